This is an optimization exercise on Yosys and OpenROAD, whose aim is small area, not a production implementation.
Where RTL was checked, it was by simulation tests only, not by an equivalence proof against the original.
The runs stand in the order in which they began. Some may have run side by side, so a run need not build on the results above it, and the first need not be the original design.
The series may have gaps, and a smaller design here may also do less where the tests do not look.
No functional check of the RTL was part of run 2.
The clock port is modelled as an ideal driver; clocking choices that lean on that would not hold on a real chip.

==> flow/config.mk <==
export PLATFORM = sky130hd
export DESIGN_NAME = top
export DESIGN_NICKNAME = top
export VERILOG_FILES = /design/flow/design.v
export SDC_FILE = /design/flow/constraint.sdc
export NUM_CORES = 4
export LEC_CHECK = 0
export CAP_MARGIN = 20
export CORE_MARGIN = 2
export CORE_UTILIZATION = 40
export PLACE_DENSITY = 0.6
export SLEW_MARGIN = 20
==> flow/constraint.sdc <==
create_clock -name core_clock -period 10.0 [get_ports {CLK}]
set_input_delay 2.0000 -clock core_clock [delete_from_list [all_inputs] [get_ports {CLK}]]
set_output_delay 2.0000 -clock core_clock [all_outputs]
set_load 0.01 [all_outputs]
==> flow/design.v <==
module vga640x480(
    input wire i_clk,            
    input wire i_pix_stb,        
    input wire i_rst,            
    output wire o_hs,            
    output wire o_vs,            
    output wire o_blanking,      
    output wire o_active,        
    output wire o_screenend,     
    output wire o_animate,       
    output wire [9:0] o_x,       
    output wire [8:0] o_y        
    );
    localparam HS_STA = 16;               
    localparam HS_END = 16 + 96;          
    localparam HA_STA = 16 + 96 + 48;     
    localparam VS_STA = 480 + 11;         
    localparam VS_END = 480 + 11 + 2;     
    localparam VA_END = 480;              
    localparam LINE   = 800;              
    localparam SCREEN = 524;              
    reg [9:0] h_count;   
    reg [9:0] v_count;   
    assign o_hs = ~((h_count >= HS_STA) & (h_count < HS_END));
    assign o_vs = ~((v_count >= VS_STA) & (v_count < VS_END));
    assign o_x = (h_count < HA_STA) ? 0 : (h_count - HA_STA);
    assign o_y = (v_count >= VA_END) ? (VA_END - 1) : (v_count);
    assign o_blanking = ((h_count < HA_STA) | (v_count > VA_END - 1));
    assign o_active = ~((h_count < HA_STA) | (v_count > VA_END - 1)); 
    assign o_screenend = ((v_count == SCREEN - 1) & (h_count == LINE));
    assign o_animate = ((v_count == VA_END - 1) & (h_count == LINE));
    always @ (posedge i_clk)
    begin
        if (i_rst)   
        begin
            h_count <= 0;
            v_count <= 0;
        end
        if (i_pix_stb)   
        begin
            if (h_count == LINE)   
            begin
                h_count <= 0;
                v_count <= v_count + 1;
            end
            else 
                h_count <= h_count + 1;
            if (v_count == SCREEN)   
                v_count <= 0;
        end
    end
endmodule
module square #(
    parameter H_SIZE=80,       
    IX=320,          
    IY=240,          
    IX_DIR=1,        
    IY_DIR=1,        
    D_WIDTH=640,     
    D_HEIGHT=480     
    )
    (
    input wire i_clk,          
    input wire i_ani_stb,      
    input wire i_rst,          
    input wire i_animate,      
    output wire [11:0] o_x1,   
    output wire [11:0] o_x2,   
    output wire [11:0] o_y1,   
    output wire [11:0] o_y2    
    );
    reg [11:0] x;         
    reg [11:0] y;         
    reg x_dir;            
    reg y_dir;            
    assign o_x1 = x - H_SIZE;   
    assign o_x2 = x + H_SIZE;   
    assign o_y1 = y - H_SIZE;   
    assign o_y2 = y + H_SIZE;   
    always @ (posedge i_clk)
    begin
        if (i_rst)   
        begin
            x <= IX;
            y <= IY;
            x_dir <= IX_DIR;
            y_dir <= IY_DIR;
        end
        if (i_animate && i_ani_stb)
        begin
            x <= (x_dir) ? x + 1 : x - 1;   
            y <= (y_dir) ? y + 1 : y - 1;   
            if (x <= H_SIZE + 1)   
                x_dir <= 1;   
            if (x >= (D_WIDTH - H_SIZE - 1))   
                x_dir <= 0;   
            if (y <= H_SIZE + 1)   
                y_dir <= 1;   
            if (y >= (D_HEIGHT - H_SIZE - 1))   
                y_dir <= 0;   
        end
    end
endmodule
module top(
    input wire CLK,              
    input wire RST_BTN,          
    output wire VGA_HS_O,        
    output wire VGA_VS_O,        
    output wire [3:0] VGA_R,     
    output wire [3:0] VGA_G,     
    output wire [3:0] VGA_B      
    );
    wire rst = ~RST_BTN;     
    wire [9:0] x;   
    wire [8:0] y;   
    wire animate;   
    reg [15:0] cnt;
    reg pix_stb;
    always @(posedge CLK)
        if (rst)
            {pix_stb, cnt} <= 0;
        else
            {pix_stb, cnt} <= cnt + 16'h8000;   
  vga640x480 display (
        .i_clk(CLK),
        .i_pix_stb(pix_stb),
        .i_rst(rst),
        .o_hs(VGA_HS_O), 
        .o_vs(VGA_VS_O), 
        .o_x(x), 
        .o_y(y),
        .o_animate(animate)
    );
    wire sq_a, sq_b, sq_c;
    wire [11:0] sq_a_x1, sq_a_x2, sq_a_y1, sq_a_y2;   
    wire [11:0] sq_b_x1, sq_b_x2, sq_b_y1, sq_b_y2;
    wire [11:0] sq_c_x1, sq_c_x2, sq_c_y1, sq_c_y2;
    square #(.IX(160), .IY(120), .H_SIZE(60)) sq_a_anim (
        .i_clk(CLK), 
        .i_ani_stb(pix_stb),
        .i_rst(rst),
        .i_animate(animate),
        .o_x1(sq_a_x1),
        .o_x2(sq_a_x2),
        .o_y1(sq_a_y1),
        .o_y2(sq_a_y2)
    );
    square #(.IX(320), .IY(240), .IY_DIR(0)) sq_b_anim (
        .i_clk(CLK), 
        .i_ani_stb(pix_stb),
        .i_rst(rst),
        .i_animate(animate),
        .o_x1(sq_b_x1),
        .o_x2(sq_b_x2),
        .o_y1(sq_b_y1),
        .o_y2(sq_b_y2)
    );    
    square #(.IX(480), .IY(360), .H_SIZE(100)) sq_c_anim (
        .i_clk(CLK), 
        .i_ani_stb(pix_stb),
        .i_rst(rst),
        .i_animate(animate),
        .o_x1(sq_c_x1),
        .o_x2(sq_c_x2),
        .o_y1(sq_c_y1),
        .o_y2(sq_c_y2)
    );
    assign sq_a = ((x > sq_a_x1) & (y > sq_a_y1) &
        (x < sq_a_x2) & (y < sq_a_y2)) ? 1 : 0;
    assign sq_b = ((x > sq_b_x1) & (y > sq_b_y1) &
        (x < sq_b_x2) & (y < sq_b_y2)) ? 1 : 0;
    assign sq_c = ((x > sq_c_x1) & (y > sq_c_y1) &
        (x < sq_c_x2) & (y < sq_c_y2)) ? 1 : 0;
    assign VGA_R[3] = sq_a;   
    assign VGA_G[3] = sq_b;   
    assign VGA_B[3] = sq_c;   
    assign VGA_R[2:0] = 3'b000;
    assign VGA_G[2:0] = 3'b000;
    assign VGA_B[2:0] = 3'b000;
endmodule
==> flow/run.sh <==
#!/bin/bash
# synth_recipe.tcl (not shown) runs the flow's synth.tcl, then flattens the netlist and writes it again
# the make line also repeats each setting of config.mk as NAME=value (left out here)
make -C /OpenROAD-flow-scripts/flow DESIGN_CONFIG=/design/flow/config.mk WORK_HOME=/design/flow/orfs CLKGATE_MAP_FILE= SYNTH_SCRIPT=/design/flow/synth_recipe.tcl finish
==> results of run 1 <==
cells in the mapped netlist (all sizes together), types with 26 or more instances:
| master | count |
|---|---|
| or3 | 26 |
| o21ai | 69 |
| xor2 | 44 |
| xnor2 | 83 |
| edfxtp | 82 |
| nand2 | 86 |
| clkbuf | 27 |
| a21oi | 104 |
| ha | 176 |
| inv | 74 |
| o21a | 42 |
| nor2 | 101 |
| nand3 | 30 |
worst paths after layout:
path	to	slack (ns)	depth (start not counted)
setup / recovery	VGA_G[3]	3.64	9
hold / removal	cnt[15]	0.41	1
setup reg to reg	sq_c_anim.y[11]	6.97	7
hold reg to reg	cnt[15]	0.41	1
layout make-up:
type                            instances  area [µm²]  area share [%]
Multi-Input combinational cell       1064        7824           66.34
Sequential cell                       100        2823           23.94
Tap cell                              378       473.0           4.011
Inverter                               74       277.8           2.355
Clock buffer                           11       275.3           2.334
Timing Repair Buffer                    8       75.07          0.6366
Clock inverter                          5       45.04          0.3820
registers in the layout (all words and copies together), names as in the netlist, 10 cells and up:
| register | count |
|---|---|
| display.h_count | 10 |
| display.v_count | 10 |
| sq_a_anim.x | 12 |
| sq_a_anim.y | 12 |
| sq_b_anim.x | 12 |
| sq_b_anim.y | 12 |
| sq_c_anim.x | 12 |
| sq_c_anim.y | 12 |
worst reg2reg max path, delay by kind of cell, from the launching register on:
family	cells	cell delay (ns)
simple gates	4	1.52
buf+inv	2	0.49
flops	1	0.44
fa+ha+maj	1	0.15
through the flow:
step | util, % | hold WS (ns)
after floorplan | - | 0.3840
after global placement | 41.61 | 0.3934
after detailed placement | 41.61 | 0.3950
after CTS | 42.77 | 0.4138
after global routing | 42.80 | 0.4244
final | 42.80 | 0.4146
kinds of logic (layout without fill, tap and decap cells):
group / count (synthesis) / in the layout / synth area share, %
and+or+nand+nor: 380 / 380 / 17.31
AOI/OAI and AO/OA: 362 / 362 / 21.23
adders and majority gates: 183 / 183 / 20.96
xor gates and xnor gates: 127 / 127 / 9.994
buffers and inverters: 125 / 98 / 4.823
DFF: 100 / 100 / 25.36
muxes: 3 / 3 / 0.2923
other: 1 / 9 / 0.03369
layer usage:
metal / vias up / GRT usage (%) / part of all wire, %
li1: 4662 / - / -
met1: 4266 / 25.98 / 49
met2: 150 / 30.80 / 46
met3: 31 / 2.105 / 2.9
met4: 0 / 4.905 / 1.7
met5: - / 0 / 0
==> summary.md, run 1 <==
| Metric | Value |
|---|---|
| Via count of the first global-routing pass | `8,770` |
| Most common cell after layout, fill and taps aside | `sky130_fd_sc_hd__ha_1` |
| Setup Total Neg Slack | `0 ns` |
| Number of buffers inserted during clock tree synthesis | `9` |
| Layout Area Growth over Synthesis | `5.959%` |
| Placed inst area | `11,460 µm²` |
| Final worst path period share | `63.59%` |
| CTS tree | `done` |
| Max stage delay cell, worst path | `sky130_fd_sc_hd__o21ai_0` |
| Worst endpoint data arrival time | `4.36 ns` |
| Number of buffer cells added on primary ports | `6` |
| Relative slew margins | `25.79%` |
| Startpoint class of the critical path | `flop` |
| Share of final-layout standard cells stronger than drive strength 1 | `3.328%` |
| Minimum setup slack in the final design | `3.641 ns` |
| Final Critical Period | `6.359 ns` |
| Type of the worst min-delay path | `flop to flop` |
| Fraction of registers with async set/reset | `0%` |
| Global routing usage summed across all routing layers | `18.68%` |
| Tightest Pin Transition | `1.102 ns` |
| Avg Synthesized Cell Area | `8.688 µm²` |
| Gr ovfl total | `0` |
| Max cap viols | `0` |
| Count of final hold-check violations | `0` |
| Drt wl/cell | `16.03 µm` |
| Dominant cell type by area after synthesis | `sky130_fd_sc_hd__edfxtp_1` |
| Syn Std Cell Area | `11,130 µm²` |
| Number of antenna-violating nets in the routed design | `0` |
| Insertion delay of the later-clocked pin in the worst-skew pair | `0.36 ns` |
| Leading cell types by total area after synthesis | `sky130_fd_sc_hd__edfxtp_1 22%, sky130_fd_sc_hd__ha_1 20%, sky130_fd_sc_hd__xnor2_1 6.5%` |
| Antenna diodes | `0` |
| Initial core utilization | `40.39%` |
| Layout fillers | `2,731` |
| Kind of end point of the critical path | `output port` |
| Reg2reg start | `display.h_count[1]` |
| Number of flip-flops and latches in the synthesized netlist | `100` |
| Startpoint of the most critical setup path | `display.h_count[7]` |
| Final std cells w/o fill | `1,640` |
| Setup repair after global routing missed its margin | `false` |
| Highest Clock Rate | `0.1573 GHz` |
| Number of max-slew violations in the final report | `0` |
| Hpwl dp | `19.41 mm` |
| Final-report setup violation count | `0` |
| Synth Flop Type | `sky130_fd_sc_hd__edfxtp_1` |
| Post-route DRC | `0` |
| CP most frequent cell | `sky130_fd_sc_hd__o21ai_0` |
| Area of the core region | `27,550 µm²` |
| Drt initial violations | `536` |
| Largest stage delay, worst path | `0.90 ns` |
| Hold-fix buffers at CTS | `0` |
| Post-placement cell count | `1,624` |
| Outcome | `timing/DRC/antenna clean` |
| Kind of cell adding the most delay to the critical path | `compound AO/OA/AOI/OAI gates` |
| Y dimension of the die | `170.8 µm` |
| Number of instances in the synthesized netlist | `1,281` |
| Clock Tree Buf Depth | `2` |
| Clock tree root buffer cell | `sky130_fd_sc_hd__clkbuf_16` |
| First-pass DRT Iterations | `5` |
| Area enclosed by the die boundary | `29,170 µm²` |
| Share of Yosys cell area claimed by the top area cell type | `22.12%` |
| Most used cells in the layout excluding fill and tap cells | `176 x sky130_fd_sc_hd__ha_1, 104 x sky130_fd_sc_hd__a21oi_1, 101 x sky130_fd_sc_hd__nor2_1` |
| Horizontal die dimension | `170.8 µm` |
| Sequential fraction of the synthesis area | `25.36%` |
| Synth cell types | `78` |
| Resized cells post-CTS | `0` |
| Clock-pin slew on the worst setup and hold paths | `0.08 ns` |
| Buffer count from post-CTS setup fixing | `0` |
| Bufs and invs on worst path | `1` |
| Start point of the worst min-delay path | `cnt[15]` |
| Global-route wire length before repair | `44.24 mm` |
| Via density | `5.554` |
| Design area | `11,790 µm²` |
| Core Rows | `61` |
| Yosys synthesis warning count | `5` |
| Post-place setup slack | `4.065 ns` |
| H-tree depth | `3` |
| Initial antenna violation count | `0` |
| Required time of the critical path | `8.00 ns` |
| RD Place Congestion | `0.8872` |
| Vias after detailed routing | `9,109` |
| Crit Path Class | `flop to output port` |
| DRT Wirelength | `26.29 mm` |
| Clock sink count | `100` |
| Clock tree skew after final layout | `0.01350 ns` |
| Maximum number of pins on one net before global-route repair | `73` |
| Cell breakdown of the critical path | `o21ai_0 > o21ai_0 > ha_1 > o21a_1 > o21ai_0 > a31oi_1 > o21a_1 > a2111oi_0 > clkdlybuf4s50_1` |
| Maximum net fanout on the critical path | `8` |
| Count of nets after finishing | `1,441` |
| I/O Pins | `16` |
| Post-synth EDFFs | `82` |
Power of run 1 is not shown: the default activity estimate is doubtful for this run.
==> run 2: changes to the inputs <==
==> flow/design.v (replaced) <==
module vga640x480(
    input  wire       i_clk,
    input  wire       i_rst,
    output wire       o_hs,
    output wire       o_vs,
    output wire [10:0] o_hc,      
    output wire [9:0] o_v,
    output wire       o_stb,      
    output wire       o_eol       
    );
    reg [10:0] hc;
    reg [9:0]  v;
    wire [9:0] h = hc[10:1];
    wire eol = (hc == 11'd1601);
    wire vstep = hc[0] & (eol | (v == 10'd524));
    assign o_hs  = ~((h >= 10'd16) & (h < 10'd112));
    assign o_vs  = ~((v >= 10'd491) & (v < 10'd493));
    assign o_hc  = hc;
    assign o_v   = v;
    assign o_stb = hc[0];
    assign o_eol = eol;
    always @(posedge i_clk) begin
        if (i_rst) begin
            hc <= 11'd1601;
            v  <= 10'd524;
        end else begin
            hc <= eol ? 11'd0 : hc + 11'd1;
            if (vstep)
                v <= (v == 10'd524) ? 10'd0 : v + 10'd1;
        end
    end
endmodule
module square #(
    parameter H_SIZE=80,       
    IX=320,                    
    IY=240,                    
    IX_DIR=1,                  
    IY_DIR=1,                  
    D_WIDTH=640,
    D_HEIGHT=480
    )
    (
    input  wire i_clk,
    input  wire i_rst,
    input  wire i_stb,       
    input  wire i_pre,       
    input  wire i_upd,       
    input  wire i_vb,        
    input  wire i_ystep,     
    input  wire i_h161,      
    input  wire i_h799,      
    input  wire i_line1,     
    output wire o_on
    );
    localparam [9:0] C0 = 10'd640 - (IX - H_SIZE);
    localparam [8:0] D0 = 9'd480 - (IY - H_SIZE);
    localparam [8:0] DB = 2*H_SIZE;
    reg [9:0] c;
    reg [8:0] d;
    reg x_dir, y_dir;
    wire cstep = (i_stb & ~(i_upd & x_dir)) | (i_pre & ~x_dir);
    wire dstep = (i_ystep & ~(i_upd & y_dir)) | (i_pre & ~y_dir);
    wire on_x = (c != 10'd0) & (c < 2*H_SIZE);
    wire on_y = i_vb ? (d == DB) : ((d != 9'd0) & (d < DB));
    assign o_on = on_x & on_y;
    always @(posedge i_clk) begin
        if (i_rst) begin
            c <= C0;
            d <= D0;
            x_dir <= IX_DIR;
            y_dir <= IY_DIR;
        end else begin
            if (cstep)
                c <= (c == 10'd800) ? 10'd0 : c + 10'd1;
            if (dstep)
                d <= (d == 9'd480) ? 9'd0 : d + 9'd1;
            if (on_x & i_h161) x_dir <= 1'b1;
            if (on_x & i_h799) x_dir <= 1'b0;
            if (on_y & i_line1) y_dir <= 1'b1;
            if (on_y & i_vb) y_dir <= 1'b0;
        end
    end
endmodule
module top(
    input wire CLK,              
    input wire RST_BTN,          
    output wire VGA_HS_O,        
    output wire VGA_VS_O,        
    output wire [3:0] VGA_R,     
    output wire [3:0] VGA_G,     
    output wire [3:0] VGA_B      
    );
    wire rst = ~RST_BTN;     
    wire [10:0] hc;
    wire [9:0] v;
    wire stb, eol;
    vga640x480 display (
        .i_clk(CLK),
        .i_rst(rst),
        .o_hs(VGA_HS_O),
        .o_vs(VGA_VS_O),
        .o_hc(hc),
        .o_v(v),
        .o_stb(stb),
        .o_eol(eol)
    );
    wire line479 = (v == 10'd479);
    wire pre = line479 & (hc == 11'd1600);
    wire upd = line479 & eol;
    wire vb = (v >= 10'd480);
    wire h161 = (hc == 11'd323);
    wire h799 = (hc == 11'd1599);
    wire line1 = (v == 10'd1);
    wire ystep = stb & ((eol & ~vb) | (v == 10'd524));
    wire sq_a, sq_b, sq_c;
    square #(.IX(160), .IY(120), .H_SIZE(60)) sq_a_anim (
        .i_clk(CLK), .i_rst(rst), .i_stb(stb), .i_pre(pre), .i_upd(upd),
        .i_vb(vb), .i_ystep(ystep),
        .i_h161(h161), .i_h799(h799), .i_line1(line1),
        .o_on(sq_a)
    );
    square #(.IX(320), .IY(240), .IY_DIR(0)) sq_b_anim (
        .i_clk(CLK), .i_rst(rst), .i_stb(stb), .i_pre(pre), .i_upd(upd),
        .i_vb(vb), .i_ystep(ystep),
        .i_h161(h161), .i_h799(h799), .i_line1(line1),
        .o_on(sq_b)
    );
    square #(.IX(480), .IY(360), .H_SIZE(100)) sq_c_anim (
        .i_clk(CLK), .i_rst(rst), .i_stb(stb), .i_pre(pre), .i_upd(upd),
        .i_vb(vb), .i_ystep(ystep),
        .i_h161(h161), .i_h799(h799), .i_line1(line1),
        .o_on(sq_c)
    );
    assign VGA_R[3] = sq_a;   
    assign VGA_G[3] = sq_b;   
    assign VGA_B[3] = sq_c;   
    assign VGA_R[2:0] = 3'b000;
    assign VGA_G[2:0] = 3'b000;
    assign VGA_B[2:0] = 3'b000;
endmodule
==> summary.md, run 2 <==
| Metric | Value |
|---|---|
| Outcome | `timing/DRC/antenna clean` |
| Post-synth EDFFs | `0` |
| Avg Synthesized Cell Area | `8.003 µm²` |
| Number of buffers inserted during clock tree synthesis | `9` |
| Most common cell in the netlist | `sky130_fd_sc_hd__dfxtp_1` |
| Tightest Pin Transition | `0.8705 ns` |
| Global routing usage summed across all routing layers | `17.12%` |
| Buffer count from post-CTS setup fixing | `0` |
| Post-route worst hold slack | `0.4866 ns` |
| Area enclosed by the die boundary | `13,270 µm²` |
| Initial core utilization | `41.01%` |
| Maximum net fanout on the critical path | `7` |
| Setup Total Neg Slack | `0 ns` |
| Count of nets after finishing | `626` |
| Gr ovfl total | `0` |
| Layer with the highest usage | `met2` |
| Clock tree skew after final layout | `0.007139 ns` |
| DRT Wirelength | `10.76 mm` |
| Hold-fix buffers at CTS | `0` |
| Syn Std Cell Area | `4946 µm²` |
| Basic-gate share of the synthesized area counting and, or, nand and nor cells | `30.18%` |
| Maximum number of pins on one net before global-route repair | `52` |
| Met1 layer usage reported by global route | `22.14%` |
| Drt wl/cell | `13.84 µm` |
| Horizontal die dimension | `115.2 µm` |
| Number of antenna-violating nets in the routed design | `0` |
| Startpoint class of the critical path | `flop` |
| Resized cells post-CTS | `0` |
| Via density | `5.635` |
| Core Rows | `40` |
| Share of the synthesized area in compound gates (AO/OA/AOI/OAI) | `20.04%` |
| Dominant cell type by area after synthesis | `sky130_fd_sc_hd__dfxtp_1` |
| Area of the core region | `12,060 µm²` |
| Leading cell types by total area after synthesis | `sky130_fd_sc_hd__dfxtp_1 34%, sky130_fd_sc_hd__ha_1 4.8%, sky130_fd_sc_hd__o21ai_0 4.6%` |
| Minimum setup slack in the final design | `4.973 ns` |
| Number of instances in the synthesized netlist | `618` |
| Required time of the critical path | `8.00 ns` |
| Crit Path Class | `flop to output port` |
| Arithmetic-cell share of the synthesized area counting full adders, half adders and majority gates | `4.806%` |
| XOR/XNOR share of the synthesized area | `2.833%` |
| RD Place Congestion | `0.8464` |
| Clock sink count | `84` |
| CTS tree | `done` |
| Vias after detailed routing | `4,384` |
| Share of final-layout standard cells stronger than drive strength 1 | `6.885%` |
| I/O Pins | `16` |
| Synth cell types | `73` |
| Clock-pin slew on the worst setup and hold paths | `0.06 ns` |
| Relative slew margins | `41.97%` |
| Final-report setup violation count | `0` |
| Number of max-slew violations in the final report | `0` |
| Type of the worst min-delay path | `flop to flop` |
| Post-route DRC | `0` |
| Initial antenna violation count | `0` |
| Setup repair after global routing missed its margin | `false` |
| Share of cell area taken by muxes after synthesis | `1.240%` |
| Share of Yosys cell area claimed by the top area cell type | `34.00%` |
| Hpwl dp | `7.429 mm` |
| Most common cell after layout, fill and taps aside | `sky130_fd_sc_hd__dfxtp_1` |
| Via count of the first global-routing pass | `4,007` |
| Layout Area Growth over Synthesis | `7.513%` |
| Fraction of registers with async set/reset | `0%` |
| Global-route wire length before repair | `18.65 mm` |
| H-tree depth | `3` |
| Met3 capacity usage during global routing | `2.425%` |
| Commonest cells post-synth | `84 x sky130_fd_sc_hd__dfxtp_1, 58 x sky130_fd_sc_hd__nand2_1, 52 x sky130_fd_sc_hd__nor2_1` |
| Synth Flop Type | `sky130_fd_sc_hd__dfxtp_1` |
| Met2 Track Usage GR | `28.94%` |
| Yosys synthesis warning count | `4` |
| Number of buffer cells added on primary ports | `6` |
| Dominant combinational cell family by area after synthesis | `simple AND/OR/NAND/NOR gates` |
| Final worst path period share | `50.27%` |
| Drt initial violations | `316` |
| Insertion delay of the later-clocked pin in the worst-skew pair | `0.34 ns` |
| Post-place setup slack | `5.362 ns` |
| Worst endpoint data arrival time | `3.03 ns` |
| Final Critical Period | `5.027 ns` |
| Count of final hold-check violations | `0` |
| First-pass DRT Iterations | `5` |
| Number of flip-flops and latches in the synthesized netlist | `84` |
| Most used cells in the layout excluding fill and tap cells | `84 x sky130_fd_sc_hd__dfxtp_1, 58 x sky130_fd_sc_hd__nand2_1, 52 x sky130_fd_sc_hd__nor2_1` |
| Clock tree root buffer cell | `sky130_fd_sc_hd__clkbuf_16` |
| Max reg flops | `11` |
| Clock Tree Buf Depth | `2` |
| Highest Clock Rate | `0.1989 GHz` |
| Sequential fraction of the synthesis area | `34.00%` |
| Kind of end point of the critical path | `output port` |
| Antenna diodes | `0` |
| Register name with the most flops | `display.hc` |
| Y dimension of the die | `115.2 µm` |
| Max cap viols | `0` |
-- run 2: stage by stage --
stage | area [µm²] | std cells | utilization [%]
2_1_floorplan | 4976 | 626 | -
3_3_place_gp | 5027 | 762 | 41.68
3_5_place_dp | 5027 | 762 | 41.68
4_1_cts | 5318 | 778 | 44.09
5_1_grt | 5318 | 778 | 44.09
6_report | 5318 | 778 | 44.09
-- run 2: final cells by class --
class / count / area (µm²)
well taps: 168 / 210.2
fillers: 1188 / 6744
clock inverters: 3 / 20.02
flip-flops and latches: 84 / 1682
inverters: 27 / 101.3
clock buffers: 13 / 270.3
multi-input cells: 474 / 2957
repair buffers: 9 / 77.57
-- run 2: kinds of logic (layout without fill, tap and decap cells) --
| family | Yosys count | in the layout |
|---|---|---|
| compound gates | 153 | 153 |
| xor+xnor | 16 | 16 |
| fa+ha+maj | 19 | 19 |
| buf+inv | 68 | 52 |
| flops | 84 | 84 |
| mux | 6 | 6 |
| other cells | 1 | 9 |
| simple gates | 271 | 271 |
-- run 2: worst max-delay path, stage by stage (launching register included) --
cell and delay (ns):
sky130_fd_sc_hd__dfxtp_1 0.37, sky130_fd_sc_hd__inv_1 0.08, sky130_fd_sc_hd__ha_1 0.15, sky130_fd_sc_hd__nor4b_1 0.56, sky130_fd_sc_hd__a21oi_1 0.14, sky130_fd_sc_hd__or4_1 0.58, sky130_fd_sc_hd__nor3_1 0.23, sky130_fd_sc_hd__clkdlybuf4s50_1 0.57
-- run 2: worst paths after layout --
check / startpoint / endpoint / slack, ns / cells after the start
max: sq_b_anim.d[0] / VGA_G[3] / 4.97 / 7
max reg2reg: display.hc[0] / sq_c_anim.c[8] / 7.06 / 7
min: sq_a_anim.d[1] / sq_a_anim.d[1] / 0.49 / 2
min reg2reg: sq_a_anim.d[1] / sq_a_anim.d[1] / 0.49 / 2
-- run 2: routing by layer --
| layer | part of all wire (%) | vias to the layer above | wire length, µm |
|---|---|---|---|
| met5 | 0 | - | 0 |
| met4 | 1.6 | 0 | 174 |
| met3 | 2.5 | 13 | 266 |
| met2 | 47 | 67 | 5028 |
| met1 | 49 | 2091 | 5294 |
| li1 | - | 2213 | - |
Power of run 2 is not shown: the default activity estimate is doubtful for this run.
==> run 3: changes to the inputs <==
==> flow/design.v (replaced) <==
module ctr #(
    parameter W = 10,
    parameter M = 1024,
    parameter RST = 0            
    )
    (
    input  wire         i_clk,
    input  wire         i_rst,
    input  wire         i_en,
    output reg  [W-1:0] o_q,
    output wire         o_wrap   
    );
    localparam [W-1:0] LOAD = (1 << W) - M;
    localparam [W-1:0] RV = RST;
    reg [W-1:0] cy;              
    integer i;
    always @* begin
        cy[0] = i_en;
        for (i = 1; i < W; i = i + 1)
            cy[i] = cy[i-1] & o_q[i-1];
    end
    assign o_wrap = cy[W-1] & o_q[W-1];
    always @(posedge i_clk)
        if (i_rst)
            o_q <= RV;
        else if (o_wrap)
            o_q <= LOAD;
        else
            o_q <= o_q ^ cy;
endmodule
module vga640x480(
    input  wire        i_clk,
    input  wire        i_rst,
    output wire        o_hs,
    output wire        o_vs,
    output wire        o_stb,     
    output wire        o_eol,     
    output wire        o_pre,     
    output wire        o_upd,     
    output wire        o_vb,      
    output wire        o_ystep,   
    output wire        o_h161,    
    output wire        o_h799,    
    output wire        o_line1    
    );
    localparam HOFF = 2048 - 1602;
    localparam VOFF = 1024 - 525;
    wire [10:0] hq;
    wire [9:0]  vq;
    wire eol, vwrap;
    wire stb = hq[0];                        
    wire vend = &vq;                         
    wire vstep = stb & (eol | vend);
    ctr #(.W(11), .M(1602), .RST(1601 + HOFF)) hcnt (
        .i_clk(i_clk), .i_rst(i_rst), .i_en(1'b1), .o_q(hq), .o_wrap(eol));
    ctr #(.W(10), .M(525), .RST(524 + VOFF)) vcnt (
        .i_clk(i_clk), .i_rst(i_rst), .i_en(vstep), .o_q(vq), .o_wrap(vwrap));
    wire line479 = (vq == 479 + VOFF);
    assign o_vb  = (vq >= 480 + VOFF);
    assign o_hs  = ~((hq >= 32 + HOFF) & (hq <= 223 + HOFF));    
    assign o_vs  = ~(vq[9:1] == (491 + VOFF) / 2);               
    assign o_stb = stb;
    assign o_eol = eol;
    assign o_pre = line479 & (hq == 1600 + HOFF);
    assign o_upd = line479 & eol;
    assign o_ystep = stb & ((eol & ~o_vb) | vend);
    assign o_h161 = (hq == 323 + HOFF);
    assign o_h799 = (hq == 1599 + HOFF);
    assign o_line1 = (vq == 1 + VOFF);
endmodule
module square #(
    parameter H_SIZE=80,       
    IX=320,                    
    IY=240,                    
    IX_DIR=1,                  
    IY_DIR=1,                  
    D_WIDTH=640,
    D_HEIGHT=480
    )
    (
    input  wire i_clk,
    input  wire i_rst,
    input  wire i_stb,       
    input  wire i_pre,       
    input  wire i_upd,       
    input  wire i_vb,        
    input  wire i_ystep,     
    input  wire i_h161,      
    input  wire i_h799,      
    input  wire i_line1,     
    output wire o_on
    );
    localparam C0 = 640 - (IX - H_SIZE);
    localparam D0 = 480 - (IY - H_SIZE);
    localparam COFF = 1024 - 801;
    localparam DOFF = 512 - 481;
    localparam CLO = (1 + 801 - C0) % 801 + COFF;
    localparam CHI = (2*H_SIZE - 1 + 801 - C0) % 801 + COFF;
    localparam DLO = (1 + 481 - D0) % 481 + DOFF;
    localparam DHI = (2*H_SIZE - 1 + 481 - D0) % 481 + DOFF;
    localparam DB  = (2*H_SIZE + 481 - D0) % 481 + DOFF;
    wire [9:0] cq;
    wire [8:0] dq;
    wire cwrap, dwrap;
    reg x_dir, y_dir;
    wire cstep = (i_stb & ~(i_upd & x_dir)) | (i_pre & ~x_dir);
    wire dstep = (i_ystep & ~(i_upd & y_dir)) | (i_pre & ~y_dir);
    ctr #(.W(10), .M(801), .RST(COFF)) xcnt (
        .i_clk(i_clk), .i_rst(i_rst), .i_en(cstep), .o_q(cq), .o_wrap(cwrap));
    ctr #(.W(9), .M(481), .RST(DOFF)) ycnt (
        .i_clk(i_clk), .i_rst(i_rst), .i_en(dstep), .o_q(dq), .o_wrap(dwrap));
    wire on_x = (cq >= CLO) & (cq <= CHI);
    wire on_y = i_vb ? (dq == DB) : ((dq >= DLO) & (dq <= DHI));
    assign o_on = on_x & on_y;
    always @(posedge i_clk) begin
        if (i_rst) begin
            x_dir <= IX_DIR;
            y_dir <= IY_DIR;
        end else begin
            if (on_x & i_h161) x_dir <= 1'b1;
            if (on_x & i_h799) x_dir <= 1'b0;
            if (on_y & i_line1) y_dir <= 1'b1;
            if (on_y & i_vb) y_dir <= 1'b0;
        end
    end
endmodule
module top(
    input wire CLK,              
    input wire RST_BTN,          
    output wire VGA_HS_O,        
    output wire VGA_VS_O,        
    output wire [3:0] VGA_R,     
    output wire [3:0] VGA_G,     
    output wire [3:0] VGA_B      
    );
    wire rst = ~RST_BTN;     
    wire stb, eol, pre, upd, vb, ystep, h161, h799, line1;
    vga640x480 display (
        .i_clk(CLK),
        .i_rst(rst),
        .o_hs(VGA_HS_O),
        .o_vs(VGA_VS_O),
        .o_stb(stb),
        .o_eol(eol),
        .o_pre(pre),
        .o_upd(upd),
        .o_vb(vb),
        .o_ystep(ystep),
        .o_h161(h161),
        .o_h799(h799),
        .o_line1(line1)
    );
    wire sq_a, sq_b, sq_c;
    square #(.IX(160), .IY(120), .H_SIZE(60)) sq_a_anim (
        .i_clk(CLK), .i_rst(rst), .i_stb(stb), .i_pre(pre), .i_upd(upd),
        .i_vb(vb), .i_ystep(ystep), .i_h161(h161), .i_h799(h799),
        .i_line1(line1), .o_on(sq_a)
    );
    square #(.IX(320), .IY(240), .IY_DIR(0)) sq_b_anim (
        .i_clk(CLK), .i_rst(rst), .i_stb(stb), .i_pre(pre), .i_upd(upd),
        .i_vb(vb), .i_ystep(ystep), .i_h161(h161), .i_h799(h799),
        .i_line1(line1), .o_on(sq_b)
    );
    square #(.IX(480), .IY(360), .H_SIZE(100)) sq_c_anim (
        .i_clk(CLK), .i_rst(rst), .i_stb(stb), .i_pre(pre), .i_upd(upd),
        .i_vb(vb), .i_ystep(ystep), .i_h161(h161), .i_h799(h799),
        .i_line1(line1), .o_on(sq_c)
    );
    assign VGA_R[3] = sq_a;   
    assign VGA_G[3] = sq_b;   
    assign VGA_B[3] = sq_c;   
    assign VGA_R[2:0] = 3'b000;
    assign VGA_G[2:0] = 3'b000;
    assign VGA_B[2:0] = 3'b000;
endmodule
==> summary.md, run 3 <==
| Metric | Value |
|---|---|
| Register name with the most flops | `display.hcnt.o_q` |
| Outcome | `timing/DRC/antenna clean` |
| Horizontal die dimension | `104.7 µm` |
| Yosys synthesis warning count | `7` |
| Leading cell types by total area after synthesis | `sky130_fd_sc_hd__dfxtp_1 41%, sky130_fd_sc_hd__ha_1 24%, sky130_fd_sc_hd__nand2b_1 8.0%` |
| Maximum number of pins on one net before global-route repair | `22` |
| Most common cell in the netlist | `sky130_fd_sc_hd__dfxtp_1` |
| Number of antenna-violating nets in the routed design | `0` |
| Most common cell after layout, fill and taps aside | `sky130_fd_sc_hd__dfxtp_1` |
| Clock tree skew after final layout | `0.01276 ns` |
| Drt initial violations | `69` |
| Number of buffer cells added on primary ports | `6` |
| Share of Yosys cell area claimed by the top area cell type | `41.49%` |
| Relative slew margins | `49.20%` |
| Final Critical Period | `5.588 ns` |
| Buffer count from post-CTS setup fixing | `0` |
| Synth Flop Type | `sky130_fd_sc_hd__dfxtp_1` |
| H-tree depth | `3` |
| Final-report setup violation count | `0` |
| Hpwl dp | `4.915 mm` |
| Count of nets after finishing | `483` |
| First-pass DRT Iterations | `4` |
| Setup Total Neg Slack | `0 ns` |
| Maximum net fanout on the critical path | `9` |
| Number of max-slew violations in the final report | `0` |
| Kind of end point of the critical path | `flop` |
| Worst endpoint data arrival time | `5.89 ns` |
| Global routing usage summed across all routing layers | `12.96%` |
| Final worst path period share | `55.88%` |
| Setup repair after global routing missed its margin | `false` |
| Startpoint class of the critical path | `flop` |
| Initial core utilization | `41.27%` |
| Required time of the critical path | `10.30 ns` |
| Crit Path Class | `flop to flop` |
| Type of the worst min-delay path | `flop to flop` |
| Number of buffers inserted during clock tree synthesis | `9` |
| Resized cells post-CTS | `0` |
| Avg Synthesized Cell Area | `10.36 µm²` |
| Drt wl/cell | `12.15 µm` |
| Vias after detailed routing | `2,715` |
| Layout Area Growth over Synthesis | `8.521%` |
| Tightest Pin Transition | `0.7596 ns` |
| Count of final hold-check violations | `0` |
| I/O Pins | `16` |
| Commonest cells post-synth | `84 x sky130_fd_sc_hd__dfxtp_1, 79 x sky130_fd_sc_hd__ha_1, 52 x sky130_fd_sc_hd__nand2b_1` |
| DRT Wirelength | `6.560 mm` |
| Number of flip-flops and latches in the synthesized netlist | `84` |
| Max reg flops | `11` |
| Clock Tree Buf Depth | `2` |
| RD Place Congestion | `0.8369` |
| Area enclosed by the die boundary | `10,950 µm²` |
| Via count of the first global-routing pass | `2,660` |
| Initial antenna violation count | `0` |
| Hold-fix buffers at CTS | `0` |
| Share of final-layout standard cells stronger than drive strength 1 | `4.668%` |
| Clock-pin slew on the worst setup and hold paths | `0.08 ns` |
| Placed inst area | `4212 µm²` |
| Clock tree root buffer cell | `sky130_fd_sc_hd__clkbuf_8` |
| Number of instances in the synthesized netlist | `391` |
| Antenna diodes | `0` |
| Highest Clock Rate | `0.1790 GHz` |
| Sequential fraction of the synthesis area | `41.49%` |
| Max cap viols | `0` |
| Synth cell types | `42` |
| Area of the core region | `9819 µm²` |
| CTS tree | `done` |
| Clock sink count | `84` |
| Global-route wire length before repair | `11.56 mm` |
| Post-route DRC | `0` |
| Dominant cell type by area after synthesis | `sky130_fd_sc_hd__dfxtp_1` |
| Design area | `4398 µm²` |
| Most used cells in the layout excluding fill and tap cells | `84 x sky130_fd_sc_hd__dfxtp_1, 79 x sky130_fd_sc_hd__ha_1, 52 x sky130_fd_sc_hd__nand2b_1` |
| Gr ovfl total | `0` |
| Via density | `5.028` |
| Y dimension of the die | `104.7 µm` |
| Core Rows | `36` |
| Fraction of registers with async set/reset | `0%` |
| Layout fillers | `969` |
| Post-synth EDFFs | `0` |
| Syn Std Cell Area | `4053 µm²` |
| Insertion delay of the later-clocked pin in the worst-skew pair | `0.36 ns` |
-- run 3: changes by cell type after synthesis, sizes merged, moves of 18 or more --
cell	delta
nand2	-49
ha	+60
a21oi	-18
nor2	-40
nand3	-28
nand2b	+48
o21ai	-29
inv	-20
-- run 3: path summary, 6_finish.rpt --
check | from | to | slack [ns] | depth (start not counted)
max | display.hcnt.o_q[0] | sq_b_anim.ycnt.o_q[6] | 4.41 | 25
min | sq_b_anim.y_dir | sq_b_anim.y_dir | 0.51 | 2
max reg2reg | display.hcnt.o_q[0] | sq_b_anim.ycnt.o_q[6] | 4.41 | 25
min reg2reg | sq_b_anim.y_dir | sq_b_anim.y_dir | 0.51 | 2
-- run 3: cell families (layout without fill, tap and decap cells) --
| kind of cell | count (synthesis) | in the layout | synth area share (%) |
|---|---|---|---|
| simple gates | 147 | 147 | 21.83 |
| flops | 84 | 84 | 41.49 |
| fa+ha+maj | 79 | 79 | 24.39 |
| compound gates | 59 | 59 | 9.139 |
| buf+inv | 21 | 29 | 3.057 |
| other cells | 1 | 9 | 0.09253 |
-- run 3: worst max-delay path, stage by stage, from the launching register on --
cell and delay (ns):
sky130_fd_sc_hd__dfxtp_1 0.37, sky130_fd_sc_hd__ha_1 0.21, sky130_fd_sc_hd__ha_1 0.19, sky130_fd_sc_hd__ha_1 0.19
sky130_fd_sc_hd__ha_1 0.18, sky130_fd_sc_hd__ha_1 0.19, sky130_fd_sc_hd__ha_1 0.18, sky130_fd_sc_hd__ha_1 0.18
sky130_fd_sc_hd__ha_1 0.19, sky130_fd_sc_hd__ha_1 0.18, sky130_fd_sc_hd__ha_1 0.24, sky130_fd_sc_hd__a41o_1 0.24
sky130_fd_sc_hd__and2_1 0.18, sky130_fd_sc_hd__a21oi_1 0.26, sky130_fd_sc_hd__a21oi_1 0.11, sky130_fd_sc_hd__ha_1 0.21
sky130_fd_sc_hd__ha_1 0.20, sky130_fd_sc_hd__ha_1 0.20, sky130_fd_sc_hd__ha_1 0.20, sky130_fd_sc_hd__ha_1 0.20
sky130_fd_sc_hd__ha_1 0.20, sky130_fd_sc_hd__ha_1 0.20, sky130_fd_sc_hd__ha_1 0.19, sky130_fd_sc_hd__ha_1 0.17
sky130_fd_sc_hd__nor2b_1 0.45, sky130_fd_sc_hd__and2_1 0.20
-- run 3: through the flow --
stage	hold slack [ns]	utilization (%)	worst slack (ns)	instances
after detailed placement	0.5025	42.89	4.450	524
after global placement	0.5014	42.89	4.608	524
after global routing	0.5662	44.79	4.012	540
after CTS	0.5168	44.79	4.391	540
after floorplan	0.4494	-	5.065	399
final	0.5074	44.79	4.412	540
-- run 3: per-layer routing --
layer  vias to the layer above  GRT usage (%)  part of all wire (%)
met4                         0          7.238                   2.7
met2                        36          21.57                    46
met3                        13          2.246                   3.0
met5                         -              0                     0
met1                      1253          15.86                    48
li1                       1413              -                     -
-- run 3: area by class of cell --
| type | count | area, µm² | share of cell area, % |
|---|---|---|---|
| Timing Repair Buffer | 6 | 60.06 | 1.366 |
| Clock inverter | 5 | 35.03 | 0.7966 |
| Tap cell | 133 | 166.4 | 3.784 |
| Multi-Input combinational cell | 294 | 2277 | 51.78 |
| Sequential cell | 84 | 1682 | 38.24 |
| Inverter | 7 | 26.28 | 0.5974 |
| Clock buffer | 11 | 151.4 | 3.442 |
Power of run 3 is not shown: the default activity estimate is doubtful for this run.
==> run 4: changes to the inputs <==
--- a/flow/config.mk
+++ b/flow/config.mk
@@ -7,6 +7,6 @@
 export LEC_CHECK = 0
 export CAP_MARGIN = 20
 export CORE_MARGIN = 2
-export CORE_UTILIZATION = 40
-export PLACE_DENSITY = 0.6
+export CORE_UTILIZATION = 70
+export PLACE_DENSITY = 0.8
 export SLEW_MARGIN = 20
==> summary.md, run 4 <==
| Metric | Value |
|---|---|
| Outcome | `timing/DRC/antenna clean` |
| Clock tree root buffer cell | `sky130_fd_sc_hd__clkbuf_8` |
| Maximum net fanout on the critical path | `9` |
| Wire length on met3 | `192 µm` |
| First-pass DRT Iterations | `4` |
| Tightest Pin Transition | `0.6734 ns` |
| Setup Total Neg Slack | `0 ns` |
| I/O Pins | `16` |
| Avg Synthesized Cell Area | `10.36 µm²` |
| Via count of the first global-routing pass | `2,646` |
| DRT Wirelength | `6.575 mm` |
| Dominant cell type by area after synthesis | `sky130_fd_sc_hd__dfxtp_1` |
| RD Place Congestion | `0.8100` |
| Final worst path period share | `54.94%` |
| Final-report setup violation count | `0` |
| Synth cell types | `42` |
| Clock Tree Buf Depth | `2` |
| Drt initial violations | `83` |
| Worst endpoint data arrival time | `5.78 ns` |
| Initial core utilization | `73.15%` |
| Initial antenna violation count | `0` |
| Synth Flop Type | `sky130_fd_sc_hd__dfxtp_1` |
| Number of buffers inserted during clock tree synthesis | `9` |
| Max reg flops | `11` |
| Layout fillers | `400` |
| Post-route DRC | `0` |
| Register name with the most flops | `display.hcnt.o_q` |
| Share of final-layout standard cells stronger than drive strength 1 | `3.704%` |
| Sequential fraction of the synthesis area | `41.49%` |
| Max cap viols | `0` |
| Share of Yosys cell area claimed by the top area cell type | `41.49%` |
| Horizontal die dimension | `80.09 µm` |
| Area enclosed by the die boundary | `6414 µm²` |
| Max Used Layer | `met4` |
| Syn Std Cell Area | `4053 µm²` |
| Startpoint class of the critical path | `flop` |
| Fin util | `77.73%` |
| Crit Path Class | `flop to flop` |
| Most common cell in the netlist | `sky130_fd_sc_hd__dfxtp_1` |
| Fraction of registers with async set/reset | `0%` |
| Vias after detailed routing | `2,713` |
| Count of final hold-check violations | `0` |
| Y dimension of the die | `80.09 µm` |
| Number of flip-flops and latches in the synthesized netlist | `84` |
| Required time of the critical path | `10.29 ns` |
| Buffer count from post-CTS setup fixing | `0` |
| Number of buffer cells added on primary ports | `6` |
| Combined area of the multi-input logic cells | `2277 µm²` |
| Clock-pin slew on the worst setup and hold paths | `0.07 ns` |
| Number of instances in the synthesized netlist | `391` |
| Global routing usage summed across all routing layers | `22.54%` |
| Layout Area Growth over Synthesis | `6.267%` |
| Post-placement cell count | `463` |
| Count of nets after finishing | `483` |
| Commonest cells post-synth | `84 x sky130_fd_sc_hd__dfxtp_1, 79 x sky130_fd_sc_hd__ha_1, 52 x sky130_fd_sc_hd__nand2b_1` |
| Insertion delay of the later-clocked pin in the worst-skew pair | `0.35 ns` |
| Hpwl dp | `4.933 mm` |
| Type of the worst min-delay path | `flop to flop` |
| Leading cell types by total area after synthesis | `sky130_fd_sc_hd__dfxtp_1 41%, sky130_fd_sc_hd__ha_1 24%, sky130_fd_sc_hd__nand2b_1 8.0%` |
| Via density | `5.688` |
| Post-synth EDFFs | `0` |
| Clock sink count | `84` |
| Most common cell after layout, fill and taps aside | `sky130_fd_sc_hd__dfxtp_1` |
| Core Rows | `27` |
| Setup repair after global routing missed its margin | `false` |
| Detailed-routing wirelength on met1 | `3.103 mm` |
| Yosys synthesis warning count | `7` |
| Most used cells in the layout excluding fill and tap cells | `84 x sky130_fd_sc_hd__dfxtp_1, 79 x sky130_fd_sc_hd__ha_1, 52 x sky130_fd_sc_hd__nand2b_1` |
| Final Critical Period | `5.494 ns` |
| Number of antenna-violating nets in the routed design | `0` |
| Final std cells w/o fill | `477` |
| Kind of end point of the critical path | `flop` |
| CTS tree | `done` |
| Highest Clock Rate | `0.1820 GHz` |
| H-tree depth | `3` |
| Global-route wire length before repair | `11.25 mm` |
| Met2 WL | `3.171 mm` |
| Clock tree skew after final layout | `0.005655 ns` |
| Relative slew margins | `54.97%` |
| Maximum number of pins on one net before global-route repair | `22` |
| Resized cells post-CTS | `0` |
| Gr ovfl total | `0` |
| Hold-fix buffers at CTS | `0` |
| Area of the core region | `5540 µm²` |
| Number of max-slew violations in the final report | `0` |
| Storage cell area | `1682 µm²` |
| Drt wl/cell | `13.78 µm` |
| Antenna diodes | `0` |
run 4: cell count changes in the layout (fill, tap and decap cells not counted), sizes merged:
cell | previous run | this run
bufinv | 0 | 1
clkinv | 3 | 2
clkinvlp | 1 | 0
inv | 8 | 7
run 4: final cells by class:
class                           instances  area share, %
Inverter                                7         0.6101
Tap cell                               72          2.092
Clock buffer                           11          3.051
Multi-Input combinational cell        294          52.88
Sequential cell                        84          39.05
Timing Repair Buffer                    6          1.395
Clock inverter                          3         0.9297
run 4: path summary, 6_finish.rpt:
check / cells past startpoint / end / slack (ns) / from
setup reg to reg: 25 / sq_a_anim.ycnt.o_q[5] / 4.51 / display.hcnt.o_q[0]
hold reg to reg: 2 / sq_b_anim.y_dir / 0.50 / sq_b_anim.y_dir
setup / recovery: 25 / sq_a_anim.ycnt.o_q[5] / 4.51 / display.hcnt.o_q[0]
hold / removal: 2 / sq_b_anim.y_dir / 0.50 / sq_b_anim.y_dir
run 4: worst max-delay path: stages, from the launching register on:
cell and delay (ns):
sky130_fd_sc_hd__dfxtp_1 0.36, sky130_fd_sc_hd__ha_1 0.20, sky130_fd_sc_hd__ha_1 0.18, sky130_fd_sc_hd__ha_1 0.19, sky130_fd_sc_hd__ha_1 0.19, sky130_fd_sc_hd__ha_1 0.18, sky130_fd_sc_hd__ha_1 0.17, sky130_fd_sc_hd__ha_1 0.18
sky130_fd_sc_hd__ha_1 0.18, sky130_fd_sc_hd__ha_1 0.18, sky130_fd_sc_hd__ha_1 0.24, sky130_fd_sc_hd__a41o_1 0.24, sky130_fd_sc_hd__and2_1 0.17, sky130_fd_sc_hd__a21oi_1 0.29, sky130_fd_sc_hd__a21oi_1 0.09, sky130_fd_sc_hd__ha_1 0.21
sky130_fd_sc_hd__ha_1 0.20, sky130_fd_sc_hd__ha_1 0.20, sky130_fd_sc_hd__ha_1 0.22, sky130_fd_sc_hd__ha_1 0.20, sky130_fd_sc_hd__ha_1 0.20, sky130_fd_sc_hd__ha_1 0.20, sky130_fd_sc_hd__ha_1 0.20, sky130_fd_sc_hd__ha_1 0.18
sky130_fd_sc_hd__nor2b_1 0.40, sky130_fd_sc_hd__and2_1 0.20
run 4: layer usage:
layer  up-vias  track usage (%)
li1       1397                -
met5         -                0
met4         0            7.458
met3        12            5.955
met2        36            39.33
met1      1268            26.83
run 4: stage by stage:
stage          hold WS [ns]  cell area, µm²  worst slack [ns]
2_1_floorplan        0.4494            4083             5.065
3_3_place_gp         0.4887            4135             4.645
3_5_place_dp         0.4894            4135             4.505
4_1_cts              0.4999            4307             4.488
5_1_grt              0.5393            4307             4.247
6_report             0.5030            4307             4.506
run 4: logic make-up after synthesis:
kind of cell / count (synthesis) / share of synthesized area (%)
and+or+nand+nor: 147 / 21.83
other: 1 / 0.09253
adders and majority gates: 79 / 24.39
DFF: 84 / 41.49
AOI/OAI and AO/OA: 59 / 9.139
buffers and inverters: 21 / 3.057
Power of run 4 is not shown: the default activity estimate is doubtful for this run.
==> run 5: changes to the inputs <==
==> flow/flow/run.sh (new file) <==
#!/bin/bash
# Layout flow: the standard flow (standard.sh) with an area-oriented
# technology mapping in synthesis (see overrides.tcl). Runs in the work
# folder; each tool's output goes to a log file here.
set -euo pipefail
work=$(pwd)
cat "$work/flow/overrides.tcl" "$work/synth_recipe.tcl" > "$work/area_synth.tcl"
sed "s|SYNTH_SCRIPT=[^ ]*|SYNTH_SCRIPT=$work/area_synth.tcl|" "$work/standard.sh" > "$work/area_standard.sh"
grep -q "SYNTH_SCRIPT=$work/area_synth.tcl" "$work/area_standard.sh"
export FLOW_AREA_ABC="$work/flow/area.abc"
bash "$work/area_standard.sh" synth > "$work/synth.log" 2>&1
bash "$work/area_standard.sh" finish > "$work/layout.log" 2>&1
==> flow/flow/area.abc (new file) <==
strash
dc2
&get -n
&st
&synch2
&dch -f
&nf -R 1000
&put
==> flow/flow/overrides.tcl (new file) <==
# Prepended to synth_recipe.tcl: the standard synthesis, except that Yosys
# does not extract half and full adders and ABC maps the logic for area
# (flow/area.abc) in place of the speed script. Registers are mapped before
# either step, so their names and cells are the standard synthesis's.
proc extract_fa {args} { puts "run.sh: extract_fa skipped" }
proc abc {args} {
  set i [lsearch -exact $args -script]
  set args [lreplace $args $i [expr {$i + 1}] -script $::env(FLOW_AREA_ABC)]
  yosys abc {*}$args
}
==> flow/standard.sh (new file) <==
#!/bin/bash
# synth_recipe.tcl (not shown) runs the flow's synth.tcl, then flattens the netlist and writes it again
# the make line also repeats each setting of config.mk as NAME=value (left out here)
make -C /OpenROAD-flow-scripts/flow DESIGN_CONFIG=/design/flow/config.mk WORK_HOME=/design/flow/orfs CLKGATE_MAP_FILE= SYNTH_SCRIPT=/design/flow/synth_recipe.tcl "${@:-finish}"
--- a/flow/config.mk
+++ b/flow/config.mk
@@ -7,6 +7,6 @@
 export LEC_CHECK = 0
 export CAP_MARGIN = 20
 export CORE_MARGIN = 2
-export CORE_UTILIZATION = 70
-export PLACE_DENSITY = 0.8
+export CORE_UTILIZATION = 40
+export PLACE_DENSITY = 0.6
 export SLEW_MARGIN = 20
removed: flow/run.sh
==> summary.md, run 5 <==
| Metric | Value |
|---|---|
| Area enclosed by the die boundary | `9748 µm²` |
| Outcome | `timing/DRC/antenna clean` |
| Cell breakdown of the critical path | `nor2_1 > nand2_1 > a21oi_1 > nor3_1 > a21oi_1 > o2111ai_1 > o2111ai_1 > nor2_1 > clkdlybuf4s50_1` |
| Max reg flops | `11` |
| Kind of end point of the critical path | `output port` |
| Clock-pin slew on the worst setup and hold paths | `0.07 ns` |
| Layout fillers | `875` |
| Resized cells post-CTS | `0` |
| Y dimension of the die | `98.73 µm` |
| Share of final-layout standard cells stronger than drive strength 1 | `2.845%` |
| Post-synth EDFFs | `0` |
| Vias after detailed routing | `2,973` |
| Met3 capacity usage during global routing | `4.113%` |
| Initial antenna violation count | `0` |
| Syn Std Cell Area | `3590 µm²` |
| Share of Yosys cell area claimed by the top area cell type | `46.85%` |
| Required time of the critical path | `8.00 ns` |
| Clock tree root buffer cell | `sky130_fd_sc_hd__clkbuf_8` |
| Number of instances in the synthesized netlist | `439` |
| H-tree depth | `3` |
| Drt wl/cell | `11.97 µm` |
| Drt initial violations | `135` |
| Register-to-register setup slack | `6.03 ns` |
| Count of nets after finishing | `454` |
| Largest stage delay, worst path | `0.56 ns` |
| Worst endpoint data arrival time | `2.83 ns` |
| DRT Wirelength | `6.762 mm` |
| Relative slew margins | `49.24%` |
| Crit Path Class | `flop to output port` |
| Count of final hold-check violations | `0` |
| First-pass DRT Iterations | `4` |
| Final worst path period share | `48.28%` |
| I/O Pins | `16` |
| Startpoint class of the critical path | `flop` |
| Clock sink count | `84` |
| Via density | `5.262` |
| Sink of the worst hold path | `sq_b_anim.x_dir` |
| Met1 layer usage reported by global route | `19.97%` |
| Layout Area Growth over Synthesis | `8.818%` |
| Minimum setup slack in the final design | `5.172 ns` |
| Avg Synthesized Cell Area | `8.177 µm²` |
| Register name with the most flops | `display.hcnt.o_q` |
| Buffer count from post-CTS setup fixing | `0` |
| Clock tree skew after final layout | `0.005161 ns` |
| Type of the worst min-delay path | `flop to flop` |
| Global routing usage summed across all routing layers | `14.84%` |
| RD Place Congestion | `0.8408` |
| Start point of the worst min-delay path | `sq_b_anim.x_dir` |
| Met2 Track Usage GR | `23.39%` |
| Highest Clock Rate | `0.2071 GHz` |
| Insertion delay of the later-clocked pin in the worst-skew pair | `0.34 ns` |
| Maximum net fanout on the critical path | `7` |
| Clock Tree Buf Depth | `2` |
| Setup repair after global routing missed its margin | `false` |
| Core Rows | `34` |
| Number of max-slew violations in the final report | `0` |
| Cells on worst reg2reg path | `15` |
| Number of antenna-violating nets in the routed design | `0` |
| Layer with the highest usage | `met2` |
| Area of the core region | `8721 µm²` |
| Max stage delay cell, worst path | `sky130_fd_sc_hd__nor3_1` |
| Final Critical Period | `4.828 ns` |
| CTS tree | `done` |
| Global-route wire length before repair | `11.96 mm` |
| Most used cells in the layout excluding fill and tap cells | `84 x sky130_fd_sc_hd__dfxtp_1, 64 x sky130_fd_sc_hd__nand2_1, 49 x sky130_fd_sc_hd__o21ai_0` |
| Final-report setup violation count | `0` |
| Commonest cells post-synth | `84 x sky130_fd_sc_hd__dfxtp_1, 64 x sky130_fd_sc_hd__nand2_1, 49 x sky130_fd_sc_hd__o21ai_0` |
| Sequential fraction of the synthesis area | `46.85%` |
| Leading cell types by total area after synthesis | `sky130_fd_sc_hd__dfxtp_1 47%, sky130_fd_sc_hd__o21ai_0 6.8%, sky130_fd_sc_hd__nand2_1 6.7%` |
| Dominant cell type by area after synthesis | `sky130_fd_sc_hd__dfxtp_1` |
| Number of buffer cells added on primary ports | `6` |
| Gr ovfl total | `0` |
| Tightest Pin Transition | `0.7591 ns` |
| Hpwl dp | `4.952 mm` |
| Most common cell after layout, fill and taps aside | `sky130_fd_sc_hd__dfxtp_1` |
| Antenna diodes | `0` |
| Reg2reg start | `display.vcnt.o_q[6]` |
| Max cap viols | `0` |
| Maximum number of pins on one net before global-route repair | `23` |
| Synth Flop Type | `sky130_fd_sc_hd__dfxtp_1` |
| Synth cell types | `32` |
| Yosys synthesis warning count | `7` |
| Number of flip-flops and latches in the synthesized netlist | `84` |
| Hold-fix buffers at CTS | `0` |
| Post-route DRC | `0` |
| Fraction of registers with async set/reset | `0%` |
| FF-to-FF End | `sq_b_anim.xcnt.o_q[5]` |
| Post-place setup slack | `5.343 ns` |
| Most common cell in the netlist | `sky130_fd_sc_hd__dfxtp_1` |
| Via count of the first global-routing pass | `2,695` |
| Horizontal die dimension | `98.73 µm` |
| Number of buffers inserted during clock tree synthesis | `9` |
| Setup Total Neg Slack | `0 ns` |
| Initial core utilization | `41.16%` |
| Number of cells on the worst hold path | `2` |
## run 5: cell types whose count changed after synthesis, sizes merged, moves of 31 or more
| cell | change |
|---|---|
| ha | -79 |
| o21ai | +31 |
| nand2b | -49 |
| nand2 | +55 |
| nor2 | +34 |
## run 5: final cells by class
type                            count  area [µm²]  area share [%]
Timing Repair Buffer                6       60.06           1.537
Inverter                            6       22.52          0.5766
Multi-Input combinational cell    345        1826           46.73
Clock inverter                      1       5.005          0.1281
Sequential cell                    84        1682           43.05
Tap cell                          108       135.1           3.459
Clock buffer                       15       176.4           4.516
## run 5: metal layers
metal,routed length (µm),vias to the layer above
li1,-,1564
met1,3458,1361
met2,3049,46
met3,229,2
met4,24,0
met5,0,-
## run 5: per-stage QoR
step	hold slack [ns]	instances	utilization (%)	cell area [µm²]
3_5_place_dp	0.4625	549	42.71	3725
6_report	0.4810	565	44.79	3906
3_3_place_gp	0.4455	549	42.71	3725
5_1_grt	0.5013	565	44.79	3906
2_1_floorplan	0.4345	447	-	3620
4_1_cts	0.4815	565	44.79	3906
## run 5: worst max-delay path: cells and delay by family, from the launching register on
kind	cells	cell delay, ns
DFF	1	0.45
and+or+nand+nor	4	0.85
buffers and inverters	1	0.56
AOI/OAI and AO/OA	4	0.63
## run 5: how the worst max path moves through the flow
| stage | slack (ns) | from | end | cells after the start |
|---|---|---|---|---|
| 3_3_place_gp | 5.38 | RST_BTN | sq_a_anim.xcnt.o_q[5] | 5 |
| 4_1_cts | 5.11 | display.vcnt.o_q[2] | VGA_B[3] | 9 |
| 6_report | 5.17 | display.vcnt.o_q[2] | VGA_B[3] | 9 |
| 5_1_grt | 4.82 | display.vcnt.o_q[2] | VGA_B[3] | 9 |
| 2_1_floorplan | 6.40 | display.vcnt.o_q[2] | VGA_B[3] | 9 |
| 3_5_place_dp | 5.34 | RST_BTN | sq_b_anim.xcnt.o_q[3] | 4 |
## run 5: logic make-up after synthesis
logic type	share of synthesized area (%)
and+or+nand+nor	25.76
buffers and inverters	3.137
AOI/OAI and AO/OA	17.57
DFF	46.85
other	0.1045
xor gates and xnor gates	6.588
Power of run 5 is not shown: the default activity estimate is doubtful for this run.
==> run 6: changes to the inputs <==
==> flow/flow/run.sh (replaced) <==
#!/bin/bash
# Layout flow: the standard flow (standard.sh) with an area-oriented
# technology mapping in synthesis (see overrides.tcl) and, if flow/cts.args
# exists, its clock tree synthesis options. Runs in the work folder; each
# tool's output goes to a log file here.
set -euo pipefail
work=$(pwd)
cat "$work/flow/overrides.tcl" "$work/synth_recipe.tcl" > "$work/area_synth.tcl"
sed "s|SYNTH_SCRIPT=[^ ]*|SYNTH_SCRIPT=$work/area_synth.tcl|" "$work/standard.sh" > "$work/area_standard.sh"
grep -q "SYNTH_SCRIPT=$work/area_synth.tcl" "$work/area_standard.sh"
export FLOW_AREA_ABC="$work/flow/area.abc"
extra=()
if [[ -f "$work/flow/cts.args" ]]; then
  extra+=("CTS_ARGS=$(tr '\n' ' ' < "$work/flow/cts.args")")
fi
bash "$work/area_standard.sh" "${extra[@]}" synth > "$work/synth.log" 2>&1
bash "$work/area_standard.sh" "${extra[@]}" finish > "$work/layout.log" 2>&1
==> flow/flow/cts.args (new file) <==
-sink_clustering_enable -repair_clock_nets -dont_use_dummy_load -buf_list sky130_fd_sc_hd__clkbuf_8 -sink_clustering_size 40 -sink_clustering_max_diameter 300
==> summary.md, run 6 <==
| Metric | Value |
|---|---|
| First-pass DRT Iterations | `4` |
| Final-report setup violation count | `0` |
| Area enclosed by the die boundary | `9748 µm²` |
| Initial antenna violation count | `0` |
| Outcome | `timing/DRC/antenna clean` |
| Clock tree root buffer cell | `sky130_fd_sc_hd__clkbuf_8` |
| Startpoint class of the critical path | `flop` |
| Share of the synthesized area in compound gates (AO/OA/AOI/OAI) | `17.57%` |
| XOR/XNOR share of the synthesized area | `6.588%` |
| Crit Path Class | `flop to output port` |
| Avg Synthesized Cell Area | `8.177 µm²` |
| Setup repair after global routing missed its margin | `false` |
| Dominant cell type by area after synthesis | `sky130_fd_sc_hd__dfxtp_1` |
| Tightest Pin Transition | `0.7586 ns` |
| Most common cell after layout, fill and taps aside | `sky130_fd_sc_hd__dfxtp_1` |
| Fraction of registers with async set/reset | `0%` |
| Kind of end point of the critical path | `output port` |
| Max cap viols | `0` |
| Hpwl dp | `4.952 mm` |
| Share of cell area taken by muxes after synthesis | `0%` |
| Basic-gate share of the synthesized area counting and, or, nand and nor cells | `25.76%` |
| Commonest cells post-synth | `84 x sky130_fd_sc_hd__dfxtp_1, 64 x sky130_fd_sc_hd__nand2_1, 49 x sky130_fd_sc_hd__o21ai_0` |
| Max reg flops | `11` |
| Number of flip-flops and latches in the synthesized netlist | `84` |
| Core Rows | `34` |
| Y dimension of the die | `98.73 µm` |
| Antenna diodes | `0` |
| Count of final hold-check violations | `0` |
| Via count of the first global-routing pass | `2,680` |
| Register name with the most flops | `display.hcnt.o_q` |
| Maximum number of pins on one net before global-route repair | `23` |
| Insertion delay of the later-clocked pin in the worst-skew pair | `0.34 ns` |
| Post-route DRC | `0` |
| Leading cell types by total area after synthesis | `sky130_fd_sc_hd__dfxtp_1 47%, sky130_fd_sc_hd__o21ai_0 6.8%, sky130_fd_sc_hd__nand2_1 6.7%` |
| Via density | `5.303` |
| Number of instances in the synthesized netlist | `439` |
| Maximum net fanout on the critical path | `7` |
| Number of buffers inserted during clock tree synthesis | `9` |
| Required time of the critical path | `8.00 ns` |
| Number of max-slew violations in the final report | `0` |
| Yosys synthesis warning count | `7` |
| CTS tree | `done` |
| Resized cells post-CTS | `0` |
| Setup Total Neg Slack | `0 ns` |
| Arithmetic-cell share of the synthesized area counting full adders, half adders and majority gates | `0%` |
| Global-route wire length before repair | `11.95 mm` |
| Share of final-layout standard cells stronger than drive strength 1 | `2.000%` |
| Number of buffer cells added on primary ports | `6` |
| Area of the core region | `8721 µm²` |
| Most common cell in the netlist | `sky130_fd_sc_hd__dfxtp_1` |
| Clock Tree Buf Depth | `2` |
| Drt initial violations | `96` |
| Number of antenna-violating nets in the routed design | `0` |
| Final worst path period share | `48.26%` |
| Buffer count from post-CTS setup fixing | `0` |
| Syn Std Cell Area | `3590 µm²` |
| Type of the worst min-delay path | `flop to flop` |
| Sequential fraction of the synthesis area | `46.85%` |
| Horizontal die dimension | `98.73 µm` |
| Synth Flop Type | `sky130_fd_sc_hd__dfxtp_1` |
| Worst endpoint data arrival time | `2.83 ns` |
| Drt wl/cell | `12.15 µm` |
| Global routing usage summed across all routing layers | `14.83%` |
| Clock-pin slew on the worst setup and hold paths | `0.07 ns` |
| Dominant combinational cell family by area after synthesis | `simple AND/OR/NAND/NOR gates` |
| Relative slew margins | `49.27%` |
| Post-synth EDFFs | `0` |
| Vias after detailed routing | `2,959` |
| Count of nets after finishing | `454` |
| DRT Wirelength | `6.778 mm` |
| Most used cells in the layout excluding fill and tap cells | `84 x sky130_fd_sc_hd__dfxtp_1, 64 x sky130_fd_sc_hd__nand2_1, 49 x sky130_fd_sc_hd__o21ai_0` |
| H-tree depth | `3` |
| Gr ovfl total | `0` |
| I/O Pins | `16` |
| Clock tree skew after final layout | `0.01038 ns` |
| Final Critical Period | `4.826 ns` |
| Highest Clock Rate | `0.2072 GHz` |
| Layout fillers | `880` |
| Share of Yosys cell area claimed by the top area cell type | `46.85%` |
| Clock sink count | `84` |
| Synth cell types | `32` |
| RD Place Congestion | `0.8408` |
| Layout Area Growth over Synthesis | `7.215%` |
| Hold-fix buffers at CTS | `0` |
| Initial core utilization | `41.16%` |
[run 6: cells by family (layout without fill, tap and decap cells)]
family	after synthesis	in the layout
compound gates	113	113
other cells	1	9
simple gates	196	196
flops	84	84
xor+xnor	27	27
buf+inv	18	21
[run 6: worst paths after layout]
check	from	end	slack, ns	cells after the start
worst max-delay path	display.vcnt.o_q[2]	VGA_B[3]	5.17	9
worst min-delay path	sq_b_anim.x_dir	sq_b_anim.x_dir	0.48	2
worst max register to register	display.vcnt.o_q[6]	sq_b_anim.xcnt.o_q[5]	6.01	15
worst min register to register	sq_b_anim.x_dir	sq_b_anim.x_dir	0.48	2
[run 6: area by class of cell]
class,instances,area (µm²),share of cell area [%]
repair buffers,6,60.06,1.560
multi-input cells,345,1826,47.43
well taps,108,135.1,3.511
flip-flops and latches,84,1682,43.69
inverters,6,22.52,0.5852
clock buffers,9,123.9,3.218
[run 6: metrics by stage]
step                      setup WS (ns)  area [µm²]  utilization (%)  hold slack (ns)  instances
after global routing              4.817        3849            44.13           0.5013        558
after floorplan                   6.395        3620                -           0.4345        447
final                             5.174        3849            44.13           0.4810        558
after CTS                         5.122        3849            44.13           0.4798        558
after global placement            5.380        3725            42.71           0.4455        549
after detailed placement          5.343        3725            42.71           0.4625        549
[run 6: critical path, cell delays in order, from the launching register on]
cell	delay, ns
sky130_fd_sc_hd__dfxtp_1	0.45
sky130_fd_sc_hd__nor2_1	0.06
sky130_fd_sc_hd__nand2_1	0.06
sky130_fd_sc_hd__a21oi_1	0.07
sky130_fd_sc_hd__nor3_1	0.56
sky130_fd_sc_hd__a21oi_1	0.14
sky130_fd_sc_hd__o2111ai_1	0.22
sky130_fd_sc_hd__o2111ai_1	0.19
sky130_fd_sc_hd__nor2_1	0.17
sky130_fd_sc_hd__clkdlybuf4s50_1	0.56
[run 6: metal layers]
layer  vias to the layer above  part of all wire, %  track usage [%]
met5                         -                    0                0
met4                         0                 0.91            4.426
met3                         7                  2.8            3.901
met2                        33                   45            23.34
met1                      1362                   52            20.11
li1                       1557                    -                -
Power of run 6 is not shown: the default activity estimate is doubtful for this run.
==> run 7: changes to the inputs <==
==> flow/flow/cts.args (replaced) <==
-sink_clustering_enable -repair_clock_nets -dont_use_dummy_load
==> summary.md, run 7 <==
| Metric | Value |
|---|---|
| Clock-pin slew on the worst setup and hold paths | `0.07 ns` |
| Via count of the first global-routing pass | `2,680` |
| Share of Yosys cell area claimed by the top area cell type | `46.85%` |
| Number of flip-flops and latches in the synthesized netlist | `84` |
| Global routing usage summed across all routing layers | `14.83%` |
| Highest Clock Rate | `0.2072 GHz` |
| Number of buffer cells added on primary ports | `6` |
| Bufs and invs on worst path | `1` |
| Synth cell types | `32` |
| Clock sink count | `84` |
| Count of nets after finishing | `454` |
| Core Rows | `34` |
| Kind of cell adding the most delay to the critical path | `simple AND/OR/NAND/NOR gates` |
| Most used cells in the layout excluding fill and tap cells | `84 x sky130_fd_sc_hd__dfxtp_1, 64 x sky130_fd_sc_hd__nand2_1, 49 x sky130_fd_sc_hd__o21ai_0` |
| Y dimension of the die | `98.73 µm` |
| Number of buffers inserted during clock tree synthesis | `9` |
| Clock Tree Buf Depth | `2` |
| Via density | `5.303` |
| Number of instances in the synthesized netlist | `439` |
| Max reg flops | `11` |
| Number of antenna-violating nets in the routed design | `0` |
| Horizontal die dimension | `98.73 µm` |
| Yosys synthesis warning count | `7` |
| Reg2reg start | `display.vcnt.o_q[6]` |
| Sequential fraction of the synthesis area | `46.85%` |
| Type of the worst min-delay path | `flop to flop` |
| Relative slew margins | `49.27%` |
| Buffer count from post-CTS setup fixing | `0` |
| Cell breakdown of the critical path | `nor2_1 > nand2_1 > a21oi_1 > nor3_1 > a21oi_1 > o2111ai_1 > o2111ai_1 > nor2_1 > clkdlybuf4s50_1` |
| Area enclosed by the die boundary | `9748 µm²` |
| Final std cells w/o fill | `558` |
| Share of final-layout standard cells stronger than drive strength 1 | `2.000%` |
| Vias after detailed routing | `2,959` |
| Synth Flop Type | `sky130_fd_sc_hd__dfxtp_1` |
| Avg Synthesized Cell Area | `8.177 µm²` |
| Post-placement cell count | `549` |
| Final-report setup violation count | `0` |
| Register name with the most flops | `display.hcnt.o_q` |
| Maximum net fanout on the critical path | `7` |
| Setup Total Neg Slack | `0 ns` |
| DRT Wirelength | `6.778 mm` |
| Final Critical Period | `4.826 ns` |
| Kind of end point of the critical path | `output port` |
| Startpoint class of the critical path | `flop` |
| Layout Area Growth over Synthesis | `7.215%` |
| Maximum number of pins on one net before global-route repair | `23` |
| Drt wl/cell | `12.15 µm` |
| First-pass DRT Iterations | `4` |
| Required time of the critical path | `8.00 ns` |
| Hpwl dp | `4.952 mm` |
| Largest stage delay, worst path | `0.56 ns` |
| Dominant cell type by area after synthesis | `sky130_fd_sc_hd__dfxtp_1` |
| Number of max-slew violations in the final report | `0` |
| Area of the core region | `8721 µm²` |
| Startpoint of the most critical setup path | `display.vcnt.o_q[2]` |
| Global-route wire length before repair | `11.95 mm` |
| Resized cells post-CTS | `0` |
| Commonest cells post-synth | `84 x sky130_fd_sc_hd__dfxtp_1, 64 x sky130_fd_sc_hd__nand2_1, 49 x sky130_fd_sc_hd__o21ai_0` |
| Most common cell after layout, fill and taps aside | `sky130_fd_sc_hd__dfxtp_1` |
| Post-route DRC | `0` |
| Antenna diodes | `0` |
| H-tree depth | `3` |
| Placed inst area | `3725 µm²` |
| Design area | `3849 µm²` |
| Fraction of registers with async set/reset | `0%` |
| Start point of the worst min-delay path | `sq_b_anim.x_dir` |
| Worst endpoint data arrival time | `2.83 ns` |
| Max cap viols | `0` |
| Drt initial violations | `96` |
| Syn Std Cell Area | `3590 µm²` |
| I/O Pins | `16` |
| Post-route worst hold slack | `0.4810 ns` |
| Leading cell types by total area after synthesis | `sky130_fd_sc_hd__dfxtp_1 47%, sky130_fd_sc_hd__o21ai_0 6.8%, sky130_fd_sc_hd__nand2_1 6.7%` |
| Insertion delay of the later-clocked pin in the worst-skew pair | `0.34 ns` |
| Clock tree root buffer cell | `sky130_fd_sc_hd__clkbuf_8` |
| Hold-fix buffers at CTS | `0` |
| Setup repair after global routing missed its margin | `false` |
| Tightest Pin Transition | `0.7586 ns` |
| Crit Path Class | `flop to output port` |
| RD Place Congestion | `0.8408` |
| Clock tree skew after final layout | `0.01038 ns` |
| CTS tree | `done` |
| Most common cell in the netlist | `sky130_fd_sc_hd__dfxtp_1` |
| Count of final hold-check violations | `0` |
| Initial antenna violation count | `0` |
| Max stage delay cell, worst path | `sky130_fd_sc_hd__nor3_1` |
| Outcome | `timing/DRC/antenna clean` |
| Post-synth EDFFs | `0` |
| Gr ovfl total | `0` |
| Initial core utilization | `41.16%` |
| Final worst path period share | `48.26%` |
[run 7: cell counts after synthesis]
Identical to the previous run, type by type.
[run 7: per-layer routing]
layer  up-vias  track usage [%]  part of all wire (%)
li1       1557                -                     -
met1      1362            20.11                    52
met2        33            23.34                    45
met3         7            3.901                   2.8
met4         0            4.426                  0.91
met5         -                0                     0
[run 7: cell families after synthesis]
kind of cell / Yosys count / synth area share [%]
and+or+nand+nor: 196 / 25.76
AOI/OAI and AO/OA: 113 / 17.57
DFF: 84 / 46.85
xor gates and xnor gates: 27 / 6.588
buffers and inverters: 18 / 3.137
other: 1 / 0.1045
[run 7: final cells by class]
| class | instances | area [µm²] |
|---|---|---|
| tap | 108 | 135.1 |
| clock buffer | 9 | 123.9 |
| sequential | 84 | 1682 |
| multi-input combinational | 345 | 1826 |
| timing repair buffer | 6 | 60.06 |
| inverter | 6 | 22.52 |
| fill | 880 | 4872 |
[run 7: worst paths after layout]
check / endpoint / slack, ns / depth (start not counted)
setup / recovery: VGA_B[3] / 5.17 / 9
hold / removal: sq_b_anim.x_dir / 0.48 / 2
setup reg to reg: sq_b_anim.xcnt.o_q[5] / 6.01 / 15
hold reg to reg: sq_b_anim.x_dir / 0.48 / 2
[run 7: worst register-to-register path, stage by stage, from the launching register on]
cell and delay (ns):
sky130_fd_sc_hd__dfxtp_1 0.38, sky130_fd_sc_hd__nand2_1 0.11, sky130_fd_sc_hd__nor2_1 0.10, sky130_fd_sc_hd__nand3_1 0.10
sky130_fd_sc_hd__nor4_1 0.55, sky130_fd_sc_hd__nand3b_1 0.13, sky130_fd_sc_hd__nor3_1 0.32, sky130_fd_sc_hd__nor2_1 0.12
sky130_fd_sc_hd__o21ai_0 0.52, sky130_fd_sc_hd__nand4_1 0.19, sky130_fd_sc_hd__nor2_1 0.24, sky130_fd_sc_hd__and3_1 0.28
sky130_fd_sc_hd__and3_1 0.22, sky130_fd_sc_hd__and2_0 0.19, sky130_fd_sc_hd__a21oi_1 0.23, sky130_fd_sc_hd__nor3b_1 0.21
[run 7: metrics by stage]
step	util (%)	setup slack, ns
after floorplan	-	6.395
after global placement	42.71	5.380
after CTS	44.13	5.122
after detailed placement	42.71	5.343
after global routing	44.13	4.817
final	44.13	5.174
Power of run 7 is not shown: the default activity estimate is doubtful for this run.
==> run 8: changes to the inputs <==
==> flow/flow/run.sh (replaced) <==
#!/bin/bash
# Layout flow: the standard flow (standard.sh) with an area-oriented
# technology mapping in synthesis (see overrides.tcl) and the extra ORFS
# make variables listed one per line in flow/make.args, if present.
# Runs in the work folder; each tool's output goes to a log file here.
set -euo pipefail
work=$(pwd)
cat "$work/flow/overrides.tcl" "$work/synth_recipe.tcl" > "$work/area_synth.tcl"
sed "s|SYNTH_SCRIPT=[^ ]*|SYNTH_SCRIPT=$work/area_synth.tcl|" "$work/standard.sh" > "$work/area_standard.sh"
grep -q "SYNTH_SCRIPT=$work/area_synth.tcl" "$work/area_standard.sh"
export FLOW_AREA_ABC="$work/flow/area.abc"
extra=()
if [[ -f "$work/flow/make.args" ]]; then
  while IFS= read -r line; do
    [[ -n "$line" ]] && extra+=("$line")
  done < "$work/flow/make.args"
fi
bash "$work/area_standard.sh" "${extra[@]}" synth > "$work/synth.log" 2>&1
bash "$work/area_standard.sh" "${extra[@]}" finish > "$work/layout.log" 2>&1
==> flow/flow/make.args (new file) <==
CTS_ARGS=-sink_clustering_enable -repair_clock_nets -dont_use_dummy_load
BUFFER_PORTS_ARGS=-buffer_cell sky130_fd_sc_hd__buf_1
SKIP_REPAIR_TIE_FANOUT=1
removed: flow/flow/cts.args
==> summary.md, run 8 <==
| Metric | Value |
|---|---|
| Dominant cell type by area after synthesis | `sky130_fd_sc_hd__dfxtp_1` |
| Number of flip-flops and latches in the synthesized netlist | `84` |
| Gr ovfl total | `0` |
| Required time of the critical path | `8.00 ns` |
| Number of antenna-violating nets in the routed design | `0` |
| Register name with the most flops | `display.hcnt.o_q` |
| Number of instances in the synthesized netlist | `439` |
| I/O Pins | `16` |
| H-tree depth | `3` |
| Avg Synthesized Cell Area | `8.177 µm²` |
| Number of buffers inserted during clock tree synthesis | `9` |
| Most common cell in the netlist | `sky130_fd_sc_hd__dfxtp_1` |
| Maximum number of pins on one net before global-route repair | `23` |
| DRT Wirelength | `6.921 mm` |
| Post-route worst hold slack | `0.4764 ns` |
| CTS tree | `done` |
| Initial core utilization | `41.16%` |
| Synth Flop Type | `sky130_fd_sc_hd__dfxtp_1` |
| Final worst path period share | `44.14%` |
| Worst endpoint data arrival time | `2.41 ns` |
| Clock-pin slew on the worst setup and hold paths | `0.07 ns` |
| Crit Path Class | `flop to output port` |
| Vias after detailed routing | `2,937` |
| Startpoint class of the critical path | `flop` |
| Clock sink count | `84` |
| Setup Total Neg Slack | `0 ns` |
| Syn Std Cell Area | `3590 µm²` |
| Hpwl dp | `4.931 mm` |
| Maximum net fanout on the critical path | `7` |
| Initial antenna violation count | `0` |
| Most common cell after layout, fill and taps aside | `sky130_fd_sc_hd__dfxtp_1` |
| Yosys synthesis warning count | `7` |
| Setup repair after global routing missed its margin | `false` |
| Global routing usage summed across all routing layers | `15.01%` |
| Tightest Pin Transition | `0.7265 ns` |
| Area of the core region | `8721 µm²` |
| Global-route wire length before repair | `12.20 mm` |
| Drt wl/cell | `12.56 µm` |
| Core Rows | `34` |
| Share of Yosys cell area claimed by the top area cell type | `46.85%` |
| Max reg flops | `11` |
| Count of final hold-check violations | `0` |
| Max cap viols | `0` |
| Count of nets after finishing | `447` |
| Hold-fix buffers at CTS | `0` |
| Clock Tree Buf Depth | `2` |
| Relative slew margins | `51.19%` |
| Area enclosed by the die boundary | `9748 µm²` |
| Share of final-layout standard cells stronger than drive strength 1 | `2.257%` |
| Sequential fraction of the synthesis area | `46.85%` |
| Insertion delay of the later-clocked pin in the worst-skew pair | `0.35 ns` |
| Outcome | `timing/DRC/antenna clean` |
| Horizontal die dimension | `98.73 µm` |
| Resized cells post-CTS | `0` |
| RD Place Congestion | `0.8768` |
| Final-report setup violation count | `0` |
| Most used cells in the layout excluding fill and tap cells | `84 x sky130_fd_sc_hd__dfxtp_1, 64 x sky130_fd_sc_hd__nand2_1, 49 x sky130_fd_sc_hd__o21ai_0` |
| Fraction of registers with async set/reset | `0%` |
| Synth cell types | `32` |
| Via density | `5.330` |
| Clock tree skew after final layout | `0.02422 ns` |
| Final Critical Period | `4.414 ns` |
| Number of max-slew violations in the final report | `0` |
| Leading cell types by total area after synthesis | `sky130_fd_sc_hd__dfxtp_1 47%, sky130_fd_sc_hd__o21ai_0 6.8%, sky130_fd_sc_hd__nand2_1 6.7%` |
| Y dimension of the die | `98.73 µm` |
| Drt initial violations | `90` |
| Post-synth EDFFs | `0` |
| First-pass DRT Iterations | `5` |
| Kind of end point of the critical path | `output port` |
| Antenna diodes | `0` |
| Post-route DRC | `0` |
| Via count of the first global-routing pass | `2,729` |
| Buffer count from post-CTS setup fixing | `0` |
| Number of buffer cells added on primary ports | `6` |
| Layout Area Growth over Synthesis | `5.542%` |
| Commonest cells post-synth | `84 x sky130_fd_sc_hd__dfxtp_1, 64 x sky130_fd_sc_hd__nand2_1, 49 x sky130_fd_sc_hd__o21ai_0` |
| Highest Clock Rate | `0.2266 GHz` |
| Type of the worst min-delay path | `flop to flop` |
| Clock tree root buffer cell | `sky130_fd_sc_hd__clkbuf_8` |
==> run 8: cell types whose count changed in the layout (fill, tap and decap cells not counted), sizes merged <==
cell	before	now
conb	9	1
buf	0	7
clkdlybuf4s50	6	0
==> run 8: final cells by class <==
type / instances / area [µm²]
Clock buffer: 9 / 123.9
Multi-Input combinational cell: 337 / 1795
Tap cell: 108 / 135.1
Sequential cell: 84 / 1682
Inverter: 6 / 22.52
Timing Repair Buffer: 7 / 30.03
Fill cell: 905 / 4932
==> run 8: cells by family after synthesis <==
group	Yosys count	share of synthesized area, %
other cells	1	0.1045
xor+xnor	27	6.588
buf+inv	18	3.137
simple gates	196	25.76
flops	84	46.85
compound gates	113	17.57
==> run 8: final timing paths <==
kind	from	endpoint	slack, ns	depth (start not counted)
worst max-delay path	display.vcnt.o_q[2]	VGA_B[3]	5.59	9
worst min-delay path	sq_c_anim.y_dir	sq_c_anim.y_dir	0.48	2
worst min register to register	sq_c_anim.y_dir	sq_c_anim.y_dir	0.48	2
worst max register to register	display.vcnt.o_q[6]	sq_b_anim.xcnt.o_q[5]	6.18	15
==> run 8: routing by layer <==
layer	vias up	part of all wire, %	global-route usage, %
met5	-	0	0
met4	0	0.68	3.793
met3	4	3.1	4.255
met2	30	45	24.12
met1	1361	51	20.02
li1	1542	-	-
==> run 8: metrics by stage <==
step	util (%)	setup slack, ns	std cells	cell area [µm²]
final	43.44	5.586	551	3789
after global routing	43.44	5.320	551	3789
after CTS	43.44	5.535	551	3789
after detailed placement	42.02	5.917	542	3665
after global placement	42.02	6.058	542	3665
after floorplan	-	6.395	439	3590
==> run 8: critical path, cell delays in order, from the launching register on <==
cell and delay (ns):
sky130_fd_sc_hd__dfxtp_1 0.45, sky130_fd_sc_hd__nor2_1 0.06, sky130_fd_sc_hd__nand2_1 0.07, sky130_fd_sc_hd__a21oi_1 0.07, sky130_fd_sc_hd__nor3_1 0.57, sky130_fd_sc_hd__a21oi_1 0.14
sky130_fd_sc_hd__o2111ai_1 0.21, sky130_fd_sc_hd__o2111ai_1 0.19, sky130_fd_sc_hd__nor2_1 0.15, sky130_fd_sc_hd__buf_1 0.17
Power of run 8 is not shown: the default activity estimate is doubtful for this run.
==> run 9: changes to the inputs <==
==> flow/flow/make.args (replaced) <==
CTS_ARGS=-sink_clustering_enable -repair_clock_nets -dont_use_dummy_load -buf_list sky130_fd_sc_hd__clkbuf_16 -sink_clustering_size 30
BUFFER_PORTS_ARGS=-buffer_cell sky130_fd_sc_hd__buf_1
SKIP_REPAIR_TIE_FANOUT=1
CORE_UTILIZATION=70
PLACE_DENSITY=0.85
==> summary.md, run 9 <==
| Metric | Value |
|---|---|
| Synth Flop Type | `sky130_fd_sc_hd__dfxtp_1` |
| Storage cell area | `1682 µm²` |
| Hold-fix buffers at CTS | `0` |
| Most common cell after layout, fill and taps aside | `sky130_fd_sc_hd__dfxtp_1` |
| Max reg flops | `11` |
| Relative slew margins | `36.02%` |
| Clock tree skew after final layout | `0.01406 ns` |
| Post-synth EDFFs | `0` |
| DRT Wirelength | `7.066 mm` |
| Area of the core region | `5042 µm²` |
| Initial antenna violation count | `0` |
| Setup Total Neg Slack | `0 ns` |
| Final-report setup violation count | `0` |
| FF-to-FF End | `sq_a_anim.xcnt.o_q[5]` |
| Final std cells w/o fill | `513` |
| Yosys synthesis warning count | `7` |
| Layout Area Growth over Synthesis | `7.041%` |
| RD Place Congestion | `0.8492` |
| Type of the worst min-delay path | `flop to flop` |
| Number of flip-flops and latches in the synthesized netlist | `84` |
| XOR/XNOR share of the synthesized area | `6.588%` |
| Number of buffer cells added on primary ports | `6` |
| Avg Synthesized Cell Area | `8.177 µm²` |
| Horizontal die dimension | `75.61 µm` |
| Syn Std Cell Area | `3590 µm²` |
| Count of nets after finishing | `447` |
| H-tree depth | `3` |
| Hpwl dp | `4.750 mm` |
| Arithmetic-cell share of the synthesized area counting full adders, half adders and majority gates | `0%` |
| I/O Pins | `16` |
| Resized cells post-CTS | `0` |
| Post-route DRC | `0` |
| Startpoint class of the critical path | `input pin` |
| Dominant cell type by area after synthesis | `sky130_fd_sc_hd__dfxtp_1` |
| Kind of end point of the critical path | `flop` |
| Synth cell types | `32` |
| Maximum number of pins on one net before global-route repair | `23` |
| Most common cell in the netlist | `sky130_fd_sc_hd__dfxtp_1` |
| Share of final-layout standard cells stronger than drive strength 1 | `2.257%` |
| Initial core utilization | `71.19%` |
| Final worst path period share | `41.79%` |
| Most used cells in the layout excluding fill and tap cells | `84 x sky130_fd_sc_hd__dfxtp_1, 64 x sky130_fd_sc_hd__nand2_1, 49 x sky130_fd_sc_hd__o21ai_0` |
| Crit Path Class | `input pin to flop` |
| Insertion delay of the later-clocked pin in the worst-skew pair | `0.33 ns` |
| Combined area of the multi-input logic cells | `1795 µm²` |
| Outcome | `timing/DRC/antenna clean` |
| Share of cell area taken by muxes after synthesis | `0%` |
| Max cap viols | `0` |
| Antenna diodes | `0` |
| Worst endpoint data arrival time | `4.42 ns` |
| Sequential fraction of the synthesis area | `46.85%` |
| Dominant combinational cell family by area after synthesis | `simple AND/OR/NAND/NOR gates` |
| CTS tree | `done` |
| Gr ovfl total | `0` |
| Via count of the first global-routing pass | `2,661` |
| Leading cell types by total area after synthesis | `sky130_fd_sc_hd__dfxtp_1 47%, sky130_fd_sc_hd__o21ai_0 6.8%, sky130_fd_sc_hd__nand2_1 6.7%` |
| Reg2reg start | `display.hcnt.o_q[0]` |
| First-pass DRT Iterations | `5` |
| Clock sink count | `84` |
| Area enclosed by the die boundary | `5717 µm²` |
| Critical path capture point | `sq_a_anim.xcnt.o_q[5]` |
| Tightest Pin Transition | `0.9476 ns` |
| Global-route wire length before repair | `11.48 mm` |
| Register-to-register setup slack | `6.11 ns` |
| Number of max-slew violations in the final report | `0` |
| Vias after detailed routing | `2,999` |
| Final Critical Period | `4.179 ns` |
| Number of antenna-violating nets in the routed design | `0` |
| Share of the synthesized area in compound gates (AO/OA/AOI/OAI) | `17.57%` |
| Count of final hold-check violations | `0` |
| Buffer count from post-CTS setup fixing | `0` |
| Clock Tree Buf Depth | `2` |
| Maximum net fanout on the critical path | `22` |
| Basic-gate share of the synthesized area counting and, or, nand and nor cells | `25.76%` |
| Drt wl/cell | `13.77 µm` |
| Layout fillers | `352` |
| Via density | `5.846` |
| Required time of the critical path | `10.24 ns` |
| Post-route worst hold slack | `0.4722 ns` |
| Post-placement cell count | `504` |
| Clock tree root buffer cell | `sky130_fd_sc_hd__clkbuf_16` |
| Number of instances in the synthesized netlist | `439` |
| Clock-pin slew on the worst setup and hold paths | `0.05 ns` |
| Number of buffers inserted during clock tree synthesis | `9` |
| Cells on worst reg2reg path | `14` |
| Y dimension of the die | `75.61 µm` |
| Fin util | `76.20%` |
| Setup repair after global routing missed its margin | `false` |
| Commonest cells post-synth | `84 x sky130_fd_sc_hd__dfxtp_1, 64 x sky130_fd_sc_hd__nand2_1, 49 x sky130_fd_sc_hd__o21ai_0` |
| Share of Yosys cell area claimed by the top area cell type | `46.85%` |
| Fraction of registers with async set/reset | `0%` |
| Core Rows | `26` |
| Register name with the most flops | `display.hcnt.o_q` |
| Global routing usage summed across all routing layers | `26.57%` |
| Drt initial violations | `149` |
| Startpoint of the most critical setup path | `RST_BTN` |
| Highest Clock Rate | `0.2393 GHz` |
-- run 9: cell count changes in the layout (fill, tap and decap cells not counted) --
| cell | change |
|---|---|
| sky130_fd_sc_hd__clkbuf_16 | +9 |
| sky130_fd_sc_hd__clkbuf_8 | -9 |
-- run 9: worst min path at each step --
stage	startpoint	to	slack, ns	cells after the start
2_1_floorplan	sq_b_anim.x_dir	sq_b_anim.x_dir	0.43	2
3_3_place_gp	sq_c_anim.x_dir	sq_c_anim.x_dir	0.45	2
3_5_place_dp	sq_b_anim.x_dir	sq_b_anim.x_dir	0.46	2
4_1_cts	sq_b_anim.x_dir	sq_b_anim.x_dir	0.47	2
5_1_grt	sq_c_anim.y_dir	sq_c_anim.y_dir	0.51	2
6_report	sq_c_anim.x_dir	sq_c_anim.x_dir	0.47	2
-- run 9: metal layers --
| layer | track usage (%) | wire, µm | up-vias |
|---|---|---|---|
| li1 | - | - | 1547 |
| met1 | 32.18 | 3282 | 1369 |
| met2 | 44.73 | 3399 | 70 |
| met3 | 7.804 | 272 | 13 |
| met4 | 10.14 | 112 | 0 |
| met5 | 0 | 0 | - |
-- run 9: kinds of logic (layout without fill, tap and decap cells) --
logic type | Yosys count | count (layout)
AND/OR/NAND/NOR | 196 | 196
AO/OA/AOI/OAI | 113 | 113
flip-flops | 84 | 84
XOR/XNOR | 27 | 27
buffers and inverters | 18 | 22
other | 1 | 1
-- run 9: area by class of cell --
type	count	area share (%)
Inverter	6	0.5861
Multi-Input combinational cell	337	46.73
Tap cell	70	2.279
Clock buffer	9	5.861
Timing Repair Buffer	7	0.7815
Sequential cell	84	43.76
-- run 9: stage by stage --
| step | setup WS [ns] | instance area (µm²) |
|---|---|---|
| floorplan | 6.395 | 3590 |
| global placement | 5.722 | 3617 |
| detailed placement | 5.685 | 3617 |
| CTS | 5.826 | 3842 |
| global route | 5.593 | 3842 |
| finish | 5.821 | 3842 |
-- run 9: critical path: stages --
cell                       delay (ns)
sky130_fd_sc_hd__buf_1           0.68
sky130_fd_sc_hd__clkinv_1        0.66
sky130_fd_sc_hd__a21oi_1         0.67
sky130_fd_sc_hd__o21ai_0         0.23
sky130_fd_sc_hd__a21oi_1         0.18
Power of run 9 is not shown: the default activity estimate is doubtful for this run.
==> run 10: changes to the inputs <==
==> flow/flow/run.sh (replaced) <==
#!/bin/bash
# Layout flow: the standard flow (standard.sh) with an area-oriented
# technology mapping in synthesis (see overrides.tcl): the design is
# synthesized once with each ABC script flow/abc*.abc, and the layout is
# made from the one with the smallest cell area. Extra ORFS make variables
# are listed one per line in flow/make.args.
# Runs in the work folder; each tool's output goes to a log file here.
set -euo pipefail
work=$(pwd)
cat "$work/flow/overrides.tcl" "$work/synth_recipe.tcl" > "$work/area_synth.tcl"
sed "s|SYNTH_SCRIPT=[^ ]*|SYNTH_SCRIPT=$work/area_synth.tcl|" "$work/standard.sh" > "$work/area_standard.sh"
grep -q "SYNTH_SCRIPT=$work/area_synth.tcl" "$work/area_standard.sh"
extra=()
if [[ -f "$work/flow/make.args" ]]; then
  while IFS= read -r line; do
    [[ -n "$line" ]] && extra+=("$line")
  done < "$work/flow/make.args"
fi

# trial syntheses, one work home each
best=""; best_area=""
pids=()
for s in "$work"/flow/abc*.abc; do
  k=$(basename "$s" .abc)
  sed "s|WORK_HOME=[^ ]*|WORK_HOME=$work/trial_$k|" "$work/area_standard.sh" > "$work/trial_$k.sh"
  grep -q "WORK_HOME=$work/trial_$k" "$work/trial_$k.sh"
  FLOW_AREA_ABC="$s" bash "$work/trial_$k.sh" "${extra[@]}" synth > "$work/synth_$k.log" 2>&1 &
  pids+=($!)
done
for p in "${pids[@]}"; do wait "$p"; done
for s in "$work"/flow/abc*.abc; do
  k=$(basename "$s" .abc)
  a=$(awk '/Chip area for module/ {print $NF}' "$work"/trial_$k/reports/*/top/base/synth_stat.txt | tail -1)
  echo "$k $a" >> "$work/trials.txt"
  if [[ -z "$best" ]] || awk -v a="$a" -v b="$best_area" 'BEGIN { exit !(a < b) }'; then
    best=$s; best_area=$a
  fi
done
echo "chosen $(basename "$best" .abc) $best_area" >> "$work/trials.txt"

export FLOW_AREA_ABC="$best"
bash "$work/area_standard.sh" "${extra[@]}" synth > "$work/synth.log" 2>&1
bash "$work/area_standard.sh" "${extra[@]}" finish > "$work/layout.log" 2>&1
==> flow/flow/abc1.abc (new file) <==
strash
dc2
&get -n
&st
&synch2
&dch -f
&nf -R 1000
&put
==> flow/flow/abc2.abc (new file) <==
strash
&get -n
&dch -f
&nf -R 1000
&put
==> flow/flow/abc3.abc (new file) <==
strash
dc2
dc2
&get -n
&st
&synch2
&dch -f
&nf -R 1000
&put
==> flow/flow/abc4.abc (new file) <==
strash
&get -n
&st
&syn2
&dch -f
&nf -R 1000
&put
==> flow/flow/make.args (replaced) <==
CTS_ARGS=-sink_clustering_enable -repair_clock_nets -dont_use_dummy_load
BUFFER_PORTS_ARGS=-buffer_cell sky130_fd_sc_hd__buf_1
SKIP_REPAIR_TIE_FANOUT=1
removed: flow/flow/area.abc
==> summary.md, run 10 <==
| Metric | Value |
|---|---|
| Maximum number of pins on one net before global-route repair | `23` |
| Largest stage delay, worst path | `0.57 ns` |
| Most used cells in the layout excluding fill and tap cells | `84 x sky130_fd_sc_hd__dfxtp_1, 64 x sky130_fd_sc_hd__nand2_1, 49 x sky130_fd_sc_hd__o21ai_0` |
| Number of antenna-violating nets in the routed design | `0` |
| Required time of the critical path | `8.00 ns` |
| Gr ovfl total | `0` |
| Maximum net fanout on the critical path | `7` |
| Via density | `5.330` |
| Layout fillers | `905` |
| First-pass DRT Iterations | `5` |
| Yosys synthesis warning count | `7` |
| Register name with the most flops | `display.hcnt.o_q` |
| Highest Clock Rate | `0.2266 GHz` |
| Number of flip-flops and latches in the synthesized netlist | `84` |
| Leading cell types by total area after synthesis | `sky130_fd_sc_hd__dfxtp_1 47%, sky130_fd_sc_hd__o21ai_0 6.8%, sky130_fd_sc_hd__nand2_1 6.7%` |
| Global routing usage summed across all routing layers | `15.01%` |
| Horizontal die dimension | `98.73 µm` |
| Worst endpoint data arrival time | `2.41 ns` |
| Final worst path period share | `44.14%` |
| Setup repair after global routing missed its margin | `false` |
| Number of instances in the synthesized netlist | `439` |
| Drt initial violations | `90` |
| Dominant cell type by area after synthesis | `sky130_fd_sc_hd__dfxtp_1` |
| Core Rows | `34` |
| Post-synth EDFFs | `0` |
| Syn Std Cell Area | `3590 µm²` |
| Clock sink count | `84` |
| Relative slew margins | `51.19%` |
| Count of nets after finishing | `447` |
| Cell breakdown of the critical path | `nor2_1 > nand2_1 > a21oi_1 > nor3_1 > a21oi_1 > o2111ai_1 > o2111ai_1 > nor2_1 > buf_1` |
| I/O Pins | `16` |
| Hpwl dp | `4.931 mm` |
| Kind of end point of the critical path | `output port` |
| Outcome | `timing/DRC/antenna clean` |
| Count of final hold-check violations | `0` |
| Antenna diodes | `0` |
| Buffer count from post-CTS setup fixing | `0` |
| Commonest cells post-synth | `84 x sky130_fd_sc_hd__dfxtp_1, 64 x sky130_fd_sc_hd__nand2_1, 49 x sky130_fd_sc_hd__o21ai_0` |
| Resized cells post-CTS | `0` |
| Avg Synthesized Cell Area | `8.177 µm²` |
| Most common cell in the netlist | `sky130_fd_sc_hd__dfxtp_1` |
| Final Critical Period | `4.414 ns` |
| Most common cell after layout, fill and taps aside | `sky130_fd_sc_hd__dfxtp_1` |
| DRT Wirelength | `6.921 mm` |
| Vias after detailed routing | `2,937` |
| Post-route DRC | `0` |
| Clock tree skew after final layout | `0.02422 ns` |
| Bufs and invs on worst path | `1` |
| Clock tree root buffer cell | `sky130_fd_sc_hd__clkbuf_8` |
| Final-report setup violation count | `0` |
| Tightest Pin Transition | `0.7265 ns` |
| Initial antenna violation count | `0` |
| Clock-pin slew on the worst setup and hold paths | `0.07 ns` |
| Area enclosed by the die boundary | `9748 µm²` |
| H-tree depth | `3` |
| Setup Total Neg Slack | `0 ns` |
| Global-route wire length before repair | `12.20 mm` |
| Sequential fraction of the synthesis area | `46.85%` |
| Share of final-layout standard cells stronger than drive strength 1 | `2.257%` |
| Y dimension of the die | `98.73 µm` |
| Number of buffers inserted during clock tree synthesis | `9` |
| Max stage delay cell, worst path | `sky130_fd_sc_hd__nor3_1` |
| Number of max-slew violations in the final report | `0` |
| Clock Tree Buf Depth | `2` |
| Via count of the first global-routing pass | `2,729` |
| Fraction of registers with async set/reset | `0%` |
| Number of buffer cells added on primary ports | `6` |
| Area of the core region | `8721 µm²` |
| Startpoint class of the critical path | `flop` |
| Drt wl/cell | `12.56 µm` |
| Share of Yosys cell area claimed by the top area cell type | `46.85%` |
| Kind of cell adding the most delay to the critical path | `simple AND/OR/NAND/NOR gates` |
| Synth Flop Type | `sky130_fd_sc_hd__dfxtp_1` |
| Hold-fix buffers at CTS | `0` |
| Type of the worst min-delay path | `flop to flop` |
| Max reg flops | `11` |
| Max cap viols | `0` |
| Insertion delay of the later-clocked pin in the worst-skew pair | `0.35 ns` |
| Crit Path Class | `flop to output port` |
| RD Place Congestion | `0.8768` |
| Initial core utilization | `41.16%` |
| CTS tree | `done` |
| Layout Area Growth over Synthesis | `5.542%` |
| Synth cell types | `32` |
## run 10: cell counts after synthesis
Identical to the previous run, type by type.
## run 10: final cells by class
type	instances	area [µm²]	area share [%]
Clock buffer	9	123.9	3.269
Inverter	6	22.52	0.5945
Multi-Input combinational cell	337	1795	47.39
Sequential cell	84	1682	44.39
Tap cell	108	135.1	3.567
Timing Repair Buffer	7	30.03	0.7926
## run 10: cells by family (layout without fill, tap and decap cells)
group / after synthesis / in the layout / share of synthesized area, %
buffers and inverters: 18 / 22 / 3.137
xor gates and xnor gates: 27 / 27 / 6.588
DFF: 84 / 84 / 46.85
and+or+nand+nor: 196 / 196 / 25.76
AOI/OAI and AO/OA: 113 / 113 / 17.57
other: 1 / 1 / 0.1045
## run 10: tightest hold or removal path, delay by kind of cell (launching register included)
| family | cells | cell delay [ns] |
|---|---|---|
| AOI/OAI and AO/OA | 1 | 0.06 |
| DFF | 1 | 0.32 |
| and+or+nand+nor | 1 | 0.06 |
## run 10: metal layers
metal | wire length, µm | vias up | track usage (%)
met1 | 3541 | 1361 | 20.02
met3 | 217 | 4 | 4.255
li1 | - | 1542 | -
met5 | 0 | - | 0
met2 | 3114 | 30 | 24.12
met4 | 47 | 0 | 3.793
## run 10: stage by stage
stage	utilization, %	area (µm²)	setup slack, ns	hold slack [ns]	instances
2_1_floorplan	-	3590	6.395	0.4345	439
3_3_place_gp	42.02	3665	6.058	0.4504	542
3_5_place_dp	42.02	3665	5.917	0.4600	542
4_1_cts	43.44	3789	5.535	0.4774	551
5_1_grt	43.44	3789	5.320	0.5031	551
6_report	43.44	3789	5.586	0.4764	551
## run 10: path summary, 6_finish.rpt
kind                                     startpoint                     to  slack, ns  depth (start not counted)
worst max-delay path            display.vcnt.o_q[2]               VGA_B[3]       5.59                          9
worst min-delay path                sq_c_anim.y_dir        sq_c_anim.y_dir       0.48                          2
worst max register to register  display.vcnt.o_q[6]  sq_b_anim.xcnt.o_q[5]       6.18                         15
worst min register to register      sq_c_anim.y_dir        sq_c_anim.y_dir       0.48                          2
Power of run 10 is not shown: the default activity estimate is doubtful for this run.
==> run 11: changes to the inputs <==
==> flow/flow/make.args (replaced) <==
CTS_ARGS=-sink_clustering_enable -repair_clock_nets -dont_use_dummy_load -buf_list sky130_fd_sc_hd__clkbuf_4
BUFFER_PORTS_ARGS=-buffer_cell sky130_fd_sc_hd__buf_1
SKIP_REPAIR_TIE_FANOUT=1
--- a/flow/config.mk
+++ b/flow/config.mk
@@ -7,6 +7,6 @@
 export LEC_CHECK = 0
 export CAP_MARGIN = 20
 export CORE_MARGIN = 2
-export CORE_UTILIZATION = 40
-export PLACE_DENSITY = 0.6
+export CORE_UTILIZATION = 65
+export PLACE_DENSITY = 0.8
 export SLEW_MARGIN = 20
==> summary.md, run 11 <==
| Metric | Value |
|---|---|
| Outcome | `timing/DRC/antenna clean` |
| Relative slew margins | `40.99%` |
| Clock-pin slew on the worst setup and hold paths | `0.10 ns` |
| Kind of cell adding the most delay to the critical path | `simple AND/OR/NAND/NOR gates` |
| Design area | `3687 µm²` |
| Initial core utilization | `66.41%` |
| Count of final hold-check violations | `0` |
| Core Rows | `27` |
| Clock sink count | `84` |
| Hpwl dp | `4.567 mm` |
| Layout fillers | `472` |
| Storage cell area | `1682 µm²` |
| Final worst path period share | `44.11%` |
| Number of flip-flops and latches in the synthesized netlist | `84` |
| Via density | `5.705` |
| Post-route DRC | `0` |
| Type of the worst min-delay path | `flop to flop` |
| Max reg flops | `11` |
| Max Used Layer | `met4` |
| Setup Total Neg Slack | `0 ns` |
| Layout Area Growth over Synthesis | `2.719%` |
| Initial antenna violation count | `0` |
| Synth Flop Type | `sky130_fd_sc_hd__dfxtp_1` |
| Bufs and invs on worst path | `1` |
| Cell breakdown of the critical path | `nor2_1 > nand2_1 > a21oi_1 > nor3_1 > a21oi_1 > o2111ai_1 > o2111ai_1 > nor2_1 > buf_1` |
| Placed inst area | `3620 µm²` |
| Clock tree skew after final layout | `0.03058 ns` |
| Clock tree root buffer cell | `sky130_fd_sc_hd__clkbuf_4` |
| Commonest cells post-synth | `84 x sky130_fd_sc_hd__dfxtp_1, 64 x sky130_fd_sc_hd__nand2_1, 49 x sky130_fd_sc_hd__o21ai_0` |
| Maximum net fanout on the critical path | `7` |
| RD Place Congestion | `0.8637` |
| Max cap viols | `0` |
| Post-synth EDFFs | `0` |
| Area of the core region | `5405 µm²` |
| Drt wl/cell | `12.42 µm` |
| Number of buffers inserted during clock tree synthesis | `9` |
| Required time of the critical path | `8.00 ns` |
| Most common cell after layout, fill and taps aside | `sky130_fd_sc_hd__dfxtp_1` |
| Global routing usage summed across all routing layers | `23.06%` |
| Number of max-slew violations in the final report | `0` |
| Count of nets after finishing | `447` |
| Hold-fix buffers at CTS | `0` |
| Share of Yosys cell area claimed by the top area cell type | `46.85%` |
| Insertion delay of the later-clocked pin in the worst-skew pair | `0.41 ns` |
| Syn Std Cell Area | `3590 µm²` |
| Dominant cell type by area after synthesis | `sky130_fd_sc_hd__dfxtp_1` |
| Number of buffer cells added on primary ports | `6` |
| Share of final-layout standard cells stronger than drive strength 1 | `2.257%` |
| Register name with the most flops | `display.hcnt.o_q` |
| CTS tree | `done` |
| Clock Tree Buf Depth | `2` |
| Global-route wire length before repair | `11.41 mm` |
| Max stage delay cell, worst path | `sky130_fd_sc_hd__nor3_1` |
| Avg Synthesized Cell Area | `8.177 µm²` |
| Horizontal die dimension | `78.32 µm` |
| Largest stage delay, worst path | `0.49 ns` |
| Crit Path Class | `flop to output port` |
| Wire length on met3 | `176 µm` |
| DRT Wirelength | `6.394 mm` |
| Fraction of registers with async set/reset | `0%` |
| Detailed-routing wirelength on met1 | `3.167 mm` |
| Antenna diodes | `0` |
| Yosys synthesis warning count | `7` |
| Gr ovfl total | `0` |
| Buffer count from post-CTS setup fixing | `0` |
| Setup repair after global routing missed its margin | `false` |
| Vias after detailed routing | `2,938` |
| Y dimension of the die | `78.32 µm` |
| Final Critical Period | `4.411 ns` |
| Final-report setup violation count | `0` |
| I/O Pins | `16` |
| Drt initial violations | `152` |
| Sequential fraction of the synthesis area | `46.85%` |
| Maximum number of pins on one net before global-route repair | `23` |
| Number of antenna-violating nets in the routed design | `0` |
| Most used cells in the layout excluding fill and tap cells | `84 x sky130_fd_sc_hd__dfxtp_1, 64 x sky130_fd_sc_hd__nand2_1, 49 x sky130_fd_sc_hd__o21ai_0` |
| Resized cells post-CTS | `0` |
| H-tree depth | `3` |
| Tightest Pin Transition | `0.8740 ns` |
| Highest Clock Rate | `0.2267 GHz` |
| Number of instances in the synthesized netlist | `439` |
| Synth cell types | `32` |
| Most common cell in the netlist | `sky130_fd_sc_hd__dfxtp_1` |
| Leading cell types by total area after synthesis | `sky130_fd_sc_hd__dfxtp_1 47%, sky130_fd_sc_hd__o21ai_0 6.8%, sky130_fd_sc_hd__nand2_1 6.7%` |
| Met2 WL | `2.934 mm` |
| Area enclosed by the die boundary | `6133 µm²` |
| Kind of end point of the critical path | `output port` |
| Worst endpoint data arrival time | `2.41 ns` |
| First-pass DRT Iterations | `5` |
| Startpoint class of the critical path | `flop` |
| Via count of the first global-routing pass | `2,662` |
| Combined area of the multi-input logic cells | `1795 µm²` |
[run 11: changes by cell type in the layout (fill, tap and decap cells not counted)]
cell,previous run,this run
sky130_fd_sc_hd__clkbuf_4,0,9
sky130_fd_sc_hd__clkbuf_8,9,0
[run 11: cells by family after synthesis]
group / count (synthesis) / synth area share [%]
buffers and inverters: 18 / 3.137
other: 1 / 0.1045
flip-flops: 84 / 46.85
XOR/XNOR: 27 / 6.588
AO/OA/AOI/OAI: 113 / 17.57
AND/OR/NAND/NOR: 196 / 25.76
[run 11: worst register-to-register path, stage by stage (launching register included)]
cell,delay (ns)
sky130_fd_sc_hd__dfxtp_1,0.50
sky130_fd_sc_hd__nand4_1,0.24
sky130_fd_sc_hd__nor4_1,0.51
sky130_fd_sc_hd__nand2_1,0.15
sky130_fd_sc_hd__nand2_1,0.15
sky130_fd_sc_hd__o21ai_0,0.18
sky130_fd_sc_hd__and3_1,0.25
sky130_fd_sc_hd__nand2_1,0.10
sky130_fd_sc_hd__clkinv_1,0.09
sky130_fd_sc_hd__and3_1,0.23
sky130_fd_sc_hd__and3_1,0.23
sky130_fd_sc_hd__and3_1,0.22
sky130_fd_sc_hd__a21oi_1,0.51
sky130_fd_sc_hd__o21ai_0,0.17
sky130_fd_sc_hd__a21oi_1,0.13
[run 11: worst paths after layout]
kind	slack (ns)	cells past startpoint	startpoint	end
max reg2reg	6.28	14	display.hcnt.o_q[0]	sq_a_anim.xcnt.o_q[5]
min reg2reg	0.48	2	sq_c_anim.x_dir	sq_c_anim.x_dir
min	0.48	2	sq_c_anim.x_dir	sq_c_anim.x_dir
max	5.59	9	display.vcnt.o_q[2]	VGA_B[3]
[run 11: layout make-up]
type / count / share of cell area (%)
tap: 72 / 2.443
timing repair buffer: 7 / 0.8144
sequential: 84 / 45.61
clock buffer: 9 / 1.832
inverter: 6 / 0.6108
multi-input combinational: 337 / 48.69
[run 11: layer usage]
layer | vias to the layer above | global-route usage, %
met1 | 1342 | 30.10
met4 | 0 | 10.88
li1 | 1544 | -
met5 | - | 0
met3 | 11 | 4.253
met2 | 41 | 37.16
[run 11: through the flow]
| stage | instances | hold WS [ns] | util (%) | setup slack (ns) |
|---|---|---|---|---|
| 2_1_floorplan | 439 | 0.4345 | - | 6.395 |
| 3_3_place_gp | 506 | 0.4483 | 66.97 | 6.068 |
| 3_5_place_dp | 506 | 0.4523 | 66.97 | 5.988 |
| 4_1_cts | 515 | 0.4789 | 68.22 | 5.537 |
| 5_1_grt | 515 | 0.5095 | 68.22 | 5.320 |
| 6_report | 515 | 0.4766 | 68.22 | 5.589 |
Power of run 11 is not shown: the default activity estimate is doubtful for this run.
==> run 12: changes to the inputs <==
--- a/flow/config.mk
+++ b/flow/config.mk
@@ -7,6 +7,6 @@
 export LEC_CHECK = 0
 export CAP_MARGIN = 20
 export CORE_MARGIN = 2
-export CORE_UTILIZATION = 65
-export PLACE_DENSITY = 0.8
+export CORE_UTILIZATION = 75
+export PLACE_DENSITY = 0.88
 export SLEW_MARGIN = 20
==> summary.md, run 12 <==
| Metric | Value |
|---|---|
| Leading cell types by total area after synthesis | `sky130_fd_sc_hd__dfxtp_1 47%, sky130_fd_sc_hd__o21ai_0 6.8%, sky130_fd_sc_hd__nand2_1 6.7%` |
| Final Critical Period | `4.528 ns` |
| Antenna diodes | `0` |
| Combined area of the multi-input logic cells | `1795 µm²` |
| Hpwl dp | `4.801 mm` |
| Startpoint class of the critical path | `flop` |
| Number of buffers inserted during clock tree synthesis | `9` |
| Clock tree skew after final layout | `0.01729 ns` |
| Initial core utilization | `77.02%` |
| Clock tree root buffer cell | `sky130_fd_sc_hd__clkbuf_4` |
| I/O Pins | `16` |
| Resized cells post-CTS | `0` |
| Most common cell in the netlist | `sky130_fd_sc_hd__dfxtp_1` |
| Y dimension of the die | `73.18 µm` |
| Final worst path period share | `45.28%` |
| Core Rows | `25` |
| Gr ovfl total | `0` |
| Via count of the first global-routing pass | `2,686` |
| Most common cell after layout, fill and taps aside | `sky130_fd_sc_hd__dfxtp_1` |
| Number of antenna-violating nets in the routed design | `0` |
| Global routing usage summed across all routing layers | `26.64%` |
| Drt initial violations | `185` |
| DRT Wirelength | `6.701 mm` |
| Layout fillers | `356` |
| Drt wl/cell | `13.48 µm` |
| Fraction of registers with async set/reset | `0%` |
| Register name with the most flops | `display.hcnt.o_q` |
| Post-route DRC | `0` |
| Synth Flop Type | `sky130_fd_sc_hd__dfxtp_1` |
| Avg Synthesized Cell Area | `8.177 µm²` |
| Maximum number of pins on one net before global-route repair | `23` |
| Start point of the worst min-delay path | `sq_b_anim.ycnt.o_q[5]` |
| Most used cells in the layout excluding fill and tap cells | `84 x sky130_fd_sc_hd__dfxtp_1, 64 x sky130_fd_sc_hd__nand2_1, 49 x sky130_fd_sc_hd__o21ai_0` |
| Reg2reg start | `display.hcnt.o_q[0]` |
| Clock sink count | `84` |
| First-pass DRT Iterations | `4` |
| Layer with the highest usage | `met2` |
| Cell breakdown of the critical path | `nor2_1 > nand2_1 > a21oi_1 > nor3_1 > a21oi_1 > o2111ai_1 > o2111ai_1 > nor2_1 > buf_1` |
| Global-route wire length before repair | `11.30 mm` |
| Final-report setup violation count | `0` |
| Syn Std Cell Area | `3590 µm²` |
| Clock Tree Buf Depth | `2` |
| RD Place Congestion | `0.8068` |
| Outcome | `timing/DRC/antenna clean` |
| Layout Area Growth over Synthesis | `2.091%` |
| Number of buffer cells added on primary ports | `6` |
| Max stage delay cell, worst path | `sky130_fd_sc_hd__nor3_1` |
| Worst endpoint data arrival time | `2.53 ns` |
| Via density | `6.054` |
| Post-synth EDFFs | `0` |
| Count of final hold-check violations | `0` |
| Area enclosed by the die boundary | `5355 µm²` |
| Count of nets after finishing | `447` |
| Relative slew margins | `51.28%` |
| Setup repair after global routing missed its margin | `false` |
| Dominant cell type by area after synthesis | `sky130_fd_sc_hd__dfxtp_1` |
| Area of the core region | `4661 µm²` |
| Met1 layer usage reported by global route | `34.15%` |
| Insertion delay of the later-clocked pin in the worst-skew pair | `0.41 ns` |
| Yosys synthesis warning count | `7` |
| Kind of cell adding the most delay to the critical path | `simple AND/OR/NAND/NOR gates` |
| H-tree depth | `3` |
| Setup Total Neg Slack | `0 ns` |
| Synth cell types | `32` |
| Hold-fix buffers at CTS | `0` |
| Horizontal die dimension | `73.18 µm` |
| Number of max-slew violations in the final report | `0` |
| Number of instances in the synthesized netlist | `439` |
| Met2 Track Usage GR | `43.94%` |
| Commonest cells post-synth | `84 x sky130_fd_sc_hd__dfxtp_1, 64 x sky130_fd_sc_hd__nand2_1, 49 x sky130_fd_sc_hd__o21ai_0` |
| Bufs and invs on worst path | `1` |
| Crit Path Class | `flop to output port` |
| Maximum net fanout on the critical path | `7` |
| CTS tree | `done` |
| Startpoint of the most critical setup path | `display.vcnt.o_q[2]` |
| Highest Clock Rate | `0.2208 GHz` |
| Largest stage delay, worst path | `0.57 ns` |
| Initial antenna violation count | `0` |
| Max cap viols | `0` |
| Sequential fraction of the synthesis area | `46.85%` |
| Met3 capacity usage during global routing | `3.867%` |
| Share of final-layout standard cells stronger than drive strength 1 | `2.257%` |
| Clock-pin slew on the worst setup and hold paths | `0.11 ns` |
| Share of Yosys cell area claimed by the top area cell type | `46.85%` |
| Number of flip-flops and latches in the synthesized netlist | `84` |
| Buffer count from post-CTS setup fixing | `0` |
| Max reg flops | `11` |
| Storage cell area | `1682 µm²` |
| Kind of end point of the critical path | `output port` |
| Required time of the critical path | `8.00 ns` |
| Vias after detailed routing | `3,009` |
| Type of the worst min-delay path | `flop to flop` |
| Tightest Pin Transition | `0.7216 ns` |
## run 12: cell counts in the layout (fill, tap and decap cells not counted)
Identical to the previous run, type by type.
## run 12: path summary, 6_finish.rpt
kind                            cells after the start  slack (ns)               endpoint
worst min register to register                      1        0.49  sq_b_anim.ycnt.o_q[5]
worst max-delay path                                9        5.47               VGA_B[3]
worst min-delay path                                1        0.49  sq_b_anim.ycnt.o_q[5]
worst max register to register                     14        6.11  sq_a_anim.xcnt.o_q[5]
## run 12: cells by family after synthesis
family / after synthesis / synth area share, %
simple gates: 196 / 25.76
compound gates: 113 / 17.57
flops: 84 / 46.85
xor+xnor: 27 / 6.588
buf+inv: 18 / 3.137
other cells: 1 / 0.1045
## run 12: cell type report
| cell class | instances | share of cell area [%] |
|---|---|---|
| sequential | 84 | 45.89 |
| clock buffer | 9 | 1.844 |
| multi-input combinational | 337 | 48.99 |
| tap | 54 | 1.844 |
| timing repair buffer | 7 | 0.8194 |
| inverter | 6 | 0.6145 |
## run 12: worst register-to-register path: stages (launching register included)
cell	delay [ns]
sky130_fd_sc_hd__dfxtp_1	0.50
sky130_fd_sc_hd__nand4_1	0.25
sky130_fd_sc_hd__nor4_1	0.51
sky130_fd_sc_hd__nand2_1	0.16
sky130_fd_sc_hd__nand2_1	0.14
sky130_fd_sc_hd__o21ai_0	0.22
sky130_fd_sc_hd__and3_1	0.29
sky130_fd_sc_hd__nand2_1	0.12
sky130_fd_sc_hd__clkinv_1	0.10
sky130_fd_sc_hd__and3_1	0.23
sky130_fd_sc_hd__and3_1	0.24
sky130_fd_sc_hd__and3_1	0.22
sky130_fd_sc_hd__a21oi_1	0.50
sky130_fd_sc_hd__o21ai_0	0.18
sky130_fd_sc_hd__a21oi_1	0.15
## run 12: layer usage
metal | part of all wire, % | up-vias
met5 | 0 | -
met4 | 2.4 | 0
met3 | 3.7 | 16
met2 | 46 | 60
met1 | 48 | 1385
li1 | - | 1548
## run 12: through the flow
step | setup slack (ns) | instances | hold WS (ns) | utilization [%] | instance area [µm²]
global route | 5.300 | 497 | 0.5201 | 78.63 | 3665
global placement | 6.041 | 488 | 0.4517 | 77.18 | 3597
finish | 5.472 | 497 | 0.4867 | 78.63 | 3665
CTS | 5.522 | 497 | 0.4893 | 78.63 | 3665
detailed placement | 5.954 | 488 | 0.4534 | 77.18 | 3597
floorplan | 6.395 | 439 | 0.4345 | - | 3590
Power of run 12 is not shown: the default activity estimate is doubtful for this run.
==> run 13: changes to the inputs <==
==> flow/flow/make.args (replaced) <==
CTS_ARGS=-sink_clustering_enable -repair_clock_nets -dont_use_dummy_load -buf_list {sky130_fd_sc_hd__clkbuf_4 sky130_fd_sc_hd__clkbuf_8}
BUFFER_PORTS_ARGS=-buffer_cell sky130_fd_sc_hd__buf_1
SKIP_REPAIR_TIE_FANOUT=1
--- a/flow/config.mk
+++ b/flow/config.mk
@@ -7,6 +7,6 @@
 export LEC_CHECK = 0
 export CAP_MARGIN = 20
 export CORE_MARGIN = 2
-export CORE_UTILIZATION = 75
-export PLACE_DENSITY = 0.88
+export CORE_UTILIZATION = 65
+export PLACE_DENSITY = 0.8
 export SLEW_MARGIN = 20
==> summary.md, run 13 <==
| Metric | Value |
|---|---|
| Crit Path Class | `flop to output port` |
| Leading cell types by total area after synthesis | `sky130_fd_sc_hd__dfxtp_1 47%, sky130_fd_sc_hd__o21ai_0 6.8%, sky130_fd_sc_hd__nand2_1 6.7%` |
| Buffer count from post-CTS setup fixing | `0` |
| Storage cell area | `1682 µm²` |
| Post-route DRC | `0` |
| Max cap viols | `0` |
| I/O Pins | `16` |
| Post-synth EDFFs | `0` |
| Insertion delay of the later-clocked pin in the worst-skew pair | `0.35 ns` |
| Setup repair after global routing missed its margin | `false` |
| Commonest cells post-synth | `84 x sky130_fd_sc_hd__dfxtp_1, 64 x sky130_fd_sc_hd__nand2_1, 49 x sky130_fd_sc_hd__o21ai_0` |
| Worst endpoint data arrival time | `2.32 ns` |
| Number of instances in the synthesized netlist | `439` |
| Outcome | `timing/DRC/antenna clean` |
| Clock Tree Buf Depth | `2` |
| Post-placement cell count | `506` |
| Number of buffer cells added on primary ports | `6` |
| RD Place Congestion | `0.8637` |
| Final Critical Period | `4.322 ns` |
| Drt initial violations | `182` |
| Highest Clock Rate | `0.2314 GHz` |
| Placed inst area | `3620 µm²` |
| Startpoint class of the critical path | `flop` |
| Number of max-slew violations in the final report | `0` |
| Horizontal die dimension | `78.32 µm` |
| Layout Area Growth over Synthesis | `4.287%` |
| Core Rows | `27` |
| Tightest Pin Transition | `0.9152 ns` |
| Initial antenna violation count | `0` |
| Hpwl dp | `4.567 mm` |
| Number of flip-flops and latches in the synthesized netlist | `84` |
| Via count of the first global-routing pass | `2,701` |
| Global-route wire length before repair | `11.54 mm` |
| Resized cells post-CTS | `0` |
| Share of final-layout standard cells stronger than drive strength 1 | `2.257%` |
| Most common cell in the netlist | `sky130_fd_sc_hd__dfxtp_1` |
| Combined area of the multi-input logic cells | `1795 µm²` |
| Number of buffers inserted during clock tree synthesis | `9` |
| Maximum net fanout on the critical path | `7` |
| Max reg flops | `11` |
| Synth Flop Type | `sky130_fd_sc_hd__dfxtp_1` |
| Y dimension of the die | `78.32 µm` |
| DRT Wirelength | `6.419 mm` |
| Vias after detailed routing | `2,931` |
| Area of the core region | `5405 µm²` |
| Setup Total Neg Slack | `0 ns` |
| Antenna diodes | `0` |
| Fraction of registers with async set/reset | `0%` |
| Final worst path period share | `43.22%` |
| Synth cell types | `32` |
| Yosys synthesis warning count | `7` |
| Clock sink count | `84` |
| Dominant cell type by area after synthesis | `sky130_fd_sc_hd__dfxtp_1` |
| Final-report setup violation count | `0` |
| Most common cell after layout, fill and taps aside | `sky130_fd_sc_hd__dfxtp_1` |
| Share of Yosys cell area claimed by the top area cell type | `46.85%` |
| Design area | `3744 µm²` |
| Final std cells w/o fill | `515` |
| Type of the worst min-delay path | `flop to flop` |
| Global routing usage summed across all routing layers | `23.43%` |
| Syn Std Cell Area | `3590 µm²` |
| Drt wl/cell | `12.46 µm` |
| Maximum number of pins on one net before global-route repair | `23` |
| H-tree depth | `3` |
| Avg Synthesized Cell Area | `8.177 µm²` |
| Count of final hold-check violations | `0` |
| Clock tree root buffer cell | `sky130_fd_sc_hd__clkbuf_8` |
| Relative slew margins | `38.22%` |
| Area enclosed by the die boundary | `6133 µm²` |
| Required time of the critical path | `8.00 ns` |
| Kind of end point of the critical path | `output port` |
| Layout fillers | `457` |
| Via density | `5.691` |
| Register name with the most flops | `display.hcnt.o_q` |
| Count of nets after finishing | `447` |
| CTS tree | `done` |
| Initial core utilization | `66.41%` |
| Hold-fix buffers at CTS | `0` |
| Clock-pin slew on the worst setup and hold paths | `0.07 ns` |
| First-pass DRT Iterations | `4` |
| Gr ovfl total | `0` |
| Post-route worst hold slack | `0.4723 ns` |
| Number of antenna-violating nets in the routed design | `0` |
| Clock tree skew after final layout | `0.01791 ns` |
| Sequential fraction of the synthesis area | `46.85%` |
| Most used cells in the layout excluding fill and tap cells | `84 x sky130_fd_sc_hd__dfxtp_1, 64 x sky130_fd_sc_hd__nand2_1, 49 x sky130_fd_sc_hd__o21ai_0` |
-- run 13: cell counts after synthesis --
Identical to the previous run, type by type.
-- run 13: cells by family (layout without fill, tap and decap cells) --
logic type	Yosys count	after routing	share of synthesized area (%)
and+or+nand+nor	196	196	25.76
AOI/OAI and AO/OA	113	113	17.57
DFF	84	84	46.85
xor gates and xnor gates	27	27	6.588
buffers and inverters	18	22	3.137
other	1	1	0.1045
-- run 13: layer usage --
| layer | global-route usage [%] | wire length, µm | vias to the layer above |
|---|---|---|---|
| li1 | - | - | 1548 |
| met1 | 30.17 | 3184 | 1334 |
| met2 | 37.67 | 2926 | 35 |
| met3 | 4.483 | 171 | 14 |
| met4 | 11.93 | 137 | 0 |
| met5 | 0 | 0 | - |
-- run 13: metrics by stage --
stage,setup WS (ns),util (%)
finish,5.678,69.26
global route,5.399,69.26
CTS,5.611,69.26
detailed placement,5.988,66.97
global placement,6.068,66.97
floorplan,6.395,-
-- run 13: worst paths after layout --
path | startpoint | endpoint | slack [ns] | cells past startpoint
worst max-delay path | display.vcnt.o_q[2] | VGA_B[3] | 5.68 | 9
worst max register to register | display.vcnt.o_q[6] | sq_b_anim.xcnt.o_q[5] | 6.27 | 15
worst min register to register | sq_c_anim.x_dir | sq_c_anim.x_dir | 0.47 | 2
worst min-delay path | sq_c_anim.x_dir | sq_c_anim.x_dir | 0.47 | 2
-- run 13: final cells by class --
type                       instances  share of cell area (%)
clock buffer                       9                   3.309
inverter                           6                  0.6016
multi-input combinational        337                   47.96
sequential                        84                   44.92
tap                               72                   2.406
timing repair buffer               7                  0.8021
-- run 13: worst max-delay path: stages, from the launching register on --
cell and delay, ns:
sky130_fd_sc_hd__dfxtp_1 0.44, sky130_fd_sc_hd__nor2_1 0.07, sky130_fd_sc_hd__nand2_1 0.07, sky130_fd_sc_hd__a21oi_1 0.07, sky130_fd_sc_hd__nor3_1 0.47, sky130_fd_sc_hd__a21oi_1 0.13
sky130_fd_sc_hd__o2111ai_1 0.21, sky130_fd_sc_hd__o2111ai_1 0.19, sky130_fd_sc_hd__nor2_1 0.16, sky130_fd_sc_hd__buf_1 0.17
Power of run 13 is not shown: the default activity estimate is doubtful for this run.
==> run 14: changes to the inputs <==
--- a/flow/flow/run.sh
+++ b/flow/flow/run.sh
@@ -38,6 +38,7 @@
 done
 echo "chosen $(basename "$best" .abc) $best_area" >> "$work/trials.txt"
 
+rm -rf "$work"/trial_*
 export FLOW_AREA_ABC="$best"
 bash "$work/area_standard.sh" "${extra[@]}" synth > "$work/synth.log" 2>&1
 bash "$work/area_standard.sh" "${extra[@]}" finish > "$work/layout.log" 2>&1
==> flow/flow/abc5.abc (new file) <==
strash
dc2
&get -n
&st
&synch2
&dch -f
&if -K 4 -a
&mfs
&put
strash
&get -n
&dch -f
&nf -R 1000
&put
==> flow/flow/abc6.abc (new file) <==
strash
balance
rewrite
refactor
balance
rewrite -z
rewrite -z
dc2
&get -n
&st
&dch -f
&nf -R 1000
&put
==> flow/flow/abc7.abc (new file) <==
strash
dc2
&get -n
&st
&synch2
&dch -f
&nf -R 2000 -C 32
&put
==> flow/flow/abc8.abc (new file) <==
strash
ifraig
dc2
&get -n
&st
&synch2
&dch -f
&nf -R 1000
&put
==> flow/flow/make.args (replaced) <==
CTS_ARGS=-sink_clustering_enable -repair_clock_nets -dont_use_dummy_load -buf_list sky130_fd_sc_hd__clkbuf_4
BUFFER_PORTS_ARGS=-buffer_cell sky130_fd_sc_hd__buf_1
SKIP_REPAIR_TIE_FANOUT=1
--- a/flow/config.mk
+++ b/flow/config.mk
@@ -7,6 +7,6 @@
 export LEC_CHECK = 0
 export CAP_MARGIN = 20
 export CORE_MARGIN = 2
-export CORE_UTILIZATION = 65
-export PLACE_DENSITY = 0.8
+export CORE_UTILIZATION = 75
+export PLACE_DENSITY = 0.88
 export SLEW_MARGIN = 20
==> summary.md, run 14 <==
| Metric | Value |
|---|---|
| Share of final-layout standard cells stronger than drive strength 1 | `2.252%` |
| Cells on worst reg2reg path | `15` |
| Antenna diodes | `0` |
| Max stage delay cell, worst path | `sky130_fd_sc_hd__or4_1` |
| Kind of cell adding the most delay to the critical path | `simple AND/OR/NAND/NOR gates` |
| Post-placement cell count | `489` |
| Crit Path Class | `flop to output port` |
| Most common cell in the netlist | `sky130_fd_sc_hd__dfxtp_1` |
| Area of the core region | `4661 µm²` |
| Y dimension of the die | `72.91 µm` |
| Core Rows | `25` |
| Clock tree root buffer cell | `sky130_fd_sc_hd__clkbuf_4` |
| Resized cells post-CTS | `0` |
| Post-route DRC | `0` |
| Clock sink count | `84` |
| Max cap viols | `0` |
| Synth cell types | `34` |
| Drt initial violations | `222` |
| Register-to-register setup slack | `6.02 ns` |
| Number of buffer cells added on primary ports | `6` |
| Number of max-slew violations in the final report | `0` |
| Final worst path period share | `44.53%` |
| Reg2reg start | `display.vcnt.o_q[6]` |
| Final Critical Period | `4.453 ns` |
| Required time of the critical path | `8.00 ns` |
| First-pass DRT Iterations | `4` |
| Placed inst area | `3568 µm²` |
| CP most frequent cell | `sky130_fd_sc_hd__nand2_1` |
| Relative slew margins | `39.20%` |
| Initial core utilization | `76.40%` |
| Design area | `3636 µm²` |
| H-tree depth | `3` |
| Worst endpoint data arrival time | `2.45 ns` |
| Final-report setup violation count | `0` |
| Area enclosed by the die boundary | `5315 µm²` |
| Setup Total Neg Slack | `0 ns` |
| Post-route worst hold slack | `0.4852 ns` |
| Sequential fraction of the synthesis area | `47.22%` |
| Via count of the first global-routing pass | `2,724` |
| Type of the worst min-delay path | `flop to flop` |
| Path length in cells of the critical path | `8` |
| I/O Pins | `16` |
| Number of antenna-violating nets in the routed design | `0` |
| Avg Synthesized Cell Area | `8.093 µm²` |
| Storage cell area | `1682 µm²` |
| Number of cells on the worst hold path | `2` |
| Number of flip-flops and latches in the synthesized netlist | `84` |
| Highest Clock Rate | `0.2246 GHz` |
| Vias after detailed routing | `3,037` |
| Initial antenna violation count | `0` |
| Count of final hold-check violations | `0` |
| Maximum net fanout on the critical path | `5` |
| Cell breakdown of the critical path | `nand2_1 > nand2_1 > a21oi_1 > or3_1 > or4_1 > o21ai_0 > and2_0 > buf_1` |
| Count of nets after finishing | `448` |
| Commonest cells post-synth | `84 x sky130_fd_sc_hd__dfxtp_1, 58 x sky130_fd_sc_hd__nand2_1, 56 x sky130_fd_sc_hd__o21ai_0` |
| Startpoint class of the critical path | `flop` |
| Hold-fix buffers at CTS | `0` |
| Yosys synthesis warning count | `7` |
| Gr ovfl total | `0` |
| Largest stage delay, worst path | `0.55 ns` |
| CTS tree | `done` |
| Setup repair after global routing missed its margin | `false` |
| Drt wl/cell | `13.42 µm` |
| Global routing usage summed across all routing layers | `27.56%` |
| Outcome | `timing/DRC/antenna clean` |
| Layout Area Growth over Synthesis | `2.108%` |
| Startpoint of the most critical setup path | `display.vcnt.o_q[1]` |
| Combined area of the multi-input logic cells | `1752 µm²` |
| Clock-pin slew on the worst setup and hold paths | `0.11 ns` |
| Share of Yosys cell area claimed by the top area cell type | `47.22%` |
| Buffer count from post-CTS setup fixing | `0` |
| RD Place Congestion | `0.9922` |
| FF-to-FF End | `sq_c_anim.xcnt.o_q[9]` |
| Global-route wire length before repair | `11.43 mm` |
| Syn Std Cell Area | `3561 µm²` |
| Kind of end point of the critical path | `output port` |
| Tightest Pin Transition | `0.9036 ns` |
| Insertion delay of the later-clocked pin in the worst-skew pair | `0.41 ns` |
| Number of instances in the synthesized netlist | `440` |
| Dominant cell type by area after synthesis | `sky130_fd_sc_hd__dfxtp_1` |
| Bufs and invs on worst path | `1` |
| Most common cell after layout, fill and taps aside | `sky130_fd_sc_hd__dfxtp_1` |
| Leading cell types by total area after synthesis | `sky130_fd_sc_hd__dfxtp_1 47%, sky130_fd_sc_hd__o21ai_0 7.9%, sky130_fd_sc_hd__a21oi_1 6.3%` |
| Maximum number of pins on one net before global-route repair | `25` |
| Number of buffers inserted during clock tree synthesis | `9` |
| Final std cells w/o fill | `498` |
| Fraction of registers with async set/reset | `0%` |
| Horizontal die dimension | `72.91 µm` |
| Clock tree skew after final layout | `0.02762 ns` |
| Critical path capture point | `VGA_G[3]` |
| Most used cells in the layout excluding fill and tap cells | `84 x sky130_fd_sc_hd__dfxtp_1, 58 x sky130_fd_sc_hd__nand2_1, 56 x sky130_fd_sc_hd__o21ai_0` |
| Hpwl dp | `4.788 mm` |
| Clock Tree Buf Depth | `2` |
| DRT Wirelength | `6.683 mm` |
| Register name with the most flops | `display.hcnt.o_q` |
| Max reg flops | `11` |
| Synth Flop Type | `sky130_fd_sc_hd__dfxtp_1` |
| Layout fillers | `349` |
| Via density | `6.098` |
| Post-synth EDFFs | `0` |
-- run 14: changes by cell type in the layout (fill, tap and decap cells not counted), moves of 3 or more --
| cell | delta |
|---|---|
| sky130_fd_sc_hd__or4_1 | +3 |
| sky130_fd_sc_hd__clkbuf_4 | +9 |
| sky130_fd_sc_hd__nand2b_1 | -3 |
| sky130_fd_sc_hd__o21a_1 | -3 |
| sky130_fd_sc_hd__xor2_1 | -4 |
| sky130_fd_sc_hd__nand4_1 | -3 |
| sky130_fd_sc_hd__nand2_1 | -6 |
| sky130_fd_sc_hd__nor3b_1 | -3 |
| sky130_fd_sc_hd__clkbuf_8 | -9 |
| sky130_fd_sc_hd__a21oi_1 | +8 |
| sky130_fd_sc_hd__o21ai_0 | +7 |
| sky130_fd_sc_hd__clkinv_1 | +4 |
-- run 14: per-stage QoR --
| stage | setup slack [ns] | util [%] |
|---|---|---|
| after floorplan | 6.196 | - |
| after global placement | 6.045 | 76.56 |
| after detailed placement | 5.994 | 76.56 |
| after CTS | 5.531 | 78.01 |
| after global routing | 5.343 | 78.01 |
| final | 5.547 | 78.01 |
-- run 14: cell families (layout without fill, tap and decap cells) --
kind of cell / after synthesis / after routing / synth area share (%)
simple gates: 186 / 186 / 24.42
other cells: 1 / 1 / 0.1053
compound gates: 125 / 125 / 19.26
xor+xnor: 22 / 22 / 5.411
flops: 84 / 84 / 47.22
buf+inv: 22 / 26 / 3.584
-- run 14: layer usage --
metal  track usage, %  vias up  routed length (µm)
li1                 -     1568                   -
met1            35.17     1398                3189
met2            45.56       57                3144
met3            4.696       14                 215
met4            12.96        0                 133
met5                0        -                   0
-- run 14: worst min-delay path: cells and delay by family (launching register included) --
family	cells	cell delay (ns)
flip-flops	1	0.34
AND/OR/NAND/NOR	1	0.06
AO/OA/AOI/OAI	1	0.06
-- run 14: worst min path at each step --
stage / end / start / slack (ns)
global route: sq_a_anim.x_dir / sq_a_anim.x_dir / 0.53
floorplan: sq_a_anim.x_dir / sq_a_anim.x_dir / 0.43
finish: sq_c_anim.x_dir / sq_c_anim.x_dir / 0.49
global placement: sq_c_anim.x_dir / sq_c_anim.x_dir / 0.45
CTS: sq_c_anim.x_dir / sq_c_anim.x_dir / 0.48
detailed placement: sq_c_anim.x_dir / sq_c_anim.x_dir / 0.46
-- run 14: layout make-up --
cell class	instances	share of cell area, %
clock buffer	9	1.858
inverter	10	1.032
multi-input combinational	334	48.18
sequential	84	46.25
tap	54	1.858
timing repair buffer	7	0.8259
Power of run 14 is not shown: the default activity estimate is doubtful for this run.
==> run 15: changes to the inputs <==
--- a/flow/config.mk
+++ b/flow/config.mk
@@ -7,6 +7,6 @@
 export LEC_CHECK = 0
 export CAP_MARGIN = 20
 export CORE_MARGIN = 2
-export CORE_UTILIZATION = 75
-export PLACE_DENSITY = 0.88
+export CORE_UTILIZATION = 85
+export PLACE_DENSITY = 0.92
 export SLEW_MARGIN = 20
==> summary.md, run 15 <==
| Metric | Value |
|---|---|
| Outcome | `aborted with a tool error` |
| Step where the flow halted | `global placement without I/O (3_1_place_gp_skip_io)` |
| Tool error message | `[ERROR GPL-0301] Utilization 101.253 % exceeds 100%.` |
| Core Rows | `23` |
| Most common cell in the netlist | `sky130_fd_sc_hd__dfxtp_1` |
| Synth Flop Type | `sky130_fd_sc_hd__dfxtp_1` |
| Yosys synthesis warning count | `7` |
| Syn Std Cell Area | `3561 µm²` |
| Post-synth EDFFs | `0` |
| Leading cell types by total area after synthesis | `sky130_fd_sc_hd__dfxtp_1 47%, sky130_fd_sc_hd__o21ai_0 7.9%, sky130_fd_sc_hd__a21oi_1 6.3%` |
| Avg Synthesized Cell Area | `8.093 µm²` |
| Share of Yosys cell area claimed by the top area cell type | `47.22%` |
| Sequential fraction of the synthesis area | `47.22%` |
| Synth cell types | `34` |
| Fraction of registers with async set/reset | `0%` |
| Dominant cell type by area after synthesis | `sky130_fd_sc_hd__dfxtp_1` |
| Horizontal die dimension | `68.73 µm` |
| Initial core utilization | `88.39%` |
| Y dimension of the die | `68.73 µm` |
| Number of flip-flops and latches in the synthesized netlist | `84` |
| Commonest cells post-synth | `84 x sky130_fd_sc_hd__dfxtp_1, 58 x sky130_fd_sc_hd__nand2_1, 56 x sky130_fd_sc_hd__o21ai_0` |
| Number of instances in the synthesized netlist | `440` |
==> run 15: cell counts after synthesis <==
No cell type changed its count.
==> run 15: kinds of logic after synthesis <==
group,Yosys count,synth area share (%)
XOR/XNOR,22,5.411
AO/OA/AOI/OAI,125,19.26
other,1,0.1053
flip-flops,84,47.22
AND/OR/NAND/NOR,186,24.42
buffers and inverters,22,3.584
==> run 16: changes to the inputs <==
==> flow/flow/make.args (replaced) <==
CTS_ARGS=-sink_clustering_enable -repair_clock_nets -dont_use_dummy_load -buf_list sky130_fd_sc_hd__clkbuf_4 -sink_clustering_size 10 -sink_clustering_max_diameter 40
BUFFER_PORTS_ARGS=-buffer_cell sky130_fd_sc_hd__buf_1
SKIP_REPAIR_TIE_FANOUT=1
--- a/flow/config.mk
+++ b/flow/config.mk
@@ -7,6 +7,6 @@
 export LEC_CHECK = 0
 export CAP_MARGIN = 20
 export CORE_MARGIN = 2
-export CORE_UTILIZATION = 85
-export PLACE_DENSITY = 0.92
+export CORE_UTILIZATION = 75
+export PLACE_DENSITY = 0.88
 export SLEW_MARGIN = 20
==> summary.md, run 16 <==
| Metric | Value |
|---|---|
| I/O Pins | `16` |
| Initial core utilization | `76.40%` |
| Kind of cell adding the most delay to the critical path | `simple AND/OR/NAND/NOR gates` |
| Area enclosed by the die boundary | `5315 µm²` |
| Startpoint class of the critical path | `flop` |
| DRT Wirelength | `6.683 mm` |
| Clock sink count | `84` |
| Number of max-slew violations in the final report | `0` |
| Relative slew margins | `39.20%` |
| Hold-fix buffers at CTS | `0` |
| RD Place Congestion | `0.9922` |
| Yosys synthesis warning count | `7` |
| Sequential fraction of the synthesis area | `47.22%` |
| Final-report setup violation count | `0` |
| Initial antenna violation count | `0` |
| Maximum number of pins on one net before global-route repair | `25` |
| Dominant cell type by area after synthesis | `sky130_fd_sc_hd__dfxtp_1` |
| Count of final hold-check violations | `0` |
| Clock Tree Buf Depth | `2` |
| Share of Yosys cell area claimed by the top area cell type | `47.22%` |
| Core Rows | `25` |
| Drt wl/cell | `13.42 µm` |
| Maximum net fanout on the critical path | `5` |
| Final Critical Period | `4.453 ns` |
| Global routing usage summed across all routing layers | `27.56%` |
| Buffer count from post-CTS setup fixing | `0` |
| Number of buffer cells added on primary ports | `6` |
| Number of antenna-violating nets in the routed design | `0` |
| Final worst path period share | `44.53%` |
| Count of nets after finishing | `448` |
| Max reg flops | `11` |
| Worst endpoint data arrival time | `2.45 ns` |
| Fraction of registers with async set/reset | `0%` |
| Drt initial violations | `222` |
| Number of flip-flops and latches in the synthesized netlist | `84` |
| Post-synth EDFFs | `0` |
| Bufs and invs on worst path | `1` |
| Area of the core region | `4661 µm²` |
| Layout Area Growth over Synthesis | `2.108%` |
| Gr ovfl total | `0` |
| Cell breakdown of the critical path | `nand2_1 > nand2_1 > a21oi_1 > or3_1 > or4_1 > o21ai_0 > and2_0 > buf_1` |
| Antenna diodes | `0` |
| Clock-pin slew on the worst setup and hold paths | `0.11 ns` |
| Placed inst area | `3568 µm²` |
| Type of the worst min-delay path | `flop to flop` |
| Post-route DRC | `0` |
| Horizontal die dimension | `72.91 µm` |
| Crit Path Class | `flop to output port` |
| Synth cell types | `34` |
| Largest stage delay, worst path | `0.55 ns` |
| Max cap viols | `0` |
| Setup repair after global routing missed its margin | `false` |
| Via count of the first global-routing pass | `2,724` |
| Number of instances in the synthesized netlist | `440` |
| Global-route wire length before repair | `11.43 mm` |
| Clock tree root buffer cell | `sky130_fd_sc_hd__clkbuf_4` |
| Number of buffers inserted during clock tree synthesis | `9` |
| Clock tree skew after final layout | `0.02762 ns` |
| CTS tree | `done` |
| Vias after detailed routing | `3,037` |
| First-pass DRT Iterations | `4` |
| Hpwl dp | `4.788 mm` |
| Via density | `6.098` |
| Most used cells in the layout excluding fill and tap cells | `84 x sky130_fd_sc_hd__dfxtp_1, 58 x sky130_fd_sc_hd__nand2_1, 56 x sky130_fd_sc_hd__o21ai_0` |
| Kind of end point of the critical path | `output port` |
| Most common cell in the netlist | `sky130_fd_sc_hd__dfxtp_1` |
| Resized cells post-CTS | `0` |
| CP most frequent cell | `sky130_fd_sc_hd__nand2_1` |
| Y dimension of the die | `72.91 µm` |
| Avg Synthesized Cell Area | `8.093 µm²` |
| Highest Clock Rate | `0.2246 GHz` |
| Max stage delay cell, worst path | `sky130_fd_sc_hd__or4_1` |
| Register name with the most flops | `display.hcnt.o_q` |
| Setup Total Neg Slack | `0 ns` |
| Leading cell types by total area after synthesis | `sky130_fd_sc_hd__dfxtp_1 47%, sky130_fd_sc_hd__o21ai_0 7.9%, sky130_fd_sc_hd__a21oi_1 6.3%` |
| Commonest cells post-synth | `84 x sky130_fd_sc_hd__dfxtp_1, 58 x sky130_fd_sc_hd__nand2_1, 56 x sky130_fd_sc_hd__o21ai_0` |
| Outcome | `timing/DRC/antenna clean` |
| Required time of the critical path | `8.00 ns` |
| Share of final-layout standard cells stronger than drive strength 1 | `2.252%` |
| Insertion delay of the later-clocked pin in the worst-skew pair | `0.41 ns` |
| H-tree depth | `3` |
| Most common cell after layout, fill and taps aside | `sky130_fd_sc_hd__dfxtp_1` |
| Synth Flop Type | `sky130_fd_sc_hd__dfxtp_1` |
| Tightest Pin Transition | `0.9036 ns` |
| Design area | `3636 µm²` |
| Syn Std Cell Area | `3561 µm²` |
-- run 16: routing by layer --
metal / up-vias / GRT usage, % / part of all wire (%)
met4: 0 / 12.96 / 2.0
met2: 57 / 45.56 / 47
met5: - / 0 / 0
met1: 1398 / 35.17 / 48
li1: 1568 / - / -
met3: 14 / 4.696 / 3.2
-- run 16: through the flow --
stage	setup WS, ns	util (%)	hold slack (ns)	instances
CTS	5.531	78.01	0.4841	498
finish	5.547	78.01	0.4852	498
global route	5.343	78.01	0.5304	498
floorplan	6.196	-	0.4345	440
global placement	6.045	76.56	0.4513	489
detailed placement	5.994	76.56	0.4574	489
-- run 16: cells by family after synthesis --
group	synth area share, %
and+or+nand+nor	24.42
xor gates and xnor gates	5.411
buffers and inverters	3.584
AOI/OAI and AO/OA	19.26
DFF	47.22
other	0.1053
-- run 16: worst register-to-register path, delay by kind of cell (launching register included) --
family          cells  cell delay (ns)
simple gates       12             2.65
compound gates      3             0.83
flops               1             0.39
-- run 16: area by class of cell --
class	instances	area [µm²]
Timing Repair Buffer	7	30.03
Inverter	10	37.54
Clock buffer	9	67.56
Tap cell	54	67.56
Sequential cell	84	1682
Fill cell	349	1025
Multi-Input combinational cell	334	1752
-- run 16: final timing paths --
check | start | end | slack [ns] | cells past startpoint
hold reg to reg | sq_c_anim.x_dir | sq_c_anim.x_dir | 0.49 | 2
hold / removal | sq_c_anim.x_dir | sq_c_anim.x_dir | 0.49 | 2
setup reg to reg | display.vcnt.o_q[6] | sq_c_anim.xcnt.o_q[9] | 6.02 | 15
setup / recovery | display.vcnt.o_q[1] | VGA_G[3] | 5.55 | 8
Power of run 16 is not shown: the default activity estimate is doubtful for this run.
==> run 17: changes to the inputs <==
--- a/flow/flow/run.sh
+++ b/flow/flow/run.sh
@@ -3,7 +3,8 @@
 # technology mapping in synthesis (see overrides.tcl): the design is
 # synthesized once with each ABC script flow/abc*.abc, and the layout is
 # made from the one with the smallest cell area. Extra ORFS make variables
-# are listed one per line in flow/make.args.
+# are listed one per line in flow/make.args (__WORK__ stands for the work
+# folder).
 # Runs in the work folder; each tool's output goes to a log file here.
 set -euo pipefail
 work=$(pwd)
@@ -13,7 +14,7 @@
 extra=()
 if [[ -f "$work/flow/make.args" ]]; then
   while IFS= read -r line; do
-    [[ -n "$line" ]] && extra+=("$line")
+    [[ -n "$line" ]] && extra+=("${line//__WORK__/$work}")
   done < "$work/flow/make.args"
 fi
 
==> flow/flow/make.args (replaced) <==
CTS_ARGS=-sink_clustering_enable -repair_clock_nets -dont_use_dummy_load -buf_list sky130_fd_sc_hd__clkbuf_4
BUFFER_PORTS_ARGS=-buffer_cell sky130_fd_sc_hd__buf_1
SKIP_REPAIR_TIE_FANOUT=1
POST_CTS_TCL=__WORK__/flow/post_cts.tcl
==> flow/flow/post_cts.tcl (new file) <==
estimate_parasitics -placement
set upsized 0
foreach inst [get_cells *] {
  set ref [get_property $inst ref_name]
  if { $ref ne "sky130_fd_sc_hd__clkbuf_4" } { continue }
  set out [get_pins [get_name $inst]/X]
  set slew [get_property $out slew_max]
  if { $slew > 0.100 } {
    puts "post_cts: [get_name $inst] slew $slew, now sky130_fd_sc_hd__clkbuf_8"
    replace_cell $inst sky130_fd_sc_hd__clkbuf_8
    incr upsized
  }
}
if { $upsized > 0 } {
  detailed_placement
  check_placement -verbose
  estimate_parasitics -placement
}
==> summary.md, run 17 <==
| Metric | Value |
|---|---|
| Outcome | `timing/DRC/antenna clean` |
| Sink of the worst hold path | `sq_c_anim.x_dir` |
| Post-route DRC | `0` |
| Horizontal die dimension | `72.91 µm` |
| Initial core utilization | `76.40%` |
| Number of antenna-violating nets in the routed design | `0` |
| Cells on worst reg2reg path | `15` |
| Max cap viols | `0` |
| Drt wl/cell | `13.53 µm` |
| Number of max-slew violations in the final report | `0` |
| Worst endpoint data arrival time | `2.49 ns` |
| Hpwl dp | `4.788 mm` |
| Vias after detailed routing | `3,051` |
| Area of the core region | `4661 µm²` |
| Layout Area Growth over Synthesis | `2.811%` |
| First-pass DRT Iterations | `4` |
| Gr ovfl total | `0` |
| Clock-pin slew on the worst setup and hold paths | `0.09 ns` |
| Count of nets after finishing | `448` |
| Via count of the first global-routing pass | `2,721` |
| Type of the worst min-delay path | `flop to flop` |
| Number of cells on the worst hold path | `2` |
| Kind of end point of the critical path | `output port` |
| Drt initial violations | `207` |
| Final Critical Period | `4.489 ns` |
| Number of flip-flops and latches in the synthesized netlist | `84` |
| Post-synth EDFFs | `0` |
| Yosys synthesis warning count | `7` |
| Area enclosed by the die boundary | `5315 µm²` |
| Number of buffer cells added on primary ports | `6` |
| DRT Wirelength | `6.737 mm` |
| Layout fillers | `345` |
| Highest Clock Rate | `0.2228 GHz` |
| Maximum net fanout on the critical path | `5` |
| Register-to-register setup slack | `6.03 ns` |
| Setup repair after global routing missed its margin | `false` |
| Wire length on met3 | `214 µm` |
| Fraction of registers with async set/reset | `0%` |
| Register name with the most flops | `display.hcnt.o_q` |
| Startpoint class of the critical path | `flop` |
| Synth cell types | `34` |
| Insertion delay of the later-clocked pin in the worst-skew pair | `0.42 ns` |
| Clock tree skew after final layout | `0.02559 ns` |
| I/O Pins | `16` |
| FF-to-FF End | `sq_c_anim.xcnt.o_q[9]` |
| Via density | `6.127` |
| Met2 WL | `3.221 mm` |
| Initial antenna violation count | `0` |
| Required time of the critical path | `8.00 ns` |
| Setup Total Neg Slack | `0 ns` |
| Crit Path Class | `flop to output port` |
| Global routing usage summed across all routing layers | `27.59%` |
| Dominant cell type by area after synthesis | `sky130_fd_sc_hd__dfxtp_1` |
| Number of instances in the synthesized netlist | `440` |
| Final worst path period share | `44.89%` |
| Avg Synthesized Cell Area | `8.093 µm²` |
| Sequential fraction of the synthesis area | `47.22%` |
| Clock sink count | `84` |
| Most used cells in the layout excluding fill and tap cells | `84 x sky130_fd_sc_hd__dfxtp_1, 58 x sky130_fd_sc_hd__nand2_1, 56 x sky130_fd_sc_hd__o21ai_0` |
| Most common cell after layout, fill and taps aside | `sky130_fd_sc_hd__dfxtp_1` |
| Final-report setup violation count | `0` |
| Share of Yosys cell area claimed by the top area cell type | `47.22%` |
| Global-route wire length before repair | `11.45 mm` |
| Relative slew margins | `39.75%` |
| Y dimension of the die | `72.91 µm` |
| Detailed-routing wirelength on met1 | `3.187 mm` |
| Share of final-layout standard cells stronger than drive strength 1 | `2.252%` |
| Start point of the worst min-delay path | `sq_c_anim.x_dir` |
| Commonest cells post-synth | `84 x sky130_fd_sc_hd__dfxtp_1, 58 x sky130_fd_sc_hd__nand2_1, 56 x sky130_fd_sc_hd__o21ai_0` |
| CTS tree | `done` |
| Antenna diodes | `0` |
| Maximum number of pins on one net before global-route repair | `25` |
| Synth Flop Type | `sky130_fd_sc_hd__dfxtp_1` |
| Tightest Pin Transition | `0.8956 ns` |
| Most common cell in the netlist | `sky130_fd_sc_hd__dfxtp_1` |
| Count of final hold-check violations | `0` |
| Reg2reg start | `display.vcnt.o_q[6]` |
| Max reg flops | `11` |
| Leading cell types by total area after synthesis | `sky130_fd_sc_hd__dfxtp_1 47%, sky130_fd_sc_hd__o21ai_0 7.9%, sky130_fd_sc_hd__a21oi_1 6.3%` |
| Max Used Layer | `met4` |
| Core Rows | `25` |
| RD Place Congestion | `0.9922` |
| Syn Std Cell Area | `3561 µm²` |
[run 17: layout make-up]
type                    instances  area (µm²)  area share (%)
repair buffers                  7       30.03          0.8202
flip-flops and latches         84        1682           45.93
well taps                      54       67.56           1.846
multi-input cells             334        1752           47.85
clock buffers                   9       92.59           2.529
inverters                      10       37.54           1.025
[run 17: worst max-delay path, cell delays in order, from the launching register on]
cell                      delay, ns
sky130_fd_sc_hd__dfxtp_1       0.40
sky130_fd_sc_hd__nand2_1       0.11
sky130_fd_sc_hd__nand2_1       0.08
sky130_fd_sc_hd__a21oi_1       0.07
sky130_fd_sc_hd__or3_1         0.42
sky130_fd_sc_hd__or4_1         0.55
sky130_fd_sc_hd__o21ai_0       0.12
sky130_fd_sc_hd__and2_0        0.17
sky130_fd_sc_hd__buf_1         0.15
[run 17: worst max path at each step]
stage	start	to	slack, ns
after floorplan	display.vcnt.o_q[2]	VGA_G[3]	6.20
final	display.vcnt.o_q[1]	VGA_G[3]	5.51
after global routing	display.vcnt.o_q[2]	VGA_G[3]	5.32
after detailed placement	display.vcnt.o_q[2]	VGA_G[3]	5.99
after global placement	display.vcnt.o_q[2]	VGA_G[3]	6.04
[run 17: layer usage]
layer / GRT usage (%) / vias up
met5: 0 / -
met4: 12.96 / 0
met3: 4.696 / 12
met2: 45.56 / 50
met1: 35.26 / 1423
li1: - / 1566
[run 17: cells by family (layout without fill, tap and decap cells)]
family / count (synthesis) / in the layout / share of synthesized area (%)
xor+xnor: 22 / 22 / 5.411
simple gates: 186 / 186 / 24.42
flops: 84 / 84 / 47.22
compound gates: 125 / 125 / 19.26
buf+inv: 22 / 26 / 3.584
other cells: 1 / 1 / 0.1053
[run 17: per-stage QoR]
step / cell area, µm² / util (%) / hold WS [ns] / instances / setup slack [ns]
final: 3661 / 78.55 / 0.4763 / 498 / 5.511
after global routing: 3661 / 78.55 / 0.5198 / 498 / 5.320
after detailed placement: 3568 / 76.56 / 0.4574 / 489 / 5.994
after global placement: 3568 / 76.56 / 0.4513 / 489 / 6.045
after floorplan: 3561 / - / 0.4345 / 440 / 6.196
Power of run 17 is not shown: the default activity estimate is doubtful for this run.
==> run 18: changes to the inputs <==
==> flow/flow/post_cts.tcl (replaced) <==
set upsized 0
while { 1 } {
  estimate_parasitics -placement
  set worst ""
  set worst_slew 0.105
  foreach inst [get_cells *] {
    if { [get_property $inst ref_name] ne "sky130_fd_sc_hd__clkbuf_4" } { continue }
    set slew [get_property [get_pins [get_name $inst]/X] slew_max]
    if { $slew > $worst_slew } {
      set worst $inst
      set worst_slew $slew
    }
  }
  if { $worst eq "" } { break }
  puts "post_cts: [get_name $worst] slew $worst_slew, now sky130_fd_sc_hd__clkbuf_8"
  replace_cell $worst sky130_fd_sc_hd__clkbuf_8
  incr upsized
}
if { $upsized > 0 } {
  detailed_placement
  check_placement -verbose
  estimate_parasitics -placement
}
==> summary.md, run 18 <==
| Metric | Value |
|---|---|
| Number of buffer cells added on primary ports | `6` |
| Vias after detailed routing | `3,040` |
| Gr ovfl total | `0` |
| Via density | `6.104` |
| Global-route wire length before repair | `11.45 mm` |
| Final Critical Period | `4.404 ns` |
| Area enclosed by the die boundary | `5315 µm²` |
| Avg Synthesized Cell Area | `8.093 µm²` |
| Clock-pin slew on the worst setup and hold paths | `0.09 ns` |
| Most common cell after layout, fill and taps aside | `sky130_fd_sc_hd__dfxtp_1` |
| DRT Wirelength | `6.763 mm` |
| Synth cell types | `34` |
| Clock tree skew after final layout | `0.02426 ns` |
| Via count of the first global-routing pass | `2,721` |
| Share of the synthesized area in compound gates (AO/OA/AOI/OAI) | `19.26%` |
| Worst endpoint data arrival time | `2.40 ns` |
| Clock sink count | `84` |
| Count of nets after finishing | `448` |
| Post-route worst hold slack | `0.4751 ns` |
| Dominant cell type by area after synthesis | `sky130_fd_sc_hd__dfxtp_1` |
| CTS tree | `done` |
| Share of final-layout standard cells stronger than drive strength 1 | `2.252%` |
| Most common cell in the netlist | `sky130_fd_sc_hd__dfxtp_1` |
| Initial core utilization | `76.40%` |
| Startpoint class of the critical path | `flop` |
| Highest Clock Rate | `0.2271 GHz` |
| Kind of end point of the critical path | `output port` |
| Arithmetic-cell share of the synthesized area counting full adders, half adders and majority gates | `0%` |
| RD Place Congestion | `0.9922` |
| Initial antenna violation count | `0` |
| Share of cell area taken by muxes after synthesis | `0%` |
| Hpwl dp | `4.788 mm` |
| Final worst path period share | `44.04%` |
| Number of flip-flops and latches in the synthesized netlist | `84` |
| Crit Path Class | `flop to output port` |
| Insertion delay of the later-clocked pin in the worst-skew pair | `0.35 ns` |
| Area of the core region | `4661 µm²` |
| Maximum number of pins on one net before global-route repair | `25` |
| Fin util | `78.68%` |
| I/O Pins | `16` |
| Number of antenna-violating nets in the routed design | `0` |
| Type of the worst min-delay path | `flop to flop` |
| Max reg flops | `11` |
| Required time of the critical path | `8.00 ns` |
| Final-report setup violation count | `0` |
| XOR/XNOR share of the synthesized area | `5.411%` |
| Basic-gate share of the synthesized area counting and, or, nand and nor cells | `24.42%` |
| Number of max-slew violations in the final report | `0` |
| Drt initial violations | `212` |
| Commonest cells post-synth | `84 x sky130_fd_sc_hd__dfxtp_1, 58 x sky130_fd_sc_hd__nand2_1, 56 x sky130_fd_sc_hd__o21ai_0` |
| Most used cells in the layout excluding fill and tap cells | `84 x sky130_fd_sc_hd__dfxtp_1, 58 x sky130_fd_sc_hd__nand2_1, 56 x sky130_fd_sc_hd__o21ai_0` |
| Post-synth EDFFs | `0` |
| Global routing usage summed across all routing layers | `27.59%` |
| Count of final hold-check violations | `0` |
| Number of instances in the synthesized netlist | `440` |
| Yosys synthesis warning count | `7` |
| Synth Flop Type | `sky130_fd_sc_hd__dfxtp_1` |
| First-pass DRT Iterations | `5` |
| Post-route DRC | `0` |
| Dominant combinational cell family by area after synthesis | `simple AND/OR/NAND/NOR gates` |
| Fraction of registers with async set/reset | `0%` |
| Drt wl/cell | `13.58 µm` |
| Setup repair after global routing missed its margin | `false` |
| Core Rows | `25` |
| Tightest Pin Transition | `0.8846 ns` |
| Share of Yosys cell area claimed by the top area cell type | `47.22%` |
| Setup Total Neg Slack | `0 ns` |
| Antenna diodes | `0` |
| Y dimension of the die | `72.91 µm` |
| Register name with the most flops | `display.hcnt.o_q` |
| Relative slew margins | `40.48%` |
| Leading cell types by total area after synthesis | `sky130_fd_sc_hd__dfxtp_1 47%, sky130_fd_sc_hd__o21ai_0 7.9%, sky130_fd_sc_hd__a21oi_1 6.3%` |
| Sequential fraction of the synthesis area | `47.22%` |
| Maximum net fanout on the critical path | `5` |
| Max cap viols | `0` |
| Outcome | `timing/DRC/antenna clean` |
| Layout Area Growth over Synthesis | `2.987%` |
| Horizontal die dimension | `72.91 µm` |
| Syn Std Cell Area | `3561 µm²` |
-- run 18: changes by cell type in the layout (fill, tap and decap cells not counted) --
| cell | change |
|---|---|
| sky130_fd_sc_hd__clkbuf_4 | -1 |
| sky130_fd_sc_hd__clkbuf_8 | +1 |
-- run 18: path summary, 6_finish.rpt --
path | start | endpoint | slack, ns | depth (start not counted)
worst max-delay path | display.vcnt.o_q[1] | VGA_G[3] | 5.60 | 8
worst max register to register | display.vcnt.o_q[6] | sq_c_anim.xcnt.o_q[9] | 6.03 | 15
worst min-delay path | sq_c_anim.x_dir | sq_c_anim.x_dir | 0.48 | 2
worst min register to register | sq_c_anim.x_dir | sq_c_anim.x_dir | 0.48 | 2
-- run 18: layer usage --
| metal | vias to the layer above | track usage (%) | part of all wire [%] |
|---|---|---|---|
| met2 | 55 | 45.56 | 48 |
| met5 | - | 0 | 0 |
| li1 | 1564 | - | - |
| met3 | 6 | 4.696 | 3.5 |
| met1 | 1415 | 35.26 | 47 |
| met4 | 0 | 12.96 | 0.78 |
-- run 18: cells by family after synthesis --
family | count (synthesis)
compound gates | 125
buf+inv | 22
flops | 84
simple gates | 186
xor+xnor | 22
other cells | 1
-- run 18: worst max-delay path, stage by stage, from the launching register on --
cell,delay [ns]
sky130_fd_sc_hd__dfxtp_1,0.39
sky130_fd_sc_hd__nand2_1,0.11
sky130_fd_sc_hd__nand2_1,0.07
sky130_fd_sc_hd__a21oi_1,0.07
sky130_fd_sc_hd__or3_1,0.41
sky130_fd_sc_hd__or4_1,0.55
sky130_fd_sc_hd__o21ai_0,0.12
sky130_fd_sc_hd__and2_0,0.17
sky130_fd_sc_hd__buf_1,0.15
-- run 18: stage by stage --
stage          instances  setup WS, ns  instance area (µm²)
6_report             498         5.596                 3667
5_1_grt              498         5.391                 3667
3_5_place_dp         489         5.994                 3568
3_3_place_gp         489         6.045                 3568
2_1_floorplan        440         6.196                 3561
-- run 18: cell type report --
| type | instances | area [µm²] |
|---|---|---|
| Clock buffer | 9 | 98.84 |
| Fill cell | 345 | 993.5 |
| Inverter | 10 | 37.54 |
| Multi-Input combinational cell | 334 | 1752 |
| Sequential cell | 84 | 1682 |
| Tap cell | 54 | 67.56 |
| Timing Repair Buffer | 7 | 30.03 |
Power of run 18 is not shown: the default activity estimate is doubtful for this run.
==> run 19: changes to the inputs <==
==> flow/flow/post_cts.tcl (replaced) <==
estimate_parasitics -placement
set leaves {}
foreach inst [get_cells *] {
  if { [get_property $inst ref_name] ne "sky130_fd_sc_hd__clkbuf_4" } { continue }
  set out [get_pins [get_name $inst]/X]
  set leaf 1
  foreach load [get_pins -of_objects [get_nets -of_objects $out] -filter "direction == input"] {
    set cell [get_cells -of_objects $load]
    if { [string match "sky130_fd_sc_hd__clkbuf*" [get_property $cell ref_name]] } {
      set leaf 0
    }
  }
  if { $leaf && [get_property $out slew_max] > 0.110 } {
    lappend leaves $inst
  }
}
foreach inst $leaves {
  puts "post_cts: [get_name $inst] now sky130_fd_sc_hd__clkbuf_8"
  replace_cell $inst sky130_fd_sc_hd__clkbuf_8
}
if { [llength $leaves] > 0 } {
  detailed_placement
  check_placement -verbose
  estimate_parasitics -placement
}
==> summary.md, run 19 <==
| Metric | Value |
|---|---|
| Setup Total Neg Slack | `0 ns` |
| Layout Area Growth over Synthesis | `2.635%` |
| Final-report setup violation count | `0` |
| Max reg flops | `11` |
| Clock-pin slew on the worst setup and hold paths | `0.11 ns` |
| Cells on worst reg2reg path | `15` |
| Post-synth EDFFs | `0` |
| Core Rows | `25` |
| Largest stage delay, worst path | `0.55 ns` |
| CTS tree | `done` |
| Via count of the first global-routing pass | `2,721` |
| Dominant cell type by area after synthesis | `sky130_fd_sc_hd__dfxtp_1` |
| Final worst path period share | `44.74%` |
| Reg2reg start | `display.vcnt.o_q[6]` |
| Register name with the most flops | `display.hcnt.o_q` |
| Fraction of registers with async set/reset | `0%` |
| Synth Flop Type | `sky130_fd_sc_hd__dfxtp_1` |
| Placed inst area | `3568 µm²` |
| Initial antenna violation count | `0` |
| Most common cell after layout, fill and taps aside | `sky130_fd_sc_hd__dfxtp_1` |
| Drt initial violations | `215` |
| Global routing usage summed across all routing layers | `27.59%` |
| Type of the worst min-delay path | `flop to flop` |
| Syn Std Cell Area | `3561 µm²` |
| Area of the core region | `4661 µm²` |
| Design area | `3655 µm²` |
| Number of max-slew violations in the final report | `0` |
| Count of final hold-check violations | `0` |
| I/O Pins | `16` |
| Share of final-layout standard cells stronger than drive strength 1 | `2.252%` |
| Via density | `6.118` |
| Storage cell area | `1682 µm²` |
| Gr ovfl total | `0` |
| Clock sink count | `84` |
| Max cap viols | `0` |
| First-pass DRT Iterations | `5` |
| RD Place Congestion | `0.9922` |
| Bufs and invs on worst path | `1` |
| Commonest cells post-synth | `84 x sky130_fd_sc_hd__dfxtp_1, 58 x sky130_fd_sc_hd__nand2_1, 56 x sky130_fd_sc_hd__o21ai_0` |
| Max stage delay cell, worst path | `sky130_fd_sc_hd__or4_1` |
| Startpoint of the most critical setup path | `display.vcnt.o_q[2]` |
| Number of buffer cells added on primary ports | `6` |
| Most used cells in the layout excluding fill and tap cells | `84 x sky130_fd_sc_hd__dfxtp_1, 58 x sky130_fd_sc_hd__nand2_1, 56 x sky130_fd_sc_hd__o21ai_0` |
| Tightest Pin Transition | `0.9172 ns` |
| Y dimension of the die | `72.91 µm` |
| Layout fillers | `347` |
| Synth cell types | `34` |
| Initial core utilization | `76.40%` |
| Outcome | `timing/DRC/antenna clean` |
| Hpwl dp | `4.788 mm` |
| Path length in cells of the critical path | `8` |
| Horizontal die dimension | `72.91 µm` |
| Kind of cell adding the most delay to the critical path | `simple AND/OR/NAND/NOR gates` |
| Kind of end point of the critical path | `output port` |
| Highest Clock Rate | `0.2235 GHz` |
| Worst endpoint data arrival time | `2.47 ns` |
| Critical path capture point | `VGA_G[3]` |
| Number of instances in the synthesized netlist | `440` |
| Crit Path Class | `flop to output port` |
| Leading cell types by total area after synthesis | `sky130_fd_sc_hd__dfxtp_1 47%, sky130_fd_sc_hd__o21ai_0 7.9%, sky130_fd_sc_hd__a21oi_1 6.3%` |
| Share of Yosys cell area claimed by the top area cell type | `47.22%` |
| Relative slew margins | `38.29%` |
| Register-to-register setup slack | `6.02 ns` |
| Cell breakdown of the critical path | `nor2_1 > nand2_1 > a21oi_1 > or3_1 > or4_1 > o21ai_0 > and2_0 > buf_1` |
| Number of flip-flops and latches in the synthesized netlist | `84` |
| Count of nets after finishing | `448` |
| Maximum net fanout on the critical path | `7` |
| Number of antenna-violating nets in the routed design | `0` |
| Maximum number of pins on one net before global-route repair | `25` |
| Setup repair after global routing missed its margin | `false` |
| Clock tree skew after final layout | `0.02908 ns` |
| Most common cell in the netlist | `sky130_fd_sc_hd__dfxtp_1` |
| Vias after detailed routing | `3,047` |
| Combined area of the multi-input logic cells | `1752 µm²` |
| Post-route DRC | `0` |
| Insertion delay of the later-clocked pin in the worst-skew pair | `0.42 ns` |
| DRT Wirelength | `6.722 mm` |
| Startpoint class of the critical path | `flop` |
| Area enclosed by the die boundary | `5315 µm²` |
| Avg Synthesized Cell Area | `8.093 µm²` |
| Final Critical Period | `4.474 ns` |
| Global-route wire length before repair | `11.45 mm` |
| Sequential fraction of the synthesis area | `47.22%` |
| Required time of the critical path | `8.00 ns` |
| Drt wl/cell | `13.50 µm` |
| Yosys synthesis warning count | `7` |
| Antenna diodes | `0` |
| FF-to-FF End | `sq_c_anim.xcnt.o_q[9]` |
==> run 19: worst min path at each step <==
stage / from / endpoint / depth (start not counted) / slack, ns
after global routing: sq_c_anim.ycnt.o_q[6] / sq_c_anim.ycnt.o_q[6] / 1 / 0.53
after detailed placement: sq_c_anim.x_dir / sq_c_anim.x_dir / 2 / 0.46
after global placement: sq_c_anim.x_dir / sq_c_anim.x_dir / 2 / 0.45
after floorplan: sq_a_anim.x_dir / sq_a_anim.x_dir / 2 / 0.43
final: sq_c_anim.x_dir / sq_c_anim.x_dir / 2 / 0.48
==> run 19: kinds of logic after synthesis <==
logic type      after synthesis  synth area share [%]
compound gates              125                 19.26
other cells                   1                0.1053
simple gates                186                 24.42
buf+inv                      22                 3.584
xor+xnor                     22                 5.411
flops                        84                 47.22
==> run 19: per-layer routing <==
| layer | global-route usage [%] | wire length (µm) |
|---|---|---|
| met3 | 4.696 | 205 |
| met5 | 0 | 0 |
| met2 | 45.56 | 3197 |
| met1 | 35.26 | 3185 |
| met4 | 12.96 | 133 |
==> run 19: tightest hold or removal path: stages (launching register included) <==
cell	delay (ns)
sky130_fd_sc_hd__dfxtp_1	0.34
sky130_fd_sc_hd__o22ai_1	0.06
sky130_fd_sc_hd__nand2_1	0.06
==> run 19: layout make-up <==
type,instances,share of cell area (%)
Inverter,10,1.027
Multi-Input combinational cell,334,47.93
Clock buffer,9,2.362
Sequential cell,84,46.01
Timing Repair Buffer,7,0.8216
Tap cell,54,1.849
==> run 19: per-stage QoR <==
stage	util, %	hold slack [ns]	worst slack [ns]	instances
after floorplan	-	0.4345	6.196	440
after global routing	78.42	0.5264	5.325	498
final	78.42	0.4840	5.526	498
after global placement	76.56	0.4513	6.045	489
after detailed placement	76.56	0.4574	5.994	489
Power of run 19 is not shown: the default activity estimate is doubtful for this run.

==> port drivers added, routing unchanged <==
How much do the figures lean on ideal ports? The routed layouts below were timed once more, with nothing changed but the port constraints. Step 1 assumes that a clkbuf_16 drives the clock port and a buf_2 every other input. Step 2 times the ports against the registers' clock, not the clock port: input delays grow and output delays shrink by t, the midpoint of the rising clock arrivals with the driver on. Three values: ideal ports, drivers, drivers and shift; two values: the first two.
| run | shift t [ns] | setup WS [ns] | latest minus earliest clock arrival (ns) | worst slew at a driven data input, ns |
|---|---|---|---|---|
| run 1 | 0.405 | 3.641 / 3.593 / 3.999 | 0.013 / 0.013 | 0.03 |
| run 2 | 0.372 | 4.973 / 4.935 / 5.307 | 0.007 / 0.008 | 0.02 |
| run 3 | 0.384 | 4.412 / 4.412 / 4.412 | 0.012 / 0.013 | 0.03 |
| run 4 | 0.372 | 4.506 / 4.506 / 4.506 | 0.005 / 0.006 | 0.03 |
| run 5 | 0.364 | 5.172 / 5.143 / 5.407 | 0.006 / 0.005 | 0.03 |
| run 6 | 0.364 | 5.174 / 5.144 / 5.413 | 0.010 / 0.010 | 0.03 |
| run 7 | 0.364 | 5.174 / 5.144 / 5.413 | 0.010 / 0.010 | 0.03 |
| run 8 | 0.371 | 5.586 / 5.555 / 5.926 | 0.024 / 0.024 | 0.03 |
| run 9 | 0.358 | 5.821 / 5.795 / 5.469 | 0.014 / 0.014 | 0.03 |
| run 10 | 0.371 | 5.586 / 5.555 / 5.926 | 0.024 / 0.024 | 0.03 |
| run 11 | 0.425 | 5.589 / 5.559 / 5.984 | 0.031 / 0.031 | 0.03 |
| run 12 | 0.424 | 5.472 / 5.447 / 5.871 | 0.017 / 0.018 | 0.03 |
| run 13 | 0.367 | 5.678 / 5.647 / 6.014 | 0.018 / 0.018 | 0.03 |
| run 14 | 0.423 | 5.547 / 5.520 / 5.943 | 0.028 / 0.028 | 0.03 |
| run 16 | 0.423 | 5.547 / 5.520 / 5.943 | 0.028 / 0.028 | 0.03 |
| run 17 | 0.439 | 5.511 / 5.484 / 5.923 | 0.026 / 0.026 | 0.03 |
| run 18 | 0.366 | 5.596 / 5.566 / 5.933 | 0.024 / 0.025 | 0.03 |
| run 19 | 0.428 | 5.526 / 5.499 / 5.927 | 0.029 / 0.029 | 0.03 |
After both steps setup and hold are still met in every run listed. The setup slack of run 9, which loses most, moves by -0.026 ns with the drivers and by -0.352 ns with both steps.
